Context: an optimization exercise on an open-source flow, tuned for small area and a short achievable clock period. The choices shown serve that exercise and are no tape-out recipe.
Only simulation tests tie the RTL to the original design; equivalence was not proved.
Order is by start time. A run may have started before the one above it ended, and the first run may already hold edits.
Some runs may be left out. An edit can pass the tests and still lose a function that they never use.
Power and IR drop assume default switching activity.

[flow/flow/run.sh]
#!/bin/bash
# Layout flow: the standard layout (standard.sh: ORFS synthesis, floorplan,
# placement, CTS, routing) with a larger setup margin for the timing repair, so
# that the repair works towards a clock period below the 10 ns constraint,
# and the smallest buffer for the ports' buffers (the repair resizes those on
# critical paths).
# Each step's full output goes to a log file of its own in this folder.
set -euo pipefail
MARGIN=$(cat flow/margin.txt)
bash standard.sh synth > log_synth.txt 2>&1
bash standard.sh SETUP_SLACK_MARGIN=$MARGIN floorplan > log_floorplan.txt 2>&1
bash standard.sh SETUP_SLACK_MARGIN=$MARGIN "BUFFER_PORTS_ARGS=-buffer_cell sky130_fd_sc_hd__buf_1" place > log_place.txt 2>&1
bash standard.sh SETUP_SLACK_MARGIN=$MARGIN cts > log_cts.txt 2>&1
bash standard.sh SETUP_SLACK_MARGIN=$MARGIN route > log_route.txt 2>&1
bash standard.sh SETUP_SLACK_MARGIN=$MARGIN finish > log_finish.txt 2>&1
test -f out/final.def
[flow/constraint.sdc]
create_clock -name core_clock -period 10.0 [get_ports {clk}]
set_input_delay 2.0000 -clock core_clock [delete_from_list [all_inputs] [get_ports {clk}]]
set_output_delay 2.0000 -clock core_clock [all_outputs]
set_load 0.01 [all_outputs]
[flow/flow/margin.txt]
6.8
[flow/config.mk]
export PLATFORM = sky130hd
export DESIGN_NAME = pipeline
export DESIGN_NICKNAME = pipeline
export VERILOG_FILES = /design/flow/design.v
export SDC_FILE = /design/flow/constraint.sdc
export NUM_CORES = 4
export LEC_CHECK = 0
export CAP_MARGIN = 20
export CORE_MARGIN = 2
export CORE_UTILIZATION = 50
export PLACE_DENSITY = 0.6
export SLEW_MARGIN = 20
[flow/standard.sh]
#!/bin/bash
# synth_recipe.tcl (not shown) runs the flow's synth.tcl, then flattens the netlist and writes it again
# the make line also repeats each setting of config.mk as NAME=value (left out here)
make -C /OpenROAD-flow-scripts/flow DESIGN_CONFIG=/design/flow/config.mk WORK_HOME=/design/flow/orfs CLKGATE_MAP_FILE= SYNTH_SCRIPT=/design/flow/synth_recipe.tcl "${@:-finish}"
[flow/design.v]
module mac (
    input  wire        clk,
    input  wire [31:0] a,
    input  wire [15:0] one,
    input  wire [15:0] two,
    input  wire [15:0] neg,
    input  wire [31:0] x,
    input  wire [31:0] y,
    input  wire        cin,
    output wire [31:0] p
);
    reg  [127:0] q1;
    wire pp1, pp2, pp3, pp4, pp5, pp6, pp7, pp8, pp9, pp10, pp11, pp12, pp13, pp14, pp15, pp16;
    wire pp17, pp18, pp19, pp20, pp21, pp22, pp23, pp24, pp25, pp26, pp27, pp28, pp29, pp30, pp31, pp32;
    wire pp33, pp34, pp35, pp36, pp37, pp38, pp39, pp40, pp41, pp42, pp43, pp44, pp45, pp46, pp47, pp48;
    wire pp49, pp50, pp51, pp52, pp53, pp54, pp55, pp56, pp57, pp58, pp59, pp60, pp61, pp62, pp63, pp64;
    wire pp65, pp66, pp67, pp68, pp69, pp70, pp71, pp72, pp73, pp74, pp75, pp76, pp77, pp78, pp79, pp80;
    wire pp81, pp82, pp83, pp84, pp85, pp86, pp87, pp88, pp89, pp90, pp91, pp92, pp93, pp94, pp95, pp96;
    wire pp97, pp98, pp99, pp100, pp101, pp102, pp103, pp104, pp105, pp106, pp107, pp108, pp109, pp110, pp111, pp112;
    wire pp113, pp114, pp115, pp116, pp117, pp118, pp119, pp120, pp121, pp122, pp123, pp124, pp125, pp126, pp127, pp128;
    wire pp129, pp130, pp131, pp132, pp133, pp134, pp135, pp136, pp137, pp138, pp139, pp140, pp141, pp142, pp143, pp144;
    wire pp145, pp146, pp147, pp148, pp149, pp150, pp151, pp152, pp153, pp154, pp155, pp156, pp157, pp158, pp159, pp160;
    wire pp161, pp162, pp163, pp164, pp165, pp166, pp167, pp168, pp169, pp170, pp171, pp172, pp173, pp174, pp175, pp176;
    wire pp177, pp178, pp179, pp180, pp181, pp182, pp183, pp184, pp185, pp186, pp187, pp188, pp189, pp190, pp191, pp192;
    wire pp193, pp194, pp195, pp196, pp197, pp198, pp199, pp200, pp201, pp202, pp203, pp204, pp205, pp206, pp207, pp208;
    wire pp209, pp210, pp211, pp212, pp213, pp214, pp215, pp216, pp217, pp218, pp219, pp220, pp221, pp222, pp223, pp224;
    wire pp225, pp226, pp227, pp228, pp229, pp230, pp231, pp232, pp233, pp234, pp235, pp236, pp237, pp238, pp239, pp240;
    wire pp241, pp242, pp243, pp244, pp245, pp246, pp247, pp248, pp249, pp250, pp251, pp252, pp253, pp254, pp255, pp256;
    wire pp257, pp258, pp259, pp260, pp261, pp262, pp263, pp264, pp265, pp266, pp267, pp268, pp269, pp270, pp271, pp272;
    wire s273, c274, s275, c276, s277, c278, s279, c280, s281, c282, s283, c284, s285, c286, s287, c288;
    wire s289, c290, s291, c292, s293, c294, s295, c296, s297, c298, s299, c300, s301, c302, s303, c304;
    wire s305, c306, s307, c308, s309, c310, s311, c312, s313, c314, s315, c316, s317, c318, s319, c320;
    wire s321, c322, s323, c324, s325, c326, s327, c328, s329, c330, s331, c332, s333, c334, s335, c336;
    wire s337, c338, s339, c340, s341, c342, s343, c344, s345, s346, s347, s348, s349, s350, s351, c352;
    wire s353, c354, s355, c356, s357, c358, s359, c360, s361, c362, s363, c364, s365, c366, s367, c368;
    wire s369, c370, s371, c372, s373, c374, s375, c376, s377, c378, s379, c380, s381, c382, s383, c384;
    wire s385, c386, s387, c388, s389, c390, s391, c392, s393, c394, s395, c396, s397, c398, s399, c400;
    wire s401, c402, s403, c404, s405, c406, s407, c408, s409, c410, s411, c412, s413, c414, s415, c416;
    wire s417, c418, s419, c420, s421, c422, s423, c424, s425, c426, s427, c428, s429, c430, s431, c432;
    wire s433, c434, s435, c436, s437, c438, s439, c440, s441, c442, s443, c444, s445, c446, s447, c448;
    wire s449, c450, s451, c452, s453, c454, s455, c456, s457, c458, s459, c460, s461, c462, s463, c464;
    wire s465, c466, s467, c468, s469, c470, s471, c472, s473, c474, s475, c476, s477, c478, s479, s480;
    wire s481, s482, s483, c484, s485, c486, s487, c488, s489, c490, s491, c492, s493, c494, s495, c496;
    wire s497, c498, s499, c500, s501, c502, s503, c504, s505, c506, s507, c508, s509, c510, s511, c512;
    wire s513, c514, s515, c516, s517, c518, s519, c520, s521, c522, s523, c524, s525, c526, s527, c528;
    wire s529, c530, s531, c532, s533, c534, s535, c536, s537, c538, s539, c540, s541, c542, s543, c544;
    wire s545, c546, s547, c548, s549, c550, s551, c552, s553, c554, s555, c556, s557, c558, s559, c560;
    wire s561, c562, s563, c564, s565, c566, s567, c568, s569, c570, s571, c572, s573, c574, s575, c576;
    wire s577, c578, s579, c580, s581, c582, s583, c584, s585, c586, s587, c588, s589, c590, s591, c592;
    wire s593, c594, s595, c596, s597, c598, s599, c600, s601, c602, s603, c604, s605, c606, s607, c608;
    wire s609, c610, s611, c612, s613, c614, s615, c616, s617, c618, s619, c620, s621, s622, s623, s624;
    wire c625, s626, c627, s628, c629, s630, c631, s632, c633, s634, c635, s636, c637, s638, c639, s640;
    wire c641, s642, c643, s644, c645, s646, c647, s648, c649, s650, c651, s652, c653, s654, c655, s656;
    wire c657, s658, c659, s660, c661, s662, c663, s664, c665, s666, c667, s668, c669, s670, c671, s672;
    wire c673, s674, c675, s676, c677, s678, c679, s680, c681, s682, c683, s684, c685, s686, c687, s688;
    wire c689, s690, c691, s692, c693, s694, c695, s696, c697, s698, c699, s700, c701, s702, c703, s704;
    wire c705, s706, c707, s708, c709, s710, c711, s712, c713, s714, c715, s716, c717, s718, c719, s720;
    wire c721, s722, c723, s724, c725, s726, c727, s728, c729, s730, c731, s732, c733, s734, c735, s736;
    wire c737, s738, s739, s740, c741, s742, c743, s744, c745, s746, c747, s748, c749, s750, c751, s752;
    wire c753, s754, c755, s756, c757, s758, c759, s760, c761, s762, c763, s764, c765, s766, c767, s768;
    wire c769, s770, c771, s772, c773, s774, c775, s776, c777, s778, c779, s780, c781, s782, c783, s784;
    wire c785, s786, c787, s788, c789, s790, c791, s792, c793, s794, c795, s796, c797, s798, c799, s800;
    wire c801, s802, s803, c804, s805, c806, s807, c808, s809, c810, s811, c812, s813, c814, s815, c816;
    wire s817, c818, s819, c820, s821, c822, s823, c824, s825, c826, s827, c828, s829, c830, s831, c832;
    wire s833, c834, s835, c836, s837, c838, s839, c840, s841, c842, s843, c844, s845, c846, s847, c848;
    wire s849, c850, s851, c852, s853, c854, s855, c856, s857, c858, s859, c860, s861, c862, s863, c864;
    wire s865;
    assign pp1 = (one[0] & a[0]) ^ neg[0];
    assign pp2 = ((one[0] & a[1]) | (two[0] & a[0])) ^ neg[0];
    assign pp3 = ((one[0] & a[2]) | (two[0] & a[1])) ^ neg[0];
    assign pp4 = ((one[0] & a[3]) | (two[0] & a[2])) ^ neg[0];
    assign pp5 = ((one[0] & a[4]) | (two[0] & a[3])) ^ neg[0];
    assign pp6 = ((one[0] & a[5]) | (two[0] & a[4])) ^ neg[0];
    assign pp7 = ((one[0] & a[6]) | (two[0] & a[5])) ^ neg[0];
    assign pp8 = ((one[0] & a[7]) | (two[0] & a[6])) ^ neg[0];
    assign pp9 = ((one[0] & a[8]) | (two[0] & a[7])) ^ neg[0];
    assign pp10 = ((one[0] & a[9]) | (two[0] & a[8])) ^ neg[0];
    assign pp11 = ((one[0] & a[10]) | (two[0] & a[9])) ^ neg[0];
    assign pp12 = ((one[0] & a[11]) | (two[0] & a[10])) ^ neg[0];
    assign pp13 = ((one[0] & a[12]) | (two[0] & a[11])) ^ neg[0];
    assign pp14 = ((one[0] & a[13]) | (two[0] & a[12])) ^ neg[0];
    assign pp15 = ((one[0] & a[14]) | (two[0] & a[13])) ^ neg[0];
    assign pp16 = ((one[0] & a[15]) | (two[0] & a[14])) ^ neg[0];
    assign pp17 = ((one[0] & a[16]) | (two[0] & a[15])) ^ neg[0];
    assign pp18 = ((one[0] & a[17]) | (two[0] & a[16])) ^ neg[0];
    assign pp19 = ((one[0] & a[18]) | (two[0] & a[17])) ^ neg[0];
    assign pp20 = ((one[0] & a[19]) | (two[0] & a[18])) ^ neg[0];
    assign pp21 = ((one[0] & a[20]) | (two[0] & a[19])) ^ neg[0];
    assign pp22 = ((one[0] & a[21]) | (two[0] & a[20])) ^ neg[0];
    assign pp23 = ((one[0] & a[22]) | (two[0] & a[21])) ^ neg[0];
    assign pp24 = ((one[0] & a[23]) | (two[0] & a[22])) ^ neg[0];
    assign pp25 = ((one[0] & a[24]) | (two[0] & a[23])) ^ neg[0];
    assign pp26 = ((one[0] & a[25]) | (two[0] & a[24])) ^ neg[0];
    assign pp27 = ((one[0] & a[26]) | (two[0] & a[25])) ^ neg[0];
    assign pp28 = ((one[0] & a[27]) | (two[0] & a[26])) ^ neg[0];
    assign pp29 = ((one[0] & a[28]) | (two[0] & a[27])) ^ neg[0];
    assign pp30 = ((one[0] & a[29]) | (two[0] & a[28])) ^ neg[0];
    assign pp31 = ((one[0] & a[30]) | (two[0] & a[29])) ^ neg[0];
    assign pp32 = ((one[0] & a[31]) | (two[0] & a[30])) ^ neg[0];
    assign pp33 = (one[1] & a[0]) ^ neg[1];
    assign pp34 = ((one[1] & a[1]) | (two[1] & a[0])) ^ neg[1];
    assign pp35 = ((one[1] & a[2]) | (two[1] & a[1])) ^ neg[1];
    assign pp36 = ((one[1] & a[3]) | (two[1] & a[2])) ^ neg[1];
    assign pp37 = ((one[1] & a[4]) | (two[1] & a[3])) ^ neg[1];
    assign pp38 = ((one[1] & a[5]) | (two[1] & a[4])) ^ neg[1];
    assign pp39 = ((one[1] & a[6]) | (two[1] & a[5])) ^ neg[1];
    assign pp40 = ((one[1] & a[7]) | (two[1] & a[6])) ^ neg[1];
    assign pp41 = ((one[1] & a[8]) | (two[1] & a[7])) ^ neg[1];
    assign pp42 = ((one[1] & a[9]) | (two[1] & a[8])) ^ neg[1];
    assign pp43 = ((one[1] & a[10]) | (two[1] & a[9])) ^ neg[1];
    assign pp44 = ((one[1] & a[11]) | (two[1] & a[10])) ^ neg[1];
    assign pp45 = ((one[1] & a[12]) | (two[1] & a[11])) ^ neg[1];
    assign pp46 = ((one[1] & a[13]) | (two[1] & a[12])) ^ neg[1];
    assign pp47 = ((one[1] & a[14]) | (two[1] & a[13])) ^ neg[1];
    assign pp48 = ((one[1] & a[15]) | (two[1] & a[14])) ^ neg[1];
    assign pp49 = ((one[1] & a[16]) | (two[1] & a[15])) ^ neg[1];
    assign pp50 = ((one[1] & a[17]) | (two[1] & a[16])) ^ neg[1];
    assign pp51 = ((one[1] & a[18]) | (two[1] & a[17])) ^ neg[1];
    assign pp52 = ((one[1] & a[19]) | (two[1] & a[18])) ^ neg[1];
    assign pp53 = ((one[1] & a[20]) | (two[1] & a[19])) ^ neg[1];
    assign pp54 = ((one[1] & a[21]) | (two[1] & a[20])) ^ neg[1];
    assign pp55 = ((one[1] & a[22]) | (two[1] & a[21])) ^ neg[1];
    assign pp56 = ((one[1] & a[23]) | (two[1] & a[22])) ^ neg[1];
    assign pp57 = ((one[1] & a[24]) | (two[1] & a[23])) ^ neg[1];
    assign pp58 = ((one[1] & a[25]) | (two[1] & a[24])) ^ neg[1];
    assign pp59 = ((one[1] & a[26]) | (two[1] & a[25])) ^ neg[1];
    assign pp60 = ((one[1] & a[27]) | (two[1] & a[26])) ^ neg[1];
    assign pp61 = ((one[1] & a[28]) | (two[1] & a[27])) ^ neg[1];
    assign pp62 = ((one[1] & a[29]) | (two[1] & a[28])) ^ neg[1];
    assign pp63 = (one[2] & a[0]) ^ neg[2];
    assign pp64 = ((one[2] & a[1]) | (two[2] & a[0])) ^ neg[2];
    assign pp65 = ((one[2] & a[2]) | (two[2] & a[1])) ^ neg[2];
    assign pp66 = ((one[2] & a[3]) | (two[2] & a[2])) ^ neg[2];
    assign pp67 = ((one[2] & a[4]) | (two[2] & a[3])) ^ neg[2];
    assign pp68 = ((one[2] & a[5]) | (two[2] & a[4])) ^ neg[2];
    assign pp69 = ((one[2] & a[6]) | (two[2] & a[5])) ^ neg[2];
    assign pp70 = ((one[2] & a[7]) | (two[2] & a[6])) ^ neg[2];
    assign pp71 = ((one[2] & a[8]) | (two[2] & a[7])) ^ neg[2];
    assign pp72 = ((one[2] & a[9]) | (two[2] & a[8])) ^ neg[2];
    assign pp73 = ((one[2] & a[10]) | (two[2] & a[9])) ^ neg[2];
    assign pp74 = ((one[2] & a[11]) | (two[2] & a[10])) ^ neg[2];
    assign pp75 = ((one[2] & a[12]) | (two[2] & a[11])) ^ neg[2];
    assign pp76 = ((one[2] & a[13]) | (two[2] & a[12])) ^ neg[2];
    assign pp77 = ((one[2] & a[14]) | (two[2] & a[13])) ^ neg[2];
    assign pp78 = ((one[2] & a[15]) | (two[2] & a[14])) ^ neg[2];
    assign pp79 = ((one[2] & a[16]) | (two[2] & a[15])) ^ neg[2];
    assign pp80 = ((one[2] & a[17]) | (two[2] & a[16])) ^ neg[2];
    assign pp81 = ((one[2] & a[18]) | (two[2] & a[17])) ^ neg[2];
    assign pp82 = ((one[2] & a[19]) | (two[2] & a[18])) ^ neg[2];
    assign pp83 = ((one[2] & a[20]) | (two[2] & a[19])) ^ neg[2];
    assign pp84 = ((one[2] & a[21]) | (two[2] & a[20])) ^ neg[2];
    assign pp85 = ((one[2] & a[22]) | (two[2] & a[21])) ^ neg[2];
    assign pp86 = ((one[2] & a[23]) | (two[2] & a[22])) ^ neg[2];
    assign pp87 = ((one[2] & a[24]) | (two[2] & a[23])) ^ neg[2];
    assign pp88 = ((one[2] & a[25]) | (two[2] & a[24])) ^ neg[2];
    assign pp89 = ((one[2] & a[26]) | (two[2] & a[25])) ^ neg[2];
    assign pp90 = ((one[2] & a[27]) | (two[2] & a[26])) ^ neg[2];
    assign pp91 = (one[3] & a[0]) ^ neg[3];
    assign pp92 = ((one[3] & a[1]) | (two[3] & a[0])) ^ neg[3];
    assign pp93 = ((one[3] & a[2]) | (two[3] & a[1])) ^ neg[3];
    assign pp94 = ((one[3] & a[3]) | (two[3] & a[2])) ^ neg[3];
    assign pp95 = ((one[3] & a[4]) | (two[3] & a[3])) ^ neg[3];
    assign pp96 = ((one[3] & a[5]) | (two[3] & a[4])) ^ neg[3];
    assign pp97 = ((one[3] & a[6]) | (two[3] & a[5])) ^ neg[3];
    assign pp98 = ((one[3] & a[7]) | (two[3] & a[6])) ^ neg[3];
    assign pp99 = ((one[3] & a[8]) | (two[3] & a[7])) ^ neg[3];
    assign pp100 = ((one[3] & a[9]) | (two[3] & a[8])) ^ neg[3];
    assign pp101 = ((one[3] & a[10]) | (two[3] & a[9])) ^ neg[3];
    assign pp102 = ((one[3] & a[11]) | (two[3] & a[10])) ^ neg[3];
    assign pp103 = ((one[3] & a[12]) | (two[3] & a[11])) ^ neg[3];
    assign pp104 = ((one[3] & a[13]) | (two[3] & a[12])) ^ neg[3];
    assign pp105 = ((one[3] & a[14]) | (two[3] & a[13])) ^ neg[3];
    assign pp106 = ((one[3] & a[15]) | (two[3] & a[14])) ^ neg[3];
    assign pp107 = ((one[3] & a[16]) | (two[3] & a[15])) ^ neg[3];
    assign pp108 = ((one[3] & a[17]) | (two[3] & a[16])) ^ neg[3];
    assign pp109 = ((one[3] & a[18]) | (two[3] & a[17])) ^ neg[3];
    assign pp110 = ((one[3] & a[19]) | (two[3] & a[18])) ^ neg[3];
    assign pp111 = ((one[3] & a[20]) | (two[3] & a[19])) ^ neg[3];
    assign pp112 = ((one[3] & a[21]) | (two[3] & a[20])) ^ neg[3];
    assign pp113 = ((one[3] & a[22]) | (two[3] & a[21])) ^ neg[3];
    assign pp114 = ((one[3] & a[23]) | (two[3] & a[22])) ^ neg[3];
    assign pp115 = ((one[3] & a[24]) | (two[3] & a[23])) ^ neg[3];
    assign pp116 = ((one[3] & a[25]) | (two[3] & a[24])) ^ neg[3];
    assign pp117 = (one[4] & a[0]) ^ neg[4];
    assign pp118 = ((one[4] & a[1]) | (two[4] & a[0])) ^ neg[4];
    assign pp119 = ((one[4] & a[2]) | (two[4] & a[1])) ^ neg[4];
    assign pp120 = ((one[4] & a[3]) | (two[4] & a[2])) ^ neg[4];
    assign pp121 = ((one[4] & a[4]) | (two[4] & a[3])) ^ neg[4];
    assign pp122 = ((one[4] & a[5]) | (two[4] & a[4])) ^ neg[4];
    assign pp123 = ((one[4] & a[6]) | (two[4] & a[5])) ^ neg[4];
    assign pp124 = ((one[4] & a[7]) | (two[4] & a[6])) ^ neg[4];
    assign pp125 = ((one[4] & a[8]) | (two[4] & a[7])) ^ neg[4];
    assign pp126 = ((one[4] & a[9]) | (two[4] & a[8])) ^ neg[4];
    assign pp127 = ((one[4] & a[10]) | (two[4] & a[9])) ^ neg[4];
    assign pp128 = ((one[4] & a[11]) | (two[4] & a[10])) ^ neg[4];
    assign pp129 = ((one[4] & a[12]) | (two[4] & a[11])) ^ neg[4];
    assign pp130 = ((one[4] & a[13]) | (two[4] & a[12])) ^ neg[4];
    assign pp131 = ((one[4] & a[14]) | (two[4] & a[13])) ^ neg[4];
    assign pp132 = ((one[4] & a[15]) | (two[4] & a[14])) ^ neg[4];
    assign pp133 = ((one[4] & a[16]) | (two[4] & a[15])) ^ neg[4];
    assign pp134 = ((one[4] & a[17]) | (two[4] & a[16])) ^ neg[4];
    assign pp135 = ((one[4] & a[18]) | (two[4] & a[17])) ^ neg[4];
    assign pp136 = ((one[4] & a[19]) | (two[4] & a[18])) ^ neg[4];
    assign pp137 = ((one[4] & a[20]) | (two[4] & a[19])) ^ neg[4];
    assign pp138 = ((one[4] & a[21]) | (two[4] & a[20])) ^ neg[4];
    assign pp139 = ((one[4] & a[22]) | (two[4] & a[21])) ^ neg[4];
    assign pp140 = ((one[4] & a[23]) | (two[4] & a[22])) ^ neg[4];
    assign pp141 = (one[5] & a[0]) ^ neg[5];
    assign pp142 = ((one[5] & a[1]) | (two[5] & a[0])) ^ neg[5];
    assign pp143 = ((one[5] & a[2]) | (two[5] & a[1])) ^ neg[5];
    assign pp144 = ((one[5] & a[3]) | (two[5] & a[2])) ^ neg[5];
    assign pp145 = ((one[5] & a[4]) | (two[5] & a[3])) ^ neg[5];
    assign pp146 = ((one[5] & a[5]) | (two[5] & a[4])) ^ neg[5];
    assign pp147 = ((one[5] & a[6]) | (two[5] & a[5])) ^ neg[5];
    assign pp148 = ((one[5] & a[7]) | (two[5] & a[6])) ^ neg[5];
    assign pp149 = ((one[5] & a[8]) | (two[5] & a[7])) ^ neg[5];
    assign pp150 = ((one[5] & a[9]) | (two[5] & a[8])) ^ neg[5];
    assign pp151 = ((one[5] & a[10]) | (two[5] & a[9])) ^ neg[5];
    assign pp152 = ((one[5] & a[11]) | (two[5] & a[10])) ^ neg[5];
    assign pp153 = ((one[5] & a[12]) | (two[5] & a[11])) ^ neg[5];
    assign pp154 = ((one[5] & a[13]) | (two[5] & a[12])) ^ neg[5];
    assign pp155 = ((one[5] & a[14]) | (two[5] & a[13])) ^ neg[5];
    assign pp156 = ((one[5] & a[15]) | (two[5] & a[14])) ^ neg[5];
    assign pp157 = ((one[5] & a[16]) | (two[5] & a[15])) ^ neg[5];
    assign pp158 = ((one[5] & a[17]) | (two[5] & a[16])) ^ neg[5];
    assign pp159 = ((one[5] & a[18]) | (two[5] & a[17])) ^ neg[5];
    assign pp160 = ((one[5] & a[19]) | (two[5] & a[18])) ^ neg[5];
    assign pp161 = ((one[5] & a[20]) | (two[5] & a[19])) ^ neg[5];
    assign pp162 = ((one[5] & a[21]) | (two[5] & a[20])) ^ neg[5];
    assign pp163 = (one[6] & a[0]) ^ neg[6];
    assign pp164 = ((one[6] & a[1]) | (two[6] & a[0])) ^ neg[6];
    assign pp165 = ((one[6] & a[2]) | (two[6] & a[1])) ^ neg[6];
    assign pp166 = ((one[6] & a[3]) | (two[6] & a[2])) ^ neg[6];
    assign pp167 = ((one[6] & a[4]) | (two[6] & a[3])) ^ neg[6];
    assign pp168 = ((one[6] & a[5]) | (two[6] & a[4])) ^ neg[6];
    assign pp169 = ((one[6] & a[6]) | (two[6] & a[5])) ^ neg[6];
    assign pp170 = ((one[6] & a[7]) | (two[6] & a[6])) ^ neg[6];
    assign pp171 = ((one[6] & a[8]) | (two[6] & a[7])) ^ neg[6];
    assign pp172 = ((one[6] & a[9]) | (two[6] & a[8])) ^ neg[6];
    assign pp173 = ((one[6] & a[10]) | (two[6] & a[9])) ^ neg[6];
    assign pp174 = ((one[6] & a[11]) | (two[6] & a[10])) ^ neg[6];
    assign pp175 = ((one[6] & a[12]) | (two[6] & a[11])) ^ neg[6];
    assign pp176 = ((one[6] & a[13]) | (two[6] & a[12])) ^ neg[6];
    assign pp177 = ((one[6] & a[14]) | (two[6] & a[13])) ^ neg[6];
    assign pp178 = ((one[6] & a[15]) | (two[6] & a[14])) ^ neg[6];
    assign pp179 = ((one[6] & a[16]) | (two[6] & a[15])) ^ neg[6];
    assign pp180 = ((one[6] & a[17]) | (two[6] & a[16])) ^ neg[6];
    assign pp181 = ((one[6] & a[18]) | (two[6] & a[17])) ^ neg[6];
    assign pp182 = ((one[6] & a[19]) | (two[6] & a[18])) ^ neg[6];
    assign pp183 = (one[7] & a[0]) ^ neg[7];
    assign pp184 = ((one[7] & a[1]) | (two[7] & a[0])) ^ neg[7];
    assign pp185 = ((one[7] & a[2]) | (two[7] & a[1])) ^ neg[7];
    assign pp186 = ((one[7] & a[3]) | (two[7] & a[2])) ^ neg[7];
    assign pp187 = ((one[7] & a[4]) | (two[7] & a[3])) ^ neg[7];
    assign pp188 = ((one[7] & a[5]) | (two[7] & a[4])) ^ neg[7];
    assign pp189 = ((one[7] & a[6]) | (two[7] & a[5])) ^ neg[7];
    assign pp190 = ((one[7] & a[7]) | (two[7] & a[6])) ^ neg[7];
    assign pp191 = ((one[7] & a[8]) | (two[7] & a[7])) ^ neg[7];
    assign pp192 = ((one[7] & a[9]) | (two[7] & a[8])) ^ neg[7];
    assign pp193 = ((one[7] & a[10]) | (two[7] & a[9])) ^ neg[7];
    assign pp194 = ((one[7] & a[11]) | (two[7] & a[10])) ^ neg[7];
    assign pp195 = ((one[7] & a[12]) | (two[7] & a[11])) ^ neg[7];
    assign pp196 = ((one[7] & a[13]) | (two[7] & a[12])) ^ neg[7];
    assign pp197 = ((one[7] & a[14]) | (two[7] & a[13])) ^ neg[7];
    assign pp198 = ((one[7] & a[15]) | (two[7] & a[14])) ^ neg[7];
    assign pp199 = ((one[7] & a[16]) | (two[7] & a[15])) ^ neg[7];
    assign pp200 = ((one[7] & a[17]) | (two[7] & a[16])) ^ neg[7];
    assign pp201 = (one[8] & a[0]) ^ neg[8];
    assign pp202 = ((one[8] & a[1]) | (two[8] & a[0])) ^ neg[8];
    assign pp203 = ((one[8] & a[2]) | (two[8] & a[1])) ^ neg[8];
    assign pp204 = ((one[8] & a[3]) | (two[8] & a[2])) ^ neg[8];
    assign pp205 = ((one[8] & a[4]) | (two[8] & a[3])) ^ neg[8];
    assign pp206 = ((one[8] & a[5]) | (two[8] & a[4])) ^ neg[8];
    assign pp207 = ((one[8] & a[6]) | (two[8] & a[5])) ^ neg[8];
    assign pp208 = ((one[8] & a[7]) | (two[8] & a[6])) ^ neg[8];
    assign pp209 = ((one[8] & a[8]) | (two[8] & a[7])) ^ neg[8];
    assign pp210 = ((one[8] & a[9]) | (two[8] & a[8])) ^ neg[8];
    assign pp211 = ((one[8] & a[10]) | (two[8] & a[9])) ^ neg[8];
    assign pp212 = ((one[8] & a[11]) | (two[8] & a[10])) ^ neg[8];
    assign pp213 = ((one[8] & a[12]) | (two[8] & a[11])) ^ neg[8];
    assign pp214 = ((one[8] & a[13]) | (two[8] & a[12])) ^ neg[8];
    assign pp215 = ((one[8] & a[14]) | (two[8] & a[13])) ^ neg[8];
    assign pp216 = ((one[8] & a[15]) | (two[8] & a[14])) ^ neg[8];
    assign pp217 = (one[9] & a[0]) ^ neg[9];
    assign pp218 = ((one[9] & a[1]) | (two[9] & a[0])) ^ neg[9];
    assign pp219 = ((one[9] & a[2]) | (two[9] & a[1])) ^ neg[9];
    assign pp220 = ((one[9] & a[3]) | (two[9] & a[2])) ^ neg[9];
    assign pp221 = ((one[9] & a[4]) | (two[9] & a[3])) ^ neg[9];
    assign pp222 = ((one[9] & a[5]) | (two[9] & a[4])) ^ neg[9];
    assign pp223 = ((one[9] & a[6]) | (two[9] & a[5])) ^ neg[9];
    assign pp224 = ((one[9] & a[7]) | (two[9] & a[6])) ^ neg[9];
    assign pp225 = ((one[9] & a[8]) | (two[9] & a[7])) ^ neg[9];
    assign pp226 = ((one[9] & a[9]) | (two[9] & a[8])) ^ neg[9];
    assign pp227 = ((one[9] & a[10]) | (two[9] & a[9])) ^ neg[9];
    assign pp228 = ((one[9] & a[11]) | (two[9] & a[10])) ^ neg[9];
    assign pp229 = ((one[9] & a[12]) | (two[9] & a[11])) ^ neg[9];
    assign pp230 = ((one[9] & a[13]) | (two[9] & a[12])) ^ neg[9];
    assign pp231 = (one[10] & a[0]) ^ neg[10];
    assign pp232 = ((one[10] & a[1]) | (two[10] & a[0])) ^ neg[10];
    assign pp233 = ((one[10] & a[2]) | (two[10] & a[1])) ^ neg[10];
    assign pp234 = ((one[10] & a[3]) | (two[10] & a[2])) ^ neg[10];
    assign pp235 = ((one[10] & a[4]) | (two[10] & a[3])) ^ neg[10];
    assign pp236 = ((one[10] & a[5]) | (two[10] & a[4])) ^ neg[10];
    assign pp237 = ((one[10] & a[6]) | (two[10] & a[5])) ^ neg[10];
    assign pp238 = ((one[10] & a[7]) | (two[10] & a[6])) ^ neg[10];
    assign pp239 = ((one[10] & a[8]) | (two[10] & a[7])) ^ neg[10];
    assign pp240 = ((one[10] & a[9]) | (two[10] & a[8])) ^ neg[10];
    assign pp241 = ((one[10] & a[10]) | (two[10] & a[9])) ^ neg[10];
    assign pp242 = ((one[10] & a[11]) | (two[10] & a[10])) ^ neg[10];
    assign pp243 = (one[11] & a[0]) ^ neg[11];
    assign pp244 = ((one[11] & a[1]) | (two[11] & a[0])) ^ neg[11];
    assign pp245 = ((one[11] & a[2]) | (two[11] & a[1])) ^ neg[11];
    assign pp246 = ((one[11] & a[3]) | (two[11] & a[2])) ^ neg[11];
    assign pp247 = ((one[11] & a[4]) | (two[11] & a[3])) ^ neg[11];
    assign pp248 = ((one[11] & a[5]) | (two[11] & a[4])) ^ neg[11];
    assign pp249 = ((one[11] & a[6]) | (two[11] & a[5])) ^ neg[11];
    assign pp250 = ((one[11] & a[7]) | (two[11] & a[6])) ^ neg[11];
    assign pp251 = ((one[11] & a[8]) | (two[11] & a[7])) ^ neg[11];
    assign pp252 = ((one[11] & a[9]) | (two[11] & a[8])) ^ neg[11];
    assign pp253 = (one[12] & a[0]) ^ neg[12];
    assign pp254 = ((one[12] & a[1]) | (two[12] & a[0])) ^ neg[12];
    assign pp255 = ((one[12] & a[2]) | (two[12] & a[1])) ^ neg[12];
    assign pp256 = ((one[12] & a[3]) | (two[12] & a[2])) ^ neg[12];
    assign pp257 = ((one[12] & a[4]) | (two[12] & a[3])) ^ neg[12];
    assign pp258 = ((one[12] & a[5]) | (two[12] & a[4])) ^ neg[12];
    assign pp259 = ((one[12] & a[6]) | (two[12] & a[5])) ^ neg[12];
    assign pp260 = ((one[12] & a[7]) | (two[12] & a[6])) ^ neg[12];
    assign pp261 = (one[13] & a[0]) ^ neg[13];
    assign pp262 = ((one[13] & a[1]) | (two[13] & a[0])) ^ neg[13];
    assign pp263 = ((one[13] & a[2]) | (two[13] & a[1])) ^ neg[13];
    assign pp264 = ((one[13] & a[3]) | (two[13] & a[2])) ^ neg[13];
    assign pp265 = ((one[13] & a[4]) | (two[13] & a[3])) ^ neg[13];
    assign pp266 = ((one[13] & a[5]) | (two[13] & a[4])) ^ neg[13];
    assign pp267 = (one[14] & a[0]) ^ neg[14];
    assign pp268 = ((one[14] & a[1]) | (two[14] & a[0])) ^ neg[14];
    assign pp269 = ((one[14] & a[2]) | (two[14] & a[1])) ^ neg[14];
    assign pp270 = ((one[14] & a[3]) | (two[14] & a[2])) ^ neg[14];
    assign pp271 = (one[15] & a[0]) ^ neg[15];
    assign pp272 = ((one[15] & a[1]) | (two[15] & a[0])) ^ neg[15];
    assign s273 = pp21 ^ pp51;
    assign c274 = pp21 & pp51;
    assign s275 = pp22 ^ pp52;
    assign c276 = pp22 & pp52;
    assign s277 = pp23 ^ pp53 ^ pp81;
    assign c278 = (pp23 & pp53) | (pp23 & pp81) | (pp53 & pp81);
    assign s279 = pp107 ^ pp131;
    assign c280 = pp107 & pp131;
    assign s281 = pp24 ^ pp54 ^ pp82;
    assign c282 = (pp24 & pp54) | (pp24 & pp82) | (pp54 & pp82);
    assign s283 = pp108 ^ pp132;
    assign c284 = pp108 & pp132;
    assign s285 = pp25 ^ pp55 ^ pp83;
    assign c286 = (pp25 & pp55) | (pp25 & pp83) | (pp55 & pp83);
    assign s287 = pp109 ^ pp133 ^ pp155;
    assign c288 = (pp109 & pp133) | (pp109 & pp155) | (pp133 & pp155);
    assign s289 = pp175 ^ pp193;
    assign c290 = pp175 & pp193;
    assign s291 = pp26 ^ pp56 ^ pp84;
    assign c292 = (pp26 & pp56) | (pp26 & pp84) | (pp56 & pp84);
    assign s293 = pp110 ^ pp134 ^ pp156;
    assign c294 = (pp110 & pp134) | (pp110 & pp156) | (pp134 & pp156);
    assign s295 = pp176 ^ pp194;
    assign c296 = pp176 & pp194;
    assign s297 = pp27 ^ pp57 ^ pp85;
    assign c298 = (pp27 & pp57) | (pp27 & pp85) | (pp57 & pp85);
    assign s299 = pp111 ^ pp135 ^ pp157;
    assign c300 = (pp111 & pp135) | (pp111 & pp157) | (pp135 & pp157);
    assign s301 = pp177 ^ pp195 ^ pp211;
    assign c302 = (pp177 & pp195) | (pp177 & pp211) | (pp195 & pp211);
    assign s303 = pp225 ^ pp237;
    assign c304 = pp225 & pp237;
    assign s305 = pp28 ^ pp58 ^ pp86;
    assign c306 = (pp28 & pp58) | (pp28 & pp86) | (pp58 & pp86);
    assign s307 = pp112 ^ pp136 ^ pp158;
    assign c308 = (pp112 & pp136) | (pp112 & pp158) | (pp136 & pp158);
    assign s309 = pp178 ^ pp196 ^ pp212;
    assign c310 = (pp178 & pp196) | (pp178 & pp212) | (pp196 & pp212);
    assign s311 = pp226 ^ pp238;
    assign c312 = pp226 & pp238;
    assign s313 = pp29 ^ pp59 ^ pp87;
    assign c314 = (pp29 & pp59) | (pp29 & pp87) | (pp59 & pp87);
    assign s315 = pp113 ^ pp137 ^ pp159;
    assign c316 = (pp113 & pp137) | (pp113 & pp159) | (pp137 & pp159);
    assign s317 = pp179 ^ pp197 ^ pp213;
    assign c318 = (pp179 & pp197) | (pp179 & pp213) | (pp197 & pp213);
    assign s319 = pp227 ^ pp239 ^ pp249;
    assign c320 = (pp227 & pp239) | (pp227 & pp249) | (pp239 & pp249);
    assign s321 = pp257 ^ pp263;
    assign c322 = pp257 & pp263;
    assign s323 = pp30 ^ pp60 ^ pp88;
    assign c324 = (pp30 & pp60) | (pp30 & pp88) | (pp60 & pp88);
    assign s325 = pp114 ^ pp138 ^ pp160;
    assign c326 = (pp114 & pp138) | (pp114 & pp160) | (pp138 & pp160);
    assign s327 = pp180 ^ pp198 ^ pp214;
    assign c328 = (pp180 & pp198) | (pp180 & pp214) | (pp198 & pp214);
    assign s329 = pp228 ^ pp240 ^ pp250;
    assign c330 = (pp228 & pp240) | (pp228 & pp250) | (pp240 & pp250);
    assign s331 = pp258 ^ pp264;
    assign c332 = pp258 & pp264;
    assign s333 = pp31 ^ pp61 ^ pp89;
    assign c334 = (pp31 & pp61) | (pp31 & pp89) | (pp61 & pp89);
    assign s335 = pp115 ^ pp139 ^ pp161;
    assign c336 = (pp115 & pp139) | (pp115 & pp161) | (pp139 & pp161);
    assign s337 = pp181 ^ pp199 ^ pp215;
    assign c338 = (pp181 & pp199) | (pp181 & pp215) | (pp199 & pp215);
    assign s339 = pp229 ^ pp241 ^ pp251;
    assign c340 = (pp229 & pp241) | (pp229 & pp251) | (pp241 & pp251);
    assign s341 = pp259 ^ pp265 ^ pp269;
    assign c342 = (pp259 & pp265) | (pp259 & pp269) | (pp265 & pp269);
    assign s343 = pp271 ^ neg[15];
    assign c344 = pp271 & neg[15];
    assign s345 = pp32 ^ pp62 ^ pp90;
    assign s346 = pp116 ^ pp140 ^ pp162;
    assign s347 = pp182 ^ pp200 ^ pp216;
    assign s348 = pp230 ^ pp242 ^ pp252;
    assign s349 = pp260 ^ pp266 ^ pp270;
    assign s350 = pp272 ^ x[31];
    assign s351 = pp13 ^ pp43;
    assign c352 = pp13 & pp43;
    assign s353 = pp14 ^ pp44;
    assign c354 = pp14 & pp44;
    assign s355 = pp15 ^ pp45 ^ pp73;
    assign c356 = (pp15 & pp45) | (pp15 & pp73) | (pp45 & pp73);
    assign s357 = pp99 ^ pp123;
    assign c358 = pp99 & pp123;
    assign s359 = pp16 ^ pp46 ^ pp74;
    assign c360 = (pp16 & pp46) | (pp16 & pp74) | (pp46 & pp74);
    assign s361 = pp100 ^ pp124;
    assign c362 = pp100 & pp124;
    assign s363 = pp17 ^ pp47 ^ pp75;
    assign c364 = (pp17 & pp47) | (pp17 & pp75) | (pp47 & pp75);
    assign s365 = pp101 ^ pp125 ^ pp147;
    assign c366 = (pp101 & pp125) | (pp101 & pp147) | (pp125 & pp147);
    assign s367 = pp167 ^ pp185;
    assign c368 = pp167 & pp185;
    assign s369 = pp18 ^ pp48 ^ pp76;
    assign c370 = (pp18 & pp48) | (pp18 & pp76) | (pp48 & pp76);
    assign s371 = pp102 ^ pp126 ^ pp148;
    assign c372 = (pp102 & pp126) | (pp102 & pp148) | (pp126 & pp148);
    assign s373 = pp168 ^ pp186;
    assign c374 = pp168 & pp186;
    assign s375 = pp19 ^ pp49 ^ pp77;
    assign c376 = (pp19 & pp49) | (pp19 & pp77) | (pp49 & pp77);
    assign s377 = pp103 ^ pp127 ^ pp149;
    assign c378 = (pp103 & pp127) | (pp103 & pp149) | (pp127 & pp149);
    assign s379 = pp169 ^ pp187 ^ pp203;
    assign c380 = (pp169 & pp187) | (pp169 & pp203) | (pp187 & pp203);
    assign s381 = pp217 ^ neg[9];
    assign c382 = pp217 & neg[9];
    assign s383 = pp20 ^ pp50 ^ pp78;
    assign c384 = (pp20 & pp50) | (pp20 & pp78) | (pp50 & pp78);
    assign s385 = pp104 ^ pp128 ^ pp150;
    assign c386 = (pp104 & pp128) | (pp104 & pp150) | (pp128 & pp150);
    assign s387 = pp170 ^ pp188 ^ pp204;
    assign c388 = (pp170 & pp188) | (pp170 & pp204) | (pp188 & pp204);
    assign s389 = pp218 ^ x[19];
    assign c390 = pp218 & x[19];
    assign s391 = pp79 ^ pp105 ^ pp129;
    assign c392 = (pp79 & pp105) | (pp79 & pp129) | (pp105 & pp129);
    assign s393 = pp151 ^ pp171 ^ pp189;
    assign c394 = (pp151 & pp171) | (pp151 & pp189) | (pp171 & pp189);
    assign s395 = pp205 ^ pp219 ^ pp231;
    assign c396 = (pp205 & pp219) | (pp205 & pp231) | (pp219 & pp231);
    assign s397 = neg[10] ^ x[20] ^ y[20];
    assign c398 = (neg[10] & x[20]) | (neg[10] & y[20]) | (x[20] & y[20]);
    assign s399 = pp80 ^ pp106 ^ pp130;
    assign c400 = (pp80 & pp106) | (pp80 & pp130) | (pp106 & pp130);
    assign s401 = pp152 ^ pp172 ^ pp190;
    assign c402 = (pp152 & pp172) | (pp152 & pp190) | (pp172 & pp190);
    assign s403 = pp206 ^ pp220 ^ pp232;
    assign c404 = (pp206 & pp220) | (pp206 & pp232) | (pp220 & pp232);
    assign s405 = x[21] ^ y[21] ^ s275;
    assign c406 = (x[21] & y[21]) | (x[21] & s275) | (y[21] & s275);
    assign s407 = pp153 ^ pp173 ^ pp191;
    assign c408 = (pp153 & pp173) | (pp153 & pp191) | (pp173 & pp191);
    assign s409 = pp207 ^ pp221 ^ pp233;
    assign c410 = (pp207 & pp221) | (pp207 & pp233) | (pp221 & pp233);
    assign s411 = pp243 ^ neg[11] ^ x[22];
    assign c412 = (pp243 & neg[11]) | (pp243 & x[22]) | (neg[11] & x[22]);
    assign s413 = y[22] ^ s277 ^ s279;
    assign c414 = (y[22] & s277) | (y[22] & s279) | (s277 & s279);
    assign s415 = pp154 ^ pp174 ^ pp192;
    assign c416 = (pp154 & pp174) | (pp154 & pp192) | (pp174 & pp192);
    assign s417 = pp208 ^ pp222 ^ pp234;
    assign c418 = (pp208 & pp222) | (pp208 & pp234) | (pp222 & pp234);
    assign s419 = pp244 ^ x[23] ^ y[23];
    assign c420 = (pp244 & x[23]) | (pp244 & y[23]) | (x[23] & y[23]);
    assign s421 = s281 ^ s283 ^ c278;
    assign c422 = (s281 & s283) | (s281 & c278) | (s283 & c278);
    assign s423 = pp209 ^ pp223 ^ pp235;
    assign c424 = (pp209 & pp223) | (pp209 & pp235) | (pp223 & pp235);
    assign s425 = pp245 ^ pp253 ^ neg[12];
    assign c426 = (pp245 & pp253) | (pp245 & neg[12]) | (pp253 & neg[12]);
    assign s427 = x[24] ^ y[24] ^ s285;
    assign c428 = (x[24] & y[24]) | (x[24] & s285) | (y[24] & s285);
    assign s429 = s287 ^ s289 ^ c282;
    assign c430 = (s287 & s289) | (s287 & c282) | (s289 & c282);
    assign s431 = pp210 ^ pp224 ^ pp236;
    assign c432 = (pp210 & pp224) | (pp210 & pp236) | (pp224 & pp236);
    assign s433 = pp246 ^ pp254 ^ x[25];
    assign c434 = (pp246 & pp254) | (pp246 & x[25]) | (pp254 & x[25]);
    assign s435 = y[25] ^ s291 ^ s293;
    assign c436 = (y[25] & s291) | (y[25] & s293) | (s291 & s293);
    assign s437 = s295 ^ c286 ^ c288;
    assign c438 = (s295 & c286) | (s295 & c288) | (c286 & c288);
    assign s439 = pp247 ^ pp255 ^ pp261;
    assign c440 = (pp247 & pp255) | (pp247 & pp261) | (pp255 & pp261);
    assign s441 = neg[13] ^ x[26] ^ y[26];
    assign c442 = (neg[13] & x[26]) | (neg[13] & y[26]) | (x[26] & y[26]);
    assign s443 = s297 ^ s299 ^ s301;
    assign c444 = (s297 & s299) | (s297 & s301) | (s299 & s301);
    assign s445 = s303 ^ c292 ^ c294;
    assign c446 = (s303 & c292) | (s303 & c294) | (c292 & c294);
    assign s447 = pp248 ^ pp256 ^ pp262;
    assign c448 = (pp248 & pp256) | (pp248 & pp262) | (pp256 & pp262);
    assign s449 = x[27] ^ y[27] ^ s305;
    assign c450 = (x[27] & y[27]) | (x[27] & s305) | (y[27] & s305);
    assign s451 = s307 ^ s309 ^ s311;
    assign c452 = (s307 & s309) | (s307 & s311) | (s309 & s311);
    assign s453 = c298 ^ c300 ^ c302;
    assign c454 = (c298 & c300) | (c298 & c302) | (c300 & c302);
    assign s455 = pp267 ^ neg[14] ^ x[28];
    assign c456 = (pp267 & neg[14]) | (pp267 & x[28]) | (neg[14] & x[28]);
    assign s457 = y[28] ^ s313 ^ s315;
    assign c458 = (y[28] & s313) | (y[28] & s315) | (s313 & s315);
    assign s459 = s317 ^ s319 ^ s321;
    assign c460 = (s317 & s319) | (s317 & s321) | (s319 & s321);
    assign s461 = c306 ^ c308 ^ c310;
    assign c462 = (c306 & c308) | (c306 & c310) | (c308 & c310);
    assign s463 = pp268 ^ x[29] ^ y[29];
    assign c464 = (pp268 & x[29]) | (pp268 & y[29]) | (x[29] & y[29]);
    assign s465 = s323 ^ s325 ^ s327;
    assign c466 = (s323 & s325) | (s323 & s327) | (s325 & s327);
    assign s467 = s329 ^ s331 ^ c314;
    assign c468 = (s329 & s331) | (s329 & c314) | (s331 & c314);
    assign s469 = c316 ^ c318 ^ c320;
    assign c470 = (c316 & c318) | (c316 & c320) | (c318 & c320);
    assign s471 = x[30] ^ y[30] ^ s333;
    assign c472 = (x[30] & y[30]) | (x[30] & s333) | (y[30] & s333);
    assign s473 = s335 ^ s337 ^ s339;
    assign c474 = (s335 & s337) | (s335 & s339) | (s337 & s339);
    assign s475 = s341 ^ s343 ^ c324;
    assign c476 = (s341 & s343) | (s341 & c324) | (s343 & c324);
    assign s477 = c326 ^ c328 ^ c330;
    assign c478 = (c326 & c328) | (c326 & c330) | (c328 & c330);
    assign s479 = y[31] ^ s345 ^ s346;
    assign s480 = s347 ^ s348 ^ s349;
    assign s481 = s350 ^ c334 ^ c336;
    assign s482 = c338 ^ c340 ^ c342;
    assign s483 = pp7 ^ pp37;
    assign c484 = pp7 & pp37;
    assign s485 = pp8 ^ pp38;
    assign c486 = pp8 & pp38;
    assign s487 = pp9 ^ pp39 ^ pp67;
    assign c488 = (pp9 & pp39) | (pp9 & pp67) | (pp39 & pp67);
    assign s489 = pp93 ^ pp117;
    assign c490 = pp93 & pp117;
    assign s491 = pp10 ^ pp40 ^ pp68;
    assign c492 = (pp10 & pp40) | (pp10 & pp68) | (pp40 & pp68);
    assign s493 = pp94 ^ pp118;
    assign c494 = pp94 & pp118;
    assign s495 = pp11 ^ pp41 ^ pp69;
    assign c496 = (pp11 & pp41) | (pp11 & pp69) | (pp41 & pp69);
    assign s497 = pp95 ^ pp119 ^ pp141;
    assign c498 = (pp95 & pp119) | (pp95 & pp141) | (pp119 & pp141);
    assign s499 = neg[5] ^ x[10];
    assign c500 = neg[5] & x[10];
    assign s501 = pp12 ^ pp42 ^ pp70;
    assign c502 = (pp12 & pp42) | (pp12 & pp70) | (pp42 & pp70);
    assign s503 = pp96 ^ pp120 ^ pp142;
    assign c504 = (pp96 & pp120) | (pp96 & pp142) | (pp120 & pp142);
    assign s505 = x[11] ^ y[11];
    assign c506 = x[11] & y[11];
    assign s507 = pp71 ^ pp97 ^ pp121;
    assign c508 = (pp71 & pp97) | (pp71 & pp121) | (pp97 & pp121);
    assign s509 = pp143 ^ pp163 ^ neg[6];
    assign c510 = (pp143 & pp163) | (pp143 & neg[6]) | (pp163 & neg[6]);
    assign s511 = x[12] ^ y[12] ^ s351;
    assign c512 = (x[12] & y[12]) | (x[12] & s351) | (y[12] & s351);
    assign s513 = pp72 ^ pp98 ^ pp122;
    assign c514 = (pp72 & pp98) | (pp72 & pp122) | (pp98 & pp122);
    assign s515 = pp144 ^ pp164 ^ x[13];
    assign c516 = (pp144 & pp164) | (pp144 & x[13]) | (pp164 & x[13]);
    assign s517 = y[13] ^ s353 ^ c352;
    assign c518 = (y[13] & s353) | (y[13] & c352) | (s353 & c352);
    assign s519 = pp145 ^ pp165 ^ pp183;
    assign c520 = (pp145 & pp165) | (pp145 & pp183) | (pp165 & pp183);
    assign s521 = neg[7] ^ x[14] ^ y[14];
    assign c522 = (neg[7] & x[14]) | (neg[7] & y[14]) | (x[14] & y[14]);
    assign s523 = s355 ^ s357 ^ c354;
    assign c524 = (s355 & s357) | (s355 & c354) | (s357 & c354);
    assign s525 = pp146 ^ pp166 ^ pp184;
    assign c526 = (pp146 & pp166) | (pp146 & pp184) | (pp166 & pp184);
    assign s527 = x[15] ^ y[15] ^ s359;
    assign c528 = (x[15] & y[15]) | (x[15] & s359) | (y[15] & s359);
    assign s529 = s361 ^ c356 ^ c358;
    assign c530 = (s361 & c356) | (s361 & c358) | (c356 & c358);
    assign s531 = pp201 ^ neg[8] ^ x[16];
    assign c532 = (pp201 & neg[8]) | (pp201 & x[16]) | (neg[8] & x[16]);
    assign s533 = y[16] ^ s363 ^ s365;
    assign c534 = (y[16] & s363) | (y[16] & s365) | (s363 & s365);
    assign s535 = s367 ^ c360 ^ c362;
    assign c536 = (s367 & c360) | (s367 & c362) | (c360 & c362);
    assign s537 = pp202 ^ x[17] ^ y[17];
    assign c538 = (pp202 & x[17]) | (pp202 & y[17]) | (x[17] & y[17]);
    assign s539 = s369 ^ s371 ^ s373;
    assign c540 = (s369 & s371) | (s369 & s373) | (s371 & s373);
    assign s541 = c364 ^ c366 ^ c368;
    assign c542 = (c364 & c366) | (c364 & c368) | (c366 & c368);
    assign s543 = x[18] ^ y[18] ^ s375;
    assign c544 = (x[18] & y[18]) | (x[18] & s375) | (y[18] & s375);
    assign s545 = s377 ^ s379 ^ s381;
    assign c546 = (s377 & s379) | (s377 & s381) | (s379 & s381);
    assign s547 = c370 ^ c372 ^ c374;
    assign c548 = (c370 & c372) | (c370 & c374) | (c372 & c374);
    assign s549 = y[19] ^ s383 ^ s385;
    assign c550 = (y[19] & s383) | (y[19] & s385) | (s383 & s385);
    assign s551 = s387 ^ s389 ^ c376;
    assign c552 = (s387 & s389) | (s387 & c376) | (s389 & c376);
    assign s553 = c378 ^ c380 ^ c382;
    assign c554 = (c378 & c380) | (c378 & c382) | (c380 & c382);
    assign s555 = s273 ^ s391 ^ s393;
    assign c556 = (s273 & s391) | (s273 & s393) | (s391 & s393);
    assign s557 = s395 ^ s397 ^ c384;
    assign c558 = (s395 & s397) | (s395 & c384) | (s397 & c384);
    assign s559 = c386 ^ c388 ^ c390;
    assign c560 = (c386 & c388) | (c386 & c390) | (c388 & c390);
    assign s561 = c274 ^ s399 ^ s401;
    assign c562 = (c274 & s399) | (c274 & s401) | (s399 & s401);
    assign s563 = s403 ^ s405 ^ c392;
    assign c564 = (s403 & s405) | (s403 & c392) | (s405 & c392);
    assign s565 = c394 ^ c396 ^ c398;
    assign c566 = (c394 & c396) | (c394 & c398) | (c396 & c398);
    assign s567 = c276 ^ s407 ^ s409;
    assign c568 = (c276 & s407) | (c276 & s409) | (s407 & s409);
    assign s569 = s411 ^ s413 ^ c400;
    assign c570 = (s411 & s413) | (s411 & c400) | (s413 & c400);
    assign s571 = c402 ^ c404 ^ c406;
    assign c572 = (c402 & c404) | (c402 & c406) | (c404 & c406);
    assign s573 = c280 ^ s415 ^ s417;
    assign c574 = (c280 & s415) | (c280 & s417) | (s415 & s417);
    assign s575 = s419 ^ s421 ^ c408;
    assign c576 = (s419 & s421) | (s419 & c408) | (s421 & c408);
    assign s577 = c410 ^ c412 ^ c414;
    assign c578 = (c410 & c412) | (c410 & c414) | (c412 & c414);
    assign s579 = c284 ^ s423 ^ s425;
    assign c580 = (c284 & s423) | (c284 & s425) | (s423 & s425);
    assign s581 = s427 ^ s429 ^ c416;
    assign c582 = (s427 & s429) | (s427 & c416) | (s429 & c416);
    assign s583 = c418 ^ c420 ^ c422;
    assign c584 = (c418 & c420) | (c418 & c422) | (c420 & c422);
    assign s585 = c290 ^ s431 ^ s433;
    assign c586 = (c290 & s431) | (c290 & s433) | (s431 & s433);
    assign s587 = s435 ^ s437 ^ c424;
    assign c588 = (s435 & s437) | (s435 & c424) | (s437 & c424);
    assign s589 = c426 ^ c428 ^ c430;
    assign c590 = (c426 & c428) | (c426 & c430) | (c428 & c430);
    assign s591 = c296 ^ s439 ^ s441;
    assign c592 = (c296 & s439) | (c296 & s441) | (s439 & s441);
    assign s593 = s443 ^ s445 ^ c432;
    assign c594 = (s443 & s445) | (s443 & c432) | (s445 & c432);
    assign s595 = c434 ^ c436 ^ c438;
    assign c596 = (c434 & c436) | (c434 & c438) | (c436 & c438);
    assign s597 = c304 ^ s447 ^ s449;
    assign c598 = (c304 & s447) | (c304 & s449) | (s447 & s449);
    assign s599 = s451 ^ s453 ^ c440;
    assign c600 = (s451 & s453) | (s451 & c440) | (s453 & c440);
    assign s601 = c442 ^ c444 ^ c446;
    assign c602 = (c442 & c444) | (c442 & c446) | (c444 & c446);
    assign s603 = c312 ^ s455 ^ s457;
    assign c604 = (c312 & s455) | (c312 & s457) | (s455 & s457);
    assign s605 = s459 ^ s461 ^ c448;
    assign c606 = (s459 & s461) | (s459 & c448) | (s461 & c448);
    assign s607 = c450 ^ c452 ^ c454;
    assign c608 = (c450 & c452) | (c450 & c454) | (c452 & c454);
    assign s609 = c322 ^ s463 ^ s465;
    assign c610 = (c322 & s463) | (c322 & s465) | (s463 & s465);
    assign s611 = s467 ^ s469 ^ c456;
    assign c612 = (s467 & s469) | (s467 & c456) | (s469 & c456);
    assign s613 = c458 ^ c460 ^ c462;
    assign c614 = (c458 & c460) | (c458 & c462) | (c460 & c462);
    assign s615 = c332 ^ s471 ^ s473;
    assign c616 = (c332 & s471) | (c332 & s473) | (s471 & s473);
    assign s617 = s475 ^ s477 ^ c464;
    assign c618 = (s475 & s477) | (s475 & c464) | (s477 & c464);
    assign s619 = c466 ^ c468 ^ c470;
    assign c620 = (c466 & c468) | (c466 & c470) | (c468 & c470);
    assign s621 = c344 ^ s479 ^ s480;
    assign s622 = s481 ^ s482 ^ c472;
    assign s623 = c474 ^ c476 ^ c478;
    assign s624 = pp1 ^ neg[0];
    assign c625 = pp1 & neg[0];
    assign s626 = pp3 ^ pp33;
    assign c627 = pp3 & pp33;
    assign s628 = pp4 ^ pp34;
    assign c629 = pp4 & pp34;
    assign s630 = pp5 ^ pp35 ^ pp63;
    assign c631 = (pp5 & pp35) | (pp5 & pp63) | (pp35 & pp63);
    assign s632 = neg[2] ^ x[4];
    assign c633 = neg[2] & x[4];
    assign s634 = pp6 ^ pp36 ^ pp64;
    assign c635 = (pp6 & pp36) | (pp6 & pp64) | (pp36 & pp64);
    assign s636 = x[5] ^ y[5];
    assign c637 = x[5] & y[5];
    assign s638 = pp65 ^ pp91 ^ neg[3];
    assign c639 = (pp65 & pp91) | (pp65 & neg[3]) | (pp91 & neg[3]);
    assign s640 = x[6] ^ y[6] ^ s483;
    assign c641 = (x[6] & y[6]) | (x[6] & s483) | (y[6] & s483);
    assign s642 = pp66 ^ pp92 ^ x[7];
    assign c643 = (pp66 & pp92) | (pp66 & x[7]) | (pp92 & x[7]);
    assign s644 = y[7] ^ s485 ^ c484;
    assign c645 = (y[7] & s485) | (y[7] & c484) | (s485 & c484);
    assign s646 = neg[4] ^ x[8] ^ y[8];
    assign c647 = (neg[4] & x[8]) | (neg[4] & y[8]) | (x[8] & y[8]);
    assign s648 = s487 ^ s489 ^ c486;
    assign c649 = (s487 & s489) | (s487 & c486) | (s489 & c486);
    assign s650 = x[9] ^ y[9] ^ s491;
    assign c651 = (x[9] & y[9]) | (x[9] & s491) | (y[9] & s491);
    assign s652 = s493 ^ c488 ^ c490;
    assign c653 = (s493 & c488) | (s493 & c490) | (c488 & c490);
    assign s654 = y[10] ^ s495 ^ s497;
    assign c655 = (y[10] & s495) | (y[10] & s497) | (s495 & s497);
    assign s656 = s499 ^ c492 ^ c494;
    assign c657 = (s499 & c492) | (s499 & c494) | (c492 & c494);
    assign s658 = s501 ^ s503 ^ s505;
    assign c659 = (s501 & s503) | (s501 & s505) | (s503 & s505);
    assign s660 = c496 ^ c498 ^ c500;
    assign c661 = (c496 & c498) | (c496 & c500) | (c498 & c500);
    assign s662 = s507 ^ s509 ^ s511;
    assign c663 = (s507 & s509) | (s507 & s511) | (s509 & s511);
    assign s664 = c502 ^ c504 ^ c506;
    assign c665 = (c502 & c504) | (c502 & c506) | (c504 & c506);
    assign s666 = s513 ^ s515 ^ s517;
    assign c667 = (s513 & s515) | (s513 & s517) | (s515 & s517);
    assign s668 = c508 ^ c510 ^ c512;
    assign c669 = (c508 & c510) | (c508 & c512) | (c510 & c512);
    assign s670 = s519 ^ s521 ^ s523;
    assign c671 = (s519 & s521) | (s519 & s523) | (s521 & s523);
    assign s672 = c514 ^ c516 ^ c518;
    assign c673 = (c514 & c516) | (c514 & c518) | (c516 & c518);
    assign s674 = s525 ^ s527 ^ s529;
    assign c675 = (s525 & s527) | (s525 & s529) | (s527 & s529);
    assign s676 = c520 ^ c522 ^ c524;
    assign c677 = (c520 & c522) | (c520 & c524) | (c522 & c524);
    assign s678 = s531 ^ s533 ^ s535;
    assign c679 = (s531 & s533) | (s531 & s535) | (s533 & s535);
    assign s680 = c526 ^ c528 ^ c530;
    assign c681 = (c526 & c528) | (c526 & c530) | (c528 & c530);
    assign s682 = s537 ^ s539 ^ s541;
    assign c683 = (s537 & s539) | (s537 & s541) | (s539 & s541);
    assign s684 = c532 ^ c534 ^ c536;
    assign c685 = (c532 & c534) | (c532 & c536) | (c534 & c536);
    assign s686 = s543 ^ s545 ^ s547;
    assign c687 = (s543 & s545) | (s543 & s547) | (s545 & s547);
    assign s688 = c538 ^ c540 ^ c542;
    assign c689 = (c538 & c540) | (c538 & c542) | (c540 & c542);
    assign s690 = s549 ^ s551 ^ s553;
    assign c691 = (s549 & s551) | (s549 & s553) | (s551 & s553);
    assign s692 = c544 ^ c546 ^ c548;
    assign c693 = (c544 & c546) | (c544 & c548) | (c546 & c548);
    assign s694 = s555 ^ s557 ^ s559;
    assign c695 = (s555 & s557) | (s555 & s559) | (s557 & s559);
    assign s696 = c550 ^ c552 ^ c554;
    assign c697 = (c550 & c552) | (c550 & c554) | (c552 & c554);
    assign s698 = s561 ^ s563 ^ s565;
    assign c699 = (s561 & s563) | (s561 & s565) | (s563 & s565);
    assign s700 = c556 ^ c558 ^ c560;
    assign c701 = (c556 & c558) | (c556 & c560) | (c558 & c560);
    assign s702 = s567 ^ s569 ^ s571;
    assign c703 = (s567 & s569) | (s567 & s571) | (s569 & s571);
    assign s704 = c562 ^ c564 ^ c566;
    assign c705 = (c562 & c564) | (c562 & c566) | (c564 & c566);
    assign s706 = s573 ^ s575 ^ s577;
    assign c707 = (s573 & s575) | (s573 & s577) | (s575 & s577);
    assign s708 = c568 ^ c570 ^ c572;
    assign c709 = (c568 & c570) | (c568 & c572) | (c570 & c572);
    assign s710 = s579 ^ s581 ^ s583;
    assign c711 = (s579 & s581) | (s579 & s583) | (s581 & s583);
    assign s712 = c574 ^ c576 ^ c578;
    assign c713 = (c574 & c576) | (c574 & c578) | (c576 & c578);
    assign s714 = s585 ^ s587 ^ s589;
    assign c715 = (s585 & s587) | (s585 & s589) | (s587 & s589);
    assign s716 = c580 ^ c582 ^ c584;
    assign c717 = (c580 & c582) | (c580 & c584) | (c582 & c584);
    assign s718 = s591 ^ s593 ^ s595;
    assign c719 = (s591 & s593) | (s591 & s595) | (s593 & s595);
    assign s720 = c586 ^ c588 ^ c590;
    assign c721 = (c586 & c588) | (c586 & c590) | (c588 & c590);
    assign s722 = s597 ^ s599 ^ s601;
    assign c723 = (s597 & s599) | (s597 & s601) | (s599 & s601);
    assign s724 = c592 ^ c594 ^ c596;
    assign c725 = (c592 & c594) | (c592 & c596) | (c594 & c596);
    assign s726 = s603 ^ s605 ^ s607;
    assign c727 = (s603 & s605) | (s603 & s607) | (s605 & s607);
    assign s728 = c598 ^ c600 ^ c602;
    assign c729 = (c598 & c600) | (c598 & c602) | (c600 & c602);
    assign s730 = s609 ^ s611 ^ s613;
    assign c731 = (s609 & s611) | (s609 & s613) | (s611 & s613);
    assign s732 = c604 ^ c606 ^ c608;
    assign c733 = (c604 & c606) | (c604 & c608) | (c606 & c608);
    assign s734 = s615 ^ s617 ^ s619;
    assign c735 = (s615 & s617) | (s615 & s619) | (s617 & s619);
    assign s736 = c610 ^ c612 ^ c614;
    assign c737 = (c610 & c612) | (c610 & c614) | (c612 & c614);
    assign s738 = s621 ^ s622 ^ s623;
    assign s739 = c616 ^ c618 ^ c620;
    always @(posedge clk) q1 <= {c737, c735, s739, s738, c733, c731, s736, s734, c729, c727, s732, s730, c725, c723, s728, s726, c721, c719, s724, s722, c717, c715, s720, s718, c713, c711, s716, s714, c709, c707, s712, s710, c705, c703, s708, s706, c701, c699, s704, s702, c697, c695, s700, s698, c693, c691, s696, s694, c689, c687, s692, s690, c685, c683, s688, s686, c681, c679, s684, s682, c677, c675, s680, s678, c673, c671, s676, s674, c669, c667, s672, s670, c665, c663, s668, s666, c661, c659, s664, s662, c657, c655, s660, s658, c653, c651, s656, s654, c649, c647, s652, s650, c645, c643, s648, s646, c641, c639, s644, s642, c637, c635, s640, s638, c633, c631, s636, s634, c629, s632, s630, y[4], c627, s628, y[3], x[3], s626, y[2], x[2], neg[1], c625, y[1], x[1], pp2, s624, cin, y[0], x[0]};
    assign s740 = q1[0] ^ q1[1];
    assign c741 = q1[0] & q1[1];
    assign s742 = q1[4] ^ q1[5] ^ q1[6];
    assign c743 = (q1[4] & q1[5]) | (q1[4] & q1[6]) | (q1[5] & q1[6]);
    assign s744 = q1[8] ^ q1[9] ^ q1[10];
    assign c745 = (q1[8] & q1[9]) | (q1[8] & q1[10]) | (q1[9] & q1[10]);
    assign s746 = q1[12] ^ q1[13] ^ q1[14];
    assign c747 = (q1[12] & q1[13]) | (q1[12] & q1[14]) | (q1[13] & q1[14]);
    assign s748 = q1[16] ^ q1[17] ^ q1[18];
    assign c749 = (q1[16] & q1[17]) | (q1[16] & q1[18]) | (q1[17] & q1[18]);
    assign s750 = q1[20] ^ q1[21] ^ q1[22];
    assign c751 = (q1[20] & q1[21]) | (q1[20] & q1[22]) | (q1[21] & q1[22]);
    assign s752 = q1[24] ^ q1[25] ^ q1[26];
    assign c753 = (q1[24] & q1[25]) | (q1[24] & q1[26]) | (q1[25] & q1[26]);
    assign s754 = q1[28] ^ q1[29] ^ q1[30];
    assign c755 = (q1[28] & q1[29]) | (q1[28] & q1[30]) | (q1[29] & q1[30]);
    assign s756 = q1[32] ^ q1[33] ^ q1[34];
    assign c757 = (q1[32] & q1[33]) | (q1[32] & q1[34]) | (q1[33] & q1[34]);
    assign s758 = q1[36] ^ q1[37] ^ q1[38];
    assign c759 = (q1[36] & q1[37]) | (q1[36] & q1[38]) | (q1[37] & q1[38]);
    assign s760 = q1[40] ^ q1[41] ^ q1[42];
    assign c761 = (q1[40] & q1[41]) | (q1[40] & q1[42]) | (q1[41] & q1[42]);
    assign s762 = q1[44] ^ q1[45] ^ q1[46];
    assign c763 = (q1[44] & q1[45]) | (q1[44] & q1[46]) | (q1[45] & q1[46]);
    assign s764 = q1[48] ^ q1[49] ^ q1[50];
    assign c765 = (q1[48] & q1[49]) | (q1[48] & q1[50]) | (q1[49] & q1[50]);
    assign s766 = q1[52] ^ q1[53] ^ q1[54];
    assign c767 = (q1[52] & q1[53]) | (q1[52] & q1[54]) | (q1[53] & q1[54]);
    assign s768 = q1[56] ^ q1[57] ^ q1[58];
    assign c769 = (q1[56] & q1[57]) | (q1[56] & q1[58]) | (q1[57] & q1[58]);
    assign s770 = q1[60] ^ q1[61] ^ q1[62];
    assign c771 = (q1[60] & q1[61]) | (q1[60] & q1[62]) | (q1[61] & q1[62]);
    assign s772 = q1[64] ^ q1[65] ^ q1[66];
    assign c773 = (q1[64] & q1[65]) | (q1[64] & q1[66]) | (q1[65] & q1[66]);
    assign s774 = q1[68] ^ q1[69] ^ q1[70];
    assign c775 = (q1[68] & q1[69]) | (q1[68] & q1[70]) | (q1[69] & q1[70]);
    assign s776 = q1[72] ^ q1[73] ^ q1[74];
    assign c777 = (q1[72] & q1[73]) | (q1[72] & q1[74]) | (q1[73] & q1[74]);
    assign s778 = q1[76] ^ q1[77] ^ q1[78];
    assign c779 = (q1[76] & q1[77]) | (q1[76] & q1[78]) | (q1[77] & q1[78]);
    assign s780 = q1[80] ^ q1[81] ^ q1[82];
    assign c781 = (q1[80] & q1[81]) | (q1[80] & q1[82]) | (q1[81] & q1[82]);
    assign s782 = q1[84] ^ q1[85] ^ q1[86];
    assign c783 = (q1[84] & q1[85]) | (q1[84] & q1[86]) | (q1[85] & q1[86]);
    assign s784 = q1[88] ^ q1[89] ^ q1[90];
    assign c785 = (q1[88] & q1[89]) | (q1[88] & q1[90]) | (q1[89] & q1[90]);
    assign s786 = q1[92] ^ q1[93] ^ q1[94];
    assign c787 = (q1[92] & q1[93]) | (q1[92] & q1[94]) | (q1[93] & q1[94]);
    assign s788 = q1[96] ^ q1[97] ^ q1[98];
    assign c789 = (q1[96] & q1[97]) | (q1[96] & q1[98]) | (q1[97] & q1[98]);
    assign s790 = q1[100] ^ q1[101] ^ q1[102];
    assign c791 = (q1[100] & q1[101]) | (q1[100] & q1[102]) | (q1[101] & q1[102]);
    assign s792 = q1[104] ^ q1[105] ^ q1[106];
    assign c793 = (q1[104] & q1[105]) | (q1[104] & q1[106]) | (q1[105] & q1[106]);
    assign s794 = q1[108] ^ q1[109] ^ q1[110];
    assign c795 = (q1[108] & q1[109]) | (q1[108] & q1[110]) | (q1[109] & q1[110]);
    assign s796 = q1[112] ^ q1[113] ^ q1[114];
    assign c797 = (q1[112] & q1[113]) | (q1[112] & q1[114]) | (q1[113] & q1[114]);
    assign s798 = q1[116] ^ q1[117] ^ q1[118];
    assign c799 = (q1[116] & q1[117]) | (q1[116] & q1[118]) | (q1[117] & q1[118]);
    assign s800 = q1[120] ^ q1[121] ^ q1[122];
    assign c801 = (q1[120] & q1[121]) | (q1[120] & q1[122]) | (q1[121] & q1[122]);
    assign s802 = q1[124] ^ q1[125] ^ q1[126];
    assign s803 = q1[2] ^ q1[3];
    assign c804 = q1[2] & q1[3];
    assign s805 = q1[7] ^ s742 ^ c741;
    assign c806 = (q1[7] & s742) | (q1[7] & c741) | (s742 & c741);
    assign s807 = q1[11] ^ s744 ^ c743;
    assign c808 = (q1[11] & s744) | (q1[11] & c743) | (s744 & c743);
    assign s809 = q1[15] ^ s746 ^ c745;
    assign c810 = (q1[15] & s746) | (q1[15] & c745) | (s746 & c745);
    assign s811 = q1[19] ^ s748 ^ c747;
    assign c812 = (q1[19] & s748) | (q1[19] & c747) | (s748 & c747);
    assign s813 = q1[23] ^ s750 ^ c749;
    assign c814 = (q1[23] & s750) | (q1[23] & c749) | (s750 & c749);
    assign s815 = q1[27] ^ s752 ^ c751;
    assign c816 = (q1[27] & s752) | (q1[27] & c751) | (s752 & c751);
    assign s817 = q1[31] ^ s754 ^ c753;
    assign c818 = (q1[31] & s754) | (q1[31] & c753) | (s754 & c753);
    assign s819 = q1[35] ^ s756 ^ c755;
    assign c820 = (q1[35] & s756) | (q1[35] & c755) | (s756 & c755);
    assign s821 = q1[39] ^ s758 ^ c757;
    assign c822 = (q1[39] & s758) | (q1[39] & c757) | (s758 & c757);
    assign s823 = q1[43] ^ s760 ^ c759;
    assign c824 = (q1[43] & s760) | (q1[43] & c759) | (s760 & c759);
    assign s825 = q1[47] ^ s762 ^ c761;
    assign c826 = (q1[47] & s762) | (q1[47] & c761) | (s762 & c761);
    assign s827 = q1[51] ^ s764 ^ c763;
    assign c828 = (q1[51] & s764) | (q1[51] & c763) | (s764 & c763);
    assign s829 = q1[55] ^ s766 ^ c765;
    assign c830 = (q1[55] & s766) | (q1[55] & c765) | (s766 & c765);
    assign s831 = q1[59] ^ s768 ^ c767;
    assign c832 = (q1[59] & s768) | (q1[59] & c767) | (s768 & c767);
    assign s833 = q1[63] ^ s770 ^ c769;
    assign c834 = (q1[63] & s770) | (q1[63] & c769) | (s770 & c769);
    assign s835 = q1[67] ^ s772 ^ c771;
    assign c836 = (q1[67] & s772) | (q1[67] & c771) | (s772 & c771);
    assign s837 = q1[71] ^ s774 ^ c773;
    assign c838 = (q1[71] & s774) | (q1[71] & c773) | (s774 & c773);
    assign s839 = q1[75] ^ s776 ^ c775;
    assign c840 = (q1[75] & s776) | (q1[75] & c775) | (s776 & c775);
    assign s841 = q1[79] ^ s778 ^ c777;
    assign c842 = (q1[79] & s778) | (q1[79] & c777) | (s778 & c777);
    assign s843 = q1[83] ^ s780 ^ c779;
    assign c844 = (q1[83] & s780) | (q1[83] & c779) | (s780 & c779);
    assign s845 = q1[87] ^ s782 ^ c781;
    assign c846 = (q1[87] & s782) | (q1[87] & c781) | (s782 & c781);
    assign s847 = q1[91] ^ s784 ^ c783;
    assign c848 = (q1[91] & s784) | (q1[91] & c783) | (s784 & c783);
    assign s849 = q1[95] ^ s786 ^ c785;
    assign c850 = (q1[95] & s786) | (q1[95] & c785) | (s786 & c785);
    assign s851 = q1[99] ^ s788 ^ c787;
    assign c852 = (q1[99] & s788) | (q1[99] & c787) | (s788 & c787);
    assign s853 = q1[103] ^ s790 ^ c789;
    assign c854 = (q1[103] & s790) | (q1[103] & c789) | (s790 & c789);
    assign s855 = q1[107] ^ s792 ^ c791;
    assign c856 = (q1[107] & s792) | (q1[107] & c791) | (s792 & c791);
    assign s857 = q1[111] ^ s794 ^ c793;
    assign c858 = (q1[111] & s794) | (q1[111] & c793) | (s794 & c793);
    assign s859 = q1[115] ^ s796 ^ c795;
    assign c860 = (q1[115] & s796) | (q1[115] & c795) | (s796 & c795);
    assign s861 = q1[119] ^ s798 ^ c797;
    assign c862 = (q1[119] & s798) | (q1[119] & c797) | (s798 & c797);
    assign s863 = q1[123] ^ s800 ^ c799;
    assign c864 = (q1[123] & s800) | (q1[123] & c799) | (s800 & c799);
    assign s865 = q1[127] ^ s802 ^ c801;
    wire [31:0] r0 = {s865, s863, s861, s859, s857, s855, s853, s851, s849, s847, s845, s843, s841, s839, s837, s835, s833, s831, s829, s827, s825, s823, s821, s819, s817, s815, s813, s811, s809, s807, s805, s740};
    wire [31:0] r1 = {c864, c862, c860, c858, c856, c854, c852, c850, c848, c846, c844, c842, c840, c838, c836, c834, c832, c830, c828, c826, c824, c822, c820, c818, c816, c814, c812, c810, c808, c806, c804, s803};
    reg  [31:0] h0, h1;
    always @(posedge clk) begin
        h0 <= r0[31:0];
        h1 <= r1[31:0];
    end
    assign p = h0 + h1;
endmodule
module pipeline (
    input  wire        clk,
    input  wire        reset,
    output wire [9:0]  imem_addr,
    input  wire [31:0] imem_rdata,
    output wire [9:0]  dmem_addr,
    output wire [31:0] dmem_wdata,
    output wire        dmem_we,
    output wire        dmem_re,
    input  wire [31:0] dmem_rdata,
    output wire        wb_en,
    output wire [4:0]  wb_reg,
    output wire [31:0] wb_data
);
    reg [9:0] pc;
    always @(posedge clk or posedge reset)
        if (reset) pc <= 10'd0;
        else       pc <= pc + 10'd1;
    assign imem_addr = pc;
    reg [5:0]  ir_op;
    reg [4:0]  ir_rd;
    reg [4:0]  ir_rs, ir_rt;
    reg [10:0] ir_lo;
    always @(posedge clk or posedge reset)
        if (reset) begin
            ir_op <= 6'd0;
            ir_rd <= 5'd0;
        end else begin
            ir_op <= imem_rdata[31:26];
            ir_rd <= imem_rdata[15:11];
        end
    always @(posedge clk) begin
        ir_rs <= imem_rdata[25:21];
        ir_rt <= imem_rdata[20:16];
        ir_lo <= imem_rdata[10:0];
    end
    reg        wb_dis_q;            
    wire       wb_we = ~wb_dis_q;
    reg [4:0]  wb_reg_q;
    reg [31:0] wb_data_q;
    reg [32*32-1:32] rf;          
    reg [31:1] rf_valid;         
    wire [31:1] rf_we;
    genvar g;
    generate for (g = 1; g < 32; g = g + 1) begin : rfw
        assign rf_we[g] = wb_we & (wb_reg_q == g);
        always @(posedge clk)
            if (rf_we[g]) rf[32*g +: 32] <= wb_data_q;
        always @(posedge clk or posedge reset)
            if (reset)          rf_valid[g] <= 1'b0;
            else if (rf_we[g])  rf_valid[g] <= 1'b1;
    end endgenerate
    wire [15:0] imm = {ir_rd, ir_lo};
    wire [31:1] sel_s, sel_t;
    wire [31:0] rv_s [0:31];
    wire [31:0] rv_t [0:31];
    assign rv_s[0] = 32'd0;
    assign rv_t[0] = 32'd0;
    generate for (g = 1; g < 32; g = g + 1) begin : rfr
        assign sel_s[g] = rf_valid[g] & (ir_rs == g);
        assign sel_t[g] = rf_valid[g] & (ir_rt == g);
        assign rv_s[g] = rv_s[g-1] | ({32{sel_s[g]}} & rf[32*g +: 32]);
        assign rv_t[g] = rv_t[g-1] | ({32{sel_t[g]}} & rf[32*g +: 32]);
    end endgenerate
    wire [31:0] val_s = rv_s[31];
    wire [31:0] val_t = rv_t[31];
    wire       is_r   = (ir_op <= 6'd5);
    wire [4:0] dest   = is_r ? ir_rd : ir_rt;
    wire       d_add  = (ir_op == 6'd0) | (ir_op == 6'd8) | (ir_op == 6'd9) | (ir_op == 6'd10) |
                        (ir_op == 6'd35) | (ir_op == 6'd43);
    wire       d_sub  = (ir_op == 6'd1) | (ir_op == 6'd11);
    wire       d_and  = (ir_op == 6'd2);
    wire       d_or   = (ir_op == 6'd3);
    wire       d_slt  = (ir_op == 6'd4) | (ir_op == 6'd12);
    wire       d_mul  = (ir_op == 6'd5);
    wire       d_lw   = (ir_op == 6'd35);
    wire       d_sw   = (ir_op == 6'd43);
    wire [32:0] tx = {val_t, 1'b0};
    wire [15:0] d_one, d_two, d_neg;
    generate for (g = 0; g < 16; g = g + 1) begin : booth
        assign d_one[g] = d_mul & (tx[2*g+1] ^ tx[2*g]);
        assign d_two[g] = d_mul & ((tx[2*g+2] & ~tx[2*g+1] & ~tx[2*g]) |
                                   (~tx[2*g+2] & tx[2*g+1] & tx[2*g]));
        assign d_neg[g] = d_mul & tx[2*g+2];
    end endgenerate
    wire       d_inv  = d_sub | d_slt;
    wire       d_gt   = (d_add | d_sub | d_slt) & is_r;
    wire       d_gi   = (d_add | d_sub | d_slt) & ~is_r;
    wire [16:0] d_yi  = {17{d_gi}} & ({imm[15], imm} ^ {17{d_inv}});
    reg [31:0] ex_a, ex_t;
    reg [15:0] b_one, b_two, b_neg;
    reg [16:0] ex_yi;
    reg        ex_gt, ex_inv;
    reg        ex_add, ex_sub, ex_and, ex_or, ex_slt, ex_mul, ex_lw, ex_sw;
    reg [4:0]  ex_dest;
    always @(posedge clk) begin
        ex_a   <= val_s;
        ex_t   <= val_t;
        ex_yi  <= d_yi;
        ex_gt  <= d_gt;
        ex_inv <= d_inv;
        b_one  <= d_one;
        b_two  <= d_two;
        b_neg  <= d_neg;
    end
    always @(posedge clk or posedge reset)
        if (reset) begin
            {ex_add, ex_sub, ex_and, ex_or, ex_slt, ex_mul, ex_lw, ex_sw} <= 8'd0;
            ex_dest <= 5'd0;
        end else begin
            {ex_add, ex_sub, ex_and, ex_or, ex_slt, ex_mul, ex_lw, ex_sw} <=
                {d_add, d_sub, d_and, d_or, d_slt, d_mul, d_lw, d_sw};
            ex_dest <= dest;
        end
    wire [31:0] row_y  = ({32{ex_gt}} & (ex_t ^ {32{ex_inv}})) | {{15{ex_yi[16]}}, ex_yi};
    wire [11:0] addr   = ex_a[11:0] + ex_yi[11:0];
    wire [32:0] cmp    = {1'b0, ex_a} + {1'b0, row_y} + 33'd1;
    wire        lt     = ~cmp[32];           
    wire        arith  = ex_add | ex_sub;
    wire [31:0] row_x  = ({32{arith}} & ex_a)
                       | ({32{ex_and}} & (ex_a & ex_t))
                       | ({32{ex_or}}  & (ex_a | ex_t));
    wire [31:0] sum;
    mac mac (.clk(clk), .a(ex_a), .one(b_one), .two(b_two), .neg(b_neg),
             .x(row_x), .y(row_y), .cin(ex_sub), .p(sum));
    reg [9:0]  mem_addr;
    reg [31:0] mem_wdata;
    reg        mem_lt;
    reg        mem_we, mem_re, mem_val, mem_slt;
    reg [4:0]  mem_dest;
    always @(posedge clk) begin
        mem_addr  <= addr[11:2];
        mem_wdata <= ex_t;
        mem_lt    <= lt;
    end
    always @(posedge clk or posedge reset)
        if (reset) begin
            {mem_we, mem_re, mem_val, mem_slt} <= 4'd0;
            mem_dest <= 5'd0;
        end else begin
            {mem_we, mem_re, mem_val, mem_slt} <=
                {ex_sw, ex_lw, arith | ex_and | ex_or | ex_mul, ex_slt};
            mem_dest <= ex_dest;
        end
    assign dmem_addr  = mem_addr;
    assign dmem_wdata = mem_wdata;
    assign dmem_we    = mem_we;
    assign dmem_re    = mem_re;
    reg        wb_lt;
    reg        wb_ld, wb_sw, wb_val, wb_slt;
    reg [4:0]  wb_dest;
    always @(posedge clk)
        wb_lt <= mem_lt;
    always @(posedge clk or posedge reset)
        if (reset) begin
            {wb_ld, wb_sw, wb_val, wb_slt} <= 4'd0;
            wb_dest <= 5'd0;
        end else begin
            {wb_ld, wb_sw, wb_val, wb_slt} <= {mem_re, mem_we, mem_val & ~mem_re, mem_slt};
            wb_dest <= mem_dest;
        end
    wire [31:0] wb_value = ({32{wb_ld}} & dmem_rdata) | ({32{wb_val}} & sum) | {31'd0, wb_slt & wb_lt};
    reg        out_en;
    reg [4:0]  out_reg;
    reg [31:0] out_data;
    always @(posedge clk or posedge reset)
        if (reset) begin
            wb_dis_q  <= 1'b1;
            wb_reg_q  <= 5'd0;
            wb_data_q <= 32'd0;
            out_en    <= 1'b0;
        end else begin
            wb_dis_q  <= wb_sw;
            wb_reg_q  <= wb_dest;
            wb_data_q <= wb_value;
            out_en    <= ~wb_sw;
        end
    always @(posedge clk) begin
        out_reg  <= wb_dest;
        out_data <= wb_value;
    end
    assign wb_en   = out_en;
    assign wb_reg  = out_reg;
    assign wb_data = out_data;
endmodule
==> results of run 1 <==
## critical path, delay by kind of cell, from the launching register on
kind,cells,cell delay [ns]
AND/OR/NAND/NOR,5,1.77
buffers and inverters,1,0.73
flip-flops,1,0.39
AO/OA/AOI/OAI,1,0.26
## area by class of cell
class / instances / area, um2
Inverter: 150 / 567
Fill cell: 11000 / 57600
Sequential cell: 1538 / 41600
Clock buffer: 208 / 4290
Timing Repair Buffer: 430 / 4230
Clock inverter: 92 / 1030
Antenna cell: 21 / 52.6
Multi-Input combinational cell: 3189 / 27700
Tap cell: 1876 / 2350
## cell families after synthesis
logic type	share of synthesized area [%]
and+or+nand+nor	7.64
AOI/OAI and AO/OA	15.7
buffers and inverters	3.50
DFF	58.9
adders and majority gates	8.99
muxes	0.185
xor gates and xnor gates	5.05
## power by group through the flow
| stage | Sequential (mW) | Clock [mW] | Combinational [mW] |
|---|---|---|---|
| final | 6.90 | 6.05 | 0.605 |
| after global routing | 6.90 | 6.33 | 0.586 |
| after CTS | 6.89 | 6.06 | 0.535 |
| after detailed placement | 7.03 | 0 | 0.512 |
| after global placement | 7.03 | 0 | 0.502 |
| after floorplan | 6.99 | 0 | 0.231 |
## cells in the mapped netlist, types with 5 or more instances
| cell | instances | area [um2] |
|---|---|---|
| edfxtp_1 | 992 | 29800 |
| a22oi_1 | 706 | 5300 |
| dfxtp_1 | 424 | 8490 |
| clkbuf_1 | 306 | 1150 |
| fa_1 | 251 | 5020 |
| xor2_1 | 226 | 1980 |
| nand2_1 | 194 | 728 |
| and3_1 | 192 | 1200 |
| xnor2_1 | 179 | 1570 |
| nand3_1 | 160 | 801 |
| a22o_1 | 154 | 1350 |
| inv_1 | 150 | 563 |
| a221oi_1 | 139 | 1220 |
| dfrtp_1 | 121 | 3030 |
| nor2_1 | 115 | 432 |
| a21oi_1 | 106 | 531 |
| ha_1 | 102 | 1280 |
| a222oi_1 | 97 | 971 |
| a21o_1 | 73 | 548 |
| nand4_1 | 66 | 413 |
| buf_1 | 65 | 244 |
| buf_2 | 53 | 265 |
| nor3_1 | 47 | 235 |
| a2111oi_0 | 46 | 403 |
| and2_1 | 46 | 288 |
| o21ai_0 | 41 | 205 |
| or2_2 | 35 | 219 |
| or4_1 | 27 | 203 |
| and3b_1 | 17 | 149 |
| buf_6 | 17 | 191 |
| nand3b_1 | 15 | 113 |
| nor2b_1 | 13 | 81.3 |
| nor3b_1 | 12 | 90.1 |
| nor4_1 | 12 | 75.1 |
| and4_1 | 9 | 78.8 |
| nand2b_1 | 9 | 56.3 |
| o21a_1 | 9 | 67.6 |
| mux2_2 | 8 | 90.1 |
| a31oi_1 | 6 | 37.5 |
| buf_4 | 6 | 45.0 |
| o21bai_1 | 6 | 45.0 |
| o31ai_1 | 6 | 45.0 |
| or3b_1 | 6 | 52.6 |
| o211ai_1 | 5 | 37.5 |
## placed cells by master (no fill, tap or decap), types with 52 or more instances in the layout
cell         n
dfxtp_2     70
xnor2_1    179
edfxtp_1   992
a22o_1     154
a221oi_1   137
nand3_1    158
nor2_1      82
a22oi_2     52
buf_4      174
dfrtp_1    113
nand2_1    191
buf_6       87
fa_1       238
dfxtp_1    321
buf_1       65
xor2_1     213
a22oi_1    654
and3_1     156
ha_1       102
a21oi_1    103
nand4_1     66
a222oi_1    97
a21o_1      73
clkbuf_16  166
inv_1      147
## how the worst min path moves through the flow
stage | startpoint | endpoint | slack, ns
detailed placement | mem_slt$_DFF_PP0_ | wb_slt$_DFF_PP0_ | 0.34
global placement | ex_slt$_DFF_PP0_ | mem_slt$_DFF_PP0_ | 0.33
floorplan | mem_lt$_DFF_P_ | wb_lt$_DFF_P_ | 0.31
finish | ex_lw$_DFF_PP0_ | mem_re$_DFF_PP0_ | 0.35
CTS | mem_dest[2]$_DFF_PP0_ | wb_dest[2]$_DFF_PP0_ | 0.35
global route | mem_dest[2]$_DFF_PP0_ | wb_dest[2]$_DFF_PP0_ | 0.35
## metal layers
metal  vias up  global-route usage [%]  wire [um]
met5         -                       0        257
met3      2008                    19.2      55400
met1     27200                    53.6     105000
met2      6350                    62.0     130000
li1      20800                       -          -
met4        16                    28.9      30300
## stage by stage
stage | util [%] | total power [mW]
floorplan | - | 7.22
global placement | 52.3 | 7.53
detailed placement | 52.3 | 7.54
CTS | 57.6 | 13.5
global route | 58.6 | 13.8
finish | 58.7 | 13.6
## timing repair
action,in CTS,in global routing
cloned,13,7
gates resized for setup,445,238
setup endpoints to repair,237,258
pin swaps,29,73
setup buffers,39,49
==> results by group, run 1 <==
Run status
  • Status: finished clean

Yosys
  • Post-synth EDFFs: 992
  • Yosys cell types: 70
  • #FFs+latches synth: 1538
  • Synth warn: 2
  • Cell Area, Synth: 70200 um2
  • Post-Synthesis Cells: 5320
  • Ys flop type: edfxtp_1
  • Syn_area_per_cell: 13.2 um2
  • Syn_nets: 5739
  • Sequential area share after synthesis: 58.9%
  • Async set or reset register ratio after synthesis: 7.93%

Placed design
  • Dpl ws: 5.85 ns
  • Dpl cells: 7074
  • Gpl congestion: 1.01
  • HPWL Detailed: 180000 um
  • Placed Area: 72900 um2
  • I/O Buffers: 157

Power
  • Combinational power share: 4.5%
  • Net Sw Power: 3.22 mW
  • Sequential power share: 50.9%
  • Int Power: 10.3 mW
  • Sw Ratio: 23.7%
  • Leak pwr: 32.7 nW
  • Peak supply drop: 0.159 mV
  • PD cells: 166 nW/um2
  • Clock share of power: 44.6%

Global route
  • Largest net degree at the start of global routing: 61
  • First-pass GRT wire length: 428000 um
  • Gr ovfl total: 0
  • GRT Total Usage: 43.6%
  • Vias in the first global route: 52.7k
  • Initial antenna violation count: 28

Routing
  • DR iter-0 viols: 13.3k
  • Routed len/inst: 42.7 um
  • DRT Pass-1 Iters: 13
  • Detailed Route WL: 320000 um
  • Routed vias/inst: 7.51
  • DRC violations left: 0
  • DR vias: 56.3k
  • Final ANT Viol Nets: 0

STA
  • Worst-Margin Slew: 1.26 ns
  • Final period util: 33.9%
  • Peak Freq: 0.295 GHz
  • Final hold violation count: 0
  • Clk_skew: 0.0679 ns
  • Final WS setup: 6.61 ns
  • Slew HR: 16.2%
  • Max-slew violations: 0
  • Fin crit period: 3.39 ns
  • RSZ-0062 raised after global routing: yes
  • Setup-failing EPs final: 0
  • Final hold slack: 0.348 ns
  • Setup TNS: 0 ns

Critical path
  • CP Data Required Time: 10.63 ns
  • Setup crit start kind: register
  • Critical path cell sequence: nor2_2, and3_2, buf_4, a222oi_1, nand4_1, nor3_1, nand2_1
  • R2R setup slack: 6.61 ns
  • Worst Reg2Reg Path Length in Cells: 7
  • CP Data Arrival Time: 4.02 ns
  • Worst setup path end: ex_a[21]$_DFF_P_
  • Critical register-to-register path startpoint: ir_rs[1]$_DFF_P_
  • R2r endpoint: ex_a[21]$_DFF_P_
  • Crit Path Max Fanout: 26
  • Kind of critical path: reg2reg
  • Crit path from: ir_rs[1]$_DFF_P_
  • Crit. End Element: register
  • CP max stage delay: 0.73 ns
  • CP max stage cell: buf_4

Floorplan
  • Initial Util: 50.4%
  • Die footprint: 143000 um2
  • Row cnt: 137
  • Chip Height: 379 um
  • Core area: 139000 um2
  • I/O Pins: 158
  • Die width: 379 um

Final layout
  • Top Registers: rf: 992 flops, mac.q1: 128 flops
  • Number of nets in the layout: 5888
  • Area grow syn2layout: 16.5%
  • Max FFs per register: 992
  • Design area: 81700 um2
  • Largest Register: rf
  • Fraction of layout cells with a size suffix above 1: 18.4%
  • Layout Cells excl Fill: 7504

Flow run
  • Max-cap violations: 0

CTS
  • CTS tree: yes
  • Clock latency (worst-skew pair): 0.84 ns
  • Clk pin slew, worst setup/hold paths: 0.06 ns
  • Cell chosen for the clock root: clkbuf_16
  • Hold-fix buffer count after cts: 0
  • CTS H-tree depth: 4
  • Clock Path Buffers: 3
  • Total CTS buffers: 160
  • Clk sinks: 1538

Hold path
  • Hold Path Stages: 0
  • Hold WC Path Type: reg2reg
==> run 2, diff against run 1 <==
--- a/flow/config.mk
+++ b/flow/config.mk
@@ -9,4 +9,6 @@
 export CORE_MARGIN = 2
 export CORE_UTILIZATION = 50
+export CTS_CLUSTER_DIAMETER = 100
+export CTS_CLUSTER_SIZE = 20
 export PLACE_DENSITY = 0.6
 export SLEW_MARGIN = 20
==> run 2 against run 1 <==
Net effect: still clean on timing, DRC and antenna; clock power down 38%; die area stayed put; first-iteration DRC count fell by 1.3%; critical path depth stayed put; final cell count is 1.9% lower; utilization decreased by 1.9 points; setup slack got worse by 0.017 ns; combinational power up 2%; global-route usage is 0.81 points lower; critical path type unchanged; largest cell class unchanged.
==> results by group, run 2 <==
Routing
  • Routed len/inst: 43.4 um (+1.6%)
  • DR iter-0 viols: 13.2k (-1.3%)
  • DR vias: 55.6k (-1.4%)
  • Final ANT Viol Nets: 0 (unchanged)
  • DRC violations left: 0 (unchanged)
  • Routed vias/inst: 7.55 (+0.58%)
  • DRT Pass-1 Iters: 15 (+2)
  • Detailed Route WL: 319000 um (-0.33%)

Yosys
  • Post-Synthesis Cells: 5320 (unchanged)
  • Most numerous cell in the Yosys netlist: edfxtp_1
  • Share of the synthesized area in the top cell type: 42.5% (unchanged)
  • Mux cell area share after synthesis: 0.185% (unchanged)
  • Ys flop type: edfxtp_1
  • Post-synth EDFFs: 992 (unchanged)
  • Synth Area in Simple Gates: 7.64% (unchanged)
  • Yosys cell types: 70 (unchanged)
  • #FFs+latches synth: 1538 (unchanged)
  • Async set or reset register ratio after synthesis: 7.93% (unchanged)
  • Compound-cell area share of the yosys netlist: 15.7% (unchanged)
  • Cell Area, Synth: 70200 um2 (unchanged)
  • Synth warn: 2 (unchanged)
  • Syn_area_per_cell: 13.2 um2 (unchanged)
  • Synth top area cells: edfxtp_1 (42%), dfxtp_1 (12%), a22oi_1 (7.6%)
  • Sequential area share after synthesis: 58.9% (unchanged)
  • Syn_nets: 5739 (unchanged)
  • Synth cell count leaders: edfxtp_1 (992), a22oi_1 (706), dfxtp_1 (424), clkbuf_1 (306), fa_1 (251)
  • Synth Area in XOR/XNOR: 5.05% (unchanged)
  • Main combinational cell family by area after synthesis: compound AO/OA/AOI/OAI gates
  • Post-synth top area cell: edfxtp_1
  • Adder-cell share of the synthesized area: 8.99% (unchanged)

Placed design
  • Dpl ws: 5.85 ns (unchanged)
  • Dpl cells: 7074 (unchanged)
  • I/O Buffers: 157 (unchanged)
  • HPWL Detailed: 180000 um (unchanged)
  • Placed Area: 72900 um2 (unchanged)
  • Gpl congestion: 1.01 (unchanged)

Critical path
  • Crit path from: ir_rs[0]$_DFF_P_
  • Critical register-to-register path startpoint: ir_rs[0]$_DFF_P_
  • Setup crit start kind: register
  • Crit. End Element: register
  • Crit Path Max Fanout: 22 (-15%)
  • CP Data Required Time: 10.57 ns (-0.06 ns)
  • Critical path cell sequence: nor2b_2, and3_2, buf_4, a221oi_1, nand4_1, nor3_1, nand2_1
  • CP Data Arrival Time: 3.98 ns (-0.04 ns)
  • Kind of critical path: reg2reg
  • CP max stage cell: and3_2
  • CP max stage delay: 0.71 ns (-0.02 ns)

CTS
  • Clock Path Buffers: 3 (unchanged)
  • CTS tree: yes
  • Total CTS buffers: 86 (-46%)
  • Clk pin slew, worst setup/hold paths: 0.09 ns (+0.03 ns)
  • Clk sinks: 1538 (unchanged)
  • Cell chosen for the clock root: clkbuf_16
  • Hold-fix buffer count after cts: 0 (unchanged)
  • Clock latency (worst-skew pair): 0.77 ns (-0.07 ns)
  • CTS H-tree depth: 3 (-1)

Final layout
  • Number of nets in the layout: 5830 (-0.99%)
  • Multi-input logic area: 27700 um2 (about the same)
  • Layout Cells excl Fill: 7360 (-1.9%)
  • Design area: 79100 um2 (-3.2%)
  • Most frequent cells in the layout: edfxtp_1 (992), a22oi_1 (656), dfxtp_1 (317)
  • Max FFs per register: 992 (unchanged)
  • Largest Register: rf
  • Top Registers: rf: 992 flops, mac.q1: 128 flops
  • Area grow syn2layout: 12.8%
  • Fraction of layout cells with a size suffix above 1: 16.4% (-2.0 points)
  • Register area: 41600 um2 (about the same)
  • Fill count: 11.3k (+2.7%)
  • Core Util, Final: 56.8% (-1.9 points)
  • Commonest non-fill, non-tap cell in the layout: edfxtp_1

Power
  • Leak pwr: 31.4 nW (-3.9%)
  • Net Sw Power: 2.66 mW (-17%)
  • Peak supply drop: 0.160 mV (+0.21%)
  • PD cells: 142 nW/um2 (-14%)
  • Pwr Total: 11.3 mW (-17%)
  • Combinational power share: 5.5% (+1.0 points)
  • Sequential power share: 61.2% (+10 points)
  • Sw Ratio: 23.6% (-0.15 points)
  • Clock share of power: 33.3% (-11 points)
  • Int Power: 8.60 mW (-17%)

Global route
  • GR peak layer: met2
  • GRT Total Usage: 42.8% (-0.81 points)
  • First-pass GRT wire length: 420000 um (-1.7%)
  • GRT met2 Usage: 60.4% (-1.6 points)
  • Largest net degree at the start of global routing: 61 (unchanged)
  • Vias in the first global route: 51.8k (-1.7%)
  • Initial antenna violation count: 28 (unchanged)
  • Met1 usage: 52.8% (-0.86 points)
  • Gr ovfl total: 0 (unchanged)
  • Met3 global-route usage: 19.4% (+0.20 points)

Floorplan
  • Chip Height: 379 um (unchanged)
  • Die width: 379 um (unchanged)
  • Die footprint: 143000 um2 (unchanged)
  • Row cnt: 137 (unchanged)
  • I/O Pins: 158 (unchanged)
  • Core area: 139000 um2 (unchanged)
  • Initial Util: 50.4% (unchanged)

STA
  • Final hold violation count: 0 (unchanged)
  • Setup-failing EPs final: 0 (unchanged)
  • Final period util: 34.0% (+0.17 points)
  • Final WS setup: 6.60 ns (-0.0170 ns)
  • Fin crit period: 3.40 ns (+0.0170 ns)
  • Max-slew violations: 0 (unchanged)
  • Clk_skew: 0.0383 ns (-0.0296 ns)
  • RSZ-0062 raised after global routing: yes
  • Final hold slack: 0.352 ns (+0.00389 ns)
  • Setup TNS: 0 ns (unchanged)
  • Slew HR: 17.2% (+1.0 points)
  • Worst-Margin Slew: 1.24 ns (-0.0156 ns)
  • Peak Freq: 0.294 GHz (-0.50%)

Hold path
  • HP Start: ex_dest[0]$_DFF_PP0_
  • Hold WC Path Type: reg2reg

Flow run
  • Max-cap violations: 0 (unchanged)

Run status
  • Status: finished clean
==> run 2: cell counts after synthesis <==
No cell type changed its count.
==> run 2: what timing repair did <==
item	4_1_cts	5_1_grt
setup endpoints to repair	292	191
pin swaps	14	69
buffers inserted	32	68
cloned	5	20
gates resized for setup	401	279
endpoints found under the hold margin	0	0
==> run 2: per-layer routing <==
metal	share of wire (%)	up-vias
li1	-	20600
met1	33	26900
met2	40	6108
met3	17	2018
met4	9.9	14
met5	0.045	-
==> run 2: path summary, 6_finish.rpt <==
| check | endpoint | slack, ns | depth (start not counted) |
|---|---|---|---|
| worst max-delay path | ex_a[21]$_DFF_P_ | 6.60 | 7 |
| worst min-delay path | mem_dest[0]$_DFF_PP0_ | 0.35 | 0 |
| worst max register to register | ex_a[21]$_DFF_P_ | 6.60 | 7 |
| worst min register to register | mem_dest[0]$_DFF_PP0_ | 0.35 | 0 |
| max in group asynchronous | wb_data_q[13]$_DFF_PP0_ | 7.06 | 4 |
| min in group asynchronous | pc[2]$_DFF_PP0_ | 1.29 | 2 |
==> run 2: final cells by class <==
| type | count | area share (%) |
|---|---|---|
| Sequential cell | 1538 | 52.5 |
| Clock buffer | 136 | 3.04 |
| Multi-Input combinational cell | 3187 | 35.0 |
| Clock inverter | 3 | 0.0522 |
| Tap cell | 1876 | 2.97 |
| Timing Repair Buffer | 448 | 5.69 |
| Antenna cell | 22 | 0.0696 |
| Inverter | 150 | 0.716 |
==> run 2: cell families after synthesis <==
group,count (synthesis)
xor+xnor,405
compound gates,1422
flops,1538
fa+ha+maj,354
simple gates,992
buf+inv,597
mux,12
==> run 2: critical path: cells and delay by family, from the launching register on <==
| family | cells | cell delay (ns) |
|---|---|---|
| AND/OR/NAND/NOR | 5 | 1.85 |
| buffers and inverters | 1 | 0.67 |
| flip-flops | 1 | 0.48 |
| AO/OA/AOI/OAI | 1 | 0.19 |
==> run 2: power groups by stage <==
| stage | Sequential, mW | Clock (mW) | Combinational (mW) |
|---|---|---|---|
| after global routing | 6.89 | 3.99 | 0.601 |
| after global placement | 7.03 | 0 | 0.502 |
| final | 6.89 | 3.76 | 0.618 |
| after detailed placement | 7.03 | 0 | 0.512 |
| after floorplan | 6.99 | 0 | 0.231 |
| after CTS | 6.88 | 3.75 | 0.532 |
==> run 3, diff against run 2 <==
--- a/flow/design.v
+++ b/flow/design.v
@@ -10,5 +10,6 @@
     output wire [31:0] p
 );
-    reg  [127:0] q1;
+    reg  [183:0] q1;
+    reg  [63:0] q2;
     wire pp1, pp2, pp3, pp4, pp5, pp6, pp7, pp8, pp9, pp10, pp11, pp12, pp13, pp14, pp15, pp16;
     wire pp17, pp18, pp19, pp20, pp21, pp22, pp23, pp24, pp25, pp26, pp27, pp28, pp29, pp30, pp31, pp32;
@@ -689,255 +690,251 @@
     assign s622 = s481 ^ s482 ^ c472;
     assign s623 = c474 ^ c476 ^ c478;
-    assign s624 = pp1 ^ neg[0];
-    assign c625 = pp1 & neg[0];
-    assign s626 = pp3 ^ pp33;
-    assign c627 = pp3 & pp33;
-    assign s628 = pp4 ^ pp34;
-    assign c629 = pp4 & pp34;
-    assign s630 = pp5 ^ pp35 ^ pp63;
-    assign c631 = (pp5 & pp35) | (pp5 & pp63) | (pp35 & pp63);
-    assign s632 = neg[2] ^ x[4];
-    assign c633 = neg[2] & x[4];
-    assign s634 = pp6 ^ pp36 ^ pp64;
-    assign c635 = (pp6 & pp36) | (pp6 & pp64) | (pp36 & pp64);
-    assign s636 = x[5] ^ y[5];
-    assign c637 = x[5] & y[5];
-    assign s638 = pp65 ^ pp91 ^ neg[3];
-    assign c639 = (pp65 & pp91) | (pp65 & neg[3]) | (pp91 & neg[3]);
-    assign s640 = x[6] ^ y[6] ^ s483;
-    assign c641 = (x[6] & y[6]) | (x[6] & s483) | (y[6] & s483);
-    assign s642 = pp66 ^ pp92 ^ x[7];
-    assign c643 = (pp66 & pp92) | (pp66 & x[7]) | (pp92 & x[7]);
-    assign s644 = y[7] ^ s485 ^ c484;
-    assign c645 = (y[7] & s485) | (y[7] & c484) | (s485 & c484);
-    assign s646 = neg[4] ^ x[8] ^ y[8];
-    assign c647 = (neg[4] & x[8]) | (neg[4] & y[8]) | (x[8] & y[8]);
-    assign s648 = s487 ^ s489 ^ c486;
-    assign c649 = (s487 & s489) | (s487 & c486) | (s489 & c486);
-    assign s650 = x[9] ^ y[9] ^ s491;
-    assign c651 = (x[9] & y[9]) | (x[9] & s491) | (y[9] & s491);
-    assign s652 = s493 ^ c488 ^ c490;
-    assign c653 = (s493 & c488) | (s493 & c490) | (c488 & c490);
-    assign s654 = y[10] ^ s495 ^ s497;
-    assign c655 = (y[10] & s495) | (y[10] & s497) | (s495 & s497);
-    assign s656 = s499 ^ c492 ^ c494;
-    assign c657 = (s499 & c492) | (s499 & c494) | (c492 & c494);
-    assign s658 = s501 ^ s503 ^ s505;
-    assign c659 = (s501 & s503) | (s501 & s505) | (s503 & s505);
-    assign s660 = c496 ^ c498 ^ c500;
-    assign c661 = (c496 & c498) | (c496 & c500) | (c498 & c500);
-    assign s662 = s507 ^ s509 ^ s511;
-    assign c663 = (s507 & s509) | (s507 & s511) | (s509 & s511);
-    assign s664 = c502 ^ c504 ^ c506;
-    assign c665 = (c502 & c504) | (c502 & c506) | (c504 & c506);
-    assign s666 = s513 ^ s515 ^ s517;
-    assign c667 = (s513 & s515) | (s513 & s517) | (s515 & s517);
-    assign s668 = c508 ^ c510 ^ c512;
-    assign c669 = (c508 & c510) | (c508 & c512) | (c510 & c512);
-    assign s670 = s519 ^ s521 ^ s523;
-    assign c671 = (s519 & s521) | (s519 & s523) | (s521 & s523);
-    assign s672 = c514 ^ c516 ^ c518;
-    assign c673 = (c514 & c516) | (c514 & c518) | (c516 & c518);
-    assign s674 = s525 ^ s527 ^ s529;
-    assign c675 = (s525 & s527) | (s525 & s529) | (s527 & s529);
-    assign s676 = c520 ^ c522 ^ c524;
-    assign c677 = (c520 & c522) | (c520 & c524) | (c522 & c524);
-    assign s678 = s531 ^ s533 ^ s535;
-    assign c679 = (s531 & s533) | (s531 & s535) | (s533 & s535);
-    assign s680 = c526 ^ c528 ^ c530;
-    assign c681 = (c526 & c528) | (c526 & c530) | (c528 & c530);
-    assign s682 = s537 ^ s539 ^ s541;
-    assign c683 = (s537 & s539) | (s537 & s541) | (s539 & s541);
-    assign s684 = c532 ^ c534 ^ c536;
-    assign c685 = (c532 & c534) | (c532 & c536) | (c534 & c536);
-    assign s686 = s543 ^ s545 ^ s547;
-    assign c687 = (s543 & s545) | (s543 & s547) | (s545 & s547);
-    assign s688 = c538 ^ c540 ^ c542;
-    assign c689 = (c538 & c540) | (c538 & c542) | (c540 & c542);
-    assign s690 = s549 ^ s551 ^ s553;
-    assign c691 = (s549 & s551) | (s549 & s553) | (s551 & s553);
-    assign s692 = c544 ^ c546 ^ c548;
-    assign c693 = (c544 & c546) | (c544 & c548) | (c546 & c548);
-    assign s694 = s555 ^ s557 ^ s559;
-    assign c695 = (s555 & s557) | (s555 & s559) | (s557 & s559);
-    assign s696 = c550 ^ c552 ^ c554;
-    assign c697 = (c550 & c552) | (c550 & c554) | (c552 & c554);
-    assign s698 = s561 ^ s563 ^ s565;
-    assign c699 = (s561 & s563) | (s561 & s565) | (s563 & s565);
-    assign s700 = c556 ^ c558 ^ c560;
-    assign c701 = (c556 & c558) | (c556 & c560) | (c558 & c560);
-    assign s702 = s567 ^ s569 ^ s571;
-    assign c703 = (s567 & s569) | (s567 & s571) | (s569 & s571);
-    assign s704 = c562 ^ c564 ^ c566;
-    assign c705 = (c562 & c564) | (c562 & c566) | (c564 & c566);
-    assign s706 = s573 ^ s575 ^ s577;
-    assign c707 = (s573 & s575) | (s573 & s577) | (s575 & s577);
-    assign s708 = c568 ^ c570 ^ c572;
-    assign c709 = (c568 & c570) | (c568 & c572) | (c570 & c572);
-    assign s710 = s579 ^ s581 ^ s583;
-    assign c711 = (s579 & s581) | (s579 & s583) | (s581 & s583);
-    assign s712 = c574 ^ c576 ^ c578;
-    assign c713 = (c574 & c576) | (c574 & c578) | (c576 & c578);
-    assign s714 = s585 ^ s587 ^ s589;
-    assign c715 = (s585 & s587) | (s585 & s589) | (s587 & s589);
-    assign s716 = c580 ^ c582 ^ c584;
-    assign c717 = (c580 & c582) | (c580 & c584) | (c582 & c584);
-    assign s718 = s591 ^ s593 ^ s595;
-    assign c719 = (s591 & s593) | (s591 & s595) | (s593 & s595);
-    assign s720 = c586 ^ c588 ^ c590;
-    assign c721 = (c586 & c588) | (c586 & c590) | (c588 & c590);
-    assign s722 = s597 ^ s599 ^ s601;
-    assign c723 = (s597 & s599) | (s597 & s601) | (s599 & s601);
-    assign s724 = c592 ^ c594 ^ c596;
-    assign c725 = (c592 & c594) | (c592 & c596) | (c594 & c596);
-    assign s726 = s603 ^ s605 ^ s607;
-    assign c727 = (s603 & s605) | (s603 & s607) | (s605 & s607);
-    assign s728 = c598 ^ c600 ^ c602;
-    assign c729 = (c598 & c600) | (c598 & c602) | (c600 & c602);
-    assign s730 = s609 ^ s611 ^ s613;
-    assign c731 = (s609 & s611) | (s609 & s613) | (s611 & s613);
-    assign s732 = c604 ^ c606 ^ c608;
-    assign c733 = (c604 & c606) | (c604 & c608) | (c606 & c608);
-    assign s734 = s615 ^ s617 ^ s619;
-    assign c735 = (s615 & s617) | (s615 & s619) | (s617 & s619);
-    assign s736 = c610 ^ c612 ^ c614;
-    assign c737 = (c610 & c612) | (c610 & c614) | (c612 & c614);
-    assign s738 = s621 ^ s622 ^ s623;
-    assign s739 = c616 ^ c618 ^ c620;
-    always @(posedge clk) q1 <= {c737, c735, s739, s738, c733, c731, s736, s734, c729, c727, s732, s730, c725, c723, s728, s726, c721, c719, s724, s722, c717, c715, s720, s718, c713, c711, s716, s714, c709, c707, s712, s710, c705, c703, s708, s706, c701, c699, s704, s702, c697, c695, s700, s698, c693, c691, s696, s694, c689, c687, s692, s690, c685, c683, s688, s686, c681, c679, s684, s682, c677, c675, s680, s678, c673, c671, s676, s674, c669, c667, s672, s670, c665, c663, s668, s666, c661, c659, s664, s662, c657, c655, s660, s658, c653, c651, s656, s654, c649, c647, s652, s650, c645, c643, s648, s646, c641, c639, s644, s642, c637, c635, s640, s638, c633, c631, s636, s634, c629, s632, s630, y[4], c627, s628, y[3], x[3], s626, y[2], x[2], neg[1], c625, y[1], x[1], pp2, s624, cin, y[0], x[0]};
-    assign s740 = q1[0] ^ q1[1];
-    assign c741 = q1[0] & q1[1];
-    assign s742 = q1[4] ^ q1[5] ^ q1[6];
-    assign c743 = (q1[4] & q1[5]) | (q1[4] & q1[6]) | (q1[5] & q1[6]);
-    assign s744 = q1[8] ^ q1[9] ^ q1[10];
-    assign c745 = (q1[8] & q1[9]) | (q1[8] & q1[10]) | (q1[9] & q1[10]);
-    assign s746 = q1[12] ^ q1[13] ^ q1[14];
-    assign c747 = (q1[12] & q1[13]) | (q1[12] & q1[14]) | (q1[13] & q1[14]);
-    assign s748 = q1[16] ^ q1[17] ^ q1[18];
-    assign c749 = (q1[16] & q1[17]) | (q1[16] & q1[18]) | (q1[17] & q1[18]);
-    assign s750 = q1[20] ^ q1[21] ^ q1[22];
-    assign c751 = (q1[20] & q1[21]) | (q1[20] & q1[22]) | (q1[21] & q1[22]);
-    assign s752 = q1[24] ^ q1[25] ^ q1[26];
-    assign c753 = (q1[24] & q1[25]) | (q1[24] & q1[26]) | (q1[25] & q1[26]);
-    assign s754 = q1[28] ^ q1[29] ^ q1[30];
-    assign c755 = (q1[28] & q1[29]) | (q1[28] & q1[30]) | (q1[29] & q1[30]);
-    assign s756 = q1[32] ^ q1[33] ^ q1[34];
-    assign c757 = (q1[32] & q1[33]) | (q1[32] & q1[34]) | (q1[33] & q1[34]);
-    assign s758 = q1[36] ^ q1[37] ^ q1[38];
-    assign c759 = (q1[36] & q1[37]) | (q1[36] & q1[38]) | (q1[37] & q1[38]);
-    assign s760 = q1[40] ^ q1[41] ^ q1[42];
-    assign c761 = (q1[40] & q1[41]) | (q1[40] & q1[42]) | (q1[41] & q1[42]);
-    assign s762 = q1[44] ^ q1[45] ^ q1[46];
-    assign c763 = (q1[44] & q1[45]) | (q1[44] & q1[46]) | (q1[45] & q1[46]);
-    assign s764 = q1[48] ^ q1[49] ^ q1[50];
-    assign c765 = (q1[48] & q1[49]) | (q1[48] & q1[50]) | (q1[49] & q1[50]);
-    assign s766 = q1[52] ^ q1[53] ^ q1[54];
-    assign c767 = (q1[52] & q1[53]) | (q1[52] & q1[54]) | (q1[53] & q1[54]);
-    assign s768 = q1[56] ^ q1[57] ^ q1[58];
-    assign c769 = (q1[56] & q1[57]) | (q1[56] & q1[58]) | (q1[57] & q1[58]);
-    assign s770 = q1[60] ^ q1[61] ^ q1[62];
-    assign c771 = (q1[60] & q1[61]) | (q1[60] & q1[62]) | (q1[61] & q1[62]);
-    assign s772 = q1[64] ^ q1[65] ^ q1[66];
-    assign c773 = (q1[64] & q1[65]) | (q1[64] & q1[66]) | (q1[65] & q1[66]);
-    assign s774 = q1[68] ^ q1[69] ^ q1[70];
-    assign c775 = (q1[68] & q1[69]) | (q1[68] & q1[70]) | (q1[69] & q1[70]);
-    assign s776 = q1[72] ^ q1[73] ^ q1[74];
-    assign c777 = (q1[72] & q1[73]) | (q1[72] & q1[74]) | (q1[73] & q1[74]);
-    assign s778 = q1[76] ^ q1[77] ^ q1[78];
-    assign c779 = (q1[76] & q1[77]) | (q1[76] & q1[78]) | (q1[77] & q1[78]);
-    assign s780 = q1[80] ^ q1[81] ^ q1[82];
-    assign c781 = (q1[80] & q1[81]) | (q1[80] & q1[82]) | (q1[81] & q1[82]);
-    assign s782 = q1[84] ^ q1[85] ^ q1[86];
-    assign c783 = (q1[84] & q1[85]) | (q1[84] & q1[86]) | (q1[85] & q1[86]);
-    assign s784 = q1[88] ^ q1[89] ^ q1[90];
-    assign c785 = (q1[88] & q1[89]) | (q1[88] & q1[90]) | (q1[89] & q1[90]);
-    assign s786 = q1[92] ^ q1[93] ^ q1[94];
-    assign c787 = (q1[92] & q1[93]) | (q1[92] & q1[94]) | (q1[93] & q1[94]);
-    assign s788 = q1[96] ^ q1[97] ^ q1[98];
-    assign c789 = (q1[96] & q1[97]) | (q1[96] & q1[98]) | (q1[97] & q1[98]);
-    assign s790 = q1[100] ^ q1[101] ^ q1[102];
-    assign c791 = (q1[100] & q1[101]) | (q1[100] & q1[102]) | (q1[101] & q1[102]);
-    assign s792 = q1[104] ^ q1[105] ^ q1[106];
-    assign c793 = (q1[104] & q1[105]) | (q1[104] & q1[106]) | (q1[105] & q1[106]);
-    assign s794 = q1[108] ^ q1[109] ^ q1[110];
-    assign c795 = (q1[108] & q1[109]) | (q1[108] & q1[110]) | (q1[109] & q1[110]);
-    assign s796 = q1[112] ^ q1[113] ^ q1[114];
-    assign c797 = (q1[112] & q1[113]) | (q1[112] & q1[114]) | (q1[113] & q1[114]);
-    assign s798 = q1[116] ^ q1[117] ^ q1[118];
-    assign c799 = (q1[116] & q1[117]) | (q1[116] & q1[118]) | (q1[117] & q1[118]);
-    assign s800 = q1[120] ^ q1[121] ^ q1[122];
-    assign c801 = (q1[120] & q1[121]) | (q1[120] & q1[122]) | (q1[121] & q1[122]);
-    assign s802 = q1[124] ^ q1[125] ^ q1[126];
-    assign s803 = q1[2] ^ q1[3];
-    assign c804 = q1[2] & q1[3];
-    assign s805 = q1[7] ^ s742 ^ c741;
-    assign c806 = (q1[7] & s742) | (q1[7] & c741) | (s742 & c741);
-    assign s807 = q1[11] ^ s744 ^ c743;
-    assign c808 = (q1[11] & s744) | (q1[11] & c743) | (s744 & c743);
-    assign s809 = q1[15] ^ s746 ^ c745;
-    assign c810 = (q1[15] & s746) | (q1[15] & c745) | (s746 & c745);
-    assign s811 = q1[19] ^ s748 ^ c747;
-    assign c812 = (q1[19] & s748) | (q1[19] & c747) | (s748 & c747);
-    assign s813 = q1[23] ^ s750 ^ c749;
-    assign c814 = (q1[23] & s750) | (q1[23] & c749) | (s750 & c749);
-    assign s815 = q1[27] ^ s752 ^ c751;
-    assign c816 = (q1[27] & s752) | (q1[27] & c751) | (s752 & c751);
-    assign s817 = q1[31] ^ s754 ^ c753;
-    assign c818 = (q1[31] & s754) | (q1[31] & c753) | (s754 & c753);
-    assign s819 = q1[35] ^ s756 ^ c755;
-    assign c820 = (q1[35] & s756) | (q1[35] & c755) | (s756 & c755);
-    assign s821 = q1[39] ^ s758 ^ c757;
-    assign c822 = (q1[39] & s758) | (q1[39] & c757) | (s758 & c757);
-    assign s823 = q1[43] ^ s760 ^ c759;
-    assign c824 = (q1[43] & s760) | (q1[43] & c759) | (s760 & c759);
-    assign s825 = q1[47] ^ s762 ^ c761;
-    assign c826 = (q1[47] & s762) | (q1[47] & c761) | (s762 & c761);
-    assign s827 = q1[51] ^ s764 ^ c763;
-    assign c828 = (q1[51] & s764) | (q1[51] & c763) | (s764 & c763);
-    assign s829 = q1[55] ^ s766 ^ c765;
-    assign c830 = (q1[55] & s766) | (q1[55] & c765) | (s766 & c765);
-    assign s831 = q1[59] ^ s768 ^ c767;
-    assign c832 = (q1[59] & s768) | (q1[59] & c767) | (s768 & c767);
-    assign s833 = q1[63] ^ s770 ^ c769;
-    assign c834 = (q1[63] & s770) | (q1[63] & c769) | (s770 & c769);
-    assign s835 = q1[67] ^ s772 ^ c771;
-    assign c836 = (q1[67] & s772) | (q1[67] & c771) | (s772 & c771);
-    assign s837 = q1[71] ^ s774 ^ c773;
-    assign c838 = (q1[71] & s774) | (q1[71] & c773) | (s774 & c773);
-    assign s839 = q1[75] ^ s776 ^ c775;
-    assign c840 = (q1[75] & s776) | (q1[75] & c775) | (s776 & c775);
-    assign s841 = q1[79] ^ s778 ^ c777;
-    assign c842 = (q1[79] & s778) | (q1[79] & c777) | (s778 & c777);
-    assign s843 = q1[83] ^ s780 ^ c779;
-    assign c844 = (q1[83] & s780) | (q1[83] & c779) | (s780 & c779);
-    assign s845 = q1[87] ^ s782 ^ c781;
-    assign c846 = (q1[87] & s782) | (q1[87] & c781) | (s782 & c781);
-    assign s847 = q1[91] ^ s784 ^ c783;
-    assign c848 = (q1[91] & s784) | (q1[91] & c783) | (s784 & c783);
-    assign s849 = q1[95] ^ s786 ^ c785;
-    assign c850 = (q1[95] & s786) | (q1[95] & c785) | (s786 & c785);
-    assign s851 = q1[99] ^ s788 ^ c787;
-    assign c852 = (q1[99] & s788) | (q1[99] & c787) | (s788 & c787);
-    assign s853 = q1[103] ^ s790 ^ c789;
-    assign c854 = (q1[103] & s790) | (q1[103] & c789) | (s790 & c789);
-    assign s855 = q1[107] ^ s792 ^ c791;
-    assign c856 = (q1[107] & s792) | (q1[107] & c791) | (s792 & c791);
-    assign s857 = q1[111] ^ s794 ^ c793;
-    assign c858 = (q1[111] & s794) | (q1[111] & c793) | (s794 & c793);
-    assign s859 = q1[115] ^ s796 ^ c795;
-    assign c860 = (q1[115] & s796) | (q1[115] & c795) | (s796 & c795);
-    assign s861 = q1[119] ^ s798 ^ c797;
-    assign c862 = (q1[119] & s798) | (q1[119] & c797) | (s798 & c797);
-    assign s863 = q1[123] ^ s800 ^ c799;
-    assign c864 = (q1[123] & s800) | (q1[123] & c799) | (s800 & c799);
-    assign s865 = q1[127] ^ s802 ^ c801;
-    wire [31:0] r0 = {s865, s863, s861, s859, s857, s855, s853, s851, s849, s847, s845, s843, s841, s839, s837, s835, s833, s831, s829, s827, s825, s823, s821, s819, s817, s815, s813, s811, s809, s807, s805, s740};
-    wire [31:0] r1 = {c864, c862, c860, c858, c856, c854, c852, c850, c848, c846, c844, c842, c840, c838, c836, c834, c832, c830, c828, c826, c824, c822, c820, c818, c816, c814, c812, c810, c808, c806, c804, s803};
-    reg  [31:0] h0, h1;
-    always @(posedge clk) begin
-        h0 <= r0[31:0];
-        h1 <= r1[31:0];
-    end
-    assign p = h0 + h1;
+    always @(posedge clk) q1 <= {c620, c618, c616, s623, s622, s621, c614, c612, c610, s619, s617, s615, c608, c606, c604, s613, s611, s609, c602, c600, c598, s607, s605, s603, c596, c594, c592, s601, s599, s597, c590, c588, c586, s595, s593, s591, c584, c582, c580, s589, s587, s585, c578, c576, c574, s583, s581, s579, c572, c570, c568, s577, s575, s573, c566, c564, c562, s571, s569, s567, c560, c558, c556, s565, s563, s561, c554, c552, c550, s559, s557, s555, c548, c546, c544, s553, s551, s549, c542, c540, c538, s547, s545, s543, c536, c534, c532, s541, s539, s537, c530, c528, c526, s535, s533, s531, c524, c522, c520, s529, s527, s525, c518, c516, c514, s523, s521, s519, c512, c510, c508, s517, s515, s513, c506, c504, c502, s511, s509, s507, c500, c498, c496, s505, s503, s501, c494, c492, s499, s497, s495, y[10], c490, c488, s493, s491, y[9], x[9], c486, s489, s487, y[8], x[8], neg[4], c484, s485, y[7], x[7], pp92, pp66, s483, y[6], x[6], neg[3], pp91, pp65, y[5], x[5], pp64, pp36, pp6, y[4], x[4], neg[2], pp63, pp35, pp5, y[3], x[3], pp34, pp4, y[2], x[2], neg[1], pp33, pp3, y[1], x[1], pp2, cin, y[0], x[0], neg[0], pp1};
+    assign s624 = q1[0] ^ q1[1];
+    assign c625 = q1[0] & q1[1];
+    assign s626 = q1[8] ^ q1[9];
+    assign c627 = q1[8] & q1[9];
+    assign s628 = q1[13] ^ q1[14];
+    assign c629 = q1[13] & q1[14];
+    assign s630 = q1[17] ^ q1[18] ^ q1[19];
+    assign c631 = (q1[17] & q1[18]) | (q1[17] & q1[19]) | (q1[18] & q1[19]);
+    assign s632 = q1[20] ^ q1[21];
+    assign c633 = q1[20] & q1[21];
+    assign s634 = q1[23] ^ q1[24] ^ q1[25];
+    assign c635 = (q1[23] & q1[24]) | (q1[23] & q1[25]) | (q1[24] & q1[25]);
+    assign s636 = q1[26] ^ q1[27];
+    assign c637 = q1[26] & q1[27];
+    assign s638 = q1[28] ^ q1[29] ^ q1[30];
+    assign c639 = (q1[28] & q1[29]) | (q1[28] & q1[30]) | (q1[29] & q1[30]);
+    assign s640 = q1[31] ^ q1[32] ^ q1[33];
+    assign c641 = (q1[31] & q1[32]) | (q1[31] & q1[33]) | (q1[32] & q1[33]);
+    assign s642 = q1[34] ^ q1[35] ^ q1[36];
+    assign c643 = (q1[34] & q1[35]) | (q1[34] & q1[36]) | (q1[35] & q1[36]);
+    assign s644 = q1[37] ^ q1[38] ^ q1[39];
+    assign c645 = (q1[37] & q1[38]) | (q1[37] & q1[39]) | (q1[38] & q1[39]);
+    assign s646 = q1[40] ^ q1[41] ^ q1[42];
+    assign c647 = (q1[40] & q1[41]) | (q1[40] & q1[42]) | (q1[41] & q1[42]);
+    assign s648 = q1[43] ^ q1[44] ^ q1[45];
+    assign c649 = (q1[43] & q1[44]) | (q1[43] & q1[45]) | (q1[44] & q1[45]);
+    assign s650 = q1[46] ^ q1[47] ^ q1[48];
+    assign c651 = (q1[46] & q1[47]) | (q1[46] & q1[48]) | (q1[47] & q1[48]);
+    assign s652 = q1[49] ^ q1[50] ^ q1[51];
+    assign c653 = (q1[49] & q1[50]) | (q1[49] & q1[51]) | (q1[50] & q1[51]);
+    assign s654 = q1[52] ^ q1[53] ^ q1[54];
+    assign c655 = (q1[52] & q1[53]) | (q1[52] & q1[54]) | (q1[53] & q1[54]);
+    assign s656 = q1[55] ^ q1[56] ^ q1[57];
+    assign c657 = (q1[55] & q1[56]) | (q1[55] & q1[57]) | (q1[56] & q1[57]);
+    assign s658 = q1[58] ^ q1[59] ^ q1[60];
+    assign c659 = (q1[58] & q1[59]) | (q1[58] & q1[60]) | (q1[59] & q1[60]);
+    assign s660 = q1[61] ^ q1[62] ^ q1[63];
+    assign c661 = (q1[61] & q1[62]) | (q1[61] & q1[63]) | (q1[62] & q1[63]);
+    assign s662 = q1[64] ^ q1[65] ^ q1[66];
+    assign c663 = (q1[64] & q1[65]) | (q1[64] & q1[66]) | (q1[65] & q1[66]);
+    assign s664 = q1[67] ^ q1[68] ^ q1[69];
+    assign c665 = (q1[67] & q1[68]) | (q1[67] & q1[69]) | (q1[68] & q1[69]);
+    assign s666 = q1[70] ^ q1[71] ^ q1[72];
+    assign c667 = (q1[70] & q1[71]) | (q1[70] & q1[72]) | (q1[71] & q1[72]);
+    assign s668 = q1[73] ^ q1[74] ^ q1[75];
+    assign c669 = (q1[73] & q1[74]) | (q1[73] & q1[75]) | (q1[74] & q1[75]);
+    assign s670 = q1[76] ^ q1[77] ^ q1[78];
+    assign c671 = (q1[76] & q1[77]) | (q1[76] & q1[78]) | (q1[77] & q1[78]);
+    assign s672 = q1[79] ^ q1[80] ^ q1[81];
+    assign c673 = (q1[79] & q1[80]) | (q1[79] & q1[81]) | (q1[80] & q1[81]);
+    assign s674 = q1[82] ^ q1[83] ^ q1[84];
+    assign c675 = (q1[82] & q1[83]) | (q1[82] & q1[84]) | (q1[83] & q1[84]);
+    assign s676 = q1[85] ^ q1[86] ^ q1[87];
+    assign c677 = (q1[85] & q1[86]) | (q1[85] & q1[87]) | (q1[86] & q1[87]);
+    assign s678 = q1[88] ^ q1[89] ^ q1[90];
+    assign c679 = (q1[88] & q1[89]) | (q1[88] & q1[90]) | (q1[89] & q1[90]);
+    assign s680 = q1[91] ^ q1[92] ^ q1[93];
+    assign c681 = (q1[91] & q1[92]) | (q1[91] & q1[93]) | (q1[92] & q1[93]);
+    assign s682 = q1[94] ^ q1[95] ^ q1[96];
+    assign c683 = (q1[94] & q1[95]) | (q1[94] & q1[96]) | (q1[95] & q1[96]);
+    assign s684 = q1[97] ^ q1[98] ^ q1[99];
+    assign c685 = (q1[97] & q1[98]) | (q1[97] & q1[99]) | (q1[98] & q1[99]);
+    assign s686 = q1[100] ^ q1[101] ^ q1[102];
+    assign c687 = (q1[100] & q1[101]) | (q1[100] & q1[102]) | (q1[101] & q1[102]);
+    assign s688 = q1[103] ^ q1[104] ^ q1[105];
+    assign c689 = (q1[103] & q1[104]) | (q1[103] & q1[105]) | (q1[104] & q1[105]);
+    assign s690 = q1[106] ^ q1[107] ^ q1[108];
+    assign c691 = (q1[106] & q1[107]) | (q1[106] & q1[108]) | (q1[107] & q1[108]);
+    assign s692 = q1[109] ^ q1[110] ^ q1[111];
+    assign c693 = (q1[109] & q1[110]) | (q1[109] & q1[111]) | (q1[110] & q1[111]);
+    assign s694 = q1[112] ^ q1[113] ^ q1[114];
+    assign c695 = (q1[112] & q1[113]) | (q1[112] & q1[114]) | (q1[113] & q1[114]);
+    assign s696 = q1[115] ^ q1[116] ^ q1[117];
+    assign c697 = (q1[115] & q1[116]) | (q1[115] & q1[117]) | (q1[116] & q1[117]);
+    assign s698 = q1[118] ^ q1[119] ^ q1[120];
+    assign c699 = (q1[118] & q1[119]) | (q1[118] & q1[120]) | (q1[119] & q1[120]);
+    assign s700 = q1[121] ^ q1[122] ^ q1[123];
+    assign c701 = (q1[121] & q1[122]) | (q1[121] & q1[123]) | (q1[122] & q1[123]);
+    assign s702 = q1[124] ^ q1[125] ^ q1[126];
+    assign c703 = (q1[124] & q1[125]) | (q1[124] & q1[126]) | (q1[125] & q1[126]);
+    assign s704 = q1[127] ^ q1[128] ^ q1[129];
+    assign c705 = (q1[127] & q1[128]) | (q1[127] & q1[129]) | (q1[128] & q1[129]);
+    assign s706 = q1[130] ^ q1[131] ^ q1[132];
+    assign c707 = (q1[130] & q1[131]) | (q1[130] & q1[132]) | (q1[131] & q1[132]);
+    assign s708 = q1[133] ^ q1[134] ^ q1[135];
+    assign c709 = (q1[133] & q1[134]) | (q1[133] & q1[135]) | (q1[134] & q1[135]);
+    assign s710 = q1[136] ^ q1[137] ^ q1[138];
+    assign c711 = (q1[136] & q1[137]) | (q1[136] & q1[138]) | (q1[137] & q1[138]);
+    assign s712 = q1[139] ^ q1[140] ^ q1[141];
+    assign c713 = (q1[139] & q1[140]) | (q1[139] & q1[141]) | (q1[140] & q1[141]);
+    assign s714 = q1[142] ^ q1[143] ^ q1[144];
+    assign c715 = (q1[142] & q1[143]) | (q1[142] & q1[144]) | (q1[143] & q1[144]);
+    assign s716 = q1[145] ^ q1[146] ^ q1[147];
+    assign c717 = (q1[145] & q1[146]) | (q1[145] & q1[147]) | (q1[146] & q1[147]);
+    assign s718 = q1[148] ^ q1[149] ^ q1[150];
+    assign c719 = (q1[148] & q1[149]) | (q1[148] & q1[150]) | (q1[149] & q1[150]);
+    assign s720 = q1[151] ^ q1[152] ^ q1[153];
+    assign c721 = (q1[151] & q1[152]) | (q1[151] & q1[153]) | (q1[152] & q1[153]);
+    assign s722 = q1[154] ^ q1[155] ^ q1[156];
+    assign c723 = (q1[154] & q1[155]) | (q1[154] & q1[156]) | (q1[155] & q1[156]);
+    assign s724 = q1[157] ^ q1[158] ^ q1[159];
+    assign c725 = (q1[157] & q1[158]) | (q1[157] & q1[159]) | (q1[158] & q1[159]);
+    assign s726 = q1[160] ^ q1[161] ^ q1[162];
+    assign c727 = (q1[160] & q1[161]) | (q1[160] & q1[162]) | (q1[161] & q1[162]);
+    assign s728 = q1[163] ^ q1[164] ^ q1[165];
+    assign c729 = (q1[163] & q1[164]) | (q1[163] & q1[165]) | (q1[164] & q1[165]);
+    assign s730 = q1[166] ^ q1[167] ^ q1[168];
+    assign c731 = (q1[166] & q1[167]) | (q1[166] & q1[168]) | (q1[167] & q1[168]);
+    assign s732 = q1[169] ^ q1[170] ^ q1[171];
+    assign c733 = (q1[169] & q1[170]) | (q1[169] & q1[171]) | (q1[170] & q1[171]);
+    assign s734 = q1[172] ^ q1[173] ^ q1[174];
+    assign c735 = (q1[172] & q1[173]) | (q1[172] & q1[174]) | (q1[173] & q1[174]);
+    assign s736 = q1[175] ^ q1[176] ^ q1[177];
+    assign c737 = (q1[175] & q1[176]) | (q1[175] & q1[177]) | (q1[176] & q1[177]);
+    assign s738 = q1[178] ^ q1[179] ^ q1[180];
+    assign s739 = q1[181] ^ q1[182] ^ q1[183];
+    assign s740 = q1[2] ^ q1[3];
+    assign c741 = q1[2] & q1[3];
+    assign s742 = q1[5] ^ q1[6] ^ q1[7];
+    assign c743 = (q1[5] & q1[6]) | (q1[5] & q1[7]) | (q1[6] & q1[7]);
+    assign s744 = q1[10] ^ q1[11] ^ q1[12];
+    assign c745 = (q1[10] & q1[11]) | (q1[10] & q1[12]) | (q1[11] & q1[12]);
+    assign s746 = q1[15] ^ q1[16] ^ s628;
+    assign c747 = (q1[15] & q1[16]) | (q1[15] & s628) | (q1[16] & s628);
+    assign s748 = q1[22] ^ s630 ^ s632;
+    assign c749 = (q1[22] & s630) | (q1[22] & s632) | (s630 & s632);
+    assign s750 = s634 ^ s636 ^ c631;
+    assign c751 = (s634 & s636) | (s634 & c631) | (s636 & c631);
+    assign s752 = s638 ^ s640 ^ c635;
+    assign c753 = (s638 & s640) | (s638 & c635) | (s640 & c635);
+    assign s754 = s642 ^ s644 ^ c639;
+    assign c755 = (s642 & s644) | (s642 & c639) | (s644 & c639);
+    assign s756 = s646 ^ s648 ^ c643;
+    assign c757 = (s646 & s648) | (s646 & c643) | (s648 & c643);
+    assign s758 = s650 ^ s652 ^ c647;
+    assign c759 = (s650 & s652) | (s650 & c647) | (s652 & c647);
+    assign s760 = s654 ^ s656 ^ c651;
+    assign c761 = (s654 & s656) | (s654 & c651) | (s656 & c651);
+    assign s762 = s658 ^ s660 ^ c655;
+    assign c763 = (s658 & s660) | (s658 & c655) | (s660 & c655);
+    assign s764 = s662 ^ s664 ^ c659;
+    assign c765 = (s662 & s664) | (s662 & c659) | (s664 & c659);
+    assign s766 = s666 ^ s668 ^ c663;
+    assign c767 = (s666 & s668) | (s666 & c663) | (s668 & c663);
+    assign s768 = s670 ^ s672 ^ c667;
+    assign c769 = (s670 & s672) | (s670 & c667) | (s672 & c667);
+    assign s770 = s674 ^ s676 ^ c671;
+    assign c771 = (s674 & s676) | (s674 & c671) | (s676 & c671);
+    assign s772 = s678 ^ s680 ^ c675;
+    assign c773 = (s678 & s680) | (s678 & c675) | (s680 & c675);
+    assign s774 = s682 ^ s684 ^ c679;
+    assign c775 = (s682 & s684) | (s682 & c679) | (s684 & c679);
+    assign s776 = s686 ^ s688 ^ c683;
+    assign c777 = (s686 & s688) | (s686 & c683) | (s688 & c683);
+    assign s778 = s690 ^ s692 ^ c687;
+    assign c779 = (s690 & s692) | (s690 & c687) | (s692 & c687);
+    assign s780 = s694 ^ s696 ^ c691;
+    assign c781 = (s694 & s696) | (s694 & c691) | (s696 & c691);
+    assign s782 = s698 ^ s700 ^ c695;
+    assign c783 = (s698 & s700) | (s698 & c695) | (s700 & c695);
+    assign s784 = s702 ^ s704 ^ c699;
+    assign c785 = (s702 & s704) | (s702 & c699) | (s704 & c699);
+    assign s786 = s706 ^ s708 ^ c703;
+    assign c787 = (s706 & s708) | (s706 & c703) | (s708 & c703);
+    assign s788 = s710 ^ s712 ^ c707;
+    assign c789 = (s710 & s712) | (s710 & c707) | (s712 & c707);
+    assign s790 = s714 ^ s716 ^ c711;
+    assign c791 = (s714 & s716) | (s714 & c711) | (s716 & c711);
+    assign s792 = s718 ^ s720 ^ c715;
+    assign c793 = (s718 & s720) | (s718 & c715) | (s720 & c715);
+    assign s794 = s722 ^ s724 ^ c719;
+    assign c795 = (s722 & s724) | (s722 & c719) | (s724 & c719);
+    assign s796 = s726 ^ s728 ^ c723;
+    assign c797 = (s726 & s728) | (s726 & c723) | (s728 & c723);
+    assign s798 = s730 ^ s732 ^ c727;
+    assign c799 = (s730 & s732) | (s730 & c727) | (s732 & c727);
+    assign s800 = s734 ^ s736 ^ c731;
+    assign c801 = (s734 & s736) | (s734 & c731) | (s736 & c731);
+    assign s802 = s738 ^ s739 ^ c735;
+    assign s803 = q1[4] ^ s624;
+    assign c804 = q1[4] & s624;
+    assign s805 = c625 ^ s742 ^ c741;
+    assign c806 = (c625 & s742) | (c625 & c741) | (s742 & c741);
+    assign s807 = s626 ^ s744 ^ c743;
+    assign c808 = (s626 & s744) | (s626 & c743) | (s744 & c743);
+    assign s809 = c627 ^ s746 ^ c745;
+    assign c810 = (c627 & s746) | (c627 & c745) | (s746 & c745);
+    assign s811 = c629 ^ s748 ^ c747;
+    assign c812 = (c629 & s748) | (c629 & c747) | (s748 & c747);
+    assign s813 = c633 ^ s750 ^ c749;
+    assign c814 = (c633 & s750) | (c633 & c749) | (s750 & c749);
+    assign s815 = c637 ^ s752 ^ c751;
+    assign c816 = (c637 & s752) | (c637 & c751) | (s752 & c751);
+    assign s817 = c641 ^ s754 ^ c753;
+    assign c818 = (c641 & s754) | (c641 & c753) | (s754 & c753);
+    assign s819 = c645 ^ s756 ^ c755;
+    assign c820 = (c645 & s756) | (c645 & c755) | (s756 & c755);
+    assign s821 = c649 ^ s758 ^ c757;
+    assign c822 = (c649 & s758) | (c649 & c757) | (s758 & c757);
+    assign s823 = c653 ^ s760 ^ c759;
+    assign c824 = (c653 & s760) | (c653 & c759) | (s760 & c759);
+    assign s825 = c657 ^ s762 ^ c761;
+    assign c826 = (c657 & s762) | (c657 & c761) | (s762 & c761);
+    assign s827 = c661 ^ s764 ^ c763;
+    assign c828 = (c661 & s764) | (c661 & c763) | (s764 & c763);
+    assign s829 = c665 ^ s766 ^ c765;
+    assign c830 = (c665 & s766) | (c665 & c765) | (s766 & c765);
+    assign s831 = c669 ^ s768 ^ c767;
+    assign c832 = (c669 & s768) | (c669 & c767) | (s768 & c767);
+    assign s833 = c673 ^ s770 ^ c769;
+    assign c834 = (c673 & s770) | (c673 & c769) | (s770 & c769);
+    assign s835 = c677 ^ s772 ^ c771;
+    assign c836 = (c677 & s772) | (c677 & c771) | (s772 & c771);
+    assign s837 = c681 ^ s774 ^ c773;
+    assign c838 = (c681 & s774) | (c681 & c773) | (s774 & c773);
+    assign s839 = c685 ^ s776 ^ c775;
+    assign c840 = (c685 & s776) | (c685 & c775) | (s776 & c775);
+    assign s841 = c689 ^ s778 ^ c777;
+    assign c842 = (c689 & s778) | (c689 & c777) | (s778 & c777);
+    assign s843 = c693 ^ s780 ^ c779;
+    assign c844 = (c693 & s780) | (c693 & c779) | (s780 & c779);
+    assign s845 = c697 ^ s782 ^ c781;
+    assign c846 = (c697 & s782) | (c697 & c781) | (s782 & c781);
+    assign s847 = c701 ^ s784 ^ c783;
+    assign c848 = (c701 & s784) | (c701 & c783) | (s784 & c783);
+    assign s849 = c705 ^ s786 ^ c785;
+    assign c850 = (c705 & s786) | (c705 & c785) | (s786 & c785);
+    assign s851 = c709 ^ s788 ^ c787;
+    assign c852 = (c709 & s788) | (c709 & c787) | (s788 & c787);
+    assign s853 = c713 ^ s790 ^ c789;
+    assign c854 = (c713 & s790) | (c713 & c789) | (s790 & c789);
+    assign s855 = c717 ^ s792 ^ c791;
+    assign c856 = (c717 & s792) | (c717 & c791) | (s792 & c791);
+    assign s857 = c721 ^ s794 ^ c793;
+    assign c858 = (c721 & s794) | (c721 & c793) | (s794 & c793);
+    assign s859 = c725 ^ s796 ^ c795;
+    assign c860 = (c725 & s796) | (c725 & c795) | (s796 & c795);
+    assign s861 = c729 ^ s798 ^ c797;
+    assign c862 = (c729 & s798) | (c729 & c797) | (s798 & c797);
+    assign s863 = c733 ^ s800 ^ c799;
+    assign c864 = (c733 & s800) | (c733 & c799) | (s800 & c799);
+    assign s865 = c737 ^ s802 ^ c801;
+    always @(posedge clk) q2 <= {c864, s865, c862, s863, c860, s861, c858, s859, c856, s857, c854, s855, c852, s853, c850, s851, c848, s849, c846, s847, c844, s845, c842, s843, c840, s841, c838, s839, c836, s837, c834, s835, c832, s833, c830, s831, c828, s829, c826, s827, c824, s825, c822, s823, c820, s821, c818, s819, c816, s817, c814, s815, c812, s813, c810, s811, c808, s809, c806, s807, c804, s805, s803, s740};
+    wire [31:0] r0 = {q2[62], q2[60], q2[58], q2[56], q2[54], q2[52], q2[50], q2[48], q2[46], q2[44], q2[42], q2[40], q2[38], q2[36], q2[34], q2[32], q2[30], q2[28], q2[26], q2[24], q2[22], q2[20], q2[18], q2[16], q2[14], q2[12], q2[10], q2[8], q2[6], q2[4], q2[2], q2[0]};
+    wire [31:0] r1 = {q2[63], q2[61], q2[59], q2[57], q2[55], q2[53], q2[51], q2[49], q2[47], q2[45], q2[43], q2[41], q2[39], q2[37], q2[35], q2[33], q2[31], q2[29], q2[27], q2[25], q2[23], q2[21], q2[19], q2[17], q2[15], q2[13], q2[11], q2[9], q2[7], q2[5], q2[3], q2[1]};
+    assign p = r0 + r1;
 endmodule
 module pipeline (
@@ -977,6 +974,5 @@
         ir_lo <= imem_rdata[10:0];
     end
-    reg        wb_dis_q;            
-    wire       wb_we = ~wb_dis_q;
+    reg        wb_en_q;
     reg [4:0]  wb_reg_q;
     reg [31:0] wb_data_q;
@@ -986,5 +982,5 @@
     genvar g;
     generate for (g = 1; g < 32; g = g + 1) begin : rfw
-        assign rf_we[g] = wb_we & (wb_reg_q == g);
+        assign rf_we[g] = wb_en_q & (wb_reg_q == g);
         always @(posedge clk)
             if (rf_we[g]) rf[32*g +: 32] <= wb_data_q;
@@ -1026,20 +1022,14 @@
         assign d_neg[g] = d_mul & tx[2*g+2];
     end endgenerate
-    wire       d_inv  = d_sub | d_slt;
-    wire       d_gt   = (d_add | d_sub | d_slt) & is_r;
-    wire       d_gi   = (d_add | d_sub | d_slt) & ~is_r;
-    wire [16:0] d_yi  = {17{d_gi}} & ({imm[15], imm} ^ {17{d_inv}});
     reg [31:0] ex_a, ex_t;
     reg [15:0] b_one, b_two, b_neg;
-    reg [16:0] ex_yi;
-    reg        ex_gt, ex_inv;
-    reg        ex_add, ex_sub, ex_and, ex_or, ex_slt, ex_mul, ex_lw, ex_sw;
+    reg [15:0] ex_imm;
+    reg        ex_r, ex_add, ex_sub, ex_and, ex_or, ex_slt, ex_mul, ex_lw, ex_sw;
     reg [4:0]  ex_dest;
     always @(posedge clk) begin
         ex_a   <= val_s;
         ex_t   <= val_t;
-        ex_yi  <= d_yi;
-        ex_gt  <= d_gt;
-        ex_inv <= d_inv;
+        ex_imm <= imm;
+        ex_r   <= is_r;
         b_one  <= d_one;
         b_two  <= d_two;
@@ -1055,12 +1045,14 @@
             ex_dest <= dest;
         end
-    wire [31:0] row_y  = ({32{ex_gt}} & (ex_t ^ {32{ex_inv}})) | {{15{ex_yi[16]}}, ex_yi};
-    wire [11:0] addr   = ex_a[11:0] + ex_yi[11:0];
-    wire [32:0] cmp    = {1'b0, ex_a} + {1'b0, row_y} + 33'd1;
-    wire        lt     = ~cmp[32];           
+    wire        inv    = ex_sub | ex_slt;
+    wire [31:0] ex_b   = ex_r ? ex_t : {{16{ex_imm[15]}}, ex_imm};
+    wire [31:0] ex_bi  = ex_b ^ {32{inv}};
+    wire [11:0] addr   = ex_a[11:0] + ex_imm[11:0];
+    wire        lt     = ~(ex_a >= ex_b);    
     wire        arith  = ex_add | ex_sub;
     wire [31:0] row_x  = ({32{arith}} & ex_a)
-                       | ({32{ex_and}} & (ex_a & ex_t))
-                       | ({32{ex_or}}  & (ex_a | ex_t));
+                       | ({32{ex_and}} & (ex_a & ex_b))
+                       | ({32{ex_or}}  & (ex_a | ex_b));
+    wire [31:0] row_y  = {32{arith}} & ex_bi;
     wire [31:0] sum;
     mac mac (.clk(clk), .a(ex_a), .one(b_one), .two(b_two), .neg(b_neg),
@@ -1102,26 +1094,13 @@
             wb_dest <= mem_dest;
         end
-    wire [31:0] wb_value = ({32{wb_ld}} & dmem_rdata) | ({32{wb_val}} & sum) | {31'd0, wb_slt & wb_lt};
-    reg        out_en;
-    reg [4:0]  out_reg;
-    reg [31:0] out_data;
     always @(posedge clk or posedge reset)
-        if (reset) begin
-            wb_dis_q  <= 1'b1;
-            wb_reg_q  <= 5'd0;
-            wb_data_q <= 32'd0;
-            out_en    <= 1'b0;
-        end else begin
-            wb_dis_q  <= wb_sw;
-            wb_reg_q  <= wb_dest;
-            wb_data_q <= wb_value;
-            out_en    <= ~wb_sw;
-        end
+        if (reset) wb_en_q <= 1'b0;
+        else       wb_en_q <= ~wb_sw;
     always @(posedge clk) begin
-        out_reg  <= wb_dest;
-        out_data <= wb_value;
+        wb_reg_q  <= wb_dest;
+        wb_data_q <= ({32{wb_ld}} & dmem_rdata) | ({32{wb_val}} & sum) | {31'd0, wb_slt & wb_lt};
     end
-    assign wb_en   = out_en;
-    assign wb_reg  = out_reg;
-    assign wb_data = out_data;
+    assign wb_en   = wb_en_q;
+    assign wb_reg  = wb_reg_q;
+    assign wb_data = wb_data_q;
 endmodule
==> flow/flow/run.sh (replaced) <==
#!/bin/bash
# Layout flow: the standard layout (standard.sh: ORFS synthesis, floorplan,
# placement, CTS, routing) with a larger setup margin for the timing repair, so
# that the repair works towards a clock period below the 10 ns constraint.
# Each step's full output goes to a log file of its own in this folder.
set -euo pipefail
MARGIN=$(cat flow/margin.txt)
bash standard.sh synth > log_synth.txt 2>&1
bash standard.sh SETUP_SLACK_MARGIN=$MARGIN floorplan > log_floorplan.txt 2>&1
bash standard.sh SETUP_SLACK_MARGIN=$MARGIN place > log_place.txt 2>&1
bash standard.sh SETUP_SLACK_MARGIN=$MARGIN cts > log_cts.txt 2>&1
bash standard.sh SETUP_SLACK_MARGIN=$MARGIN route > log_route.txt 2>&1
bash standard.sh SETUP_SLACK_MARGIN=$MARGIN finish > log_finish.txt 2>&1
test -f out/final.def
--- a/flow/config.mk
+++ b/flow/config.mk
@@ -8,7 +8,4 @@
 export CAP_MARGIN = 20
 export CORE_MARGIN = 2
-export CORE_UTILIZATION = 50
-export CTS_CLUSTER_DIAMETER = 100
-export CTS_CLUSTER_SIZE = 20
-export PLACE_DENSITY = 0.6
+export CORE_UTILIZATION = 40
 export SLEW_MARGIN = 20
==> run 3 against run 2 <==
Net effect: via count shrank 1.3%; hold slack lost 0.028 ns; register-to-register slack gained 0.09 ns; setup slack lost 0.11 ns; highest routed layer unchanged; critical path type is now reg2out; design area grew 4.6%.
==> results by group, run 3 <==
Placed design
  • I/O Buffers: 157 (unchanged)
  • Gpl congestion: 0.924 (-8.1%)
  • HPWL Detailed: 162000 um (-10%)
  • Dpl ws: 6.13 ns (+0.282 ns)

CTS
  • Cell chosen for the clock root: clkbuf_16
  • Clk sinks: 1555 (+1.1%)
  • Clk pin slew, worst setup/hold paths: 0.06 ns (-0.03 ns)
  • Clock Path Buffers: 3 (unchanged)
  • CTS tree: yes
  • CTS H-tree depth: 4 (+1)
  • Total CTS buffers: 163 (+90%)
  • Hold-fix buffer count after cts: 0 (unchanged)
  • Clock latency (worst-skew pair): 0.83 ns (+0.06 ns)

Critical path
  • CP Data Required Time: 8.00 ns (-2.57 ns)
  • CP max stage delay: 0.46 ns (-0.25 ns)
  • Kind of critical path: reg2out
  • Crit Path Max Fanout: 2 (-91%)
  • Crit path from: wb_data_q[20]$_DFF_P_
  • Crit. End Element: output pin
  • CP Data Arrival Time: 1.51 ns (-2.47 ns)
  • Worst setup path end: wb_data[20]
  • Setup crit start kind: register
  • R2R setup slack: 6.69 ns (+0.09 ns)
  • Critical path cell sequence: buf_12, buf_6
  • R2r endpoint: ex_a[20]$_DFF_P_
  • CP max stage cell: dfxtp_4
  • Critical register-to-register path startpoint: ir_rs[0]$_DFF_P_
  • Worst Reg2Reg Path Length in Cells: 9 (+2)

Final layout
  • Area grow syn2layout: 16.6%
  • Max FFs per register: 992 (unchanged)
  • Top Registers: rf: 992 flops, mac.q1: 184 flops, mac.q2: 64 flops
  • Fraction of layout cells with a size suffix above 1: 15.8% (-0.67 points)
  • Number of nets in the layout: 6041 (+3.6%)
  • Commonest non-fill, non-tap cell in the layout: edfxtp_1
  • Most frequent cells in the layout: edfxtp_1 (992), a22oi_1 (755), dfxtp_1 (391)
  • Largest Register: rf
  • Core Util, Final: 46.9% (-9.8 points)

STA
  • Fin crit period: 3.51 ns (+0.107 ns)
  • Final period util: 35.1% (+1.1 points)
  • Clk_skew: 0.0507 ns (+0.0124 ns)
  • Setup TNS: 0 ns (unchanged)
  • Max-slew violations: 0 (unchanged)
  • Slew HR: 22.5% (+5.3 points)
  • Worst-Margin Slew: 1.15 ns (-0.0919 ns)
  • Final hold slack: 0.324 ns (-0.0277 ns)
  • RSZ-0062 raised after global routing: yes
  • Final WS setup: 6.49 ns (-0.107 ns)
  • Setup-failing EPs final: 0 (unchanged)
  • Peak Freq: 0.285 GHz (-3.0%)
  • Final hold violation count: 0 (unchanged)

Power
  • Net Sw Power: 3.23 mW (+22%)
  • Sequential power share: 50.0% (-11 points)
  • Clock share of power: 45.7% (+12 points)
  • Peak supply drop: 0.159 mV (-0.46%)
  • Combinational power share: 4.2% (-1.3 points)
  • Int Power: 10.6 mW (+23%)
  • Leak pwr: 32.3 nW (+3.0%)
  • Sw Ratio: 23.3% (-0.28 points)
  • PD cells: 167 nW/um2 (+18%)

Yosys
  • Cell Area, Synth: 71000 um2 (+1.1%)
  • Synth top area cells: edfxtp_1 (42%), dfxtp_1 (14%), a22oi_1 (8.0%)
  • Sequential area share after synthesis: 58.4% (-0.45 points)
  • Share of the synthesized area in the top cell type: 42.0% (-0.48 points)
  • Syn_nets: 5930 (+3.3%)
  • Ys flop type: edfxtp_1
  • Synth cell count leaders: edfxtp_1 (992), a22oi_1 (755), dfxtp_1 (479), inv_1 (375), clkbuf_1 (314)
  • Syn_area_per_cell: 13.0 um2 (-1.2%)
  • Async set or reset register ratio after synthesis: 5.40% (-2.5 points)
  • Synth warn: 2 (unchanged)
  • Most numerous cell in the Yosys netlist: edfxtp_1
  • Yosys cell types: 63 (-10%)
  • Post-Synthesis Cells: 5444 (+2.3%)
  • Post-synth EDFFs: 992 (unchanged)
  • Post-synth top area cell: edfxtp_1
  • #FFs+latches synth: 1555 (+1.1%)

Routing
  • Final ANT Viol Nets: 0 (unchanged)
  • Routed vias/inst: 6.82 (-9.7%)
  • DRT Pass-1 Iters: 13 (-2)
  • DR vias: 54.8k (-1.3%)
  • Routed len/inst: 38.3 um (-12%)
  • DR iter-0 viols: 11.0k (-17%)
  • Detailed Route WL: 308000 um (-3.3%)
  • DRC violations left: 0 (unchanged)

Floorplan
  • Row cnt: 154 (+12%)
  • Die width: 425 um (+12%)
  • Initial Util: 40.3% (-10 points)
  • Chip Height: 425 um (+12%)
  • Core area: 176000 um2 (+27%)
  • Die footprint: 181000 um2 (+26%)
  • I/O Pins: 158 (unchanged)

Global route
  • Largest net degree at the start of global routing: 75 (+23%)
  • Gr ovfl total: 0 (unchanged)
  • Vias in the first global route: 53.3k (+2.9%)
  • First-pass GRT wire length: 420000 um (about the same)
  • Initial antenna violation count: 13 (-54%)
  • GRT Total Usage: 33.4% (-9.4 points)

Hold path
  • Hold WC Path Type: reg2reg

Flow run
  • Max-cap violations: 0 (unchanged)

Run status
  • Status: finished clean
[run 3: worst min path at each step]
stage | slack, ns | depth (start not counted) | end | start
after global routing | 0.33 | 0 | ex_imm[7]$_DFF_P_ | ir_lo[7]$_DFF_P_
after floorplan | 0.31 | 0 | ex_imm[0]$_DFF_P_ | ir_lo[0]$_DFF_P_
after CTS | 0.32 | 0 | ex_imm[10]$_DFF_P_ | ir_lo[10]$_DFF_P_
after detailed placement | 0.31 | 0 | ex_imm[10]$_DFF_P_ | ir_lo[10]$_DFF_P_
after global placement | 0.32 | 0 | ex_imm[3]$_DFF_P_ | ir_lo[3]$_DFF_P_
final | 0.32 | 0 | ex_imm[10]$_DFF_P_ | ir_lo[10]$_DFF_P_
[run 3: per-stage QoR]
step	total power [mW]	instances	cell area (um2)
2_1_floorplan	7.28	5444	71000
3_3_place_gp	7.58	7621	75000
3_5_place_dp	7.59	7621	75000
4_1_cts	13.8	8027	82400
5_1_grt	14.1	8035	82700
6_report	13.9	8044	82800
[run 3: cell families (layout without fill, tap and decap cells)]
family,after synthesis,after routing,synth area share [%]
AOI/OAI and AO/OA,1438,1438,15.9
xor gates and xnor gates,395,395,4.87
adders and majority gates,420,420,10.1
buffers and inverters,826,1077,4.66
DFF,1555,1555,58.4
muxes,25,25,0.370
other,0,9,0
and+or+nand+nor,785,785,5.72
[run 3: layout make-up]
class / instances / area [um2]
antenna: 9 / 22.5
inverter: 376 / 1420
clock buffer: 214 / 4540
timing repair buffer: 396 / 4200
tap: 2340 / 2930
multi-input combinational: 3063 / 26900
sequential: 1555 / 41700
clock inverter: 91 / 1020
fill: 15400 / 93500
[run 3: critical path: cells and delay by family, from the launching register on]
| family | cells | cell delay (ns) |
|---|---|---|
| buffers and inverters | 2 | 0.24 |
| flip-flops | 1 | 0.46 |
[run 3: power by group through the flow]
stage	clock, mW	sequential [mW]	combinational [mW]
3_3_place_gp	0	7.08	0.503
3_5_place_dp	0	7.08	0.507
5_1_grt	6.61	6.93	0.588
4_1_cts	6.34	6.93	0.553
2_1_floorplan	0	7.05	0.226
6_report	6.34	6.93	0.588
[run 3: routing by layer]
metal	wire [um]	global-route usage [%]
met1	102000	39.7
met2	131000	49.5
met3	48000	13.4
met4	27400	22.7
met5	96	0
[run 3: timing repair]
action                                  in CTS  in global routing
pin swaps                                    4                 10
cloned                                      17                  0
gates resized for setup                    702                 68
setup buffers                               84                  8
endpoints found under the setup margin     187                171
==> run 4, diff against run 3 <==
--- a/flow/design.v
+++ b/flow/design.v
@@ -10,6 +10,5 @@
     output wire [31:0] p
 );
-    reg  [183:0] q1;
-    reg  [63:0] q2;
+    reg  [127:0] q1;
     wire pp1, pp2, pp3, pp4, pp5, pp6, pp7, pp8, pp9, pp10, pp11, pp12, pp13, pp14, pp15, pp16;
     wire pp17, pp18, pp19, pp20, pp21, pp22, pp23, pp24, pp25, pp26, pp27, pp28, pp29, pp30, pp31, pp32;
@@ -690,251 +689,255 @@
     assign s622 = s481 ^ s482 ^ c472;
     assign s623 = c474 ^ c476 ^ c478;
-    always @(posedge clk) q1 <= {c620, c618, c616, s623, s622, s621, c614, c612, c610, s619, s617, s615, c608, c606, c604, s613, s611, s609, c602, c600, c598, s607, s605, s603, c596, c594, c592, s601, s599, s597, c590, c588, c586, s595, s593, s591, c584, c582, c580, s589, s587, s585, c578, c576, c574, s583, s581, s579, c572, c570, c568, s577, s575, s573, c566, c564, c562, s571, s569, s567, c560, c558, c556, s565, s563, s561, c554, c552, c550, s559, s557, s555, c548, c546, c544, s553, s551, s549, c542, c540, c538, s547, s545, s543, c536, c534, c532, s541, s539, s537, c530, c528, c526, s535, s533, s531, c524, c522, c520, s529, s527, s525, c518, c516, c514, s523, s521, s519, c512, c510, c508, s517, s515, s513, c506, c504, c502, s511, s509, s507, c500, c498, c496, s505, s503, s501, c494, c492, s499, s497, s495, y[10], c490, c488, s493, s491, y[9], x[9], c486, s489, s487, y[8], x[8], neg[4], c484, s485, y[7], x[7], pp92, pp66, s483, y[6], x[6], neg[3], pp91, pp65, y[5], x[5], pp64, pp36, pp6, y[4], x[4], neg[2], pp63, pp35, pp5, y[3], x[3], pp34, pp4, y[2], x[2], neg[1], pp33, pp3, y[1], x[1], pp2, cin, y[0], x[0], neg[0], pp1};
-    assign s624 = q1[0] ^ q1[1];
-    assign c625 = q1[0] & q1[1];
-    assign s626 = q1[8] ^ q1[9];
-    assign c627 = q1[8] & q1[9];
-    assign s628 = q1[13] ^ q1[14];
-    assign c629 = q1[13] & q1[14];
-    assign s630 = q1[17] ^ q1[18] ^ q1[19];
-    assign c631 = (q1[17] & q1[18]) | (q1[17] & q1[19]) | (q1[18] & q1[19]);
-    assign s632 = q1[20] ^ q1[21];
-    assign c633 = q1[20] & q1[21];
-    assign s634 = q1[23] ^ q1[24] ^ q1[25];
-    assign c635 = (q1[23] & q1[24]) | (q1[23] & q1[25]) | (q1[24] & q1[25]);
-    assign s636 = q1[26] ^ q1[27];
-    assign c637 = q1[26] & q1[27];
-    assign s638 = q1[28] ^ q1[29] ^ q1[30];
-    assign c639 = (q1[28] & q1[29]) | (q1[28] & q1[30]) | (q1[29] & q1[30]);
-    assign s640 = q1[31] ^ q1[32] ^ q1[33];
-    assign c641 = (q1[31] & q1[32]) | (q1[31] & q1[33]) | (q1[32] & q1[33]);
-    assign s642 = q1[34] ^ q1[35] ^ q1[36];
-    assign c643 = (q1[34] & q1[35]) | (q1[34] & q1[36]) | (q1[35] & q1[36]);
-    assign s644 = q1[37] ^ q1[38] ^ q1[39];
-    assign c645 = (q1[37] & q1[38]) | (q1[37] & q1[39]) | (q1[38] & q1[39]);
-    assign s646 = q1[40] ^ q1[41] ^ q1[42];
-    assign c647 = (q1[40] & q1[41]) | (q1[40] & q1[42]) | (q1[41] & q1[42]);
-    assign s648 = q1[43] ^ q1[44] ^ q1[45];
-    assign c649 = (q1[43] & q1[44]) | (q1[43] & q1[45]) | (q1[44] & q1[45]);
-    assign s650 = q1[46] ^ q1[47] ^ q1[48];
-    assign c651 = (q1[46] & q1[47]) | (q1[46] & q1[48]) | (q1[47] & q1[48]);
-    assign s652 = q1[49] ^ q1[50] ^ q1[51];
-    assign c653 = (q1[49] & q1[50]) | (q1[49] & q1[51]) | (q1[50] & q1[51]);
-    assign s654 = q1[52] ^ q1[53] ^ q1[54];
-    assign c655 = (q1[52] & q1[53]) | (q1[52] & q1[54]) | (q1[53] & q1[54]);
-    assign s656 = q1[55] ^ q1[56] ^ q1[57];
-    assign c657 = (q1[55] & q1[56]) | (q1[55] & q1[57]) | (q1[56] & q1[57]);
-    assign s658 = q1[58] ^ q1[59] ^ q1[60];
-    assign c659 = (q1[58] & q1[59]) | (q1[58] & q1[60]) | (q1[59] & q1[60]);
-    assign s660 = q1[61] ^ q1[62] ^ q1[63];
-    assign c661 = (q1[61] & q1[62]) | (q1[61] & q1[63]) | (q1[62] & q1[63]);
-    assign s662 = q1[64] ^ q1[65] ^ q1[66];
-    assign c663 = (q1[64] & q1[65]) | (q1[64] & q1[66]) | (q1[65] & q1[66]);
-    assign s664 = q1[67] ^ q1[68] ^ q1[69];
-    assign c665 = (q1[67] & q1[68]) | (q1[67] & q1[69]) | (q1[68] & q1[69]);
-    assign s666 = q1[70] ^ q1[71] ^ q1[72];
-    assign c667 = (q1[70] & q1[71]) | (q1[70] & q1[72]) | (q1[71] & q1[72]);
-    assign s668 = q1[73] ^ q1[74] ^ q1[75];
-    assign c669 = (q1[73] & q1[74]) | (q1[73] & q1[75]) | (q1[74] & q1[75]);
-    assign s670 = q1[76] ^ q1[77] ^ q1[78];
-    assign c671 = (q1[76] & q1[77]) | (q1[76] & q1[78]) | (q1[77] & q1[78]);
-    assign s672 = q1[79] ^ q1[80] ^ q1[81];
-    assign c673 = (q1[79] & q1[80]) | (q1[79] & q1[81]) | (q1[80] & q1[81]);
-    assign s674 = q1[82] ^ q1[83] ^ q1[84];
-    assign c675 = (q1[82] & q1[83]) | (q1[82] & q1[84]) | (q1[83] & q1[84]);
-    assign s676 = q1[85] ^ q1[86] ^ q1[87];
-    assign c677 = (q1[85] & q1[86]) | (q1[85] & q1[87]) | (q1[86] & q1[87]);
-    assign s678 = q1[88] ^ q1[89] ^ q1[90];
-    assign c679 = (q1[88] & q1[89]) | (q1[88] & q1[90]) | (q1[89] & q1[90]);
-    assign s680 = q1[91] ^ q1[92] ^ q1[93];
-    assign c681 = (q1[91] & q1[92]) | (q1[91] & q1[93]) | (q1[92] & q1[93]);
-    assign s682 = q1[94] ^ q1[95] ^ q1[96];
-    assign c683 = (q1[94] & q1[95]) | (q1[94] & q1[96]) | (q1[95] & q1[96]);
-    assign s684 = q1[97] ^ q1[98] ^ q1[99];
-    assign c685 = (q1[97] & q1[98]) | (q1[97] & q1[99]) | (q1[98] & q1[99]);
-    assign s686 = q1[100] ^ q1[101] ^ q1[102];
-    assign c687 = (q1[100] & q1[101]) | (q1[100] & q1[102]) | (q1[101] & q1[102]);
-    assign s688 = q1[103] ^ q1[104] ^ q1[105];
-    assign c689 = (q1[103] & q1[104]) | (q1[103] & q1[105]) | (q1[104] & q1[105]);
-    assign s690 = q1[106] ^ q1[107] ^ q1[108];
-    assign c691 = (q1[106] & q1[107]) | (q1[106] & q1[108]) | (q1[107] & q1[108]);
-    assign s692 = q1[109] ^ q1[110] ^ q1[111];
-    assign c693 = (q1[109] & q1[110]) | (q1[109] & q1[111]) | (q1[110] & q1[111]);
-    assign s694 = q1[112] ^ q1[113] ^ q1[114];
-    assign c695 = (q1[112] & q1[113]) | (q1[112] & q1[114]) | (q1[113] & q1[114]);
-    assign s696 = q1[115] ^ q1[116] ^ q1[117];
-    assign c697 = (q1[115] & q1[116]) | (q1[115] & q1[117]) | (q1[116] & q1[117]);
-    assign s698 = q1[118] ^ q1[119] ^ q1[120];
-    assign c699 = (q1[118] & q1[119]) | (q1[118] & q1[120]) | (q1[119] & q1[120]);
-    assign s700 = q1[121] ^ q1[122] ^ q1[123];
-    assign c701 = (q1[121] & q1[122]) | (q1[121] & q1[123]) | (q1[122] & q1[123]);
-    assign s702 = q1[124] ^ q1[125] ^ q1[126];
-    assign c703 = (q1[124] & q1[125]) | (q1[124] & q1[126]) | (q1[125] & q1[126]);
-    assign s704 = q1[127] ^ q1[128] ^ q1[129];
-    assign c705 = (q1[127] & q1[128]) | (q1[127] & q1[129]) | (q1[128] & q1[129]);
-    assign s706 = q1[130] ^ q1[131] ^ q1[132];
-    assign c707 = (q1[130] & q1[131]) | (q1[130] & q1[132]) | (q1[131] & q1[132]);
-    assign s708 = q1[133] ^ q1[134] ^ q1[135];
-    assign c709 = (q1[133] & q1[134]) | (q1[133] & q1[135]) | (q1[134] & q1[135]);
-    assign s710 = q1[136] ^ q1[137] ^ q1[138];
-    assign c711 = (q1[136] & q1[137]) | (q1[136] & q1[138]) | (q1[137] & q1[138]);
-    assign s712 = q1[139] ^ q1[140] ^ q1[141];
-    assign c713 = (q1[139] & q1[140]) | (q1[139] & q1[141]) | (q1[140] & q1[141]);
-    assign s714 = q1[142] ^ q1[143] ^ q1[144];
-    assign c715 = (q1[142] & q1[143]) | (q1[142] & q1[144]) | (q1[143] & q1[144]);
-    assign s716 = q1[145] ^ q1[146] ^ q1[147];
-    assign c717 = (q1[145] & q1[146]) | (q1[145] & q1[147]) | (q1[146] & q1[147]);
-    assign s718 = q1[148] ^ q1[149] ^ q1[150];
-    assign c719 = (q1[148] & q1[149]) | (q1[148] & q1[150]) | (q1[149] & q1[150]);
-    assign s720 = q1[151] ^ q1[152] ^ q1[153];
-    assign c721 = (q1[151] & q1[152]) | (q1[151] & q1[153]) | (q1[152] & q1[153]);
-    assign s722 = q1[154] ^ q1[155] ^ q1[156];
-    assign c723 = (q1[154] & q1[155]) | (q1[154] & q1[156]) | (q1[155] & q1[156]);
-    assign s724 = q1[157] ^ q1[158] ^ q1[159];
-    assign c725 = (q1[157] & q1[158]) | (q1[157] & q1[159]) | (q1[158] & q1[159]);
-    assign s726 = q1[160] ^ q1[161] ^ q1[162];
-    assign c727 = (q1[160] & q1[161]) | (q1[160] & q1[162]) | (q1[161] & q1[162]);
-    assign s728 = q1[163] ^ q1[164] ^ q1[165];
-    assign c729 = (q1[163] & q1[164]) | (q1[163] & q1[165]) | (q1[164] & q1[165]);
-    assign s730 = q1[166] ^ q1[167] ^ q1[168];
-    assign c731 = (q1[166] & q1[167]) | (q1[166] & q1[168]) | (q1[167] & q1[168]);
-    assign s732 = q1[169] ^ q1[170] ^ q1[171];
-    assign c733 = (q1[169] & q1[170]) | (q1[169] & q1[171]) | (q1[170] & q1[171]);
-    assign s734 = q1[172] ^ q1[173] ^ q1[174];
-    assign c735 = (q1[172] & q1[173]) | (q1[172] & q1[174]) | (q1[173] & q1[174]);
-    assign s736 = q1[175] ^ q1[176] ^ q1[177];
-    assign c737 = (q1[175] & q1[176]) | (q1[175] & q1[177]) | (q1[176] & q1[177]);
-    assign s738 = q1[178] ^ q1[179] ^ q1[180];
-    assign s739 = q1[181] ^ q1[182] ^ q1[183];
-    assign s740 = q1[2] ^ q1[3];
-    assign c741 = q1[2] & q1[3];
-    assign s742 = q1[5] ^ q1[6] ^ q1[7];
-    assign c743 = (q1[5] & q1[6]) | (q1[5] & q1[7]) | (q1[6] & q1[7]);
-    assign s744 = q1[10] ^ q1[11] ^ q1[12];
-    assign c745 = (q1[10] & q1[11]) | (q1[10] & q1[12]) | (q1[11] & q1[12]);
-    assign s746 = q1[15] ^ q1[16] ^ s628;
-    assign c747 = (q1[15] & q1[16]) | (q1[15] & s628) | (q1[16] & s628);
-    assign s748 = q1[22] ^ s630 ^ s632;
-    assign c749 = (q1[22] & s630) | (q1[22] & s632) | (s630 & s632);
-    assign s750 = s634 ^ s636 ^ c631;
-    assign c751 = (s634 & s636) | (s634 & c631) | (s636 & c631);
-    assign s752 = s638 ^ s640 ^ c635;
-    assign c753 = (s638 & s640) | (s638 & c635) | (s640 & c635);
-    assign s754 = s642 ^ s644 ^ c639;
-    assign c755 = (s642 & s644) | (s642 & c639) | (s644 & c639);
-    assign s756 = s646 ^ s648 ^ c643;
-    assign c757 = (s646 & s648) | (s646 & c643) | (s648 & c643);
-    assign s758 = s650 ^ s652 ^ c647;
-    assign c759 = (s650 & s652) | (s650 & c647) | (s652 & c647);
-    assign s760 = s654 ^ s656 ^ c651;
-    assign c761 = (s654 & s656) | (s654 & c651) | (s656 & c651);
-    assign s762 = s658 ^ s660 ^ c655;
-    assign c763 = (s658 & s660) | (s658 & c655) | (s660 & c655);
-    assign s764 = s662 ^ s664 ^ c659;
-    assign c765 = (s662 & s664) | (s662 & c659) | (s664 & c659);
-    assign s766 = s666 ^ s668 ^ c663;
-    assign c767 = (s666 & s668) | (s666 & c663) | (s668 & c663);
-    assign s768 = s670 ^ s672 ^ c667;
-    assign c769 = (s670 & s672) | (s670 & c667) | (s672 & c667);
-    assign s770 = s674 ^ s676 ^ c671;
-    assign c771 = (s674 & s676) | (s674 & c671) | (s676 & c671);
-    assign s772 = s678 ^ s680 ^ c675;
-    assign c773 = (s678 & s680) | (s678 & c675) | (s680 & c675);
-    assign s774 = s682 ^ s684 ^ c679;
-    assign c775 = (s682 & s684) | (s682 & c679) | (s684 & c679);
-    assign s776 = s686 ^ s688 ^ c683;
-    assign c777 = (s686 & s688) | (s686 & c683) | (s688 & c683);
-    assign s778 = s690 ^ s692 ^ c687;
-    assign c779 = (s690 & s692) | (s690 & c687) | (s692 & c687);
-    assign s780 = s694 ^ s696 ^ c691;
-    assign c781 = (s694 & s696) | (s694 & c691) | (s696 & c691);
-    assign s782 = s698 ^ s700 ^ c695;
-    assign c783 = (s698 & s700) | (s698 & c695) | (s700 & c695);
-    assign s784 = s702 ^ s704 ^ c699;
-    assign c785 = (s702 & s704) | (s702 & c699) | (s704 & c699);
-    assign s786 = s706 ^ s708 ^ c703;
-    assign c787 = (s706 & s708) | (s706 & c703) | (s708 & c703);
-    assign s788 = s710 ^ s712 ^ c707;
-    assign c789 = (s710 & s712) | (s710 & c707) | (s712 & c707);
-    assign s790 = s714 ^ s716 ^ c711;
-    assign c791 = (s714 & s716) | (s714 & c711) | (s716 & c711);
-    assign s792 = s718 ^ s720 ^ c715;
-    assign c793 = (s718 & s720) | (s718 & c715) | (s720 & c715);
-    assign s794 = s722 ^ s724 ^ c719;
-    assign c795 = (s722 & s724) | (s722 & c719) | (s724 & c719);
-    assign s796 = s726 ^ s728 ^ c723;
-    assign c797 = (s726 & s728) | (s726 & c723) | (s728 & c723);
-    assign s798 = s730 ^ s732 ^ c727;
-    assign c799 = (s730 & s732) | (s730 & c727) | (s732 & c727);
-    assign s800 = s734 ^ s736 ^ c731;
-    assign c801 = (s734 & s736) | (s734 & c731) | (s736 & c731);
-    assign s802 = s738 ^ s739 ^ c735;
-    assign s803 = q1[4] ^ s624;
-    assign c804 = q1[4] & s624;
-    assign s805 = c625 ^ s742 ^ c741;
-    assign c806 = (c625 & s742) | (c625 & c741) | (s742 & c741);
-    assign s807 = s626 ^ s744 ^ c743;
-    assign c808 = (s626 & s744) | (s626 & c743) | (s744 & c743);
-    assign s809 = c627 ^ s746 ^ c745;
-    assign c810 = (c627 & s746) | (c627 & c745) | (s746 & c745);
-    assign s811 = c629 ^ s748 ^ c747;
-    assign c812 = (c629 & s748) | (c629 & c747) | (s748 & c747);
-    assign s813 = c633 ^ s750 ^ c749;
-    assign c814 = (c633 & s750) | (c633 & c749) | (s750 & c749);
-    assign s815 = c637 ^ s752 ^ c751;
-    assign c816 = (c637 & s752) | (c637 & c751) | (s752 & c751);
-    assign s817 = c641 ^ s754 ^ c753;
-    assign c818 = (c641 & s754) | (c641 & c753) | (s754 & c753);
-    assign s819 = c645 ^ s756 ^ c755;
-    assign c820 = (c645 & s756) | (c645 & c755) | (s756 & c755);
-    assign s821 = c649 ^ s758 ^ c757;
-    assign c822 = (c649 & s758) | (c649 & c757) | (s758 & c757);
-    assign s823 = c653 ^ s760 ^ c759;
-    assign c824 = (c653 & s760) | (c653 & c759) | (s760 & c759);
-    assign s825 = c657 ^ s762 ^ c761;
-    assign c826 = (c657 & s762) | (c657 & c761) | (s762 & c761);
-    assign s827 = c661 ^ s764 ^ c763;
-    assign c828 = (c661 & s764) | (c661 & c763) | (s764 & c763);
-    assign s829 = c665 ^ s766 ^ c765;
-    assign c830 = (c665 & s766) | (c665 & c765) | (s766 & c765);
-    assign s831 = c669 ^ s768 ^ c767;
-    assign c832 = (c669 & s768) | (c669 & c767) | (s768 & c767);
-    assign s833 = c673 ^ s770 ^ c769;
-    assign c834 = (c673 & s770) | (c673 & c769) | (s770 & c769);
-    assign s835 = c677 ^ s772 ^ c771;
-    assign c836 = (c677 & s772) | (c677 & c771) | (s772 & c771);
-    assign s837 = c681 ^ s774 ^ c773;
-    assign c838 = (c681 & s774) | (c681 & c773) | (s774 & c773);
-    assign s839 = c685 ^ s776 ^ c775;
-    assign c840 = (c685 & s776) | (c685 & c775) | (s776 & c775);
-    assign s841 = c689 ^ s778 ^ c777;
-    assign c842 = (c689 & s778) | (c689 & c777) | (s778 & c777);
-    assign s843 = c693 ^ s780 ^ c779;
-    assign c844 = (c693 & s780) | (c693 & c779) | (s780 & c779);
-    assign s845 = c697 ^ s782 ^ c781;
-    assign c846 = (c697 & s782) | (c697 & c781) | (s782 & c781);
-    assign s847 = c701 ^ s784 ^ c783;
-    assign c848 = (c701 & s784) | (c701 & c783) | (s784 & c783);
-    assign s849 = c705 ^ s786 ^ c785;
-    assign c850 = (c705 & s786) | (c705 & c785) | (s786 & c785);
-    assign s851 = c709 ^ s788 ^ c787;
-    assign c852 = (c709 & s788) | (c709 & c787) | (s788 & c787);
-    assign s853 = c713 ^ s790 ^ c789;
-    assign c854 = (c713 & s790) | (c713 & c789) | (s790 & c789);
-    assign s855 = c717 ^ s792 ^ c791;
-    assign c856 = (c717 & s792) | (c717 & c791) | (s792 & c791);
-    assign s857 = c721 ^ s794 ^ c793;
-    assign c858 = (c721 & s794) | (c721 & c793) | (s794 & c793);
-    assign s859 = c725 ^ s796 ^ c795;
-    assign c860 = (c725 & s796) | (c725 & c795) | (s796 & c795);
-    assign s861 = c729 ^ s798 ^ c797;
-    assign c862 = (c729 & s798) | (c729 & c797) | (s798 & c797);
-    assign s863 = c733 ^ s800 ^ c799;
-    assign c864 = (c733 & s800) | (c733 & c799) | (s800 & c799);
-    assign s865 = c737 ^ s802 ^ c801;
-    always @(posedge clk) q2 <= {c864, s865, c862, s863, c860, s861, c858, s859, c856, s857, c854, s855, c852, s853, c850, s851, c848, s849, c846, s847, c844, s845, c842, s843, c840, s841, c838, s839, c836, s837, c834, s835, c832, s833, c830, s831, c828, s829, c826, s827, c824, s825, c822, s823, c820, s821, c818, s819, c816, s817, c814, s815, c812, s813, c810, s811, c808, s809, c806, s807, c804, s805, s803, s740};
-    wire [31:0] r0 = {q2[62], q2[60], q2[58], q2[56], q2[54], q2[52], q2[50], q2[48], q2[46], q2[44], q2[42], q2[40], q2[38], q2[36], q2[34], q2[32], q2[30], q2[28], q2[26], q2[24], q2[22], q2[20], q2[18], q2[16], q2[14], q2[12], q2[10], q2[8], q2[6], q2[4], q2[2], q2[0]};
-    wire [31:0] r1 = {q2[63], q2[61], q2[59], q2[57], q2[55], q2[53], q2[51], q2[49], q2[47], q2[45], q2[43], q2[41], q2[39], q2[37], q2[35], q2[33], q2[31], q2[29], q2[27], q2[25], q2[23], q2[21], q2[19], q2[17], q2[15], q2[13], q2[11], q2[9], q2[7], q2[5], q2[3], q2[1]};
-    assign p = r0 + r1;
+    assign s624 = pp1 ^ neg[0];
+    assign c625 = pp1 & neg[0];
+    assign s626 = pp3 ^ pp33;
+    assign c627 = pp3 & pp33;
+    assign s628 = pp4 ^ pp34;
+    assign c629 = pp4 & pp34;
+    assign s630 = pp5 ^ pp35 ^ pp63;
+    assign c631 = (pp5 & pp35) | (pp5 & pp63) | (pp35 & pp63);
+    assign s632 = neg[2] ^ x[4];
+    assign c633 = neg[2] & x[4];
+    assign s634 = pp6 ^ pp36 ^ pp64;
+    assign c635 = (pp6 & pp36) | (pp6 & pp64) | (pp36 & pp64);
+    assign s636 = x[5] ^ y[5];
+    assign c637 = x[5] & y[5];
+    assign s638 = pp65 ^ pp91 ^ neg[3];
+    assign c639 = (pp65 & pp91) | (pp65 & neg[3]) | (pp91 & neg[3]);
+    assign s640 = x[6] ^ y[6] ^ s483;
+    assign c641 = (x[6] & y[6]) | (x[6] & s483) | (y[6] & s483);
+    assign s642 = pp66 ^ pp92 ^ x[7];
+    assign c643 = (pp66 & pp92) | (pp66 & x[7]) | (pp92 & x[7]);
+    assign s644 = y[7] ^ s485 ^ c484;
+    assign c645 = (y[7] & s485) | (y[7] & c484) | (s485 & c484);
+    assign s646 = neg[4] ^ x[8] ^ y[8];
+    assign c647 = (neg[4] & x[8]) | (neg[4] & y[8]) | (x[8] & y[8]);
+    assign s648 = s487 ^ s489 ^ c486;
+    assign c649 = (s487 & s489) | (s487 & c486) | (s489 & c486);
+    assign s650 = x[9] ^ y[9] ^ s491;
+    assign c651 = (x[9] & y[9]) | (x[9] & s491) | (y[9] & s491);
+    assign s652 = s493 ^ c488 ^ c490;
+    assign c653 = (s493 & c488) | (s493 & c490) | (c488 & c490);
+    assign s654 = y[10] ^ s495 ^ s497;
+    assign c655 = (y[10] & s495) | (y[10] & s497) | (s495 & s497);
+    assign s656 = s499 ^ c492 ^ c494;
+    assign c657 = (s499 & c492) | (s499 & c494) | (c492 & c494);
+    assign s658 = s501 ^ s503 ^ s505;
+    assign c659 = (s501 & s503) | (s501 & s505) | (s503 & s505);
+    assign s660 = c496 ^ c498 ^ c500;
+    assign c661 = (c496 & c498) | (c496 & c500) | (c498 & c500);
+    assign s662 = s507 ^ s509 ^ s511;
+    assign c663 = (s507 & s509) | (s507 & s511) | (s509 & s511);
+    assign s664 = c502 ^ c504 ^ c506;
+    assign c665 = (c502 & c504) | (c502 & c506) | (c504 & c506);
+    assign s666 = s513 ^ s515 ^ s517;
+    assign c667 = (s513 & s515) | (s513 & s517) | (s515 & s517);
+    assign s668 = c508 ^ c510 ^ c512;
+    assign c669 = (c508 & c510) | (c508 & c512) | (c510 & c512);
+    assign s670 = s519 ^ s521 ^ s523;
+    assign c671 = (s519 & s521) | (s519 & s523) | (s521 & s523);
+    assign s672 = c514 ^ c516 ^ c518;
+    assign c673 = (c514 & c516) | (c514 & c518) | (c516 & c518);
+    assign s674 = s525 ^ s527 ^ s529;
+    assign c675 = (s525 & s527) | (s525 & s529) | (s527 & s529);
+    assign s676 = c520 ^ c522 ^ c524;
+    assign c677 = (c520 & c522) | (c520 & c524) | (c522 & c524);
+    assign s678 = s531 ^ s533 ^ s535;
+    assign c679 = (s531 & s533) | (s531 & s535) | (s533 & s535);
+    assign s680 = c526 ^ c528 ^ c530;
+    assign c681 = (c526 & c528) | (c526 & c530) | (c528 & c530);
+    assign s682 = s537 ^ s539 ^ s541;
+    assign c683 = (s537 & s539) | (s537 & s541) | (s539 & s541);
+    assign s684 = c532 ^ c534 ^ c536;
+    assign c685 = (c532 & c534) | (c532 & c536) | (c534 & c536);
+    assign s686 = s543 ^ s545 ^ s547;
+    assign c687 = (s543 & s545) | (s543 & s547) | (s545 & s547);
+    assign s688 = c538 ^ c540 ^ c542;
+    assign c689 = (c538 & c540) | (c538 & c542) | (c540 & c542);
+    assign s690 = s549 ^ s551 ^ s553;
+    assign c691 = (s549 & s551) | (s549 & s553) | (s551 & s553);
+    assign s692 = c544 ^ c546 ^ c548;
+    assign c693 = (c544 & c546) | (c544 & c548) | (c546 & c548);
+    assign s694 = s555 ^ s557 ^ s559;
+    assign c695 = (s555 & s557) | (s555 & s559) | (s557 & s559);
+    assign s696 = c550 ^ c552 ^ c554;
+    assign c697 = (c550 & c552) | (c550 & c554) | (c552 & c554);
+    assign s698 = s561 ^ s563 ^ s565;
+    assign c699 = (s561 & s563) | (s561 & s565) | (s563 & s565);
+    assign s700 = c556 ^ c558 ^ c560;
+    assign c701 = (c556 & c558) | (c556 & c560) | (c558 & c560);
+    assign s702 = s567 ^ s569 ^ s571;
+    assign c703 = (s567 & s569) | (s567 & s571) | (s569 & s571);
+    assign s704 = c562 ^ c564 ^ c566;
+    assign c705 = (c562 & c564) | (c562 & c566) | (c564 & c566);
+    assign s706 = s573 ^ s575 ^ s577;
+    assign c707 = (s573 & s575) | (s573 & s577) | (s575 & s577);
+    assign s708 = c568 ^ c570 ^ c572;
+    assign c709 = (c568 & c570) | (c568 & c572) | (c570 & c572);
+    assign s710 = s579 ^ s581 ^ s583;
+    assign c711 = (s579 & s581) | (s579 & s583) | (s581 & s583);
+    assign s712 = c574 ^ c576 ^ c578;
+    assign c713 = (c574 & c576) | (c574 & c578) | (c576 & c578);
+    assign s714 = s585 ^ s587 ^ s589;
+    assign c715 = (s585 & s587) | (s585 & s589) | (s587 & s589);
+    assign s716 = c580 ^ c582 ^ c584;
+    assign c717 = (c580 & c582) | (c580 & c584) | (c582 & c584);
+    assign s718 = s591 ^ s593 ^ s595;
+    assign c719 = (s591 & s593) | (s591 & s595) | (s593 & s595);
+    assign s720 = c586 ^ c588 ^ c590;
+    assign c721 = (c586 & c588) | (c586 & c590) | (c588 & c590);
+    assign s722 = s597 ^ s599 ^ s601;
+    assign c723 = (s597 & s599) | (s597 & s601) | (s599 & s601);
+    assign s724 = c592 ^ c594 ^ c596;
+    assign c725 = (c592 & c594) | (c592 & c596) | (c594 & c596);
+    assign s726 = s603 ^ s605 ^ s607;
+    assign c727 = (s603 & s605) | (s603 & s607) | (s605 & s607);
+    assign s728 = c598 ^ c600 ^ c602;
+    assign c729 = (c598 & c600) | (c598 & c602) | (c600 & c602);
+    assign s730 = s609 ^ s611 ^ s613;
+    assign c731 = (s609 & s611) | (s609 & s613) | (s611 & s613);
+    assign s732 = c604 ^ c606 ^ c608;
+    assign c733 = (c604 & c606) | (c604 & c608) | (c606 & c608);
+    assign s734 = s615 ^ s617 ^ s619;
+    assign c735 = (s615 & s617) | (s615 & s619) | (s617 & s619);
+    assign s736 = c610 ^ c612 ^ c614;
+    assign c737 = (c610 & c612) | (c610 & c614) | (c612 & c614);
+    assign s738 = s621 ^ s622 ^ s623;
+    assign s739 = c616 ^ c618 ^ c620;
+    always @(posedge clk) q1 <= {c737, c735, s739, s738, c733, c731, s736, s734, c729, c727, s732, s730, c725, c723, s728, s726, c721, c719, s724, s722, c717, c715, s720, s718, c713, c711, s716, s714, c709, c707, s712, s710, c705, c703, s708, s706, c701, c699, s704, s702, c697, c695, s700, s698, c693, c691, s696, s694, c689, c687, s692, s690, c685, c683, s688, s686, c681, c679, s684, s682, c677, c675, s680, s678, c673, c671, s676, s674, c669, c667, s672, s670, c665, c663, s668, s666, c661, c659, s664, s662, c657, c655, s660, s658, c653, c651, s656, s654, c649, c647, s652, s650, c645, c643, s648, s646, c641, c639, s644, s642, c637, c635, s640, s638, c633, c631, s636, s634, c629, s632, s630, y[4], c627, s628, y[3], x[3], s626, y[2], x[2], neg[1], c625, y[1], x[1], pp2, s624, cin, y[0], x[0]};
+    assign s740 = q1[0] ^ q1[1];
+    assign c741 = q1[0] & q1[1];
+    assign s742 = q1[4] ^ q1[5] ^ q1[6];
+    assign c743 = (q1[4] & q1[5]) | (q1[4] & q1[6]) | (q1[5] & q1[6]);
+    assign s744 = q1[8] ^ q1[9] ^ q1[10];
+    assign c745 = (q1[8] & q1[9]) | (q1[8] & q1[10]) | (q1[9] & q1[10]);
+    assign s746 = q1[12] ^ q1[13] ^ q1[14];
+    assign c747 = (q1[12] & q1[13]) | (q1[12] & q1[14]) | (q1[13] & q1[14]);
+    assign s748 = q1[16] ^ q1[17] ^ q1[18];
+    assign c749 = (q1[16] & q1[17]) | (q1[16] & q1[18]) | (q1[17] & q1[18]);
+    assign s750 = q1[20] ^ q1[21] ^ q1[22];
+    assign c751 = (q1[20] & q1[21]) | (q1[20] & q1[22]) | (q1[21] & q1[22]);
+    assign s752 = q1[24] ^ q1[25] ^ q1[26];
+    assign c753 = (q1[24] & q1[25]) | (q1[24] & q1[26]) | (q1[25] & q1[26]);
+    assign s754 = q1[28] ^ q1[29] ^ q1[30];
+    assign c755 = (q1[28] & q1[29]) | (q1[28] & q1[30]) | (q1[29] & q1[30]);
+    assign s756 = q1[32] ^ q1[33] ^ q1[34];
+    assign c757 = (q1[32] & q1[33]) | (q1[32] & q1[34]) | (q1[33] & q1[34]);
+    assign s758 = q1[36] ^ q1[37] ^ q1[38];
+    assign c759 = (q1[36] & q1[37]) | (q1[36] & q1[38]) | (q1[37] & q1[38]);
+    assign s760 = q1[40] ^ q1[41] ^ q1[42];
+    assign c761 = (q1[40] & q1[41]) | (q1[40] & q1[42]) | (q1[41] & q1[42]);
+    assign s762 = q1[44] ^ q1[45] ^ q1[46];
+    assign c763 = (q1[44] & q1[45]) | (q1[44] & q1[46]) | (q1[45] & q1[46]);
+    assign s764 = q1[48] ^ q1[49] ^ q1[50];
+    assign c765 = (q1[48] & q1[49]) | (q1[48] & q1[50]) | (q1[49] & q1[50]);
+    assign s766 = q1[52] ^ q1[53] ^ q1[54];
+    assign c767 = (q1[52] & q1[53]) | (q1[52] & q1[54]) | (q1[53] & q1[54]);
+    assign s768 = q1[56] ^ q1[57] ^ q1[58];
+    assign c769 = (q1[56] & q1[57]) | (q1[56] & q1[58]) | (q1[57] & q1[58]);
+    assign s770 = q1[60] ^ q1[61] ^ q1[62];
+    assign c771 = (q1[60] & q1[61]) | (q1[60] & q1[62]) | (q1[61] & q1[62]);
+    assign s772 = q1[64] ^ q1[65] ^ q1[66];
+    assign c773 = (q1[64] & q1[65]) | (q1[64] & q1[66]) | (q1[65] & q1[66]);
+    assign s774 = q1[68] ^ q1[69] ^ q1[70];
+    assign c775 = (q1[68] & q1[69]) | (q1[68] & q1[70]) | (q1[69] & q1[70]);
+    assign s776 = q1[72] ^ q1[73] ^ q1[74];
+    assign c777 = (q1[72] & q1[73]) | (q1[72] & q1[74]) | (q1[73] & q1[74]);
+    assign s778 = q1[76] ^ q1[77] ^ q1[78];
+    assign c779 = (q1[76] & q1[77]) | (q1[76] & q1[78]) | (q1[77] & q1[78]);
+    assign s780 = q1[80] ^ q1[81] ^ q1[82];
+    assign c781 = (q1[80] & q1[81]) | (q1[80] & q1[82]) | (q1[81] & q1[82]);
+    assign s782 = q1[84] ^ q1[85] ^ q1[86];
+    assign c783 = (q1[84] & q1[85]) | (q1[84] & q1[86]) | (q1[85] & q1[86]);
+    assign s784 = q1[88] ^ q1[89] ^ q1[90];
+    assign c785 = (q1[88] & q1[89]) | (q1[88] & q1[90]) | (q1[89] & q1[90]);
+    assign s786 = q1[92] ^ q1[93] ^ q1[94];
+    assign c787 = (q1[92] & q1[93]) | (q1[92] & q1[94]) | (q1[93] & q1[94]);
+    assign s788 = q1[96] ^ q1[97] ^ q1[98];
+    assign c789 = (q1[96] & q1[97]) | (q1[96] & q1[98]) | (q1[97] & q1[98]);
+    assign s790 = q1[100] ^ q1[101] ^ q1[102];
+    assign c791 = (q1[100] & q1[101]) | (q1[100] & q1[102]) | (q1[101] & q1[102]);
+    assign s792 = q1[104] ^ q1[105] ^ q1[106];
+    assign c793 = (q1[104] & q1[105]) | (q1[104] & q1[106]) | (q1[105] & q1[106]);
+    assign s794 = q1[108] ^ q1[109] ^ q1[110];
+    assign c795 = (q1[108] & q1[109]) | (q1[108] & q1[110]) | (q1[109] & q1[110]);
+    assign s796 = q1[112] ^ q1[113] ^ q1[114];
+    assign c797 = (q1[112] & q1[113]) | (q1[112] & q1[114]) | (q1[113] & q1[114]);
+    assign s798 = q1[116] ^ q1[117] ^ q1[118];
+    assign c799 = (q1[116] & q1[117]) | (q1[116] & q1[118]) | (q1[117] & q1[118]);
+    assign s800 = q1[120] ^ q1[121] ^ q1[122];
+    assign c801 = (q1[120] & q1[121]) | (q1[120] & q1[122]) | (q1[121] & q1[122]);
+    assign s802 = q1[124] ^ q1[125] ^ q1[126];
+    assign s803 = q1[2] ^ q1[3];
+    assign c804 = q1[2] & q1[3];
+    assign s805 = q1[7] ^ s742 ^ c741;
+    assign c806 = (q1[7] & s742) | (q1[7] & c741) | (s742 & c741);
+    assign s807 = q1[11] ^ s744 ^ c743;
+    assign c808 = (q1[11] & s744) | (q1[11] & c743) | (s744 & c743);
+    assign s809 = q1[15] ^ s746 ^ c745;
+    assign c810 = (q1[15] & s746) | (q1[15] & c745) | (s746 & c745);
+    assign s811 = q1[19] ^ s748 ^ c747;
+    assign c812 = (q1[19] & s748) | (q1[19] & c747) | (s748 & c747);
+    assign s813 = q1[23] ^ s750 ^ c749;
+    assign c814 = (q1[23] & s750) | (q1[23] & c749) | (s750 & c749);
+    assign s815 = q1[27] ^ s752 ^ c751;
+    assign c816 = (q1[27] & s752) | (q1[27] & c751) | (s752 & c751);
+    assign s817 = q1[31] ^ s754 ^ c753;
+    assign c818 = (q1[31] & s754) | (q1[31] & c753) | (s754 & c753);
+    assign s819 = q1[35] ^ s756 ^ c755;
+    assign c820 = (q1[35] & s756) | (q1[35] & c755) | (s756 & c755);
+    assign s821 = q1[39] ^ s758 ^ c757;
+    assign c822 = (q1[39] & s758) | (q1[39] & c757) | (s758 & c757);
+    assign s823 = q1[43] ^ s760 ^ c759;
+    assign c824 = (q1[43] & s760) | (q1[43] & c759) | (s760 & c759);
+    assign s825 = q1[47] ^ s762 ^ c761;
+    assign c826 = (q1[47] & s762) | (q1[47] & c761) | (s762 & c761);
+    assign s827 = q1[51] ^ s764 ^ c763;
+    assign c828 = (q1[51] & s764) | (q1[51] & c763) | (s764 & c763);
+    assign s829 = q1[55] ^ s766 ^ c765;
+    assign c830 = (q1[55] & s766) | (q1[55] & c765) | (s766 & c765);
+    assign s831 = q1[59] ^ s768 ^ c767;
+    assign c832 = (q1[59] & s768) | (q1[59] & c767) | (s768 & c767);
+    assign s833 = q1[63] ^ s770 ^ c769;
+    assign c834 = (q1[63] & s770) | (q1[63] & c769) | (s770 & c769);
+    assign s835 = q1[67] ^ s772 ^ c771;
+    assign c836 = (q1[67] & s772) | (q1[67] & c771) | (s772 & c771);
+    assign s837 = q1[71] ^ s774 ^ c773;
+    assign c838 = (q1[71] & s774) | (q1[71] & c773) | (s774 & c773);
+    assign s839 = q1[75] ^ s776 ^ c775;
+    assign c840 = (q1[75] & s776) | (q1[75] & c775) | (s776 & c775);
+    assign s841 = q1[79] ^ s778 ^ c777;
+    assign c842 = (q1[79] & s778) | (q1[79] & c777) | (s778 & c777);
+    assign s843 = q1[83] ^ s780 ^ c779;
+    assign c844 = (q1[83] & s780) | (q1[83] & c779) | (s780 & c779);
+    assign s845 = q1[87] ^ s782 ^ c781;
+    assign c846 = (q1[87] & s782) | (q1[87] & c781) | (s782 & c781);
+    assign s847 = q1[91] ^ s784 ^ c783;
+    assign c848 = (q1[91] & s784) | (q1[91] & c783) | (s784 & c783);
+    assign s849 = q1[95] ^ s786 ^ c785;
+    assign c850 = (q1[95] & s786) | (q1[95] & c785) | (s786 & c785);
+    assign s851 = q1[99] ^ s788 ^ c787;
+    assign c852 = (q1[99] & s788) | (q1[99] & c787) | (s788 & c787);
+    assign s853 = q1[103] ^ s790 ^ c789;
+    assign c854 = (q1[103] & s790) | (q1[103] & c789) | (s790 & c789);
+    assign s855 = q1[107] ^ s792 ^ c791;
+    assign c856 = (q1[107] & s792) | (q1[107] & c791) | (s792 & c791);
+    assign s857 = q1[111] ^ s794 ^ c793;
+    assign c858 = (q1[111] & s794) | (q1[111] & c793) | (s794 & c793);
+    assign s859 = q1[115] ^ s796 ^ c795;
+    assign c860 = (q1[115] & s796) | (q1[115] & c795) | (s796 & c795);
+    assign s861 = q1[119] ^ s798 ^ c797;
+    assign c862 = (q1[119] & s798) | (q1[119] & c797) | (s798 & c797);
+    assign s863 = q1[123] ^ s800 ^ c799;
+    assign c864 = (q1[123] & s800) | (q1[123] & c799) | (s800 & c799);
+    assign s865 = q1[127] ^ s802 ^ c801;
+    wire [31:0] r0 = {s865, s863, s861, s859, s857, s855, s853, s851, s849, s847, s845, s843, s841, s839, s837, s835, s833, s831, s829, s827, s825, s823, s821, s819, s817, s815, s813, s811, s809, s807, s805, s740};
+    wire [31:0] r1 = {c864, c862, c860, c858, c856, c854, c852, c850, c848, c846, c844, c842, c840, c838, c836, c834, c832, c830, c828, c826, c824, c822, c820, c818, c816, c814, c812, c810, c808, c806, c804, s803};
+    reg  [31:0] h0, h1;
+    always @(posedge clk) begin
+        h0 <= r0[31:0];
+        h1 <= r1[31:0];
+    end
+    assign p = h0 + h1;
 endmodule
 module pipeline (
@@ -952,13 +955,21 @@
     output wire [31:0] wb_data
 );
-    reg [9:0] pc;
+    reg [9:0] pc_n, pc_out;
+    wire [9:0] pc_next = ~pc_n + 10'd1;
     always @(posedge clk or posedge reset)
-        if (reset) pc <= 10'd0;
-        else       pc <= pc + 10'd1;
-    assign imem_addr = pc;
+        if (reset) begin
+            pc_n   <= 10'h3ff;
+            pc_out <= 10'd0;
+        end else begin
+            pc_n   <= ~pc_next;
+            pc_out <= pc_next;
+        end
+    assign imem_addr = pc_out;
     reg [5:0]  ir_op;
     reg [4:0]  ir_rd;
-    reg [4:0]  ir_rs, ir_rt;
+    reg [4:0]  ir_rt;
     reg [10:0] ir_lo;
+    reg [3:0]  rs_hi, rt_hi;
+    reg [7:0]  rs_lo, rt_lo;
     always @(posedge clk or posedge reset)
         if (reset) begin
@@ -970,9 +981,13 @@
         end
     always @(posedge clk) begin
-        ir_rs <= imem_rdata[25:21];
         ir_rt <= imem_rdata[20:16];
+        rs_hi <= 4'b0001 << imem_rdata[25:24];
+        rs_lo <= 8'b00000001 << imem_rdata[23:21];
+        rt_hi <= 4'b0001 << imem_rdata[20:19];
+        rt_lo <= 8'b00000001 << imem_rdata[18:16];
         ir_lo <= imem_rdata[10:0];
     end
-    reg        wb_en_q;
+    reg        wb_dis_q;            
+    wire       wb_we = ~wb_dis_q;
     reg [4:0]  wb_reg_q;
     reg [31:0] wb_data_q;
@@ -982,5 +997,5 @@
     genvar g;
     generate for (g = 1; g < 32; g = g + 1) begin : rfw
-        assign rf_we[g] = wb_en_q & (wb_reg_q == g);
+        assign rf_we[g] = wb_we & (wb_reg_q == g);
         always @(posedge clk)
             if (rf_we[g]) rf[32*g +: 32] <= wb_data_q;
@@ -996,6 +1011,6 @@
     assign rv_t[0] = 32'd0;
     generate for (g = 1; g < 32; g = g + 1) begin : rfr
-        assign sel_s[g] = rf_valid[g] & (ir_rs == g);
-        assign sel_t[g] = rf_valid[g] & (ir_rt == g);
+        assign sel_s[g] = rf_valid[g] & rs_hi[g / 8] & rs_lo[g % 8];
+        assign sel_t[g] = rf_valid[g] & rt_hi[g / 8] & rt_lo[g % 8];
         assign rv_s[g] = rv_s[g-1] | ({32{sel_s[g]}} & rf[32*g +: 32]);
         assign rv_t[g] = rv_t[g-1] | ({32{sel_t[g]}} & rf[32*g +: 32]);
@@ -1022,14 +1037,20 @@
         assign d_neg[g] = d_mul & tx[2*g+2];
     end endgenerate
+    wire       d_inv  = d_sub | d_slt;
+    wire       d_gt   = (d_add | d_sub | d_slt) & is_r;
+    wire       d_gi   = (d_add | d_sub | d_slt) & ~is_r;
+    wire [16:0] d_yi  = {17{d_gi}} & ({imm[15], imm} ^ {17{d_inv}});
     reg [31:0] ex_a, ex_t;
     reg [15:0] b_one, b_two, b_neg;
-    reg [15:0] ex_imm;
-    reg        ex_r, ex_add, ex_sub, ex_and, ex_or, ex_slt, ex_mul, ex_lw, ex_sw;
+    reg [16:0] ex_yi;
+    reg        ex_gt, ex_inv;
+    reg        ex_add, ex_sub, ex_and, ex_or, ex_slt, ex_mul, ex_lw, ex_sw;
     reg [4:0]  ex_dest;
     always @(posedge clk) begin
         ex_a   <= val_s;
         ex_t   <= val_t;
-        ex_imm <= imm;
-        ex_r   <= is_r;
+        ex_yi  <= d_yi;
+        ex_gt  <= d_gt;
+        ex_inv <= d_inv;
         b_one  <= d_one;
         b_two  <= d_two;
@@ -1045,14 +1066,12 @@
             ex_dest <= dest;
         end
-    wire        inv    = ex_sub | ex_slt;
-    wire [31:0] ex_b   = ex_r ? ex_t : {{16{ex_imm[15]}}, ex_imm};
-    wire [31:0] ex_bi  = ex_b ^ {32{inv}};
-    wire [11:0] addr   = ex_a[11:0] + ex_imm[11:0];
-    wire        lt     = ~(ex_a >= ex_b);    
+    wire [31:0] row_y  = ({32{ex_gt}} & (ex_t ^ {32{ex_inv}})) | {{15{ex_yi[16]}}, ex_yi};
+    wire [11:0] addr   = ex_a[11:0] + ex_yi[11:0];
+    wire [32:0] cmp    = {1'b0, ex_a} + {1'b0, row_y} + 33'd1;
+    wire        lt     = ~cmp[32];           
     wire        arith  = ex_add | ex_sub;
     wire [31:0] row_x  = ({32{arith}} & ex_a)
-                       | ({32{ex_and}} & (ex_a & ex_b))
-                       | ({32{ex_or}}  & (ex_a | ex_b));
-    wire [31:0] row_y  = {32{arith}} & ex_bi;
+                       | ({32{ex_and}} & (ex_a & ex_t))
+                       | ({32{ex_or}}  & (ex_a | ex_t));
     wire [31:0] sum;
     mac mac (.clk(clk), .a(ex_a), .one(b_one), .two(b_two), .neg(b_neg),
@@ -1094,13 +1113,26 @@
             wb_dest <= mem_dest;
         end
+    wire [31:0] wb_value = ({32{wb_ld}} & dmem_rdata) | ({32{wb_val}} & sum) | {31'd0, wb_slt & wb_lt};
+    reg        out_en;
+    reg [4:0]  out_reg;
+    reg [31:0] out_data;
     always @(posedge clk or posedge reset)
-        if (reset) wb_en_q <= 1'b0;
-        else       wb_en_q <= ~wb_sw;
+        if (reset) begin
+            wb_dis_q  <= 1'b1;
+            wb_reg_q  <= 5'd0;
+            wb_data_q <= 32'd0;
+            out_en    <= 1'b0;
+        end else begin
+            wb_dis_q  <= wb_sw;
+            wb_reg_q  <= wb_dest;
+            wb_data_q <= wb_value;
+            out_en    <= ~wb_sw;
+        end
     always @(posedge clk) begin
-        wb_reg_q  <= wb_dest;
-        wb_data_q <= ({32{wb_ld}} & dmem_rdata) | ({32{wb_val}} & sum) | {31'd0, wb_slt & wb_lt};
+        out_reg  <= wb_dest;
+        out_data <= wb_value;
     end
-    assign wb_en   = wb_en_q;
-    assign wb_reg  = wb_reg_q;
-    assign wb_data = wb_data_q;
+    assign wb_en   = out_en;
+    assign wb_reg  = out_reg;
+    assign wb_data = out_data;
 endmodule
==> flow/flow/run.sh (replaced) <==
#!/bin/bash
# Layout flow: the standard layout (standard.sh: ORFS synthesis, floorplan,
# placement, CTS, routing) with a larger setup margin for the timing repair, so
# that the repair works towards a clock period below the 10 ns constraint,
# and the smallest buffer for the ports' buffers (the repair resizes those on
# critical paths).
# Each step's full output goes to a log file of its own in this folder.
set -euo pipefail
MARGIN=$(cat flow/margin.txt)
bash standard.sh synth > log_synth.txt 2>&1
bash standard.sh SETUP_SLACK_MARGIN=$MARGIN floorplan > log_floorplan.txt 2>&1
bash standard.sh SETUP_SLACK_MARGIN=$MARGIN "BUFFER_PORTS_ARGS=-buffer_cell sky130_fd_sc_hd__buf_1" place > log_place.txt 2>&1
bash standard.sh SETUP_SLACK_MARGIN=$MARGIN cts > log_cts.txt 2>&1
bash standard.sh SETUP_SLACK_MARGIN=$MARGIN route > log_route.txt 2>&1
bash standard.sh SETUP_SLACK_MARGIN=$MARGIN finish > log_finish.txt 2>&1
test -f out/final.def
--- a/flow/config.mk
+++ b/flow/config.mk
@@ -8,4 +8,7 @@
 export CAP_MARGIN = 20
 export CORE_MARGIN = 2
-export CORE_UTILIZATION = 40
+export CORE_UTILIZATION = 50
+export CTS_CLUSTER_DIAMETER = 100
+export CTS_CLUSTER_SIZE = 20
+export PLACE_DENSITY = 0.6
 export SLEW_MARGIN = 20
==> run 4 against run 3 <==
Net effect: still clean; maximum frequency up 4.4%; hold slack improved by 0.025 ns; count of clock-buffer cells in the layout shrank 61; via count grew 3.0%; sequential share of layout area increased by 3.5 points; sequential cell count is 12 higher; synthesized cell count is 0.35% lower; area after synthesis up 0.19%; setup slack better by 0.15 ns; combinational power grew 16%; highest routed layer unchanged.
==> results by group, run 4 <==
Run status
  • Status: finished clean

Yosys
  • Yosys cell types: 71 (+13%)
  • Async set or reset register ratio after synthesis: 8.42% (+3.0 points)
  • Post-Synthesis Cells: 5425 (-0.35%)
  • Cell Area, Synth: 71100 um2 (+0.19%)
  • Synth warn: 2 (unchanged)
  • Syn_area_per_cell: 13.1 um2 (+0.54%)
  • Share of the synthesized area in the top cell type: 41.9% (-0.079 points)
  • Synth cell count leaders: edfxtp_1 (992), a22oi_1 (915), dfxtp_1 (443), clkbuf_1 (364), nand4_1 (295)
  • Sequential area share after synthesis: 59.0% (+0.59 points)
  • Synth top area cells: edfxtp_1 (42%), dfxtp_1 (12%), a22oi_1 (9.7%)
  • Most numerous cell in the Yosys netlist: edfxtp_1
  • Syn_nets: 5844 (-1.5%)
  • Ys flop type: edfxtp_1
  • Post-synth EDFFs: 992 (unchanged)
  • Post-synth top area cell: edfxtp_1
  • #FFs+latches synth: 1567 (+0.77%)

Critical path
  • CP max stage delay: 0.73 ns (+0.27 ns)
  • CP Data Arrival Time: 3.89 ns (+2.38 ns)
  • Crit Path Max Fanout: 19 (+17)
  • R2r endpoint: ex_a[19]$_DFF_P_
  • Setup crit start kind: register
  • Worst Reg2Reg Path Length in Cells: 6 (-3)
  • Critical path cell sequence: and3_2, buf_4, a22o_1, a221oi_1, nand3_1, or4_1
  • CP Data Required Time: 10.52 ns (+2.52 ns)
  • Crit path buf inv count: 1 (-1)
  • Critical Path Stages: 6 (+4)
  • CP max stage cell: or4_1
  • Critical register-to-register path startpoint: rf_valid[31]$_DFFE_PP0P_
  • Kind of critical path: reg2reg
  • Worst path top cell family by delay: simple AND/OR/NAND/NOR gates
  • Crit. End Element: register
  • R2R setup slack: 6.63 ns (-0.06 ns)

Final layout
  • Number of nets in the layout: 5799 (-4.0%)
  • Largest Register: rf
  • Commonest non-fill, non-tap cell in the layout: edfxtp_1
  • Design area: 78300 um2 (-5.4%)
  • Top Registers: rf: 992 flops, mac.q1: 128 flops
  • Area grow syn2layout: 10.1%
  • Core Util, Final: 55.4% (+8.4 points)
  • Most frequent cells in the layout: edfxtp_1 (992), a22oi_1 (867), dfxtp_1 (351)
  • Fraction of layout cells with a size suffix above 1: 13.3% (-2.4 points)
  • Max FFs per register: 992 (unchanged)
  • Fill count: 11.5k (-25%)

STA
  • Setup TNS: 0 ns (unchanged)
  • Fin crit period: 3.37 ns (-0.147 ns)
  • RSZ-0062 raised after global routing: yes
  • Worst-Margin Slew: 1.25 ns (+0.0983 ns)
  • Final hold slack: 0.350 ns (+0.0255 ns)
  • Peak Freq: 0.297 GHz (+4.4%)
  • Final period util: 33.7% (-1.5 points)
  • Slew HR: 16.8% (-5.7 points)
  • Final hold violation count: 0 (unchanged)
  • Setup-failing EPs final: 0 (unchanged)
  • Max-slew violations: 0 (unchanged)
  • Clk_skew: 0.0586 ns (+0.00792 ns)

Global route
  • Gr ovfl total: 0 (unchanged)
  • First-pass GRT wire length: 431000 um (+2.6%)
  • Vias in the first global route: 52.9k (-0.86%)
  • Largest net degree at the start of global routing: 118 (+57%)
  • Initial antenna violation count: 25 (+12)
  • GRT Total Usage: 42.8% (+9.4 points)

Routing
  • Routed vias/inst: 7.66 (+12%)
  • Routed len/inst: 43.9 um (+14%)
  • Detailed Route WL: 323000 um (+4.9%)
  • Final ANT Viol Nets: 0 (unchanged)
  • DRC violations left: 0 (unchanged)
  • DR iter-0 viols: 12.8k (+16%)
  • DR vias: 56.5k (+3.0%)
  • DRT Pass-1 Iters: 13 (unchanged)

Hold path
  • Hold EP: mem_slt$_DFF_PP0_
  • HP Start: ex_slt$_DFF_PP0_
  • Hold WC Path Type: reg2reg
  • Hold Path Stages: 0 (unchanged)

Placed design
  • Placed Area: 73700 um2 (-1.9%)
  • Gpl congestion: 0.967 (+4.6%)
  • HPWL Detailed: 187000 um (+15%)
  • I/O Buffers: 157 (unchanged)

Power
  • PD cells: 150 nW/um2 (-10%)
  • Peak supply drop: 0.154 mV (-3.2%)
  • Leak pwr: 29.7 nW (-8.1%)
  • Pwr Total: 11.7 mW (-15%)

Floorplan
  • Die footprint: 145000 um2 (-20%)
  • Core area: 141000 um2 (-20%)
  • Chip Height: 381 um (-10%)
  • Initial Util: 50.3% (+10 points)
  • Die width: 381 um (-10%)
  • I/O Pins: 158 (unchanged)
  • Row cnt: 138 (-10%)

CTS
  • CTS tree: yes
  • Cell chosen for the clock root: clkbuf_16
  • Clk sinks: 1567 (+0.77%)
  • Hold-fix buffer count after cts: 0 (unchanged)
  • Clock Path Buffers: 3 (unchanged)
  • CTS H-tree depth: 3 (-1)
  • Clock latency (worst-skew pair): 0.77 ns (-0.06 ns)
  • Total CTS buffers: 89 (-45%)
  • Clk pin slew, worst setup/hold paths: 0.08 ns (+0.02 ns)

Flow run
  • Max-cap violations: 0 (unchanged)
## run 4: changes by cell type after synthesis, moves of 66 or more
cell,previous run,this run
xor2_1,152,219
a22o_1,202,80
ha_1,168,102
inv_1,375,160
nand4_1,60,295
a221oi_1,189,66
a22oi_1,755,915
## run 4: worst max path at each step
stage,from,end,slack (ns)
3_5_place_dp,rt_hi[2]$_SDFF_PN0_,b_two[1]$_DFF_P_,6.28
3_3_place_gp,b_one[0]$_DFF_P_,mac.q1[116]$_DFF_P_,6.32
2_1_floorplan,reset,ex_add$_DFF_PP0_,6.37
5_1_grt,mem_we$_DFF_PP0_,dmem_we,6.66
4_1_cts,rt_lo[4]$_SDFF_PN0_,b_two[1]$_DFF_P_,6.66
6_report,rf_valid[31]$_DFFE_PP0P_,ex_a[19]$_DFF_P_,6.63
## run 4: worst reg2reg max path, delay by kind of cell, from the launching register on
family                 cells  cell delay [ns]
buffers and inverters      1             0.42
AO/OA/AOI/OAI              2             0.54
flip-flops                 1             0.69
AND/OR/NAND/NOR            3             1.47
## run 4: power by group
group | internal [mW] | switching, mW | leakage, nW | total [mW]
Combinational | 0.149 | 0.536 | 11.8 | 0.685
Clock | 1.72 | 2.18 | 1.22 | 3.90
Sequential | 6.93 | 0.221 | 16.7 | 7.15
Total | 8.80 | 2.94 | 29.7 | 11.7
## run 4: layout make-up
| cell class | instances | area, um2 | share of cell area, % |
|---|---|---|---|
| Antenna cell | 29 | 72.6 | 0.0927 |
| Clock buffer | 153 | 2470 | 3.15 |
| Clock inverter | 6 | 114 | 0.145 |
| Inverter | 160 | 604 | 0.772 |
| Multi-Input combinational cell | 3209 | 27400 | 35.0 |
| Sequential cell | 1567 | 42200 | 53.8 |
| Tap cell | 1890 | 2360 | 3.02 |
| Timing Repair Buffer | 353 | 3150 | 4.02 |
## run 4: cells by family (layout without fill, tap and decap cells)
family          after synthesis  count (layout)  synth area share, %
simple gates               1039            1039                 8.43
buf+inv                     649             672                 3.68
compound gates             1404            1404                 14.9
mux                          12              12                0.185
xor+xnor                    401             401                 4.94
other cells                   0              29                    0
flops                      1567            1567                 59.0
fa+ha+maj                   353             353                 8.86
## run 4: layer usage
layer,up-vias,track usage [%],part of all wire (%)
met3,1976,18.2,16
met2,6277,60.9,41
met1,27300,52.1,33
met5,-,0.231,0.23
li1,20800,-,-
met4,24,30.6,9.9
## run 4: through the flow
stage / setup WS [ns] / instances
finish: 6.63 / 7367
floorplan: 6.37 / 5425
global placement: 6.32 / 7146
CTS: 6.66 / 7310
global route: 6.66 / 7345
detailed placement: 6.28 / 7146
## run 4: repair_timing
item | in CTS | in global routing
setup buffers | 5 | 17
pin swaps | 2 | 37
setup endpoints to repair | 219 | 138
gates cloned | 0 | 11
gates resized for setup | 271 | 233
endpoints found under the hold margin | 0 | 0

[what the ideal ports hide]
The results above use ideal ports. As a check the final layouts listed here were re-extracted and re-timed, cells and wires unchanged. Step 1 (the two cells are an assumption about what drives the block):
set clk [get_ports {clk}]
set_driving_cell -lib_cell sky130_fd_sc_hd__clkbuf_16 $clk
set_driving_cell -lib_cell sky130_fd_sc_hd__buf_2 [delete_from_list [all_inputs] $clk]
Step 2 also shifts input and output timing later by t, the mid clock arrival at the registers, as if the neighbouring blocks saw the same clock. Three values: ideal, step 1, step 2; two values: the first two.
run	t, ns	setup slack, ns	worst data-port slew with drivers (ns)
run 1	0.887	6.612 / 6.549 / 6.280	0.06
run 2	0.835	6.595 / 6.595 / 6.296	0.06
run 3	0.899	6.488 / 6.400 / 6.407	0.09
run 4	0.829	6.635 / 6.593 / 6.635	0.06
After both steps setup and hold are still met in every run listed. The setup slack of run 1, which loses most, moves by -0.063 ns with the drivers and by -0.332 ns with both steps. The worst setup slack also covers recovery checks on asynchronous resets.
